What follows belongs to an exercise in optimizing a design on an open flow for small area; a production flow would make more cautious choices. At most, simulation tests tie the RTL to the original design; equivalence was not proved. Order is by start time. A run may have started before the one above it ended, and the first run may already hold edits. Some runs may be left out. An edit can pass the tests and still lose a function that they never use. Only the layout flow was run in runs 1 and 4 to 7; the RTL was not checked for function there. The flow treats the clock pin as an ideal source, which a real chip does not have.

$ cat flow/constraint.sdc
create_clock -name core_clock -period 36.0 [get_ports {CLK}]
set_input_delay 7.2000 -clock core_clock [delete_from_list [all_inputs] [get_ports {CLK}]]
set_output_delay 7.2000 -clock core_clock [all_outputs]
set_load 0.01 [all_outputs]
$ cat flow/config.mk
export PLATFORM = sky130hd
export DESIGN_NAME = SYS_TOP
export DESIGN_NICKNAME = SYS_TOP
export VERILOG_FILES = /design/flow/design.v
export SDC_FILE = /design/flow/constraint.sdc
export NUM_CORES = 4
export LEC_CHECK = 0
export CAP_MARGIN = 20
export CORE_MARGIN = 2
export CORE_UTILIZATION = 40
export PLACE_DENSITY = 0.6
export SLEW_MARGIN = 20
$ cat flow/run.sh
#!/bin/bash
# synth_recipe.tcl (not shown) runs the flow's synth.tcl, then flattens the netlist and writes it again
# the make line also repeats each setting of config.mk as NAME=value (left out here)
make -C /OpenROAD-flow-scripts/flow DESIGN_CONFIG=/design/flow/config.mk WORK_HOME=/design/flow/orfs CLKGATE_MAP_FILE= SYNTH_SCRIPT=/design/flow/synth_recipe.tcl finish
$ cat flow/design.v
module D_FF 
(
	input   wire   D   ,
	input   wire   CLK ,
	input   wire   RST ,
	input   wire   EN  ,
	output  reg    Q 
);
always @(posedge CLK or negedge RST) begin
	if (!RST) begin
		Q <= 0 ;
	end
	else if (EN) begin
		Q <= D ;
	end
end
endmodule
module BIT_SYNC #(parameter BUS_WIDTH = 1 , parameter NUM_STAGES = 2)       
(
	input   wire  [BUS_WIDTH-1 : 0] ASYNC  ,
	input   wire                    CLK    ,
	input   wire                    RST    ,
	input   wire                    EN     ,
	output  wire  [BUS_WIDTH-1 : 0] SYNC
);
wire [BUS_WIDTH-1 : 0]   internal [NUM_STAGES-2  : 0] ;                 
generate
	genvar i;
	for (i = 0 ; i < BUS_WIDTH ; i = i + 1)
	begin: Multiple_Bit_Synchronizers
		D_FF U0 (                                                       
				 .D   (ASYNC[i])       , 
				 .CLK (CLK)            , 
				 .RST (RST)            , 
				 .EN  (EN)             , 
				 .Q   (internal[0] [i]) 
				);
		genvar j;		
		for (j = 0 ; j < NUM_STAGES-1 ; j = j + 1)
		begin: Multi_Flop_Synchronization
		    if (j < NUM_STAGES-2) begin: Multi_Flop_Synchronization
			D_FF Uj (                                                   
				     .D   (internal[j] [i])   , 
				     .CLK (CLK)               , 
				     .RST (RST)               , 
				     .EN  (EN)                , 
				     .Q   (internal[j+1] [i]) 
				    );
		    end
		    else begin: Multi_Flop_Synchronization
		    D_FF UN (                                                   
				 .D   (internal[j] [i])  , 
				 .CLK (CLK)              , 
				 .RST (RST)              , 
				 .EN  (EN)               , 
				 .Q   (SYNC[i]) 
				);				
		    end
		end
	end
endgenerate
endmodule
module Pulse_Gen
(
	input   wire  Pulse_Gen_input  ,
	input   wire  CLK              ,
	input   wire  RST              ,
	input   wire  EN               ,
	output  wire  Pulse_Gen_output 
);
wire internal ;
D_FF U0 (                         
		 .D   (Pulse_Gen_input) , 
		 .CLK (CLK)             , 
		 .RST (RST)             , 
		 .EN  (EN)              , 
         .Q   (internal) 
		);
assign Pulse_Gen_output = (Pulse_Gen_input & ~internal) ;
endmodule
module DATA_SYNC #(parameter BUS_WIDTH = 8 , parameter NUM_STAGES = 2)       
(
	input   wire  [BUS_WIDTH-1 : 0] Unsync_bus   ,
	input   wire                    bus_enable   ,	
	input   wire                    dest_clk     ,
	input   wire                    dest_rst     ,
	input   wire                    dest_en      ,
	output  reg   [BUS_WIDTH-1 : 0] sync_bus     ,
	output  reg                     enable_pulse
);
wire Pulse_Gen_input  ;
wire Pulse_Gen_output ;
BIT_SYNC #(.BUS_WIDTH(1) , .NUM_STAGES(NUM_STAGES)) B1 (
	                                                     .ASYNC (bus_enable)      ,
	                                                     .CLK   (dest_clk)        ,
	                                                     .RST   (dest_rst)        ,
	                                                     .EN    (dest_en)         ,
	                                                     .SYNC  (Pulse_Gen_input)
	                                                    );
Pulse_Gen B2 (
	          .Pulse_Gen_input  (Pulse_Gen_input)  ,
	          .CLK              (dest_clk)         ,
	          .RST              (dest_rst)         ,
	          .EN               (dest_en)          ,
	          .Pulse_Gen_output (Pulse_Gen_output)
	         );
always @(posedge dest_clk or negedge dest_rst) begin
	if (!dest_rst) begin
		sync_bus <= 0 ;		
	end
	else if (dest_en && Pulse_Gen_output) begin
		sync_bus <= Unsync_bus ;
	end
	else begin
		sync_bus <= sync_bus ;
	end
end
always @(posedge dest_clk or negedge dest_rst) begin
	if (!dest_rst) begin
		enable_pulse <= 0 ;
	end
	else if (dest_en) begin
		enable_pulse <= Pulse_Gen_output ;
	end
end
endmodule
module RST_SYNC #(parameter NUM_STAGES = 2)          
(
	input   wire  CLK      ,
	input   wire  RST      ,
	output  wire  SYNC_RST
);
wire [NUM_STAGES-2  : 0] internal  ;                 
generate
	D_FF U0 (                                        
			 .D   (1'b1)        , 
			 .CLK (CLK)         , 
			 .RST (RST)         , 
			 .EN  (1'b1)        , 
			 .Q   (internal[0]) 
			);
	genvar j;		
	for (j = 0 ; j < NUM_STAGES-1 ; j = j + 1)
	begin: Multi_Flop_Synchronization
		if (j < NUM_STAGES-2) begin: Multi_Flop_Synchronization
		D_FF Uj (                                    
				 .D   (internal[j])   , 
				 .CLK (CLK)           , 
				 .RST (RST)           , 
				 .EN  (1'b1)          , 
				 .Q   (internal[j+1]) 
				);
		end
		else begin: Multi_Flop_Synchronization
		D_FF UN (                                    
				 .D   (internal[j])  , 
				 .CLK (CLK)          , 
				 .RST (RST)          , 
				 .EN  (1'b1)         , 
				 .Q   (SYNC_RST) 
				);				
		end
	end
endgenerate
endmodule
module ClkDiv
#(parameter RARIO_SIZE = 4)
(
 	input    wire                    i_ref_clk    ,
 	input    wire                    i_rst_n      ,
 	input    wire                    i_clk_en     ,
 	input    wire  [RARIO_SIZE-1:0]  i_div_ratio  ,
	output   wire                    o_tick
);
reg [RARIO_SIZE-1:0] counter  ;
reg                  odd_flag ;
reg                  new_clk  ;
wire                 clk_en   ;
assign clk_en = (i_clk_en == 1'b1  &&  i_div_ratio != 1'b1  &&  i_div_ratio != 1'b0 )? 1'b1 : 1'b0 ;
wire                 toggle   ;
assign toggle = (i_div_ratio[0] == 0 && counter == (i_div_ratio>>1)-1)  ||
                (i_div_ratio[0] == 1 && counter == (i_div_ratio>>1)-1 && odd_flag != 1)  ||
                (i_div_ratio[0] == 1 && counter == (i_div_ratio>>1) && odd_flag == 1) ;
assign o_tick = (clk_en == 1'b1)? (toggle && !new_clk) : 1'b1 ;
always @(posedge i_ref_clk or negedge i_rst_n)
begin
	if (! i_rst_n) begin
		new_clk <= 0 ;
		counter <= 0 ;
		odd_flag <= 0 ;
	end	
	else if (clk_en != 1) begin
		new_clk <= new_clk ;
		counter <= 0 ;
	end
	else if (i_div_ratio[0] == 0 && counter == (i_div_ratio>>1)-1) begin
		new_clk <= ~new_clk ;
		counter <= 0 ;
	end
	else if ((i_div_ratio[0] == 1 && counter == (i_div_ratio>>1)-1 && odd_flag != 1)  ||  (i_div_ratio[0] == 1 && counter == (i_div_ratio>>1) && odd_flag == 1)) begin
		new_clk <= ~new_clk ;
		counter <= 0 ;
		odd_flag <= ~odd_flag ;
	end
	else begin
		counter <= counter + 1 ;
	end
end
endmodule
module ALU 
#(parameter IN_WIDTH  = 8  ,
  parameter OUT_WIDTH = 16 ,
  parameter FUN_WIDTH = 4  )
(
  input  wire [IN_WIDTH-1 : 0]  A         ,
  input  wire [IN_WIDTH-1 : 0]  B         ,
  input  wire [FUN_WIDTH-1 : 0] ALU_FUN   ,
  input  wire                   Enable    ,
  input  wire                   CLK       ,
  input  wire                   CLK_EN    ,
  input  wire                   RST       ,
  output reg  [OUT_WIDTH-1 : 0] ALU_OUT   ,
  output reg                    ALU_VALID 
);
always @(posedge CLK or negedge RST) begin
  if (!RST) begin
      ALU_OUT   <=  'b0 ;
      ALU_VALID <= 1'b0 ;
  end
  else if (!CLK_EN) begin       
  end
  else if (Enable) begin
    case (ALU_FUN)
      4'b0000: ALU_OUT <= A + B ;
      4'b0001: ALU_OUT <= A - B ;
      4'b0010: ALU_OUT <= A * B ;
      4'b0011: ALU_OUT <= (B != 0)? A / B : 16'b0 ;
      4'b0100: ALU_OUT <=  (A & B) ;
      4'b0101: ALU_OUT <=  (A | B) ;
      4'b0110: ALU_OUT <= ~(A & B) ;
      4'b0111: ALU_OUT <= ~(A | B) ;
      4'b1000: ALU_OUT <=  (A ^ B) ;
      4'b1001: ALU_OUT <= ~(A ^ B) ;
      4'b1010: ALU_OUT <= (A == B)? 'd1 : 'd0 ;
      4'b1011: ALU_OUT <= (A  > B)? 'd2 : 'd0 ;
      4'b1100: ALU_OUT <= (A <  B)? 'd3 : 'd0 ;
      4'b1101: ALU_OUT <= A >> 1 ;
      4'b1110: ALU_OUT <= A << 1 ;
      default: ALU_OUT <= 'b0 ;
    endcase    
    ALU_VALID <= 1'b1 ;
  end
  else begin
      ALU_OUT   <= ALU_OUT ;
      ALU_VALID <= 1'b0    ;    
  end
end
endmodule 
module RegFile                        
#(parameter WIDTH     = 8  ,          
  parameter DEPTH     = 16 ,
  parameter ADDR_SIZE = 4  )          
 (
	input   wire  [WIDTH-1:0]     WrData       ,
	input   wire  [ADDR_SIZE-1:0] Address      ,
	input   wire                  WrEn         ,
	input   wire                  RdEn         ,
	input   wire                  CLK          ,
	input   wire                  RST          ,
	output  reg   [WIDTH-1:0]     RdData       ,
	output  reg                   RdData_Valid ,
	output  wire  [WIDTH-1:0]     REG0         ,      
	output  wire  [WIDTH-1:0]     REG1         ,      
	output  wire  [WIDTH-1:0]     REG2         ,      
	output  wire  [WIDTH-1:0]     REG3                
 );
reg [WIDTH-1:0] mem [DEPTH-1:0] ;
integer i ;
always @(posedge CLK or negedge RST) begin
	if (!RST) begin
		RdData       <=  'b0 ;
		RdData_Valid <= 1'b0 ;
		for (i=0 ; i<DEPTH ; i=i+1) begin
			if ((i == 'd0) || (i == 'd1)) begin
				mem[i] <= 'b 0000_0000 ;     
			end
			else if (i == 'd2) begin
				mem[i] <= 'b 1000_0_0  ;     
			end
			else if (i == 'd3) begin
				mem[i] <= 'b 0000_1000 ;     
			end
			else begin
				mem[i] <= 'b 0000_0000 ;
			end
		end
	end
	else if (WrEn && !RdEn) begin    
		mem[Address] <= WrData ;	
		RdData       <= RdData ;
		RdData_Valid <= 1'b0   ;
	end
	else if (RdEn && !WrEn) begin    
		RdData       <= mem[Address] ;
		RdData_Valid <= 1'b1         ;
	end
	else begin
		RdData       <= RdData ;
		RdData_Valid <= 1'b0   ;		
	end
end
assign REG0 = mem[0] ;
assign REG1 = mem[1] ;
assign REG2 = mem[2] ;
assign REG3 = mem[3] ;
endmodule
module SYS_CTRL_Rx
(
	input   wire   [7:0]   RX_P_DATA    ,
	input   wire           RX_D_VLD     ,
	input   wire           CLK          ,
	input   wire           RST          ,
    output  reg            ALU_EN       ,
    output  reg    [3:0]   ALU_FUN      ,
    output  reg            CLK_EN_reg   ,
    output  reg    [3:0]   Address      ,
    output  reg            RdEn         ,
    output  reg            WrEn         ,
    output  reg    [7:0]   WrData       
);
localparam IDLE     = 4'b 0000 ;
localparam WR_ADD   = 4'b 0001 ;
localparam WR_DATA  = 4'b 0011 ;
localparam RD_ADD   = 4'b 0010 ;
localparam ALU_OP_A = 4'b 0110 ;
localparam ALU_OP_B = 4'b 0111 ;
localparam ALU_FUNC = 4'b 1111 ;
localparam ALU_NOP  = 4'b 1000 ;
reg [3:0] current_state , next_state ;
reg [3:0] Addr_reg ;                      
reg       CLK_EN   ;
always @(posedge CLK or negedge RST) begin
	if (!RST) begin
		current_state <= IDLE ;
		Addr_reg      <= 4'b0 ;
		CLK_EN_reg    <= 1'b0 ;
	end
	else begin
		current_state <= next_state ;
		Addr_reg      <= Address    ;          
		CLK_EN_reg    <= CLK_EN     ;          
	end
end
always @(*) begin
	case(current_state)
		IDLE: begin
			ALU_EN  = 1'b0 ;
			ALU_FUN = 4'b0 ;
			Address = 4'h4 ;   
			RdEn    = 1'b0 ;
			WrEn    = 1'b0 ;
			WrData  = 8'b0 ;
			if (!RX_D_VLD) begin
				CLK_EN  = 1'b0 ;
				next_state = IDLE ;
			end
			else begin
				case(RX_P_DATA)
					8'h AA: begin
						CLK_EN  = 1'b0 ;
						next_state = WR_ADD ;
					end  
					8'h BB: begin
						CLK_EN  = 1'b0 ;
						next_state = RD_ADD ;
					end
					8'h CC: begin
						CLK_EN  = 1'b0 ;
						next_state = ALU_OP_A ;
					end
					8'h DD: begin
						CLK_EN  = 1'b0 ;
						next_state = ALU_NOP ;
					end
					default: begin
						CLK_EN  = 1'b0 ;
						next_state = IDLE ;
					end
				endcase
			end
		end
		WR_ADD: begin
			ALU_EN  = 1'b0 ;
			ALU_FUN = 4'b0 ;
			CLK_EN  = 1'b0 ;
			RdEn    = 1'b0 ;
			WrEn    = 1'b0 ;
			WrData  = 8'b0 ;	
			if (!RX_D_VLD) begin
				Address = 4'h4 ;
				next_state = WR_ADD ;
			end
			else begin
				Address = RX_P_DATA ;
				next_state = WR_DATA ;	
			end	
		end
		WR_DATA: begin
			ALU_EN  = 1'b0      ;
			ALU_FUN = 4'b0      ;
			CLK_EN  = 1'b0      ;
			Address = Addr_reg  ;
			RdEn    = 1'b0      ;
			WrData  = RX_P_DATA ;	
			if (!RX_D_VLD) begin
			    WrEn = 1'b0 ;
				next_state = WR_DATA ;
			end
			else begin
			    WrEn = 1'b1 ;
				next_state = IDLE ;	
			end					
		end
		RD_ADD: begin
			ALU_EN  = 1'b0 ;
			ALU_FUN = 4'b0 ;
			CLK_EN  = 1'b0 ;
			WrEn    = 1'b0 ;
			WrData  = 8'b0 ;
			if (!RX_D_VLD) begin
				Address = 4'h4 ;
				RdEn    = 1'b0 ;
				next_state = RD_ADD ;
			end
			else begin
				Address = RX_P_DATA ;
				RdEn    = 1'b1      ;
				next_state = IDLE ;	
			end				
		end
		ALU_OP_A: begin
			ALU_EN  = 1'b0 ;
			ALU_FUN = 4'b0 ;
			CLK_EN  = 1'b0 ;
			RdEn    = 1'b0 ;	
			if (!RX_D_VLD) begin
				Address = 4'h4 ;
				WrEn    = 1'b0 ;
				WrData  = 8'b0 ;
				next_state = ALU_OP_A ;
			end
			else begin
				Address = 4'h0      ;   
				WrEn    = 1'b1      ;
				WrData  = RX_P_DATA ;
				next_state = ALU_OP_B ;	
			end						
		end
		ALU_OP_B: begin
			ALU_EN  = 1'b0 ;
			ALU_FUN = 4'b0 ;
			CLK_EN  = 1'b0 ;
			RdEn    = 1'b0 ;	
			if (!RX_D_VLD) begin
				Address = 4'h4 ;
				WrEn    = 1'b0 ;
				WrData  = 8'b0 ;
				next_state = ALU_OP_B ;
			end
			else begin
				Address = 4'h1      ;   
				WrEn    = 1'b1      ;
				WrData  = RX_P_DATA ;
				next_state = ALU_FUNC ;	
			end				
		end
		ALU_FUNC: begin
			CLK_EN  = 1'b1 ;
			Address = 4'h4 ;
			RdEn    = 1'b0 ;
			WrEn    = 1'b0 ;
			WrData  = 8'b0 ;	
			if (!RX_D_VLD) begin
				ALU_EN  = 1'b0 ;
				ALU_FUN = 4'b0 ;
				next_state = ALU_FUNC ;
			end
			else begin
				ALU_EN  = 1'b1      ;
				ALU_FUN = RX_P_DATA ;
				next_state = IDLE ;	
			end				
		end
		ALU_NOP: begin
			CLK_EN  = 1'b1 ;
			Address = 4'h4 ;
			RdEn    = 1'b0 ;
			WrEn    = 1'b0 ;
			WrData  = 8'b0 ;	
			if (!RX_D_VLD) begin
				ALU_EN  = 1'b0 ;
				ALU_FUN = 4'b0 ;
				next_state = ALU_NOP ;
			end
			else begin
				ALU_EN  = 1'b1      ;
				ALU_FUN = RX_P_DATA ;
				next_state = IDLE ;	
			end				
		end
		default: begin
			ALU_EN  = 1'b0 ;
			ALU_FUN = 4'b0 ;
			CLK_EN  = 1'b0 ;
			Address = 4'h4 ; 
			RdEn    = 1'b0 ;
			WrEn    = 1'b0 ;
			WrData  = 8'b0 ;
			next_state = IDLE ;			
		end
	endcase
end
endmodule
module SYS_CTRL_Tx
(
	input   wire   [15:0]  ALU_OUT      ,
	input   wire           OUT_Valid    ,
	input   wire   [7:0]   RdData       ,
	input   wire           RdData_Valid ,
	input   wire           Busy         ,
	input   wire           CLK          ,
	input   wire           RST          ,
    output  reg    [7:0]   TX_P_DATA    ,
    output  reg            TX_D_VLD     ,
    output  reg            clk_div_en
);
localparam IDLE     = 3'b 000 ;
localparam RD_DATA  = 3'b 001 ;
localparam ALU_B1   = 3'b 010 ;   
localparam ALU_WAIT = 3'b 011 ;		 
localparam ALU_B2   = 3'b 111 ;		 
reg [2:0] current_state , next_state ;
reg [7:0] TX_P_DATA_reg ;
always @(posedge CLK or negedge RST) begin
	if (!RST) begin
		current_state <= IDLE ;
		TX_P_DATA_reg <= 8'b0 ;
	end
	else begin
		current_state <= next_state ;
		TX_P_DATA_reg <= TX_P_DATA  ;	 
	end
end
always @(*) begin
	case(current_state)
		IDLE: begin
			TX_P_DATA  = TX_P_DATA_reg ;
			TX_D_VLD   = 1'b0          ;
			clk_div_en = 1'b1          ; 
			case({OUT_Valid , RdData_Valid})
				2'b 00: begin
					next_state = IDLE ;
				end 
				2'b 01: begin
					if (Busy) begin
						next_state = IDLE    ;
					end
					else begin
						next_state = RD_DATA ;
					end
				end
				2'b 10: begin
					if (Busy) begin
						next_state = IDLE   ;
					end
					else begin
						next_state = ALU_B1 ;
					end
				end
				default: begin
					next_state = IDLE ;
				end
			endcase				
		end
		RD_DATA: begin 
			TX_P_DATA  = RdData ;
			TX_D_VLD   = 1'b1   ;
			clk_div_en = 1'b1   ; 
			if (!Busy) begin
				next_state = RD_DATA ;
			end
			else begin
				next_state = IDLE    ;	
			end	
		end
		ALU_B1: begin
			TX_P_DATA  = ALU_OUT[7:0] ;
			TX_D_VLD   = 1'b1         ;
			clk_div_en = 1'b1         ; 
			if (!Busy) begin
				next_state = ALU_B1   ;
			end
			else begin
				next_state = ALU_WAIT ;	
			end					
		end
		ALU_WAIT: begin
			TX_P_DATA  = TX_P_DATA_reg;
			TX_D_VLD   = 1'b0         ;
			clk_div_en = 1'b1         ; 
			if (Busy) begin
				next_state = ALU_WAIT ;
			end
			else begin
				next_state = ALU_B2   ;	
			end					
		end
		ALU_B2: begin
			TX_P_DATA  = ALU_OUT[15:8] ;
			TX_D_VLD   = 1'b1          ;
			clk_div_en = 1'b1          ; 
			if (!Busy) begin
				next_state = ALU_B2 ;
			end
			else begin
				case({OUT_Valid , RdData_Valid})
					2'b 00: begin
						next_state = IDLE    ;
					end 
					2'b 01: begin
						next_state = RD_DATA ;
					end
					2'b 10: begin
						next_state = ALU_B1  ;
					end
					default: begin
						next_state = IDLE    ;
					end
				endcase
			end			
		end
		default: begin
			TX_P_DATA  = 8'b0 ;
			TX_D_VLD   = 1'b0 ;
			clk_div_en = 4'b0 ;
			next_state = IDLE ;			
		end
	endcase
end
endmodule
module SYS_CTRL
(
	input   wire   [15:0]  ALU_OUT      ,
	input   wire           OUT_Valid    ,
	input   wire   [7:0]   RdData       ,
	input   wire           RdData_Valid ,
	input   wire   [7:0]   RX_P_DATA    ,
	input   wire           RX_D_VLD     ,
	input   wire           Busy         ,
	input   wire           CLK          ,
	input   wire           RST          ,
    output  wire           ALU_EN       ,
    output  wire   [3:0]   ALU_FUN      ,
    output  wire           CLK_EN       ,
    output  wire   [3:0]   Address      ,
    output  wire           RdEn         ,
    output  wire           WrEn         ,
    output  wire   [7:0]   WrData       ,
    output  wire   [7:0]   TX_P_DATA    ,
    output  wire           TX_D_VLD     ,
    output  wire           clk_div_en
);
SYS_CTRL_Tx TX_CTRL (
	.ALU_OUT      (ALU_OUT)      ,
	.OUT_Valid    (OUT_Valid)    ,
	.RdData       (RdData)       ,
	.RdData_Valid (RdData_Valid) ,
	.Busy         (Busy)         ,
	.CLK          (CLK)          ,
	.RST          (RST)          ,
	.TX_P_DATA    (TX_P_DATA)    ,
	.TX_D_VLD     (TX_D_VLD)     ,
	.clk_div_en   (clk_div_en)
);
SYS_CTRL_Rx RX_CTRL (
	.RX_P_DATA  (RX_P_DATA) ,
	.RX_D_VLD   (RX_D_VLD)  ,
	.CLK        (CLK)    ,
	.RST        (RST)       ,
	.ALU_EN     (ALU_EN)    ,
	.ALU_FUN    (ALU_FUN)   ,
	.CLK_EN_reg (CLK_EN)    ,
	.Address    (Address)   ,
	.RdEn       (RdEn)      ,
	.WrEn       (WrEn)      ,
	.WrData     (WrData)
);
endmodule
module UART_Rx_FSM 
(
	input   wire       RX_IN       ,
	input   wire       PAR_EN      ,
	input   wire [4:0] edge_cnt    ,    
	input   wire [3:0] bit_cnt     ,    
	input   wire       strt_glitch ,
	input   wire       par_err     ,
	input   wire       stp_err     ,
	input   wire [4:0] Prescale    ,
	input   wire       CLK         ,
	input   wire       RST         ,
	output  reg        dat_samp_en ,
	output  reg        cnt_enable  ,
	output  reg        strt_chk_en ,	
	output  reg        par_chk_en  ,
	output  reg        stp_chk_en  ,
	output  reg        data_valid  ,
	output  reg        deser_en    
);
localparam IDLE   = 3'b000 ;
localparam START  = 3'b001 ;
localparam DATA   = 3'b011 ; 
localparam PAR    = 3'b010 ;
localparam STOP   = 3'b110 ;
reg [2:0] current_state , next_state ;
reg data_valid_comp ;
always @(posedge CLK or negedge RST) begin
	if (!RST) begin
		current_state <= IDLE ;
		data_valid    <= 1'd0 ;
	end
	else begin
		current_state <= next_state      ;
		data_valid    <= data_valid_comp ;		
	end
end
always @(*) begin
	case(current_state)
	    IDLE: begin
	    	dat_samp_en     = 1'd0 ;
	    	cnt_enable      = 1'd0 ;
	    	strt_chk_en     = 1'd0 ;
	    	par_chk_en      = 1'd0 ;
	    	stp_chk_en      = 1'd0 ;
	    	data_valid_comp = 1'd0 ;
	    	deser_en        = 1'd0 ;
	    	if (RX_IN == 1'd1) begin       
	    		next_state = IDLE  ;
	    	end
	    	else begin
	    		next_state = START ;
	    	end
	    end
	    START: begin
	    	dat_samp_en     = 1'd1 ;
	    	cnt_enable      = 1'd1 ;
	    	if (edge_cnt == (Prescale>>1)) begin
	    	    strt_chk_en = 1'd1 ;	    		
	    	end
	    	else begin
	    	    strt_chk_en = 1'd0 ;
	    	end
	    	par_chk_en      = 1'd0 ;
	    	stp_chk_en      = 1'd0 ;
	    	data_valid_comp = 1'd0 ;
	    	deser_en        = 1'd0 ;
	    	if (bit_cnt == 4'd0) begin     
	    		next_state = START ;
	    	end
	    	else begin
	    	    if (strt_glitch == 1'd1) begin
	    	    	next_state = IDLE ;
	    	    end
	    	    else begin
	    	    	next_state = DATA  ;
	    	    end
	    	end
	    end
	    DATA: begin
	    	dat_samp_en     = 1'd1 ;
	    	cnt_enable      = 1'd1 ;
	    	strt_chk_en     = 1'd0 ;
	    	if (PAR_EN == 1'd1) begin
	    	    par_chk_en  = 1'd1 ;
	    	end
	    	else begin
	    	    par_chk_en  = 1'd0 ;
	    	end
	    	stp_chk_en      = 1'd0 ;
	    	data_valid_comp = 1'd0 ;
	    	deser_en        = 1'd1 ;
	    	if (bit_cnt != 4'd9) begin     
	    		next_state = DATA ;
	    	end
	    	else begin
	    	    if (PAR_EN == 1'd1) begin
	    	    	next_state = PAR  ;
	    	    end
	    	    else begin
	    	    	next_state = STOP ;
	    	    end
	    	end
	    end
	    PAR: begin
	    	dat_samp_en     = 1'd1 ;
	    	cnt_enable      = 1'd1 ;
	    	strt_chk_en     = 1'd0 ;
	    	par_chk_en      = 1'd1 ;
	    	stp_chk_en      = 1'd0 ;
	    	data_valid_comp = 1'd0 ;
	    	deser_en        = 1'd0 ;
	    	if (bit_cnt != 4'd10) begin     
	    		next_state = PAR ;
	    	end
	    	else begin
	    	    if (par_err == 1'd1) begin
	    	    	next_state = IDLE ;
	    	    end
	    	    else begin
	    	    	next_state = STOP ;
	    	    end
	    	end
	    end
	    STOP: begin
	    	dat_samp_en     = 1'd1 ;
	    	cnt_enable      = 1'd1 ;
	    	strt_chk_en     = 1'd0 ;
	    	par_chk_en      = 1'd0 ;
	    	if (edge_cnt == (Prescale>>1)) begin     
	    	    stp_chk_en  = 1'd1 ;	    		
	    	end
	    	else begin
	    	    stp_chk_en  = 1'd0 ;
	    	end
	    	deser_en        = 1'd0 ;	
            if (edge_cnt != 5'd7) begin
	    	    data_valid_comp = 1'd0 ;
	    	    next_state = STOP ;
	    	end
	    	else if (stp_err == 1'd1) begin
	    	    data_valid_comp = 1'd0 ;
	    	    next_state = IDLE ;	    	        	
	    	end
	    	else if (RX_IN == 1'd1) begin
	    	    data_valid_comp = 1'd1 ;
	    	    next_state = IDLE ;
	    	end
	    	else begin                            
	    	    data_valid_comp = 1'd1 ;
	    	    next_state = START ;
	    	end            	
        end
        default: begin
	    	dat_samp_en     = 1'd0 ;
	    	cnt_enable      = 1'd0 ;
	    	strt_chk_en     = 1'd0 ;
	    	par_chk_en      = 1'd0 ;
	    	stp_chk_en      = 1'd0 ;
	    	data_valid_comp = 1'd0 ;
	    	deser_en        = 1'd0 ;
	    	next_state      = IDLE ;     	
        end
	endcase
end
endmodule
module UART_Rx_data_sampling 
(
	input   wire       RX_IN       ,
	input   wire [4:0] Prescale    ,
	input   wire       dat_samp_en ,
	input   wire [4:0] edge_cnt    ,
	input   wire       CLK         ,
	input   wire       RST         ,
	output  wire       sampled_bit
);
reg first_sample  ;
reg second_sample ;
reg third_sample  ;
wire [2:0] samples ;
assign samples = {first_sample , second_sample , third_sample} ;
assign sampled_bit = ((~^samples & |samples)  |  &samples) ;        
always @(posedge CLK or negedge RST) begin
	if (!RST) begin
		first_sample  <= 1'd0 ;
		second_sample <= 1'd0 ;
		third_sample  <= 1'd0 ;
	end
	else if (dat_samp_en) begin
		if (edge_cnt == (Prescale>>1) - 2) begin
			first_sample  <= RX_IN ;
			second_sample <= second_sample ;
			third_sample  <= third_sample  ;
		end
		else if (edge_cnt == (Prescale>>1) - 1) begin
		    first_sample  <= first_sample ;
			second_sample <= RX_IN ;
			third_sample  <= third_sample ;
		end
		else if (edge_cnt == (Prescale>>1)) begin
		    first_sample  <= first_sample  ;
		    second_sample <= second_sample ;
			third_sample  <= RX_IN ;
		end
		else begin
			first_sample  <= first_sample  ;
		    second_sample <= second_sample ;
			third_sample  <= third_sample  ;
		end
	end
	else begin
		first_sample  <= first_sample  ;
		second_sample <= second_sample ;
		third_sample  <= third_sample  ;		
	end
end
endmodule
module UART_Rx_deserializer
(
	input   wire       deser_en    ,
	input   wire       sampled_bit ,
	input   wire [3:0] bit_cnt     ,
	input   wire       CLK         ,
	input   wire       RST         ,
	output  reg  [7:0] P_DATA 
);
always @(posedge CLK or negedge RST) begin
	if (!RST) begin
		P_DATA  <= 8'd0 ;
	end
	else if (deser_en) begin
		if (bit_cnt >= 4'd1 && bit_cnt <= 4'd8)     
			P_DATA[bit_cnt-1] <= sampled_bit ;
	end
	else begin
		P_DATA  <= P_DATA  ;
	end
end
endmodule
module UART_Rx_edge_bit_counter
#(parameter PRESCALE = 5'd8)
(
	input  wire      cnt_enable ,
	input  wire      PAR_EN     ,
	input  wire      CLK        ,
	input  wire      RST        ,
	output reg [4:0] edge_cnt   ,    
	output reg [3:0] bit_cnt         
);
always @(posedge CLK or negedge RST) begin
	if (!RST) begin
		edge_cnt <= 5'd0 ;
		bit_cnt  <= 4'd0 ;
	end
	else if (cnt_enable) begin
		if (edge_cnt < (PRESCALE-1)) begin
			edge_cnt <= edge_cnt + 5'd1 ;
		end
		else begin
			edge_cnt <= 5'd0 ;
			if (PAR_EN) begin
				if (bit_cnt < 4'd10) begin
                    bit_cnt <= bit_cnt + 4'd1 ;
				end
				else begin
					bit_cnt <= 4'd0 ;
				end
			end
			else begin
				if (bit_cnt < 4'd9) begin
                    bit_cnt <= bit_cnt + 4'd1 ;
				end
				else begin
					bit_cnt <= 4'd0 ;
				end						
			end	
	    end
	end 
	else begin
		edge_cnt <= 5'd0 ;
		bit_cnt  <= 4'd0 ;		
	end
end
endmodule
module UART_Rx_parity_check
(
	input   wire  	   PAR_TYP     ,
	input   wire       par_chk_en  ,
	input   wire       sampled_bit ,
	input   wire [3:0] bit_cnt     ,
	input   wire [4:0] edge_cnt    ,
	input   wire [4:0] Prescale    ,
	input   wire       CLK         ,
	input   wire   	   RST         ,
	output  reg        par_err
);
reg [7:0] data ;
reg       par_bit ;
always @(posedge CLK or negedge RST) begin
	if (!RST) begin
		data    <= 8'd0 ;
		par_err <= 1'd0 ;
	end
	else if (par_chk_en) begin
		if (bit_cnt < 5'd9) begin
		    if (bit_cnt >= 4'd1)     
			    data[bit_cnt-1] <= sampled_bit ;
		    par_err <= 1'd0 ;
		end
		else if (edge_cnt == (Prescale>>1) + 1) begin
	        data <= data ;
			if (par_bit == sampled_bit) begin
				par_err <= 1'd0 ;
			end
			else begin
				par_err <= 1'd1 ;
			end
		end	
		else begin
		        data    <= data    ;
				par_err <= par_err ;
			end	
	end
	else begin
		data    <= data    ;
		par_err <= par_err ;
	end
end
always @(posedge CLK or negedge RST) begin
    if (!RST) begin
    	par_bit <= 1'd0 ;
    end
	else if (bit_cnt == 4'd8) begin
		if ((PAR_TYP && ~^data) || (~PAR_TYP && ^data)) begin
			par_bit <= 1'd1 ;
		end
		else begin
			par_bit <= 1'd0 ;
		end
	end
	else begin
		par_bit <= par_bit ;
	end
end
endmodule
module UART_Rx_strt_check
(
	input   wire   strt_chk_en  ,
	input   wire   sampled_bit  ,
	output  wire   strt_glitch
);
assign strt_glitch = (strt_chk_en && sampled_bit)? 1'd1 : 1'd0 ;     
endmodule
module UART_Rx_stop_check
(
	input   wire   stp_chk_en  ,
	input   wire   sampled_bit ,
	input   wire   CLK         ,
	input   wire   RST         ,
	output  reg   stp_err
);
always @(posedge CLK or negedge RST) begin
	if (!RST) begin
		stp_err <= 1'd0 ;
	end
	else if (stp_chk_en) begin    
	    if (~sampled_bit) begin
			stp_err <= 1'd1 ;	    	
	    end
	    else begin
	    	stp_err <= 1'd0 ;
	    end
	end
	else begin
		stp_err <= stp_err ;
	end
end
endmodule
module UART_Rx_Top 
(
	input   wire       RX_IN         ,
	input   wire [4:0] Prescale      ,
	input   wire       PAR_EN        ,
	input   wire       PAR_TYP       ,
	input   wire       CLK           ,
	input   wire       RST           ,
	output  wire [7:0] P_DATA        ,
	output  wire       data_valid    ,
	output  wire       parity_error  ,
	output  wire       framing_error 
);
wire [4:0] edge_cnt    ;
wire [3:0] bit_cnt     ;
wire       strt_glitch ;
wire       dat_samp_en ;
wire       cnt_enable  ;
wire       strt_chk_en ;
wire       par_chk_en  ;
wire       stp_chk_en  ;
wire       deser_en    ;
wire       sampled_bit ;
UART_Rx_FSM U0 (
	.RX_IN       (RX_IN)         ,
	.PAR_EN      (PAR_EN)        ,
	.edge_cnt    (edge_cnt)      ,
	.bit_cnt     (bit_cnt)       ,
	.strt_glitch (strt_glitch)   ,
	.par_err     (parity_error)  ,
	.stp_err     (framing_error) ,
	.Prescale    (Prescale)      ,
	.CLK         (CLK)           ,
	.RST         (RST)           ,
	.dat_samp_en (dat_samp_en)   ,
	.cnt_enable  (cnt_enable)    ,
	.strt_chk_en (strt_chk_en)   ,  
	.par_chk_en  (par_chk_en)    , 
	.stp_chk_en  (stp_chk_en)    , 
	.data_valid  (data_valid)    , 
	.deser_en    (deser_en)  
);
UART_Rx_data_sampling U1 (
	.RX_IN       (RX_IN)       ,
	.Prescale    (Prescale)    ,
	.dat_samp_en (dat_samp_en) ,
	.edge_cnt    (edge_cnt)    ,
	.CLK         (CLK)         ,
	.RST         (RST)         ,
	.sampled_bit (sampled_bit)
);
UART_Rx_deserializer U2 (
	.deser_en    (deser_en)    ,
	.sampled_bit (sampled_bit) ,
	.bit_cnt     (bit_cnt)     ,
	.CLK         (CLK)         ,
	.RST         (RST)         ,
	.P_DATA      (P_DATA)
);
UART_Rx_edge_bit_counter U3 (
	.cnt_enable (cnt_enable) ,
	.PAR_EN     (PAR_EN)     ,
	.CLK        (CLK)        ,
	.RST        (RST)        ,
	.edge_cnt   (edge_cnt)   ,
	.bit_cnt    (bit_cnt)
);
UART_Rx_parity_check U4 (
	.PAR_TYP     (PAR_TYP)      ,
	.par_chk_en  (par_chk_en)   ,
	.sampled_bit (sampled_bit)  , 
	.bit_cnt     (bit_cnt)      ,
	.edge_cnt    (edge_cnt)     ,
	.Prescale    (Prescale)     ,
	.CLK         (CLK)          ,
	.RST         (RST)          ,
	.par_err     (parity_error)
);
UART_Rx_strt_check U5 (
	.strt_chk_en (strt_chk_en) ,
	.sampled_bit (sampled_bit) ,
	.strt_glitch (strt_glitch)
);
UART_Rx_stop_check U6 (
	.stp_chk_en  (stp_chk_en)    ,
	.sampled_bit (sampled_bit)   ,
	.CLK         (CLK)           ,
	.RST         (RST)           ,
	.stp_err     (framing_error)
);
endmodule
module UART_Tx_FSM 
(
	input   wire        Data_Valid ,
	input   wire        PAR_EN     ,
	input   wire        ser_done   ,
	input   wire        CLK        ,
	input   wire        RST        ,
	input   wire        EN         ,
	output  reg         ser_en     ,
	output  reg   [1:0] mux_sel    ,
	output  reg         busy      
);
localparam IDLE  = 3'b000 ;
localparam START = 3'b001 ;
localparam DATA  = 3'b011 ; 
localparam PAR   = 3'b010 ;
localparam STOP  = 3'b110 ;
reg [2:0] current_state , next_state ;
reg busy_comp ;
always @(posedge CLK or negedge RST)
 begin
 	if (!RST) begin
 		current_state <= IDLE ; 
 		busy          <= 1'd0 ;		
 	end
 	else if (EN) begin
 		current_state <= next_state ; 	
 		busy          <= busy_comp  ;	 	 
 	end
 end
always @(*) begin 		
    case (current_state)
 		IDLE : begin
 			ser_en  = 1'd0 ;
 			mux_sel = 2'd1 ;           
 			busy_comp    = 1'd0 ;
 			if (Data_Valid) begin
 				next_state = START ;
 			end
 			else begin
 				next_state = IDLE  ;
 			end
 		end
 		START: begin
 			ser_en     = 1'd1 ;      
 			mux_sel    = 2'd0 ;
 			busy_comp  = 1'd1 ;
 			next_state = DATA ;		
 		end
 		DATA : begin 			 
 			mux_sel   = 2'd2 ;
 			busy_comp = 1'd1 ;
 			if (ser_done) begin
 			    ser_en  = 1'd0 ;         
 			    if (PAR_EN) begin
 			    	next_state = PAR  ;
 			    end
 			    else begin
 			    	next_state = STOP ;
 			    end
 			end
 			else begin
 			    ser_en     = 1'd1 ;
 				next_state = DATA  ;
 			end
 		end
 		PAR  : begin
 			ser_en     = 1'd0 ;   
 			mux_sel    = 2'd3 ;
 			busy_comp  = 1'd1 ;
 			next_state = STOP ;	
 		end
 		STOP : begin
 			ser_en    = 1'd0 ;  
 			mux_sel   = 2'd1 ;
 			busy_comp = 1'd1 ;
 			if (Data_Valid) begin
 				next_state = START   ;
 			end
 			else begin
 				next_state = IDLE  ;
 			end
 		end
 		default : begin
 		ser_en     = 1'd0 ;
 		mux_sel    = 2'd1 ;
 		busy_comp  = 1'd0 ;
 		next_state = IDLE ; 	
 		end
 	endcase
end
 endmodule
module UART_Tx_Serializer 
(
	input   wire [7:0] P_DATA   ,
	input   wire       ser_en   ,
	input   wire       CLK      ,
	input   wire       RST      ,
	input   wire       EN       ,
	output  reg        ser_data ,
	output  reg        ser_done
);
reg [2:0] counter ;
always @(posedge CLK or negedge RST)
 begin
 	if (!RST) begin
 		counter  <= 3'd0 ;
 		ser_data <= 1'd0 ;
 		ser_done <= 1'd0 ;
 	end
 	else if (!EN) begin
 	end
 	else if (ser_en == 1'd1) begin
 		if (counter != 3'd7) begin
 			counter  <= counter + 3'd1  ;
 			ser_data <= P_DATA[counter] ;
 			ser_done <= 1'd0            ;
  		end
  		else begin
  			counter  <= 3'd0      ;
  			ser_data <= P_DATA[7] ;
  			ser_done <= 1'd1      ;
  		end
 	end
 	else begin
 		counter  <= 3'd0 ;
 		ser_data <= 1'd0 ;
 		ser_done <= 1'd0 ;
 	end
 end
endmodule
module UART_Tx_ParityCalc 
(
	input   wire [7:0] P_DATA     ,
	input   wire       Data_Valid ,
	input   wire       PAR_EN     ,   
	input   wire       PAR_TYP    ,   
	input   wire       CLK        ,
	input   wire       RST        ,
	input   wire       EN         ,
	output  reg        par_bit 
);
always @(posedge CLK or negedge RST) begin
    if (!RST) begin
    	par_bit <= 1'd0 ;
    end
	else if (EN && Data_Valid && PAR_EN) begin
		if ((PAR_TYP && ~^P_DATA) || (~PAR_TYP && ^P_DATA)) begin
			par_bit <= 1'd1 ;
		end
		else begin
			par_bit <= 1'd0 ;
		end
	end
	else begin
		par_bit <= par_bit ;
	end
end
endmodule
module UART_Tx_MUX 
(
	input   wire  [1:0]  mux_sel  ,
	input   wire         ser_data ,
	input   wire         par_bit  ,
    input   wire         CLK      ,
    input   wire         EN       ,
	output  reg          TX_OUT
);
always @(posedge CLK) begin
	if (EN)
	case (mux_sel)
	2'b00: TX_OUT <= 1'd0     ;     
	2'b01: TX_OUT <= 1'd1     ;     
	2'b10: TX_OUT <= ser_data ;
	2'b11: TX_OUT <= par_bit  ;
	default: TX_OUT <= 1'd1 ;       
	endcase
end
endmodule
module UART_Tx_Top 
(
	input   wire [7:0] P_DATA     ,
	input   wire       DATA_VALID ,
	input   wire       PAR_EN     ,
	input   wire       PAR_TYP    ,
	input   wire       CLK        ,
	input   wire       RST        ,
	input   wire       EN         ,
	output  wire       TX_OUT     ,
	output  wire       Busy
);
wire       ser_done ;
wire       ser_en   ;
wire [1:0] mux_sel  ;
wire       ser_data ;
wire       par_bit  ;
UART_Tx_FSM U0 (
	.Data_Valid (DATA_VALID) ,
	.PAR_EN     (PAR_EN)     ,
	.ser_done   (ser_done)   ,
	.CLK        (CLK)        ,
	.RST        (RST)        ,
	.EN         (EN)         ,
	.ser_en     (ser_en)     ,
	.mux_sel    (mux_sel)    ,
	.busy       (Busy)    
);
UART_Tx_Serializer U1 (
	.P_DATA   (P_DATA)   ,
	.ser_en   (ser_en)   ,
	.CLK      (CLK)      ,
	.RST      (RST)      ,
	.EN       (EN)       ,
	.ser_data (ser_data) ,
	.ser_done (ser_done)
);
UART_Tx_ParityCalc U2 (
	.P_DATA     (P_DATA)     ,
	.Data_Valid (DATA_VALID) ,
	.PAR_EN     (PAR_EN)     ,
	.PAR_TYP    (PAR_TYP)    ,
	.CLK        (CLK)        ,
	.RST        (RST)        ,
	.EN         (EN)         ,
	.par_bit    (par_bit)
);
UART_Tx_MUX U3 (
	.mux_sel  (mux_sel)  ,
	.ser_data (ser_data) ,
	.par_bit  (par_bit)  , 
	.CLK      (CLK)      ,
	.EN       (EN)       ,
	.TX_OUT   (TX_OUT)
);
endmodule
module UART
(
	input   wire [7:0] UART_Config   ,	
	input   wire       RX_IN         ,	
	input   wire [7:0] TX_P_DATA     ,
	input   wire       TX_DATA_VALID ,
	input   wire       CLK           ,
	input   wire       TX_EN         ,
	input   wire       RST           ,
	output  wire       TX_OUT        ,
	output  wire       Busy          ,
	output  wire [7:0] RX_P_DATA     ,
	output  wire       RX_DATA_VALID ,
	output  wire       parity_error  ,
	output  wire       framing_error 
);
UART_Tx_Top TX (
	.P_DATA     (TX_P_DATA)      ,
	.DATA_VALID (TX_DATA_VALID)  ,
	.PAR_EN     (UART_Config[0]) ,
	.PAR_TYP    (UART_Config[1]) ,
	.CLK        (CLK)            ,
	.EN         (TX_EN)          ,
	.RST        (RST)            ,
	.TX_OUT     (TX_OUT)         ,
	.Busy       (Busy)
);
UART_Rx_Top RX (
	.RX_IN         (RX_IN)            ,
	.Prescale      (UART_Config[6:2]) ,
	.PAR_EN        (UART_Config[0])   ,
	.PAR_TYP       (UART_Config[1])   ,
	.CLK           (CLK)              ,
	.RST           (RST)              ,
	.P_DATA        (RX_P_DATA)        ,
	.data_valid    (RX_DATA_VALID)    ,
	.parity_error  (parity_error)     ,
	.framing_error (framing_error) 
);
endmodule
module SYS_TOP 
(
	input   wire   RX_IN    ,    
	input   wire   CLK      ,    
	input   wire   RST      ,    
	output  wire   TX_OUT   ,    
	output  wire   PAR_ERR  ,    
	output  wire   STP_ERR       
);
wire   [15:0]  ALU_OUT        ;    
wire           OUT_Valid      ;    
wire           ALU_EN         ;    
wire   [3:0]   ALU_FUN        ;    
wire           CLK_EN         ;    
wire   [7:0]   RdData         ;    
wire           RdData_Valid   ;    
wire   [3:0]   Address        ;    
wire           RdEn           ;    
wire           WrEn           ;    
wire   [7:0]   WrData         ;    
wire   [7:0]   REG0           ;    
wire   [7:0]   REG1           ;    
wire   [7:0]   REG2           ;    
wire   [7:0]   REG3           ;    
wire           clk_div_en     ;    
wire           tx_tick        ;    
wire           Busy           ;    
wire           SYNC_Busy      ;    
wire   [7:0]   RX_P_DATA      ;    
wire           RX_D_VLD       ;    
wire   [7:0]   SYNC_RX_P_DATA ;    
wire           SYNC_RX_D_VLD  ;    
wire   [7:0]   TX_P_DATA      ;    
wire           TX_D_VLD       ;    
wire   [7:0]   SYNC_TX_P_DATA ;    
wire           SYNC_TX_D_VLD  ;    
wire           SYNC_RST       ;    
SYS_CTRL U0 (
	.ALU_OUT      (ALU_OUT)        ,
	.OUT_Valid    (OUT_Valid)      ,
	.RdData       (RdData)         ,
	.RdData_Valid (RdData_Valid)   ,
	.RX_P_DATA    (SYNC_RX_P_DATA) ,
	.RX_D_VLD     (SYNC_RX_D_VLD)  ,	
	.Busy         (SYNC_Busy)      ,
	.CLK          (CLK)            ,
	.RST          (SYNC_RST)       ,
	.ALU_EN    	  (ALU_EN)         ,
	.ALU_FUN      (ALU_FUN)        ,
	.CLK_EN       (CLK_EN)         ,
	.Address      (Address)        ,
	.RdEn         (RdEn)           ,
	.WrEn         (WrEn)           ,
	.WrData       (WrData)         ,
	.TX_P_DATA    (TX_P_DATA)      ,
	.TX_D_VLD     (TX_D_VLD)       ,
	.clk_div_en   (clk_div_en)
	);
ALU U1 (
	.A         (REG0)       ,
	.B         (REG1)       ,
	.ALU_FUN   (ALU_FUN)    ,
	.Enable    (ALU_EN)     ,
	.CLK       (CLK)        ,
	.CLK_EN    (CLK_EN)     ,
	.RST       (SYNC_RST)   ,
	.ALU_OUT   (ALU_OUT)    ,
	.ALU_VALID (OUT_Valid)  
	);
RegFile U2 (
	.WrData       (WrData)       ,
	.Address      (Address)      ,
	.WrEn         (WrEn)         ,
	.RdEn         (RdEn)         ,
	.CLK          (CLK)          ,
	.RST          (SYNC_RST)     ,
	.RdData       (RdData)       ,
	.RdData_Valid (RdData_Valid) ,
	.REG0         (REG0)         ,
	.REG1         (REG1)         ,
	.REG2         (REG2)         ,
	.REG3         (REG3)         
	);
UART U3 (
	.UART_Config   (REG2)            ,
	.RX_IN         (RX_IN)           ,
	.TX_P_DATA     (SYNC_TX_P_DATA)  ,
	.TX_DATA_VALID (SYNC_TX_D_VLD)   ,
	.CLK           (CLK)             ,
	.TX_EN         (tx_tick)         ,
	.RST           (SYNC_RST)        ,
	.TX_OUT        (TX_OUT)          ,
	.Busy          (Busy)            ,
	.RX_P_DATA     (RX_P_DATA)       ,
	.RX_DATA_VALID (RX_D_VLD)        ,
	.parity_error  (PAR_ERR)         ,
	.framing_error (STP_ERR)
	);
ClkDiv U4 (
	.i_ref_clk   (CLK)        ,
	.i_rst_n     (SYNC_RST)   ,
	.i_clk_en    (clk_div_en) ,
	.i_div_ratio (REG3[3:0])  ,
	.o_tick      (tx_tick)
	);
BIT_SYNC U6 (
	.ASYNC  (Busy)       ,
	.CLK    (CLK)        , 
	.RST    (SYNC_RST)   , 
	.EN     (1'b1)       ,
	.SYNC   (SYNC_Busy)
	);
DATA_SYNC U7 (
	.Unsync_bus   (RX_P_DATA)      ,
	.bus_enable   (RX_D_VLD)       ,
	.dest_clk     (CLK)            ,
	.dest_rst     (SYNC_RST)       ,
	.dest_en      (1'b1)           ,
	.sync_bus     (SYNC_RX_P_DATA) ,
	.enable_pulse (SYNC_RX_D_VLD)
	);
DATA_SYNC U8 (
	.Unsync_bus   (TX_P_DATA)      ,
	.bus_enable   (TX_D_VLD)       ,
	.dest_clk     (CLK)            ,
	.dest_rst     (SYNC_RST)       ,
	.dest_en      (tx_tick)        ,
	.sync_bus     (SYNC_TX_P_DATA) ,
	.enable_pulse (SYNC_TX_D_VLD)
	);
RST_SYNC U9 (
	.CLK      (CLK)        ,
	.RST      (RST)        ,
	.SYNC_RST (SYNC_RST)
	);
endmodule
==> run_results.csv, run 1 <==
group,metric,value,unit
placement,placed_area,0.0211,mm2
clocking,cts_root_buf,"clkbuf_16",
sta,rsz0062_at_grt,"false",
drt,drc,0,
finish,layout_common_cells,"nand2_1, dfrtp_1, o21ai_0, ha_1, nor2_1",
floorplanning,num_rows,82,
logic_synthesis,yosys_warnings,20,
sta,worst_pin_slew,1010,ps
sta,setup_tns,0,ps
setup_path,cpMostUsedCell,"o21a_1",
logic_synthesis,synth_top_family_by_area,"compound AO/OA/AOI/OAI gates",
finish,reg_top3,"U2.mem (128), U1.ALU_OUT (16)",
sta,relSlewSlack,32.5,%
logic_synthesis,yosys.area_share.simple,18.0,%
floorplanning,dieArea,0.0528,mm2
finish,drive_gt1_share,7.25,%
global_route,grt_pass1_vias,17600,
global_route,grt-ovfl-total,0,
drt,wl_per_cell,19.3,um
global_route,grt_usage,22.3,%
finish,fillers,5053,
logic_synthesis,synth_cell_types,97,
logic_synthesis,synth_xor_area_share,4.51,%
floorplanning,start_util,40.6,%
finish,largest_reg_flops,128,
placement,portBuffers,5,
sta,finClkSkew,20.1,ps
floorplanning,fp.dieH,230,um
finish,antenna_cells,0,
global_route,grt_pass1_wl,96.0,mm
logic_synthesis,netlist_area,0.0204,mm2
setup_path,critical_path_class,"flip-flop to flip-flop",
setup_path,crit_arrival,30920,ps
clocking,cts_max_level,1,
clocking,hold_buffers,0,
floorplanning,pin_count,6,
clocking,clkTransAtPathRegs,70,ps
setup_path,critPathMaxStageDelay,810,ps
global_route,grt_max_degree,74,
finish,stdcell_area,0.0220,mm2
logic_synthesis,post_synth.cell_area_avg,8.54,um2
drt,via_per_inst,5.80,
clocking,insertion_delay,550,ps
floorplanning,core,0.0503,mm2
global_route,antenna_found_initial,0,
logic_synthesis,synthAdderAreaFrac,15.4,%
sta,hold_ws,335,ps
logic_synthesis,syn-instance-count,2386,
hold_path,min_from,"U9.U0.Q",
placement,hpwl,42.4,mm
clocking,cts_tree,"built",
run,cap_violations,0,
logic_synthesis,synth_seq_cells,254,
finish,registers.top_by_ff_count,"U2.mem",
logic_synthesis,synth_compound_area_share,21.2,%
logic_synthesis,synth.area.mux_share,5.25,%
drt,vias,17700,
floorplanning,die_x,230,um
setup_path,cpMaxStageDelayCell,"o41ai_2",
sta,setup_violations,0,
sta,final_max_slew_viol_count,0,
logic_synthesis,async_reset_ff_share,99.6,%
placement,gp_congestion,0.922,
setup_path,required,36410,ps
clocking,post_cts_buffers,0,
logic_synthesis,yosysTopAreaCellShare,30.8,%
setup_path,cp-startpoint,"U2.mem[1][2]",
logic_synthesis,synth_edf_count,1,
run_status,status,"finished clean",
drt,drt_iter0_drc,1439,
hold_path,hold_class,"flip-flop to flip-flop",
setup_path,r2r_start,"U2.mem[1][2]",
drt,final_antenna_net_count,0,
sta,final_hold_viol_count,0,
clocking,cts_buffers,26,
clocking,cts_resized,0,
finish,fin_nets,2583,
drt,postRouteWirelength,58.7,mm
sta,layout_worst_path_cycle_share,84.7,%
logic_synthesis,ys_seq_area_share,31.2,%
clocking,clkSinkCount,254,
sta,max_clock_freq,0.0328,GHz
logic_synthesis,yosysTopAreaCell,"dfrtp_1",
logic_synthesis,synthTopCellsByArea,"dfrtp_1, ha_1, nand2_1, o21ai_0, fa_1",
setup_path,startpoint_type,"flip-flop",
finish,final_common_cell,"nand2_1",
clocking,cts.path.max_buffers,3,
logic_synthesis,synth-main-ff-cell,"dfrtp_1",
finish,areaGrowthSynthToFinish,8.06,%
drt,first_pass_iters,5,
setup_path,crit_fanout,20,
setup_path,crit_path_end_kind,"flip-flop",
sta,fin_crit,30500,ps
## path summary, 6_finish.rpt
check / cells after the start / end / slack, ps
hold / removal: 0 / flip-flop / 330
setup reg to reg: 116 / U1.ALU_OUT[0] / 5500
setup / recovery: 116 / U1.ALU_OUT[0] / 5500
hold reg to reg: 0 / flip-flop / 330
max in group asynchronous: 1 / asynchronous set/reset pin / 29060
min in group asynchronous: 0 / U4.counter[0] / 430
## per-layer routing
layer,GRT usage (%),vias up,share of wire (%)
li1,-,8463,-
met1,30.2,8593,45
met2,37.6,489,47
met3,1.80,105,4.6
met4,7.56,0,3.2
met5,0,-,0
## Yosys cell counts (all sizes together) (26+ instances only)
cell and n:
nand2 356, o21a 45, nand4 33, fa 39, a21oi 117, dfrtp 251
inv 127, o21ai 244, xor2 30, nand3 45, a22oi 41, nor3 56
mux2 67, nor2 171, xnor2 75, clkbuf 85, ha 188, mux2i 26
## cell type report
cell class,instances,area [um2],area share (%)
repair buffers,29,230,1.04
multi-input cells,1914,13200,59.9
clock inverters,11,174,0.789
flip-flops and latches,254,6370,28.9
clock buffers,37,742,3.37
inverters,128,480,2.18
well taps,672,841,3.82
## through the flow
| stage | utilization [%] | setup WS [ps] | instances |
|---|---|---|---|
| floorplan | - | 9310 | 2395 |
| global placement | 42.0 | 6480 | 2997 |
| detailed placement | 42.0 | 5560 | 2997 |
| CTS | 43.8 | 5410 | 3045 |
| global route | 43.8 | 2810 | 3045 |
| finish | 43.8 | 5500 | 3045 |
## critical path: cells and delay by family (launching register included)
kind                     cells  cell delay (ps)
AO/OA/AOI/OAI               66            16220
adder cells (fa/ha/maj)     14             4150
buffers and inverters        3              550
flip-flops                   1              500
multiplexers                 7             2530
AND/OR/NAND/NOR             26             6480
## logic make-up after synthesis
kind of cell	count (synthesis)
simple gates	800
flops	254
fa+ha+maj	227
xor+xnor	105
other cells	2
buf+inv	227
mux	95
compound gates	676
Power of run 1 is left out: the tool's default activity adds up to more than one toggle a clock period on the data nets, which glitch-free logic cannot reach.
==> run 2, diff against run 1 <==
==> flow/design.v (replaced) <==
module SYS_TOP
(
	input   wire   RX_IN    ,
	input   wire   CLK      ,
	input   wire   RST      ,
	output  reg    TX_OUT   ,
	output  reg    PAR_ERR  ,
	output  reg    STP_ERR
);
localparam IDLE = 3'd0, WA = 3'd1, WD = 3'd2, RA = 3'd3, CA = 3'd4, CB = 3'd5, CF = 3'd6;
reg  [2:0]  ph;               
reg         init;             
reg  [2:0]  cs;               
reg         pend, go;         
reg         rsp;              
reg         tx;               
reg         fr;               
reg  [3:0]  sc;               
reg  [3:0]  tm;               
reg         tp;               
reg         rxa;              
reg  [2:0]  e;                
reg  [3:0]  b;                
reg         u, rp, prev;      
reg  [7:0]  sr;               
reg  [7:0]  S;                
reg         eq;               
reg  [7:0]  r0, r1, r3;
reg         r2p, r2t, r2h;    
reg  [95:0] ring;             
wire dbit   = (b != 4'd0) & ~(b[3] & (b[2:0] != 3'd0));    
wire pbit   = (b == 4'd9) & r2p;
wire sbit   = dbit | pbit;
wire stopb  = r2p ? (b == 4'd10) : (b == 4'd9);
wire rxend  = rxa & stopb & (e == 3'd1);
wire par_ok = ~r2p | ~(rp ^ r2t);
wire vld    = rxend & par_ok & RX_IN;
always @(posedge CLK or negedge RST) begin
	if (!RST)
		rxa <= 1'b0;
	else if (!rxa)
		rxa <= prev & ~RX_IN;
	else if (rxend)
		rxa <= 1'b0;
end
always @(posedge CLK) begin
	prev <= RX_IN;
	if (!rxa) begin
		e  <= 3'd1;
		b  <= 4'd0;
		rp <= 1'b0;
	end
	else begin
		e <= e + 3'd1;
		if (e == 3'd7)
			b <= b + 4'd1;
		if (sbit) begin
			if (e == 3'd2)
				u <= RX_IN;
			if (e == 3'd3) begin
				u <= u ^ RX_IN;
				if (u & RX_IN)
					rp <= ~rp;
			end
			if (e == 3'd4 && u && RX_IN)
				rp <= ~rp;
		end
	end
end
always @(posedge CLK or negedge RST) begin
	if (!RST) begin
		PAR_ERR <= 1'b0;
		STP_ERR <= 1'b0;
	end
	else if (rxend) begin
		if (r2p)
			PAR_ERR <= ~par_ok;
		if (par_ok)
			STP_ERR <= ~RX_IN;
	end
end
wire wwin = go & ~rsp;                 
wire pre  = go &  rsp;                 
wire isrd = (cs == RA);
wire isal = (cs == CF);
wire [3:0] F = sr[3:0];
wire f_add = (F == 4'd0);
wire f_sub = (F == 4'd1);
wire f_mul = (F == 4'd2);
wire f_div = (F == 4'd3);
wire f_shr = (F == 4'd13);
wire f_shl = (F == 4'd14);
wire f_cmp = (F == 4'd10) | (F == 4'd11) | (F == 4'd12);
wire pre_rd  = pre & isrd;
wire pre_div = pre & isal & f_div;
wire pre_cmp = pre & isal & f_cmp;
wire [3:0] N    = r3[3:0];
wire       bnd  = (N[3:1] == 3'd0) | (tm == N - 4'd1);
wire       txs  = tx & bnd & ~sc[3];           
wire       g    = ~fr;
wire [3:0] last = r2p ? 4'd10 : 4'd9;
wire a0 = r0[0];
wire b0 = r1[0];
wire ar = isal & (f_add | f_sub | f_shl | f_cmp);
wire x0 = g ? ((f_shl ? a0 : b0) ^ (f_sub | f_cmp)) : f_sub;
wire [7:0] X = pre_div ? {1'b1, ~r1[7:1]} :
               (isal & (f_mul | f_div)) ? (r1 & {8{g & a0}}) :
               {7'b0, ar & x0};
wire cin = pre_div ? (r0[7] | ~b0) : (ar & g & a0);
wire [8:0] sum = S + X + cin;
wire bnz = |r1;
wire q   = sum[8] & bnz;
reg rbit;
wire rd2 = ((ph == 3'd0) & r2p) | ((ph == 3'd1) & r2t) | (ph == 3'd5) | ((ph == 3'd7) & r2h);
integer k;
always @(*) begin
	case (F)
		4'd0: rbit = r0[0];
		4'd1: rbit = r1[0];
		4'd2: rbit = rd2;
		4'd3: rbit = r3[0];
		default: rbit = ring[8*(F-4)];
	endcase
end
reg ob;
always @(*) begin
	if (isrd)
		ob = sum[0];
	else if (g) begin
		case (F)
			4'd3:  ob = a0;
			4'd4:  ob = a0 & b0;
			4'd5:  ob = a0 | b0;
			4'd6:  ob = ~(a0 & b0);
			4'd7:  ob = ~(a0 | b0);
			4'd8:  ob = a0 ^ b0;
			4'd9:  ob = ~(a0 ^ b0);
			4'd10: ob = (sc == 4'd0) & eq;
			4'd11: ob = (sc == 4'd1) & S[0] & ~eq;
			4'd12: ob = (sc[3:1] == 3'd0) & ~S[0];
			4'd13: ob = (sc != 4'd7) & r0[1];
			4'd15: ob = 1'b0;
			default: ob = sum[0];
		endcase
	end
	else begin
		case (F)
			4'd0, 4'd1, 4'd2, 4'd3, 4'd14: ob = sum[0];
			4'd6, 4'd7, 4'd9: ob = 1'b1;
			default: ob = 1'b0;
		endcase
	end
end
always @(posedge CLK or negedge RST) begin
	if (!RST) begin
		ph   <= 3'd0;
		init <= 1'b1;
		cs   <= IDLE;
		pend <= 1'b0;
		go   <= 1'b0;
		rsp  <= 1'b0;
		tx   <= 1'b0;
	end
	else begin
		ph <= ph + 3'd1;
		if (ph == 3'd7)
			init <= 1'b0;
		if (vld) begin
			case (cs)
				IDLE: begin
					if (sr == 8'hAA)      cs <= WA;
					else if (sr == 8'hBB) cs <= RA;
					else if (sr == 8'hCC) cs <= CA;
					else if (sr == 8'hDD) cs <= CF;
				end
				WA: cs <= WD;
				WD: begin cs <= IDLE; pend <= 1'b1; end
				CA: begin cs <= CB;   pend <= 1'b1; end
				CB: begin cs <= CF;   pend <= 1'b1; end
				default: begin pend <= 1'b1; rsp <= 1'b1; end    
			endcase
		end
		if (pend && ph == 3'd7) begin
			pend <= 1'b0;
			go   <= 1'b1;
		end
		if (go && ph == 3'd7) begin
			go <= 1'b0;
			if (rsp)
				tx <= 1'b1;
		end
		if (tx && bnd && sc == last && !(isal && g)) begin
			tx  <= 1'b0;
			rsp <= 1'b0;
			cs  <= IDLE;
		end
	end
end
wire txstart = pre & (ph == 3'd7);
always @(posedge CLK) begin
	if (vld)
		fr <= 1'b0;
	if (txstart) begin
		TX_OUT <= 1'b0;
		sc <= 4'd0;
		tm <= 4'd0;
		tp <= 1'b0;
	end
	else if (tx) begin
		if (!bnd)
			tm <= tm + 4'd1;
		else begin
			tm <= 4'd0;
			if (!sc[3]) begin
				TX_OUT <= ob;
				tp <= tp ^ ob;
				sc <= sc + 4'd1;
			end
			else if (sc == 4'd8 && r2p) begin
				TX_OUT <= tp ^ r2t;
				sc <= 4'd9;
			end
			else if (sc != last) begin
				TX_OUT <= 1'b1;
				sc <= sc + 4'd1;
			end
			else if (isal && g) begin
				TX_OUT <= 1'b0;
				sc <= 4'd0;
				fr <= 1'b1;
				tp <= 1'b0;
			end
			else
				TX_OUT <= 1'b1;
		end
	end
	else
		TX_OUT <= 1'b1;
end
always @(posedge CLK) begin
	if (vld && cs != WD)
		S <= {4'b0, (cs == WA) ? sr[3:1] : 3'b0,
		      (cs == WA) ? sr[0] : ((cs == CB) | ((cs == CF) & (f_sub | f_cmp)))};
	else if (pre_div)
		S <= q ? {sum[6:0], r0[7] ^ b0} : {S[6:0], r0[7]};
	else if (pre_rd | pre_cmp | (txs & ~(isal & f_cmp)))
		S <= {sum[8] | (pre_rd & rbit), sum[7:1]};
	if (vld)
		eq <= 1'b1;
	else if (pre_cmp && (a0 != b0))
		eq <= 1'b0;
	if (rxa && dbit && e == 3'd2)
		sr <= {RX_IN, sr[7:1]};
	else if (rxa && dbit && e == 3'd4 && u)
		sr[7] <= RX_IN;
	else if (wwin)
		sr <= {sr[0], sr[7:1]};
end
wire [3:0] wa   = S[3:0];
wire       wbit = ~init & sr[0];
always @(posedge CLK) begin
	if (init || (wwin && wa == 4'd0))
		r0 <= {wbit, r0[7:1]};
	else if (pre_div)
		r0 <= {r0[6:0], q};
	else if (pre_rd || pre_cmp || (txs && g && isal))
		r0 <= {(isal & f_div) ? sum[0] : r0[0], r0[7:1]};
	if (init || (wwin && wa == 4'd1))
		r1 <= {wbit, r1[7:1]};
	else if (pre_rd || pre_cmp || (txs && g && isal && !(f_mul || f_div)))
		r1 <= {r1[0], r1[7:1]};
	if (init || (wwin && wa == 4'd3))
		r3 <= {init ? (ph == 3'd3) : sr[0], r3[7:1]};
	else if (pre_rd)
		r3 <= {r3[0], r3[7:1]};
	if (init)
		{r2h, r2t, r2p} <= 3'b0;
	else if (wwin && wa == 4'd2 && ph == 3'd0)
		{r2h, r2t, r2p} <= {sr[7], sr[1], sr[0]};
	for (k = 0; k < 12; k = k + 1)
		ring[8*k +: 8] <= {(init || (wwin && wa == k + 4)) ? wbit : ring[8*k], ring[8*k+1 +: 7]};
end
endmodule
==> run 2 against run 1 <==
Net effect: still clean; worst hold slack got worse by 7.5 ps; maximum frequency grew to 3.6 times the previous value; final cell count is 69% lower; area after synthesis shrank 64%; sequential cell count fell by 79; register-to-register slack improved by 25000 ps; design area is 63% lower; via count is 71% lower; core utilization up 1.9 points; die area shrank 63%; first-iteration DRC count decreased by 64%; critical endpoint is now S[2].
==> run_results.csv, run 2 <==
group,metric,value,unit
finish,drive_gt1_share,9.00,%
drt,postRouteWirelength,14.9,mm
logic_synthesis,synth_most_common_cell,"dfxtp_1",
logic_synthesis,yosys_warnings,1,
global_route,grt_pass1_wl,25.1,mm
drt,drt_iter0_drc,520,
setup_path,startpoint_type,"input port",
floorplanning,start_util,41.0,%
floorplanning,die_x,140,um
sta,max_clock_freq,0.117,GHz
setup_path,path_delay_family,"simple AND/OR/NAND/NOR gates",
run,cap_violations,0,
finish,final_common_cell,"dfxtp_1",
sta,setup_violations,0,
global_route,grt-ovfl-total,0,
setup_path,critical_path_class,"input port to flip-flop",
drt,wl_per_cell,15.8,um
placement,hpwl,10.6,mm
clocking,clkSinkCount,175,
clocking,insertion_delay,430,ps
logic_synthesis,post_synth.cell_area_avg,10.7,um2
finish,fin_nets,740,
clocking,hold_buffers,0,
logic_synthesis,syn-instance-count,694,
hold_path,hold_class,"flip-flop to flip-flop",
finish,layout_common_cells,"dfxtp_1, nor2_1, nand2_1, o21ai_0",
drt,via_per_inst,5.37,
setup_path,cpMostUsedCell,"nand3_1",
sta,final_max_slew_viol_count,0,
logic_synthesis,synth-main-ff-cell,"dfxtp_1",
sta,layout_worst_path_cycle_share,23.8,%
clocking,cts_buffers,17,
floorplanning,fp.dieH,140,um
clocking,cts_max_level,4,
run_status,status,"finished clean",
sta,fin_crit,8560,ps
logic_synthesis,yosysTopAreaCellShare,33.5,%
sta,worst_pin_slew,917,ps
global_route,antenna_found_initial,0,
global_route,grt_pass1_vias,4980,
finish,registers.top_by_ff_count,"ring",
setup_path,critPathBufInv,1,
global_route,grt_usage,16.1,%
floorplanning,num_rows,49,
logic_synthesis,synth_cell_types,74,
sta,finClkSkew,12.6,ps
logic_synthesis,synthTopCellsByArea,"dfxtp_1, edfxtp_1, ha_1, dfrtp_1, mux2i_1",
setup_path,crit_arrival,8830,ps
sta,final_hold_viol_count,0,
sta,relSlewSlack,38.4,%
setup_path,critPathMaxStageDelay,620,ps
logic_synthesis,yosys-top-cells-count,"dfxtp_1, nor2_1, nand2_1",
clocking,cts_tree,"built",
setup_path,crit_chain,"clkdlybuf4s50_1, nand3_1, nor2_1, nand3_1, o21ai_0",
floorplanning,core,0.0181,mm2
logic_synthesis,ys_seq_area_share,53.2,%
sta,setup_tns,0,ps
logic_synthesis,async_reset_ff_share,8.00,%
floorplanning,pin_count,6,
drt,vias,5044,
drt,first_pass_iters,7,
finish,antenna_cells,0,
placement,gp_congestion,0.912,
logic_synthesis,netlist_area,0.00741,mm2
setup_path,cpMaxStageDelayCell,"clkdlybuf4s50_1",
sta,rsz0062_at_grt,"false",
drt,final_antenna_net_count,0,
clocking,cts.path.max_buffers,2,
logic_synthesis,yosysTopAreaCell,"dfxtp_1",
clocking,post_cts_buffers,0,
setup_path,required,36270,ps
finish,areaGrowthSynthToFinish,11.5,%
clocking,cts_root_buf,"clkbuf_16",
global_route,grt_max_degree,26,
clocking,cts_resized,0,
placement,portBuffers,5,
logic_synthesis,synth_edf_count,37,
logic_synthesis,synth_seq_cells,175,
setup_path,crit_fanout,8,
setup_path,crit_path_end_kind,"flip-flop",
drt,drc,0,
finish,largest_reg_flops,96,
floorplanning,dieArea,0.0196,mm2
clocking,clkTransAtPathRegs,70,ps
[run 2: kinds of logic after synthesis]
| group | count (synthesis) | synth area share (%) |
|---|---|---|
| adder cells (fa/ha/maj) | 39 | 6.79 |
| buffers and inverters | 58 | 3.09 |
| XOR/XNOR | 17 | 2.21 |
| AO/OA/AOI/OAI | 129 | 11.6 |
| AND/OR/NAND/NOR | 236 | 16.8 |
| flip-flops | 175 | 53.2 |
| multiplexers | 40 | 6.25 |
[run 2: worst reg2reg max path, cell delays in order, from the launching register on]
cell and delay [ps]:
edfxtp_1 490, inv_1 190, ha_1 390, nand3_1 150, nor2_1 230, nand2_1 480
nor2_1 270, a41oi_1 90, fa_1 490, fa_1 420, nor2b_1 180, o211ai_1 250
a211oi_2 780, mux2_2 410, o221ai_1 170, o21ai_0 120
[run 2: cell type report]
type | instances | area, um2
Clock inverter | 14 | 163
Multi-Input combinational cell | 461 | 3240
Tap cell | 229 | 287
Inverter | 36 | 135
Sequential cell | 175 | 3950
Timing Repair Buffer | 7 | 65.1
Clock buffer | 18 | 429
Fill cell | 1660 | 9830
[run 2: routing by layer]
layer  vias up  wire, um  share of wire (%)  global-route usage [%]
met5         -         0                  0                       0
met4         0       353                2.4                    7.07
met3        23       628                4.2                    3.73
met2       111      6720                 45                    24.9
met1      2419      7170                 48                    21.8
li1       2491         -                  -                       -
[run 2: per-stage QoR]
step | cells | area (um2) | hold slack [ps] | util [%] | worst slack [ps]
3_5_place_dp | 908 | 7670 | 312 | 42.4 | 27040
4_1_cts | 940 | 8260 | 329 | 45.7 | 27470
5_1_grt | 940 | 8260 | 335 | 45.7 | 27260
3_3_place_gp | 908 | 7670 | 310 | 42.4 | 27100
6_report | 940 | 8260 | 327 | 45.7 | 27440
2_1_floorplan | 694 | 7410 | 310 | - | 27960
[run 2: final timing paths]
check                      startpoint        to  slack, ps  cells after the start
min in group asynchronous         RST       rxa       7170                      1
setup reg to reg                sr[2]      S[3]      30620                     15
hold reg to reg              ring[89]  ring[88]        330                      0
hold / removal               ring[89]  ring[88]        330                      0
max in group asynchronous         RST   STP_ERR      28410                      1
setup / recovery                RX_IN      S[2]      27440                      5
Power of run 2 is not shown: the default activity estimate is doubtful for this run.
==> run 3, diff against run 2 <==
--- a/flow/config.mk
+++ b/flow/config.mk
@@ -5,8 +5,9 @@
 export SDC_FILE = /design/flow/constraint.sdc
 export NUM_CORES = 4
 export LEC_CHECK = 0
+export ABC_AREA = 1
 export CAP_MARGIN = 20
 export CORE_MARGIN = 2
-export CORE_UTILIZATION = 40
-export PLACE_DENSITY = 0.6
+export CORE_UTILIZATION = 60
+export PLACE_DENSITY = 0.75
 export SLEW_MARGIN = 20
==> run 3 against run 2 <==
Net effect: still clean; setup slack got worse by 51 ps; register-to-register slack gained 1100 ps; final cell count rose by 12%; critical path depth did not move; global-route usage grew 8.8 points; sequential share of layout area is 0.30 points lower; worst hold slack got worse by 1.4 ps; design area up 0.64%; sequential cell count is the same; clock skew is essentially flat; non-clock buffer count is 2 lower; first-iteration DRC count is 1.3% lower; critical endpoint is now S[0].
==> run_results.csv, run 3 <==
group,metric,value,unit
run_status,status,"finished clean",
floorplanning,dieArea,0.0134,mm2
logic_synthesis,yosysTopAreaCell,"dfxtp_1",
global_route,grt_max_degree,19,
finish,antenna_cells,0,
logic_synthesis,synth_most_common_cell,"nand2_1",
setup_path,crit_chain,"clkdlybuf4s50_1, inv_1, nor2_2, nand2_2, nand2_1",
global_route,antenna_found_initial,0,
sta,fin_crit,8610,ps
run,cap_violations,0,
sta,worst_slack,27390,ps
logic_synthesis,synth_edf_count,37,
sta,worst_pin_slew,1000,ps
global_route,grt_pass1_vias,5569,
sta,rsz0062_at_grt,"false",
clocking,clkSinkCount,175,
hold_path,min_from,"ring[93]",
logic_synthesis,yosysTopAreaCellShare,33.0,%
floorplanning,start_util,62.0,%
sta,layout_worst_path_cycle_share,23.9,%
logic_synthesis,synth_cell_types,52,
finish,fillers,978,
clocking,cts_root_buf,"clkbuf_16",
sta,max_clock_freq,0.116,GHz
drt,drc,0,
clocking,cts_tree,"built",
clocking,cts_resized,0,
logic_synthesis,netlist_area,0.00751,mm2
logic_synthesis,yosys_warnings,1,
logic_synthesis,synthTopCellsByArea,"dfxtp_1, edfxtp_1, nand2_1, ha_1, inv_1",
setup_path,r2r_start,"sr[2]",
placement,place_ws,27000,ps
setup_path,path_delay_family,"simple AND/OR/NAND/NOR gates",
sta,final_hold_viol_count,0,
global_route,grt-ovfl-total,0,
setup_path,reg2reg_depth,19,
finish,registers.top_by_ff_count,"ring",
setup_path,cpMaxStageDelayCell,"clkdlybuf4s50_1",
setup_path,crit_fanout,10,
logic_synthesis,synth_seq_cells,175,
sta,finClkSkew,13.0,ps
clocking,hold_buffers,0,
sta,setup_violations,0,
hold_path,min_to,"ring[92]",
drt,postRouteWirelength,15.7,mm
finish,fin_nets,912,
finish,final_cells,1051,
global_route,grt_usage,24.9,%
clocking,insertion_delay,430,ps
logic_synthesis,async_reset_ff_share,8.00,%
hold_path,hold_depth,0,
drt,via_per_inst,5.43,
clocking,clkTransAtPathRegs,70,ps
global_route,grt_pass1_wl,26.0,mm
floorplanning,num_rows,40,
logic_synthesis,post_synth.cell_area_avg,8.81,um2
sta,final_max_slew_viol_count,0,
logic_synthesis,ys_seq_area_share,52.5,%
logic_synthesis,syn-instance-count,853,
floorplanning,die_x,116,um
setup_path,critPathMaxStageDelay,570,ps
floorplanning,fp.dieH,116,um
drt,drt_iter0_drc,513,
placement,hpwl,11.3,mm
finish,layout_common_cells,"nand2_1, dfxtp_1, inv_1, nor2_1, o21ai_0",
clocking,cts_max_level,4,
setup_path,crit_path_end_kind,"flip-flop",
finish,largest_reg_flops,96,
drt,final_antenna_net_count,0,
floorplanning,core,0.0121,mm2
setup_path,r2r_end,"S[0]",
setup_path,startpoint_type,"input port",
drt,vias,5709,
clocking,cts.path.max_buffers,2,
placement,portBuffers,5,
sta,relSlewSlack,32.8,%
setup_path,critical_path_class,"input port to flip-flop",
placement,gp_congestion,0.909,
placement,placed_cells,1019,
finish,areaGrowthSynthToFinish,10.7,%
setup_path,critPathBufInv,2,
setup_path,crit_arrival,8730,ps
sta,setup_tns,0,ps
logic_synthesis,yosys-top-cells-count,"nand2_1, dfxtp_1, inv_1",
setup_path,reg2reg_slack,31700,ps
finish,final_common_cell,"nand2_1",
floorplanning,pin_count,6,
drt,wl_per_cell,14.9,um
clocking,post_cts_buffers,0,
sta,hold_ws,326,ps
setup_path,required,36120,ps
logic_synthesis,synth-main-ff-cell,"dfxtp_1",
drt,first_pass_iters,6,
clocking,cts_buffers,17,
finish,drive_gt1_share,7.59,%
hold_path,hold_class,"flip-flop to flip-flop",
## run 3: changes by cell type in the layout (fill, tap and decap cells not counted), moves of 13 or more
cell / before / now
o21ai_0: 39 / 58
mux2i_1: 26 / 5
nand2b_1: 13 / 0
inv_1: 36 / 117
nand2_1: 46 / 185
nand3_1: 29 / 55
nor2_1: 51 / 69
## run 3: cell type report
cell class | count | area, um2 | area share (%)
Sequential cell | 175 | 3950 | 47.5
Multi-Input combinational cell | 547 | 3040 | 36.6
Inverter | 124 | 470 | 5.66
Clock buffer | 18 | 429 | 5.16
Tap cell | 168 | 210 | 2.53
Clock inverter | 14 | 168 | 2.02
Timing Repair Buffer | 5 | 50.0 | 0.602
## run 3: kinds of logic (layout without fill, tap and decap cells)
kind of cell,Yosys count,in the layout,share of synthesized area (%)
simple gates,371,371,22.8
fa+ha+maj,39,39,6.70
mux,5,5,0.666
compound gates,124,124,9.43
buf+inv,131,161,7.01
flops,175,175,52.5
xor+xnor,8,8,0.933
## run 3: per-stage QoR
step           utilization, %  instance area [um2]
2_1_floorplan               -                 7510
3_3_place_gp             63.7                 7720
3_5_place_dp             63.7                 7720
4_1_cts                  68.6                 8310
5_1_grt                  68.6                 8310
6_report                 68.6                 8310
## run 3: worst max path at each step
stage / endpoint / from / slack (ps) / cells past startpoint
finish: S[0] / RX_IN / 27390 / 5
global route: S[1] / RX_IN / 27310 / 5
CTS: S[0] / RX_IN / 27430 / 5
detailed placement: S[0] / RX_IN / 27000 / 5
global placement: S[0] / RX_IN / 27050 / 5
floorplan: S[0] / RX_IN / 27900 / 4
## run 3: per-layer routing
metal	global-route usage, %	vias up	share of wire (%)
met5	0	-	0
met4	10.4	0	2.1
met3	5.44	28	5.0
met2	41.9	174	49
met1	31.2	2674	44
li1	-	2833	-
Power of run 3 is not shown: the default activity estimate is doubtful for this run.
==> run 4, diff against run 3 <==
--- a/flow/design.v
+++ b/flow/design.v
@@ -13,21 +13,24 @@
 reg  [2:0]  cs;               
 reg         pend, go;         
 reg         rsp;              
-reg         tx;               
 reg         fr;               
-reg  [3:0]  sc;               
-reg  [3:0]  tm;               
-reg         tp;               
 reg         rxa;              
-reg  [2:0]  e;                
-reg  [3:0]  b;                
-reg         u, rp, prev;      
+reg  [3:0]  lo, hi;
+reg         u;                
+reg         rp;               
+reg         prev;             
 reg  [7:0]  sr;               
 reg  [7:0]  S;                
-reg         eq;               
 reg  [7:0]  r0, r1, r3;
 reg         r2p, r2t, r2h;    
 reg  [95:0] ring;             
+wire [2:0] e = lo[2:0];
+wire [3:0] b = hi;
+wire [3:0] tm = lo;
+wire [3:0] sc = hi;
+wire eq = u;
+wire tx = rsp & ~pend & ~go;          
+wire rxst = ~rxa & prev & ~RX_IN;    
 wire dbit   = (b != 4'd0) & ~(b[3] & (b[2:0] != 3'd0));    
 wire pbit   = (b == 4'd9) & r2p;
 wire sbit   = dbit | pbit;
@@ -39,33 +42,20 @@
 	if (!RST)
 		rxa <= 1'b0;
 	else if (!rxa)
-		rxa <= prev & ~RX_IN;
+		rxa <= rxst;
 	else if (rxend)
 		rxa <= 1'b0;
 end
 always @(posedge CLK) begin
 	prev <= RX_IN;
-	if (!rxa) begin
-		e  <= 3'd1;
-		b  <= 4'd0;
-		rp <= 1'b0;
-	end
-	else begin
-		e <= e + 3'd1;
-		if (e == 3'd7)
-			b <= b + 4'd1;
-		if (sbit) begin
-			if (e == 3'd2)
-				u <= RX_IN;
-			if (e == 3'd3) begin
-				u <= u ^ RX_IN;
-				if (u & RX_IN)
-					rp <= ~rp;
-			end
-			if (e == 3'd4 && u && RX_IN)
-				rp <= ~rp;
-		end
-	end
+	if (rxa && sbit && e == 3'd2)
+		u <= RX_IN;
+	else if (rxa && sbit && e == 3'd3)
+		u <= u ^ RX_IN;
+	else if (vld)
+		u <= 1'b1;                    
+	else if (pre_cmp && (a0 != b0))
+		u <= 1'b0;
 end
 always @(posedge CLK or negedge RST) begin
 	if (!RST) begin
@@ -159,7 +149,6 @@
 		pend <= 1'b0;
 		go   <= 1'b0;
 		rsp  <= 1'b0;
-		tx   <= 1'b0;
 	end
 	else begin
 		ph <= ph + 3'd1;
@@ -184,13 +173,9 @@
 			pend <= 1'b0;
 			go   <= 1'b1;
 		end
-		if (go && ph == 3'd7) begin
+		if (go && ph == 3'd7)
 			go <= 1'b0;
-			if (rsp)
-				tx <= 1'b1;
-		end
 		if (tx && bnd && sc == last && !(isal && g)) begin
-			tx  <= 1'b0;
 			rsp <= 1'b0;
 			cs  <= IDLE;
 		end
@@ -200,35 +185,47 @@
 always @(posedge CLK) begin
 	if (vld)
 		fr <= 1'b0;
+	if (rxst) begin
+		lo <= 4'd1;
+		hi <= 4'd0;
+		rp <= 1'b0;
+	end
+	else if (rxa) begin
+		lo[2:0] <= lo[2:0] + 3'd1;
+		if (lo[2:0] == 3'd7)
+			hi <= hi + 4'd1;
+		if (sbit && RX_IN && u && (e == 3'd3 || e == 3'd4))
+			rp <= ~rp;
+	end
 	if (txstart) begin
 		TX_OUT <= 1'b0;
-		sc <= 4'd0;
-		tm <= 4'd0;
-		tp <= 1'b0;
+		hi <= 4'd0;
+		lo <= 4'd0;
+		rp <= 1'b0;
 	end
 	else if (tx) begin
 		if (!bnd)
-			tm <= tm + 4'd1;
+			lo <= lo + 4'd1;
 		else begin
-			tm <= 4'd0;
+			lo <= 4'd0;
 			if (!sc[3]) begin
 				TX_OUT <= ob;
-				tp <= tp ^ ob;
-				sc <= sc + 4'd1;
+				rp <= rp ^ ob;
+				hi <= hi + 4'd1;
 			end
 			else if (sc == 4'd8 && r2p) begin
-				TX_OUT <= tp ^ r2t;
-				sc <= 4'd9;
+				TX_OUT <= rp ^ r2t;
+				hi <= 4'd9;
 			end
 			else if (sc != last) begin
 				TX_OUT <= 1'b1;
-				sc <= sc + 4'd1;
+				hi <= hi + 4'd1;
 			end
 			else if (isal && g) begin
 				TX_OUT <= 1'b0;
-				sc <= 4'd0;
+				hi <= 4'd0;
 				fr <= 1'b1;
-				tp <= 1'b0;
+				rp <= 1'b0;
 			end
 			else
 				TX_OUT <= 1'b1;
@@ -245,10 +242,6 @@
 		S <= q ? {sum[6:0], r0[7] ^ b0} : {S[6:0], r0[7]};
 	else if (pre_rd | pre_cmp | (txs & ~(isal & f_cmp)))
 		S <= {sum[8] | (pre_rd & rbit), sum[7:1]};
-	if (vld)
-		eq <= 1'b1;
-	else if (pre_cmp && (a0 != b0))
-		eq <= 1'b0;
 	if (rxa && dbit && e == 3'd2)
 		sr <= {RX_IN, sr[7:1]};
 	else if (rxa && dbit && e == 3'd4 && u)
==> flow/config.mk (replaced) <==
export PLATFORM = sky130hd
export DESIGN_NAME = SYS_TOP
export DESIGN_NICKNAME = SYS_TOP
export VERILOG_FILES = /design/flow/design.v
export SDC_FILE = /design/flow/constraint.sdc
export NUM_CORES = 4
export LEC_CHECK = 0
export CAP_MARGIN = 20
export CORE_MARGIN = 2
export CORE_UTILIZATION = 40
export CTS_BUF_LIST = sky130_fd_sc_hd__clkbuf_8
export CTS_CLUSTER_DIAMETER = 300
export CTS_CLUSTER_SIZE = 50
export PLACE_DENSITY = 0.6
export SLEW_MARGIN = 20
==> run 4 against run 3 <==
Net effect: setup slack got worse by 160 ps; maximum frequency fell by 1.8%; core utilization fell by 25 points; final cell count fell by 12%.
==> run_results.csv, run 4 <==
group,metric,value,unit
floorplanning,start_util,40.4,%
sta,setup_violations,0,
drt,vias,5093,
clocking,hold_buffers,0,
logic_synthesis,synth-main-ff-cell,"dfxtp_1",
setup_path,crit_path_end_kind,"flip-flop",
logic_synthesis,synth_seq_cells,165,
setup_path,cpMaxStageDelayCell,"clkdlybuf4s50_1",
logic_synthesis,syn-instance-count,690,
floorplanning,dieArea,0.0191,mm2
run,cap_violations,0,
global_route,antenna_found_initial,0,
setup_path,critPathMaxStageDelay,630,ps
sta,finClkSkew,11.5,ps
clocking,insertion_delay,450,ps
logic_synthesis,yosys_warnings,1,
clocking,clkSinkCount,165,
global_route,grt-ovfl-total,0,
clocking,cts.path.max_buffers,2,
sta,relSlewSlack,44.8,%
logic_synthesis,yosys-top-cells-count,"dfxtp_1, nor2_1, nand2_1",
logic_synthesis,ys_seq_area_share,51.9,%
global_route,use_met3,2.91,%
sta,final_max_slew_viol_count,0,
finish,areaGrowthSynthToFinish,8.35,%
logic_synthesis,post_synth.cell_area_avg,10.4,um2
logic_synthesis,yosysTopAreaCellShare,31.9,%
clocking,cts_root_buf,"clkbuf_8",
finish,registers.top_by_ff_count,"ring",
placement,hpwl,11.3,mm
drt,final_antenna_net_count,0,
setup_path,path_delay_family,"simple AND/OR/NAND/NOR gates",
drt,drt_iter0_drc,356,
sta,max_clock_freq,0.114,GHz
floorplanning,fp.dieH,138,um
floorplanning,pin_count,6,
logic_synthesis,netlist_area,0.00721,mm2
clocking,cts_tree,"built",
drt,wl_per_cell,16.9,um
logic_synthesis,synth_most_common_cell,"dfxtp_1",
floorplanning,die_x,138,um
global_route,grt_usage,16.7,%
setup_path,required,36150,ps
finish,fin_nets,722,
sta,final_hold_viol_count,0,
finish,drive_gt1_share,9.17,%
finish,final_common_cell,"dfxtp_1",
drt,first_pass_iters,5,
drt,via_per_inst,5.49,
finish,layout_common_cells,"dfxtp_1, nor2_1, nand2_1, edfxtp_1, o21ai_0",
logic_synthesis,synthTopCellsByArea,"dfxtp_1, edfxtp_1, ha_1, dfrtp_1, nor2_1",
placement,gp_congestion,0.861,
placement,portBuffers,5,
setup_path,critPathBufInv,1,
run_status,status,"finished clean",
clocking,cts_max_level,4,
setup_path,crit_arrival,8920,ps
floorplanning,num_rows,49,
sta,layout_worst_path_cycle_share,24.4,%
global_route,grt_max_degree,26,
clocking,cts_resized,0,
floorplanning,core,0.0178,mm2
global_route,busiest_layer,"met2",
logic_synthesis,async_reset_ff_share,7.88,%
logic_synthesis,synth_edf_count,37,
finish,largest_reg_flops,96,
global_route,grt_pass1_wl,25.4,mm
sta,worst_pin_slew,828,ps
setup_path,crit_fanout,9,
global_route,grt_pass1_vias,4931,
clocking,clkTransAtPathRegs,90,ps
sta,rsz0062_at_grt,"false",
clocking,post_cts_buffers,0,
global_route,grtUsageMet2,26.4,%
setup_path,crit_chain,"clkdlybuf4s50_1, nor3b_1, o21ai_0, nand2_1",
sta,setup_tns,0,ps
setup_path,critical_path_class,"input port to flip-flop",
finish,antenna_cells,0,
logic_synthesis,yosysTopAreaCell,"dfxtp_1",
drt,drc,0,
logic_synthesis,synth_cell_types,82,
drt,postRouteWirelength,15.7,mm
hold_path,hold_class,"flip-flop to flip-flop",
setup_path,startpoint_type,"input port",
clocking,cts_buffers,17,
sta,fin_crit,8770,ps
global_route,use_met1,22.7,%
## run 4: cell count changes after synthesis, moves of 9 or more
| cell | delta |
|---|---|
| nor2b_1 | +9 |
| nand2_1 | -132 |
| a21o_1 | +9 |
| o21ai_0 | -25 |
| buf_2 | +9 |
| mux2i_1 | +15 |
| dfxtp_1 | -9 |
| nand3_1 | -29 |
| nor2_1 | -15 |
| inv_1 | -91 |
| clkbuf_1 | +15 |
## run 4: layout make-up
type                    instances  area, um2
inverters                      27        101
clock inverters                11        111
well taps                     229        287
clock buffers                  21        289
multi-input cells             466       3210
flip-flops and latches        165       3740
fillers                      1671      10000
repair buffers                  8       72.6
## run 4: path summary, 6_finish.rpt
check	startpoint	slack [ps]	cells after the start	endpoint
max	RX_IN	27230	4	S[0]
min	ring[1]	330	0	ring[0]
max reg2reg	sr[2]	31330	17	S[1]
min reg2reg	ring[1]	330	0	ring[0]
max in group asynchronous	RST	28410	1	pend
min in group asynchronous	RST	7150	1	rxa
## run 4: metrics by stage
| step | worst slack, ps | std cells | instance area (um2) | utilization [%] | hold slack (ps) |
|---|---|---|---|---|---|
| 6_report | 27230 | 927 | 7810 | 43.8 | 325 |
| 2_1_floorplan | 27770 | 690 | 7210 | - | 310 |
| 3_3_place_gp | 26860 | 895 | 7410 | 41.5 | 312 |
| 3_5_place_dp | 26780 | 895 | 7410 | 41.5 | 312 |
| 5_1_grt | 27070 | 927 | 7810 | 43.8 | 331 |
| 4_1_cts | 27260 | 927 | 7810 | 43.8 | 320 |
## run 4: logic make-up after synthesis
kind of cell	after synthesis	share of synthesized area, %
DFF	165	51.9
AOI/OAI and AO/OA	152	14.3
and+or+nand+nor	236	17.3
muxes	30	4.86
xor gates and xnor gates	14	1.91
adders and majority gates	34	6.11
buffers and inverters	59	3.59
## run 4: worst register-to-register path: cells and delay by family (launching register included)
family | cells | cell delay, ps
fa+ha+maj | 3 | 1030
simple gates | 3 | 380
mux | 2 | 430
flops | 1 | 460
buf+inv | 2 | 250
compound gates | 7 | 1880
## run 4: metal layers
metal,vias to the layer above,part of all wire (%)
met5,-,0
met4,0,1.8
met3,17,3.6
met2,91,47
met1,2488,48
li1,2497,-
Power of run 4 is not shown: the default activity estimate is doubtful for this run.
==> run 5, diff against run 4 <==
==> flow/flow/run.sh (new file) <==
#!/bin/bash
# Standard layout, unchanged.
bash standard.sh > standard.log 2>&1
==> flow/standard.sh (new file) <==
#!/bin/bash
# synth_recipe.tcl (not shown) runs the flow's synth.tcl, then flattens the netlist and writes it again
# the make line also repeats each setting of config.mk as NAME=value (left out here)
make -C /OpenROAD-flow-scripts/flow DESIGN_CONFIG=/design/flow/config.mk WORK_HOME=/design/flow/orfs CLKGATE_MAP_FILE= SYNTH_SCRIPT=/design/flow/synth_recipe.tcl "${@:-finish}"
--- a/flow/config.mk
+++ b/flow/config.mk
@@ -8,8 +8,5 @@
 export CAP_MARGIN = 20
 export CORE_MARGIN = 2
 export CORE_UTILIZATION = 40
-export CTS_BUF_LIST = sky130_fd_sc_hd__clkbuf_8
-export CTS_CLUSTER_DIAMETER = 300
-export CTS_CLUSTER_SIZE = 50
 export PLACE_DENSITY = 0.6
 export SLEW_MARGIN = 20
removed: flow/run.sh
==> run 5 against run 4 <==
Net effect: routed wire length is 1.0% higher; area after synthesis unchanged; via count up 1.2%; clock skew increased by 2.2 ps; sequential share of layout area fell by 1.1 points; global-route usage is essentially flat; first-iteration DRC count down 9.3%; count of clock-buffer cells in the layout grew 2; sequential cell count did not move; final cell count did not move.
==> run_results.csv, run 5 <==
group,metric,value,unit
run_status,status,"finished clean",
logic_synthesis,yosysTopAreaCellShare,31.9,%
floorplanning,die_x,138,um
clocking,insertion_delay,430,ps
global_route,grt_pass1_vias,4928,
setup_path,r2r_start,"sr[2]",
clocking,clkSinkCount,165,
sta,max_clock_freq,0.113,GHz
finish,final_common_cell,"dfxtp_1",
hold_path,hold_class,"flip-flop to flip-flop",
setup_path,critPathMaxStageDelay,630,ps
clocking,cts_tree,"built",
clocking,cts_root_buf,"clkbuf_16",
finish,antenna_cells,0,
drt,first_pass_iters,5,
finish,registers.top_by_ff_count,"ring",
global_route,antenna_found_initial,0,
logic_synthesis,synth-main-ff-cell,"dfxtp_1",
sta,final_hold_viol_count,0,
logic_synthesis,yosysTopAreaCell,"dfxtp_1",
drt,drc,0,
clocking,cts_resized,0,
finish,layout_common_cells,"dfxtp_1, nor2_1, nand2_1, edfxtp_1, o21ai_0",
setup_path,crit_fanout,9,
setup_path,cp.depth,4,
floorplanning,fp.dieH,138,um
setup_path,crit_chain,"clkdlybuf4s50_1, nor3b_1, o21ai_0, nand2_1",
global_route,use_met1,22.6,%
setup_path,r2r_end,"S[1]",
logic_synthesis,syn-instance-count,690,
clocking,cts_buffers,17,
sta,fin_crit,8850,ps
clocking,hold_buffers,0,
floorplanning,pin_count,6,
logic_synthesis,async_reset_ff_share,7.88,%
logic_synthesis,synth_edf_count,37,
drt,wl_per_cell,17.1,um
logic_synthesis,yosys-top-cells-count,"dfxtp_1, nor2_1, nand2_1",
sta,rsz0062_at_grt,"false",
setup_path,path_delay_family,"simple AND/OR/NAND/NOR gates",
drt,vias,5152,
finish,areaGrowthSynthToFinish,10.9,%
finish,drive_gt1_share,9.17,%
clocking,cts.path.max_buffers,2,
drt,postRouteWirelength,15.8,mm
floorplanning,core,0.0178,mm2
logic_synthesis,post_synth.cell_area_avg,10.4,um2
logic_synthesis,synth_cell_types,82,
logic_synthesis,ys_seq_area_share,51.9,%
global_route,grt_max_degree,26,
logic_synthesis,yosys_warnings,1,
global_route,grt_pass1_wl,25.4,mm
placement,gp_congestion,0.861,
placement,portBuffers,5,
floorplanning,dieArea,0.0191,mm2
floorplanning,num_rows,49,
sta,setup_tns,0,ps
logic_synthesis,synthTopCellsByArea,"dfxtp_1, edfxtp_1, ha_1, dfrtp_1, nor2_1",
drt,via_per_inst,5.56,
drt,final_antenna_net_count,0,
setup_path,cpMaxStageDelayCell,"clkdlybuf4s50_1",
global_route,grt-ovfl-total,0,
setup_path,reg2reg_depth,17,
placement,hpwl,11.3,mm
drt,drt_iter0_drc,323,
clocking,cts_max_level,4,
floorplanning,start_util,40.4,%
sta,relSlewSlack,42.2,%
setup_path,crit_end,"S[0]",
clocking,post_cts_buffers,0,
setup_path,reg2reg_slack,31320,ps
global_route,use_met3,2.81,%
setup_path,critical_path_class,"input port to flip-flop",
setup_path,cp-startpoint,"RX_IN",
clocking,clkTransAtPathRegs,60,ps
logic_synthesis,synth_seq_cells,165,
logic_synthesis,synth_most_common_cell,"dfxtp_1",
logic_synthesis,netlist_area,0.00721,mm2
sta,final_max_slew_viol_count,0,
global_route,grt_usage,16.7,%
setup_path,crit_path_end_kind,"flip-flop",
setup_path,startpoint_type,"input port",
sta,layout_worst_path_cycle_share,24.6,%
setup_path,crit_arrival,8960,ps
global_route,busiest_layer,"met2",
finish,fin_nets,722,
sta,setup_violations,0,
setup_path,required,36110,ps
run,cap_violations,0,
sta,worst_pin_slew,867,ps
setup_path,critPathBufInv,1,
sta,finClkSkew,13.7,ps
global_route,grtUsageMet2,26.5,%
finish,largest_reg_flops,96,
==> run 5: cell counts after synthesis <==
No cell type changed its count.
==> run 5: through the flow <==
stage / std cells / hold WS, ps / utilization, % / setup WS, ps / area (um2)
finish: 927 / 325 / 44.8 / 27150 / 8000
global route: 927 / 328 / 44.8 / 27030 / 8000
CTS: 927 / 325 / 44.8 / 27220 / 8000
detailed placement: 895 / 312 / 41.5 / 26780 / 7410
global placement: 895 / 312 / 41.5 / 26860 / 7410
floorplan: 690 / 310 / - / 27770 / 7210
==> run 5: worst min-delay path by stage <==
stage	from	end	slack, ps	depth (start not counted)
finish	ring[47]	ring[46]	320	0
global route	ring[45]	ring[44]	330	0
CTS	ring[1]	ring[0]	320	0
detailed placement	ring[62]	ring[61]	310	0
global placement	ring[33]	ring[32]	310	0
floorplan	ring[1]	ring[0]	310	0
==> run 5: area by class of cell <==
cell class                 instances  area (um2)
fill                            1645        9840
tap                              229         287
clock inverter                     9        77.6
sequential                       165        3740
timing repair buffer               8        72.6
inverter                          27         101
multi-input combinational        466        3210
clock buffer                      23         509
==> run 5: worst reg2reg max path: stages (launching register included) <==
cell and delay, ps:
edfxtp_1 460, inv_1 150, ha_1 320, mux2_4 310
a22o_4 290, a21oi_1 310, a221oi_1 140, a32oi_1 230
mux2i_1 120, fa_1 510, inv_1 100, fa_1 200
nor2b_1 70, o31a_1 330, o211a_1 380, and3_1 240
o32ai_1 210, nand2_1 80
==> run 5: cells by family after synthesis <==
| group | after synthesis | synth area share [%] |
|---|---|---|
| DFF | 165 | 51.9 |
| adders and majority gates | 34 | 6.11 |
| xor gates and xnor gates | 14 | 1.91 |
| and+or+nand+nor | 236 | 17.3 |
| AOI/OAI and AO/OA | 152 | 14.3 |
| muxes | 30 | 4.86 |
| buffers and inverters | 59 | 3.59 |
==> run 5: metal layers <==
metal,vias up,share of wire (%)
li1,2501,-
met1,2512,47
met2,116,46
met3,23,4.3
met4,0,1.9
met5,-,0
Power of run 5 is not shown: the default activity estimate is doubtful for this run.
==> run 6, diff against run 5 <==
==> flow/flow/run.sh (replaced) <==
#!/bin/bash
# Own layout flow: the standard flow (standard.sh) with two changes:
#  * synthesis maps the combinational logic with an area-oriented ABC script
#    (flow/area.abc) and without the full/half-adder extraction; registers
#    are mapped exactly as in the standard synthesis (dfflibmap runs before abc);
#  * CTS builds the clock tree from clkbuf_8 cells without dummy loads.
# Every tool's output goes to standard.log (make) and ORFS's own logs under orfs/logs.
set -euo pipefail
W=$PWD
{
  echo "proc abc {args} { set i \[lsearch -exact \$args -script\]; if {\$i >= 0} { lset args \[expr {\$i+1}\] $W/flow/area.abc }; puts \"area abc: \$args\"; yosys abc {*}\$args }"
  cat synth_recipe.tcl
} > my_synth.tcl
bash standard.sh SYNTH_SCRIPT=$W/my_synth.tcl ADDER_MAP_FILE= \
  "CTS_ARGS=-sink_clustering_enable -repair_clock_nets -dont_use_dummy_load -buf_list sky130_fd_sc_hd__clkbuf_8 -sink_clustering_size 30 -sink_clustering_max_diameter 300" \
  finish > standard.log 2>&1
==> flow/flow/area.abc (new file) <==
strash
dch
map -a
strash
dch
map -a
strash
dch
map -a
strash
dch
map -a
topo
==> run 6 against run 5 <==
Net effect: the run now fails in synthesis.
==> run_results.csv, run 6 <==
group,metric,value,unit
run_status,stop_error,"ERROR: TCL interpreter returned an error: wrong # args: should be \"set varName ?newValue?\"",
run_status,stop_stage,"synthesis",
run_status,status,"did not finish",
logic_synthesis,yosys_warnings,1,
==> run 7, diff against run 6 <==
==> flow/flow/run.sh (replaced) <==
#!/bin/bash
# Own layout flow: the standard flow (standard.sh) with two changes:
#  * synthesis maps the combinational logic with an area-oriented ABC script
#    (flow/area.abc) and without the full/half-adder extraction; registers
#    are mapped exactly as in the standard synthesis (dfflibmap runs before abc);
#  * CTS builds the clock tree from clkbuf_8 cells without dummy loads.
# make's output goes to standard.log; ORFS keeps each step's log under orfs/logs.
set -euo pipefail
W=$PWD
sed "s#__ABC__#$W/flow/area.abc#" flow/abc_override.tcl > my_synth.tcl
cat synth_recipe.tcl >> my_synth.tcl
bash standard.sh SYNTH_SCRIPT=$W/my_synth.tcl ADDER_MAP_FILE= \
  "CTS_ARGS=-sink_clustering_enable -repair_clock_nets -dont_use_dummy_load -buf_list sky130_fd_sc_hd__clkbuf_8 -sink_clustering_size 30 -sink_clustering_max_diameter 300" \
  finish > standard.log 2>&1
==> flow/flow/abc_override.tcl (new file) <==
# Prepended to synth_recipe.tcl by run.sh: ORFS's synthesis calls abc once for
# the combinational logic; this runs it with the area script flow/area.abc.
proc abc {args} {
  set i [lsearch -exact $args -script]
  if {$i >= 0} { lset args [expr {$i + 1}] __ABC__ }
  puts "area abc: $args"
  yosys abc {*}$args
}
==> run 7 against run 6 <==
Net effect: the run now finishes clean.
==> run_results.csv, run 7 <==
group,metric,value,unit
sta,worst_pin_slew,842,ps
logic_synthesis,synth_seq_cells,165,
setup_path,crit_fanout,7,
setup_path,critical_path_class,"input port to flip-flop",
clocking,insertion_delay,440,ps
clocking,cts_buffers,17,
logic_synthesis,syn-instance-count,683,
floorplanning,fp.dieH,128,um
drt,final_antenna_net_count,0,
floorplanning,die_x,128,um
placement,gp_congestion,0.906,
setup_path,cpMostUsedCell,"clkinv_1",
run_status,status,"finished clean",
drt,via_per_inst,5.33,
drt,first_pass_iters,4,
finish,drive_gt1_share,3.26,%
drt,postRouteWirelength,14.4,mm
floorplanning,num_rows,45,
global_route,grt_max_degree,19,
global_route,antenna_found_initial,0,
global_route,grt_usage,18.7,%
global_route,grt_pass1_wl,23.5,mm
hold_path,min_to,"ring[4]",
clocking,clkSinkCount,165,
clocking,post_cts_buffers,0,
logic_synthesis,async_reset_ff_share,7.88,%
finish,layout_common_cells,"dfxtp_1, nor2_1, clkinv_1, nand2_1, o21ai_0",
logic_synthesis,synth_edf_count,37,
hold_path,min_from,"ring[5]",
finish,fin_nets,711,
logic_synthesis,synth-main-ff-cell,"dfxtp_1",
placement,portBuffers,5,
finish,largest_reg_flops,96,
setup_path,crit_chain,"clkdlybuf4s50_1, clkinv_1, nor2_1, clkinv_1, a21oi_1, clkinv_1, nand2_1",
setup_path,required,36130,ps
logic_synthesis,yosys_warnings,1,
setup_path,cpMaxStageDelayCell,"clkdlybuf4s50_1",
run,cap_violations,0,
setup_path,reg2reg_depth,30,
clocking,cts_resized,0,
sta,max_clock_freq,0.108,GHz
sta,relSlewSlack,43.7,%
logic_synthesis,synth_cell_types,31,
clocking,cts.path.max_buffers,2,
setup_path,critPathMaxStageDelay,550,ps
sta,worst_slack,26740,ps
clocking,hold_buffers,0,
setup_path,startpoint_type,"input port",
setup_path,r2r_start,"sr[2]",
sta,setup_violations,0,
logic_synthesis,synth_most_common_cell,"dfxtp_1",
drt,drc,0,
sta,layout_worst_path_cycle_share,25.7,%
floorplanning,dieArea,0.0165,mm2
logic_synthesis,yosysTopAreaCellShare,37.2,%
sta,setup_tns,0,ps
clocking,cts_root_buf,"clkbuf_8",
logic_synthesis,synthTopCellsByArea,"dfxtp_1, edfxtp_1, nor2_1, clkinv_1, nand2_1",
setup_path,crit_path_end_kind,"flip-flop",
placement,placed_cells,877,
logic_synthesis,ys_seq_area_share,60.4,%
clocking,cts_max_level,4,
finish,areaGrowthSynthToFinish,8.51,%
setup_path,r2r_end,"S[2]",
clocking,cts_tree,"built",
setup_path,crit_arrival,9390,ps
drt,drt_iter0_drc,411,
global_route,grt_pass1_vias,4558,
hold_path,hold_class,"flip-flop to flip-flop",
finish,antenna_cells,0,
drt,wl_per_cell,16.1,um
placement,hpwl,10.7,mm
hold_path,hold_depth,0,
drt,vias,4767,
finish,fillers,1465,
sta,final_max_slew_viol_count,0,
sta,fin_crit,9260,ps
logic_synthesis,post_synth.cell_area_avg,9.07,um2
sta,finClkSkew,27.7,ps
floorplanning,pin_count,6,
logic_synthesis,netlist_area,0.00619,mm2
sta,final_hold_viol_count,0,
global_route,grt-ovfl-total,0,
finish,registers.top_by_ff_count,"ring",
setup_path,reg2reg_slack,30520,ps
clocking,clkTransAtPathRegs,70,ps
sta,rsz0062_at_grt,"false",
finish,final_cells,894,
floorplanning,core,0.0151,mm2
placement,place_ws,26310,ps
finish,final_common_cell,"dfxtp_1",
floorplanning,start_util,40.9,%
logic_synthesis,yosysTopAreaCell,"dfxtp_1",
logic_synthesis,yosys-top-cells-count,"dfxtp_1, nor2_1, clkinv_1",
## run 7: final cells by class
cell class / count / area, um2 / area share (%)
Sequential cell: 165 / 3740 / 55.7
Inverter: 93 / 349 / 5.20
Clock buffer: 17 / 234 / 3.48
Multi-Input combinational cell: 425 / 2100 / 31.3
Timing Repair Buffer: 6 / 57.6 / 0.857
Tap cell: 188 / 235 / 3.50
## run 7: worst max-delay path by stage
stage	from	to
after global placement	RX_IN	S[3]
after detailed placement	RX_IN	S[2]
after global routing	RX_IN	S[2]
after CTS	RX_IN	S[2]
after floorplan	RX_IN	S[0]
final	RX_IN	S[2]
## run 7: per-layer routing
layer,up-vias,GRT usage (%),wire (um)
li1,2385,-,-
met1,2205,25.9,7060
met2,149,27.4,6150
met3,28,5.24,760
met4,0,7.69,412
met5,-,0,0
## run 7: critical path, delay by kind of cell
kind            cells  cell delay (ps)
simple gates        2              600
compound gates      1              400
buf+inv             4             1190
## run 7: cells by family after synthesis
| kind of cell | share of synthesized area, % |
|---|---|
| and+or+nand+nor | 16.9 |
| DFF | 60.4 |
| AOI/OAI and AO/OA | 14.7 |
| buffers and inverters | 5.64 |
| xor gates and xnor gates | 2.40 |
## run 7: stage by stage
stage	hold slack, ps	utilization [%]	area, um2
detailed placement	312	42.8	6480
global route	326	44.4	6720
finish	315	44.4	6720
CTS	320	44.4	6720
floorplan	310	-	6190
global placement	310	42.8	6480
Power of run 7 is not shown: the default activity estimate is doubtful for this run.
==> run 8, diff against run 7 <==
--- a/flow/design.v
+++ b/flow/design.v
@@ -7,9 +7,8 @@
 	output  reg    PAR_ERR  ,
 	output  reg    STP_ERR
 );
-localparam IDLE = 3'd0, WA = 3'd1, WD = 3'd2, RA = 3'd3, CA = 3'd4, CB = 3'd5, CF = 3'd6;
+localparam IDLE = 3'd0, WA = 3'd1, WD = 3'd2, RA = 3'd3, CA = 3'd4, CB = 3'd5, CF = 3'd6, INIT = 3'd7;
 reg  [2:0]  ph;               
-reg         init;             
 reg  [2:0]  cs;               
 reg         pend, go;         
 reg         rsp;              
@@ -18,7 +17,6 @@
 reg  [3:0]  lo, hi;
 reg         u;                
 reg         rp;               
-reg         prev;             
 reg  [7:0]  sr;               
 reg  [7:0]  S;                
 reg  [7:0]  r0, r1, r3;
@@ -30,7 +28,8 @@
 wire [3:0] sc = hi;
 wire eq = u;
 wire tx = rsp & ~pend & ~go;          
-wire rxst = ~rxa & prev & ~RX_IN;    
+wire init = (cs == INIT);
+wire rxst = ~rxa & ~RX_IN;           
 wire dbit   = (b != 4'd0) & ~(b[3] & (b[2:0] != 3'd0));    
 wire pbit   = (b == 4'd9) & r2p;
 wire sbit   = dbit | pbit;
@@ -43,11 +42,10 @@
 		rxa <= 1'b0;
 	else if (!rxa)
 		rxa <= rxst;
-	else if (rxend)
-		rxa <= 1'b0;
-end
-always @(posedge CLK) begin
-	prev <= RX_IN;
+	else if (stopb && ((e == 3'd1 && RX_IN) || e == 3'd7))
+		rxa <= 1'b0;                  
+end
+always @(posedge CLK) begin
 	if (rxa && sbit && e == 3'd2)
 		u <= RX_IN;
 	else if (rxa && sbit && e == 3'd3)
@@ -85,7 +83,8 @@
 wire pre_div = pre & isal & f_div;
 wire pre_cmp = pre & isal & f_cmp;
 wire [3:0] N    = r3[3:0];
-wire       bnd  = (N[3:1] == 3'd0) | (tm == N - 4'd1);
+wire [3:0] lo1  = lo + 4'd1;
+wire       bnd  = (N[3:1] == 3'd0) | (lo1 == N);
 wire       txs  = tx & bnd & ~sc[3];           
 wire       g    = ~fr;
 wire [3:0] last = r2p ? 4'd10 : 4'd9;
@@ -144,16 +143,15 @@
 always @(posedge CLK or negedge RST) begin
 	if (!RST) begin
 		ph   <= 3'd0;
-		init <= 1'b1;
-		cs   <= IDLE;
+		cs   <= INIT;
 		pend <= 1'b0;
 		go   <= 1'b0;
 		rsp  <= 1'b0;
 	end
 	else begin
 		ph <= ph + 3'd1;
-		if (ph == 3'd7)
-			init <= 1'b0;
+		if (init && ph == 3'd7)
+			cs <= IDLE;
 		if (vld) begin
 			case (cs)
 				IDLE: begin
@@ -205,7 +203,7 @@
 	end
 	else if (tx) begin
 		if (!bnd)
-			lo <= lo + 4'd1;
+			lo <= lo1;
 		else begin
 			lo <= 4'd0;
 			if (!sc[3]) begin
==> run 8 against run 7 <==
Net effect: still clean on timing, DRC and antenna; routed wire length shrank 2.8%; register-to-register slack lost 1000 ps; first-iteration DRC count shrank 2.9%; count of clock-buffer cells in the layout is the same; area after synthesis shrank 0.91%; clock skew grew 0.86 ps; sequential share of layout area shrank 0.17 points; non-clock buffer count is the same; final cell count grew 0.11%; design area shrank 0.84%; critical path type unchanged; highest routed layer unchanged.
==> run_results.csv, run 8 <==
group,metric,value,unit
clocking,cts_resized,0,
setup_path,crit_arrival,9650,ps
clocking,cts.path.max_buffers,2,
hold_path,min_from,"ring[66]",
setup_path,reg2reg_slack,29480,ps
global_route,grt_max_degree,23,
clocking,cts_root_buf,"clkbuf_8",
floorplanning,num_rows,45,
global_route,grt_usage,17.8,%
floorplanning,core,0.0151,mm2
clocking,cts_tree,"built",
finish,areaGrowthSynthToFinish,8.58,%
floorplanning,die_x,128,um
sta,relSlewSlack,47.6,%
setup_path,r2r_start,"sr[1]",
global_route,grt_pass1_wl,22.2,mm
logic_synthesis,synth-main-ff-cell,"dfxtp_1",
sta,fin_crit,9530,ps
drt,final_antenna_net_count,0,
finish,fin_nets,712,
floorplanning,fp.dieH,128,um
logic_synthesis,post_synth.cell_area_avg,8.97,um2
clocking,hold_buffers,0,
logic_synthesis,yosys-top-cells-count,"dfxtp_1, nor2_1, nand2_1",
run_status,status,"finished clean",
run,cap_violations,0,
logic_synthesis,synth_most_common_cell,"dfxtp_1",
drt,vias,4713,
logic_synthesis,ys_seq_area_share,60.3,%
setup_path,crit_end,"S[0]",
placement,gp_congestion,0.926,
logic_synthesis,syn-instance-count,684,
clocking,post_cts_buffers,0,
hold_path,hold_depth,0,
clocking,cts_buffers,17,
logic_synthesis,synthTopCellsByArea,"dfxtp_1, edfxtp_1, nor2_1, nand2_1, clkinv_1",
drt,wl_per_cell,15.6,um
drt,drc,0,
global_route,antenna_found_initial,0,
finish,registers.top_by_ff_count,"ring",
hold_path,hold_class,"flip-flop to flip-flop",
sta,layout_worst_path_cycle_share,26.5,%
finish,largest_reg_flops,96,
setup_path,crit_path_end_kind,"flip-flop",
finish,final_common_cell,"dfxtp_1",
setup_path,cp-startpoint,"RX_IN",
sta,finClkSkew,28.6,ps
logic_synthesis,yosysTopAreaCell,"dfxtp_1",
drt,first_pass_iters,5,
sta,worst_pin_slew,783,ps
setup_path,critical_path_class,"input port to flip-flop",
finish,antenna_cells,0,
sta,final_max_slew_viol_count,0,
finish,layout_common_cells,"dfxtp_1, nor2_1, nand2_1, clkinv_1, a21oi_1",
logic_synthesis,yosys_warnings,1,
setup_path,r2r_end,"S[1]",
sta,setup_violations,0,
clocking,insertion_delay,440,ps
global_route,grt_pass1_vias,4303,
logic_synthesis,yosysTopAreaCellShare,37.2,%
floorplanning,pin_count,6,
clocking,cts_max_level,4,
clocking,clkSinkCount,163,
drt,via_per_inst,5.27,
placement,hpwl,10.3,mm
sta,max_clock_freq,0.105,GHz
sta,final_hold_viol_count,0,
logic_synthesis,async_reset_ff_share,7.36,%
sta,rsz0062_at_grt,"false",
placement,portBuffers,5,
floorplanning,dieArea,0.0163,mm2
logic_synthesis,netlist_area,0.00614,mm2
clocking,clkTransAtPathRegs,80,ps
logic_synthesis,synth_edf_count,37,
drt,postRouteWirelength,14.0,mm
drt,drt_iter0_drc,399,
finish,drive_gt1_share,3.82,%
sta,setup_tns,0,ps
setup_path,crit_fanout,7,
logic_synthesis,synth_seq_cells,163,
global_route,grt-ovfl-total,0,
floorplanning,start_util,40.7,%
setup_path,required,36120,ps
setup_path,startpoint_type,"input port",
setup_path,reg2reg_depth,35,
logic_synthesis,synth_cell_types,33,
run 8: cells by family (layout without fill, tap and decap cells):
family / after synthesis / count (layout) / share of synthesized area [%]
flip-flops: 163 / 163 / 60.3
AND/OR/NAND/NOR: 272 / 272 / 18.3
buffers and inverters: 93 / 116 / 5.69
XOR/XNOR: 17 / 17 / 2.43
AO/OA/AOI/OAI: 139 / 139 / 13.3
run 8: cell type report:
| class | count | area (um2) |
|---|---|---|
| Fill cell | 1495 | 8430 |
| Timing Repair Buffer | 6 | 57.6 |
| Sequential cell | 163 | 3700 |
| Inverter | 93 | 349 |
| Tap cell | 188 | 235 |
| Multi-Input combinational cell | 428 | 2090 |
| Clock buffer | 17 | 234 |
run 8: per-stage QoR:
stage	setup slack [ps]	util [%]	cells	instance area, um2	hold WS [ps]
6_report	26470	44.2	895	6660	297
3_3_place_gp	26220	42.6	878	6430	310
2_1_floorplan	27280	-	684	6140	310
3_5_place_dp	26100	42.6	878	6430	312
4_1_cts	26520	44.2	895	6660	296
5_1_grt	26270	44.2	895	6660	297
run 8: worst min path at each step:
stage	endpoint
after detailed placement	ring[6]
final	ring[65]
after global routing	ring[65]
after global placement	ring[40]
after floorplan	ring[0]
after CTS	ring[65]
run 8: worst max-delay path, cell delays in order:
cell             delay (ps)
clkdlybuf4s50_1         560
clkinv_1                160
nor2_1                  410
clkinv_1                220
a31oi_1                 520
clkinv_1                320
nand2_1                 250
run 8: metal layers:
layer,part of all wire (%),GRT usage [%],up-vias
met3,4.8,4.09,10
met1,48,24.7,2230
met2,46,27.9,108
met4,1.1,5.24,0
li1,-,-,2365
met5,0,0,-
Power of run 8 is not shown: the default activity estimate is doubtful for this run.
==> run 9, diff against run 8 <==
--- a/flow/design.v
+++ b/flow/design.v
@@ -17,8 +17,9 @@
 reg  [3:0]  lo, hi;
 reg         u;                
 reg         rp;               
-reg  [7:0]  sr;               
-reg  [7:0]  S;                
+reg  [11:0] Z;
+wire [7:0]  sr = Z[7:0];
+wire [7:0]  S  = Z[11:4];
 reg  [7:0]  r0, r1, r3;
 reg         r2p, r2t, r2h;    
 reg  [95:0] ring;             
@@ -92,10 +93,11 @@
 wire b0 = r1[0];
 wire ar = isal & (f_add | f_sub | f_shl | f_cmp);
 wire x0 = g ? ((f_shl ? a0 : b0) ^ (f_sub | f_cmp)) : f_sub;
-wire [7:0] X = pre_div ? {1'b1, ~r1[7:1]} :
-               (isal & (f_mul | f_div)) ? (r1 & {8{g & a0}}) :
+wire dsub = (ph == 3'd0) | a0;
+wire [7:0] X = pre_div ? {dsub, r1[7:1] ^ {7{dsub}}} :
+               (isal & (f_mul | f_div)) ? (r1 & {8{g & (a0 | (f_div & (sc == 4'd0)))}}) :
                {7'b0, ar & x0};
-wire cin = pre_div ? (r0[7] | ~b0) : (ar & g & a0);
+wire cin = pre_div ? (dsub ? (r0[7] | ~b0) : (r0[7] & b0)) : (ar & g & a0);
 wire [8:0] sum = S + X + cin;
 wire bnz = |r1;
 wire q   = sum[8] & bnz;
@@ -134,7 +136,7 @@
 	end
 	else begin
 		case (F)
-			4'd0, 4'd1, 4'd2, 4'd3, 4'd14: ob = sum[0];
+			4'd0, 4'd1, 4'd2, 4'd14: ob = sum[0];
 			4'd6, 4'd7, 4'd9: ob = 1'b1;
 			default: ob = 1'b0;
 		endcase
@@ -233,21 +235,22 @@
 		TX_OUT <= 1'b1;
 end
 always @(posedge CLK) begin
-	if (vld && cs != WD)
-		S <= {4'b0, (cs == WA) ? sr[3:1] : 3'b0,
-		      (cs == WA) ? sr[0] : ((cs == CB) | ((cs == CF) & (f_sub | f_cmp)))};
+	if (vld && (cs == WA || cs == CA || cs == CB))
+		Z[11:8] <= (cs == WA) ? sr[3:0] : {3'b0, cs == CB};      
+	else if (vld && (cs == RA || cs == CF))
+		Z[11:4] <= {7'b0, (cs == CF) & (f_sub | f_cmp)};
 	else if (pre_div)
-		S <= q ? {sum[6:0], r0[7] ^ b0} : {S[6:0], r0[7]};
+		Z[11:4] <= {sum[6:0], r0[7] ^ b0};
 	else if (pre_rd | pre_cmp | (txs & ~(isal & f_cmp)))
-		S <= {sum[8] | (pre_rd & rbit), sum[7:1]};
-	if (rxa && dbit && e == 3'd2)
-		sr <= {RX_IN, sr[7:1]};
+		Z[11:4] <= {sum[8] | (pre_rd & rbit), sum[7:1]};
+	else if (rxa && dbit && e == 3'd2)
+		Z[7:0] <= {RX_IN, sr[7:1]};
 	else if (rxa && dbit && e == 3'd4 && u)
-		sr[7] <= RX_IN;
+		Z[7] <= RX_IN;
 	else if (wwin)
-		sr <= {sr[0], sr[7:1]};
-end
-wire [3:0] wa   = S[3:0];
+		Z[7:0] <= {sr[0], sr[7:1]};
+end
+wire [3:0] wa   = Z[11:8];
 wire       wbit = ~init & sr[0];
 always @(posedge CLK) begin
 	if (init || (wwin && wa == 4'd0))
==> run 9 against run 8 <==
Net effect: via count rose by 2.6%; maximum frequency increased by 1.6%; non-clock buffer count is 2 higher; still clean; core utilization is 0.14 points lower; area after synthesis down 1.0%; design area shrank 0.69%; final cell count down 0.67%; clock skew shrank 5.6 ps; critical endpoint is now Z[2]; register-to-register slack better by 490 ps; worst hold slack about the same.
==> run_results.csv, run 9 <==
group,metric,value,unit
placement,hpwl,10.7,mm
drt,drc,0,
sta,setup_tns,0,ps
sta,setup_violations,0,
drt,vias,4837,
logic_synthesis,ys_seq_area_share,59.5,%
setup_path,critical_path_class,"input port to flip-flop",
sta,rsz0062_at_grt,"false",
finish,drive_gt1_share,4.28,%
drt,postRouteWirelength,14.4,mm
placement,portBuffers,5,
logic_synthesis,synthTopCellsByArea,"dfxtp_1, edfxtp_1, nor2_1, nand2_1, clkinv_1",
logic_synthesis,yosysTopAreaCell,"dfxtp_1",
logic_synthesis,synth_edf_count,37,
sta,final_hold_viol_count,0,
clocking,post_cts_buffers,0,
clocking,cts_max_level,4,
logic_synthesis,synth-main-ff-cell,"dfxtp_1",
logic_synthesis,async_reset_ff_share,7.55,%
sta,relSlewSlack,44.7,%
floorplanning,start_util,40.4,%
logic_synthesis,synth_cell_types,35,
finish,registers.top_by_ff_count,"ring",
placement,gp_congestion,0.970,
finish,reg_top3,"ring (96), Z (12)",
finish,antenna_cells,0,
global_route,grt_pass1_vias,4528,
floorplanning,die_x,127,um
global_route,grt_pass1_wl,23.1,mm
clocking,cts_buffers,17,
floorplanning,num_rows,45,
setup_path,crit_chain,"clkdlybuf4s50_1, clkinv_1, nor2_1, clkinv_1, a21oi_1, nor2_1, nand2_1, nor2_1",
global_route,grt_usage,18.6,%
run,cap_violations,0,
clocking,cts.path.max_buffers,2,
clocking,cts_root_buf,"clkbuf_8",
setup_path,cpMaxStageDelayCell,"clkdlybuf4s50_1",
finish,fillers,1453,
setup_path,crit_fanout,8,
sta,max_clock_freq,0.107,GHz
sta,fin_crit,9380,ps
drt,final_antenna_net_count,0,
global_route,grt-ovfl-total,0,
sta,final_max_slew_viol_count,0,
drt,via_per_inst,5.44,
placement,place_ws,26260,ps
floorplanning,fp.dieH,127,um
floorplanning,core,0.0150,mm2
clocking,clkTransAtPathRegs,80,ps
floorplanning,dieArea,0.0162,mm2
setup_path,cpMostUsedCell,"nor2_1",
drt,first_pass_iters,5,
clocking,cts_resized,0,
setup_path,crit_path_end_kind,"flip-flop",
clocking,cts_tree,"built",
logic_synthesis,syn-instance-count,676,
clocking,clkSinkCount,159,
sta,worst_pin_slew,826,ps
drt,drt_iter0_drc,440,
setup_path,required,36180,ps
run_status,status,"finished clean",
logic_synthesis,yosys_warnings,1,
logic_synthesis,synth_most_common_cell,"dfxtp_1",
finish,layout_common_cells,"dfxtp_1, nor2_1, nand2_1, clkinv_1, o21ai_0",
finish,final_common_cell,"dfxtp_1",
setup_path,startpoint_type,"input port",
drt,wl_per_cell,16.2,um
floorplanning,pin_count,6,
setup_path,critPathMaxStageDelay,570,ps
global_route,antenna_found_initial,0,
global_route,grt_max_degree,24,
logic_synthesis,synth_seq_cells,159,
finish,fin_nets,706,
logic_synthesis,yosys-top-cells-count,"dfxtp_1, nor2_1, nand2_1",
hold_path,hold_class,"flip-flop to flip-flop",
sta,layout_worst_path_cycle_share,26.1,%
clocking,insertion_delay,450,ps
finish,largest_reg_flops,96,
logic_synthesis,netlist_area,0.00607,mm2
logic_synthesis,post_synth.cell_area_avg,8.99,um2
setup_path,crit_arrival,9560,ps
sta,finClkSkew,23.0,ps
logic_synthesis,yosysTopAreaCellShare,36.3,%
finish,areaGrowthSynthToFinish,8.92,%
sta,worst_slack,26620,ps
clocking,hold_buffers,0,
run 9: cell types whose count changed after synthesis, moves of 5 or more:
cell      previous run  this run
clkinv_1            93        88
xor2_1              14         7
a22oi_1              2         8
nand2_1            100        95
o21ai_0             39        48
nor3_1              20        26
o22ai_1             19         6
run 9: cells by family (layout without fill, tap and decap cells):
group           Yosys count  count (layout)  share of synthesized area (%)
fa+ha+maj                 1               1                          0.165
xor+xnor                 14              14                           2.02
flops                   159             159                           59.5
compound gates          146             146                           14.5
simple gates            268             268                           18.4
buf+inv                  88             113                           5.44
run 9: layout make-up:
| class | count | area [um2] | area share (%) |
|---|---|---|---|
| Clock buffer | 17 | 234 | 3.54 |
| Sequential cell | 159 | 3620 | 54.7 |
| Timing Repair Buffer | 8 | 72.6 | 1.10 |
| Inverter | 88 | 330 | 4.99 |
| Multi-Input combinational cell | 429 | 2130 | 32.1 |
| Tap cell | 188 | 235 | 3.56 |
run 9: metrics by stage:
stage,instances,cell area [um2],hold WS (ps),utilization (%)
after global placement,872,6380,310,42.5
after floorplan,676,6070,310,-
after CTS,889,6620,305,44.0
after detailed placement,872,6380,312,42.5
after global routing,889,6620,315,44.0
final,889,6620,298,44.0
run 9: per-layer routing:
metal | vias up | global-route usage (%) | part of all wire (%)
li1 | 2362 | - | -
met3 | 29 | 4.23 | 4.9
met5 | - | 0 | 0
met2 | 148 | 28.3 | 45
met1 | 2298 | 25.4 | 47
met4 | 0 | 8.53 | 2.5
run 9: final timing paths:
| check | start | end | slack [ps] | cells after the start |
|---|---|---|---|---|
| worst max-delay path | RX_IN | Z[2] | 26620 | 8 |
| worst min-delay path | ring[7] | ring[6] | 300 | 0 |
| worst max register to register | Z[1] | Z[11] | 29970 | 29 |
| worst min register to register | ring[7] | ring[6] | 300 | 0 |
| max in group asynchronous | RST | ph[1] | 28420 | 1 |
| min in group asynchronous | RST | rsp | 7160 | 1 |
run 9: worst max-delay path, delay by kind of cell:
family | cells | cell delay, ps
buffers and inverters | 3 | 1060
AND/OR/NAND/NOR | 4 | 900
AO/OA/AOI/OAI | 1 | 390
Power of run 9 is not shown: the default activity estimate is doubtful for this run.
==> run 10, diff against run 9 <==
--- a/flow/flow/run.sh
+++ b/flow/flow/run.sh
@@ -1,6 +1,7 @@
 #!/bin/bash
 # Own layout flow: the standard flow (standard.sh) with two changes:
 #  * synthesis maps the combinational logic with an area-oriented ABC script
+#    (deep AIG resynthesis, then repeated area mapping)
 #    (flow/area.abc) and without the full/half-adder extraction; registers
 #    are mapped exactly as in the standard synthesis (dfflibmap runs before abc);
 #  * CTS builds the clock tree from clkbuf_8 cells without dummy loads.
==> flow/flow/area.abc (replaced) <==
strash
&get -n
&deepsyn -T 20
&put
dch
map -a
strash
dch
map -a
topo
==> run 10 against run 9 <==
Net effect: maximum frequency decreased by 0.95%; routed wire length decreased by 0.65%; sequential share of layout area increased by 1.4 points; design area decreased by 2.4%; clock skew increased by 1.5 ps; non-clock buffer count decreased by 2; core utilization increased by 0.40 points; area after synthesis decreased by 2.3%; still clean; die area decreased by 2.3%.
==> run_results.csv, run 10 <==
group,metric,value,unit
sta,rsz0062_at_grt,"false",
sta,final_max_slew_viol_count,0,
setup_path,critical_path_class,"input port to flip-flop",
drt,top_layer_used,"met4",
logic_synthesis,synth_seq_cells,159,
logic_synthesis,synthTopCellsByArea,"dfxtp_1, edfxtp_1, clkinv_1, nand2_1, nor2_1",
hold_path,hold_class,"flip-flop to flip-flop",
floorplanning,core,0.0145,mm2
drt,met2_length,6.76,mm
finish,antenna_cells,0,
logic_synthesis,synth_most_common_cell,"dfxtp_1",
finish,areaGrowthSynthToFinish,8.79,%
clocking,insertion_delay,440,ps
clocking,cts_resized,0,
sta,final_hold_viol_count,0,
drt,via_per_inst,5.31,
logic_synthesis,synth_edf_count,37,
drt,drc,0,
finish,fin_nets,672,
floorplanning,die_x,126,um
drt,vias,4521,
finish,registers.top_by_ff_count,"ring",
logic_synthesis,post_synth.cell_area_avg,9.21,um2
setup_path,required,36140,ps
logic_synthesis,netlist_area,0.00593,mm2
logic_synthesis,async_reset_ff_share,7.55,%
setup_path,crit_arrival,9610,ps
clocking,clkTransAtPathRegs,80,ps
finish,largest_reg_flops,96,
sta,setup_tns,0,ps
global_route,grt_pass1_vias,4295,
finish,final_common_cell,"dfxtp_1",
logic_synthesis,synth-main-ff-cell,"dfxtp_1",
logic_synthesis,syn-instance-count,644,
sta,layout_worst_path_cycle_share,26.3,%
sta,worst_slack,26530,ps
sta,fin_crit,9470,ps
drt,wl_per_cell,16.8,um
clocking,cts_max_level,4,
run,cap_violations,0,
floorplanning,fp.dieH,126,um
clocking,clkSinkCount,159,
clocking,cts.path.max_buffers,2,
global_route,grt_max_degree,19,
floorplanning,pin_count,6,
setup_path,startpoint_type,"input port",
placement,place_ws,26100,ps
setup_path,crit_fanout,6,
global_route,grt-ovfl-total,0,
setup_path,crit_path_end_kind,"flip-flop",
floorplanning,num_rows,44,
clocking,cts_tree,"built",
clocking,post_cts_buffers,0,
placement,portBuffers,5,
finish,layout_common_cells,"dfxtp_1, clkinv_1, nand2_1, nor2_1, a21oi_1",
sta,relSlewSlack,33.3,%
drt,postRouteWirelength,14.3,mm
sta,finClkSkew,24.5,ps
sta,max_clock_freq,0.106,GHz
drt,first_pass_iters,5,
sta,setup_violations,0,
logic_synthesis,synth_cell_types,33,
logic_synthesis,ys_seq_area_share,61.0,%
global_route,antenna_found_initial,0,
drt,met3RoutedLength,706,um
floorplanning,dieArea,0.0158,mm2
global_route,grt_usage,18.7,%
clocking,cts_root_buf,"clkbuf_8",
global_route,grt_pass1_wl,22.7,mm
drt,wl_met1,6.58,mm
finish,reg_top3,"ring (96), Z (12)",
run_status,status,"finished clean",
drt,drt_iter0_drc,376,
clocking,cts_buffers,17,
logic_synthesis,yosysTopAreaCellShare,37.1,%
placement,hpwl,10.9,mm
logic_synthesis,yosysTopAreaCell,"dfxtp_1",
floorplanning,start_util,40.8,%
logic_synthesis,yosys_warnings,1,
logic_synthesis,yosys-top-cells-count,"dfxtp_1, clkinv_1, nand2_1",
clocking,hold_buffers,0,
drt,final_antenna_net_count,0,
sta,worst_pin_slew,990,ps
placement,gp_congestion,0.911,
finish,drive_gt1_share,4.20,%
==> run 10: final timing paths <==
| kind | startpoint | endpoint | slack, ps | cells after the start |
|---|---|---|---|---|
| worst max register to register | cs[2] | Z[11] | 30940 | 24 |
| min in group asynchronous | RST | ph[2] | 7120 | 1 |
| max in group asynchronous | RST | cs[0] | 28500 | 1 |
| worst min-delay path | ring[1] | ring[0] | 310 | 0 |
| worst max-delay path | RX_IN | Z[9] | 26530 | 10 |
| worst min register to register | ring[1] | ring[0] | 310 | 0 |
==> run 10: cells by family (layout without fill, tap and decap cells) <==
logic type | Yosys count | in the layout | synth area share [%]
AOI/OAI and AO/OA | 155 | 155 | 15.5
xor gates and xnor gates | 13 | 13 | 1.92
adders and majority gates | 1 | 1 | 0.169
buffers and inverters | 92 | 115 | 5.82
DFF | 159 | 159 | 61.0
and+or+nand+nor | 224 | 224 | 15.6
==> run 10: worst max-delay path, stage by stage <==
cell             delay (ps)
clkdlybuf4s50_1         530
clkinv_1                190
nor2_1                  380
clkinv_1                170
a21oi_1                 270
nand2_1                 130
nor2_1                  360
nor2_1                  130
clkinv_1                 80
or2_2                   170
==> run 10: layout make-up <==
type / count / area (um2)
inverters: 92 / 345
repair buffers: 6 / 57.6
multi-input cells: 393 / 1970
well taps: 184 / 230
flip-flops and latches: 159 / 3620
fillers: 1430 / 8080
clock buffers: 17 / 234
==> run 10: per-stage QoR <==
| step | hold WS (ps) | util, % | cell area, um2 | cells |
|---|---|---|---|---|
| 3_3_place_gp | 310 | 42.8 | 6220 | 834 |
| 6_report | 310 | 44.4 | 6450 | 851 |
| 4_1_cts | 307 | 44.4 | 6450 | 851 |
| 2_1_floorplan | 310 | - | 5930 | 644 |
| 5_1_grt | 326 | 44.4 | 6450 | 851 |
| 3_5_place_dp | 312 | 42.8 | 6220 | 834 |
==> run 10: metal layers <==
layer	vias to the layer above	GRT usage [%]
met1	2140	24.5
li1	2254	-
met3	15	4.21
met5	-	0
met2	112	30.7
met4	0	6.59
Power of run 10 is not shown: the default activity estimate is doubtful for this run.
==> run 11, diff against run 10 <==
--- a/flow/design.v
+++ b/flow/design.v
@@ -10,7 +10,7 @@
 localparam IDLE = 3'd0, WA = 3'd1, WD = 3'd2, RA = 3'd3, CA = 3'd4, CB = 3'd5, CF = 3'd6, INIT = 3'd7;
 reg  [2:0]  ph;               
 reg  [2:0]  cs;               
-reg         pend, go;         
+reg         go;               
 reg         rsp;              
 reg         fr;               
 reg         rxa;              
@@ -28,14 +28,14 @@
 wire [3:0] tm = lo;
 wire [3:0] sc = hi;
 wire eq = u;
-wire tx = rsp & ~pend & ~go;          
+wire tx = rsp & ~go;                  
 wire init = (cs == INIT);
 wire rxst = ~rxa & ~RX_IN;           
 wire dbit   = (b != 4'd0) & ~(b[3] & (b[2:0] != 3'd0));    
 wire pbit   = (b == 4'd9) & r2p;
 wire sbit   = dbit | pbit;
 wire stopb  = r2p ? (b == 4'd10) : (b == 4'd9);
-wire rxend  = rxa & stopb & (e == 3'd1);
+wire rxend  = rxa & stopb & (ph == 3'd7);
 wire par_ok = ~r2p | ~(rp ^ r2t);
 wire vld    = rxend & par_ok & RX_IN;
 always @(posedge CLK or negedge RST) begin
@@ -43,7 +43,7 @@
 		rxa <= 1'b0;
 	else if (!rxa)
 		rxa <= rxst;
-	else if (stopb && ((e == 3'd1 && RX_IN) || e == 3'd7))
+	else if ((rxend && RX_IN) || (stopb && e == 3'd7))
 		rxa <= 1'b0;                  
 end
 always @(posedge CLK) begin
@@ -146,7 +146,6 @@
 	if (!RST) begin
 		ph   <= 3'd0;
 		cs   <= INIT;
-		pend <= 1'b0;
 		go   <= 1'b0;
 		rsp  <= 1'b0;
 	end
@@ -163,15 +162,11 @@
 					else if (sr == 8'hDD) cs <= CF;
 				end
 				WA: cs <= WD;
-				WD: begin cs <= IDLE; pend <= 1'b1; end
-				CA: begin cs <= CB;   pend <= 1'b1; end
-				CB: begin cs <= CF;   pend <= 1'b1; end
-				default: begin pend <= 1'b1; rsp <= 1'b1; end    
+				WD: begin cs <= IDLE; go <= 1'b1; end
+				CA: begin cs <= CB;   go <= 1'b1; end
+				CB: begin cs <= CF;   go <= 1'b1; end
+				default: begin go <= 1'b1; rsp <= 1'b1; end    
 			endcase
-		end
-		if (pend && ph == 3'd7) begin
-			pend <= 1'b0;
-			go   <= 1'b1;
 		end
 		if (go && ph == 3'd7)
 			go <= 1'b0;
==> run 11 against run 10 <==
Net effect: first-iteration DRC count is 13% higher; via count is 3.2% higher; global-route usage is 1.0 points higher; routed wire length is 4.2% higher; critical path depth is 1 higher; maximum frequency is 3.1% lower; non-clock buffer count is 2 higher; sequential share of layout area is 0.20 points lower; synthesized cell count is 0.16% lower; highest routed layer unchanged.
==> run_results.csv, run 11 <==
group,metric,value,unit
finish,fin_nets,673,
logic_synthesis,yosys-top-cells-count,"dfxtp_1, clkinv_1, nor2_1",
run,cap_violations,0,
clocking,cts.path.max_buffers,2,
clocking,post_cts_buffers,0,
hold_path,hold_class,"flip-flop to flip-flop",
finish,multi_input_area,0.00196,mm2
sta,relSlewSlack,60.4,%
finish,regArea,0.00359,mm2
logic_synthesis,netlist_area,0.00590,mm2
logic_synthesis,syn-instance-count,643,
run_status,status,"finished clean",
setup_path,required,36150,ps
drt,via_per_inst,5.48,
global_route,antenna_found_initial,0,
drt,first_pass_iters,5,
logic_synthesis,synth-main-ff-cell,"dfxtp_1",
global_route,grt_usage,19.7,%
placement,gp_congestion,0.964,
logic_synthesis,yosysTopAreaCellShare,37.3,%
finish,areaGrowthSynthToFinish,9.10,%
drt,final_antenna_net_count,0,
sta,setup_tns,0,ps
clocking,cts_root_buf,"clkbuf_8",
finish,drive_gt1_share,4.19,%
drt,postRouteWirelength,14.9,mm
clocking,cts_resized,0,
hold_path,min_to,"ring[45]",
sta,layout_worst_path_cycle_share,27.2,%
logic_synthesis,synth_seq_cells,158,
setup_path,critical_path_class,"input port to flip-flop",
global_route,grt_pass1_wl,23.8,mm
sta,max_clock_freq,0.102,GHz
setup_path,r2r_start,"Z[0]",
floorplanning,die_x,125,um
clocking,insertion_delay,460,ps
clocking,hold_buffers,0,
logic_synthesis,synthTopCellsByArea,"dfxtp_1, edfxtp_1, clkinv_1, nor2_1, nand2_1",
sta,fin_crit,9780,ps
clocking,cts_tree,"built",
hold_path,min_from,"ring[46]",
clocking,clkSinkCount,158,
finish,largest_reg_flops,96,
setup_path,reg2reg_depth,27,
placement,hpwl,11.4,mm
sta,setup_violations,0,
finish,layout_common_cells,"dfxtp_1, clkinv_1, nor2_1, nand2_1, o21ai_0",
logic_synthesis,synth_most_common_cell,"dfxtp_1",
finish,reg_top3,"ring (96), Z (12)",
setup_path,reg2reg_slack,30200,ps
floorplanning,core,0.0145,mm2
logic_synthesis,synth_cell_types,33,
sta,rsz0062_at_grt,"false",
setup_path,r2r_end,"Z[11]",
finish,fillers,1409,
floorplanning,dieArea,0.0157,mm2
finish,final_common_cell,"dfxtp_1",
placement,portBuffers,5,
floorplanning,start_util,40.7,%
sta,final_max_slew_viol_count,0,
finish,registers.top_by_ff_count,"ring",
finish,antenna_cells,0,
clocking,cts_buffers,17,
setup_path,startpoint_type,"input port",
sta,finClkSkew,28.6,ps
logic_synthesis,post_synth.cell_area_avg,9.17,um2
setup_path,crit_arrival,9920,ps
setup_path,crit_path_end_kind,"flip-flop",
clocking,clkTransAtPathRegs,90,ps
floorplanning,fp.dieH,125,um
global_route,grt_pass1_vias,4408,
hold_path,hold_depth,0,
setup_path,crit_fanout,11,
drt,drt_iter0_drc,426,
clocking,cts_max_level,4,
logic_synthesis,yosys_warnings,1,
sta,final_hold_viol_count,0,
drt,drc,0,
floorplanning,pin_count,6,
floorplanning,num_rows,44,
global_route,grt-ovfl-total,0,
global_route,grt_max_degree,18,
logic_synthesis,ys_seq_area_share,60.9,%
drt,wl_per_cell,17.4,um
logic_synthesis,yosysTopAreaCell,"dfxtp_1",
logic_synthesis,async_reset_ff_share,6.96,%
logic_synthesis,synth_edf_count,37,
sta,worst_pin_slew,592,ps
drt,vias,4667,
run 11: cell types whose count changed after synthesis, sizes merged, moves of 6 or more:
cell   previous run  this run
o21ai            39        51
nand3            20        27
nor2             86        92
a21oi            59        30
nor3             13        22
a31oi            13         3
run 11: stage by stage:
| step | instances | setup slack, ps | util (%) | hold WS [ps] | instance area, um2 |
|---|---|---|---|---|---|
| after global placement | 835 | 26050 | 42.8 | 310 | 6200 |
| after global routing | 852 | 26070 | 44.4 | 294 | 6430 |
| final | 852 | 26220 | 44.4 | 301 | 6430 |
| after detailed placement | 835 | 25920 | 42.8 | 312 | 6200 |
| after CTS | 852 | 26340 | 44.4 | 298 | 6430 |
| after floorplan | 643 | 26780 | - | 310 | 5900 |
run 11: worst max path at each step:
| stage | slack, ps | endpoint | cells past startpoint | start |
|---|---|---|---|---|
| 5_1_grt | 26070 | Z[7] | 11 | RX_IN |
| 2_1_floorplan | 26780 | Z[7] | 9 | RX_IN |
| 4_1_cts | 26340 | Z[7] | 11 | RX_IN |
| 3_3_place_gp | 26050 | Z[7] | 11 | RX_IN |
| 6_report | 26220 | Z[7] | 11 | RX_IN |
| 3_5_place_dp | 25920 | Z[7] | 11 | RX_IN |
run 11: layout make-up:
type,count,area share (%)
flip-flops and latches,158,55.8
repair buffers,8,1.13
clock buffers,17,3.64
inverters,93,5.43
multi-input cells,392,30.4
well taps,184,3.58
run 11: logic make-up (layout without fill, tap and decap cells):
logic type,Yosys count,in the layout,synth area share (%)
AOI/OAI and AO/OA,131,131,13.5
xor gates and xnor gates,13,13,1.93
DFF,158,158,60.9
buffers and inverters,93,118,5.92
and+or+nand+nor,247,247,17.6
adders and majority gates,1,1,0.170
run 11: layer usage:
metal  up-vias  part of all wire [%]  GRT usage (%)
met1      2227                    48           27.3
met3        37                   5.8           4.54
met4         0                   3.7           9.48
li1       2234                     -              -
met5         -                     0              0
met2       169                    43           29.3
run 11: critical path, stage by stage:
cell             delay, ps
clkdlybuf4s50_1        630
clkinv_1               220
nor2_1                 140
buf_4                  200
nor2_1                  70
nor3_1                 240
clkinv_1               190
o21ai_0                420
clkinv_1               170
o21ai_0                230
or2_2                  200
Power of run 11 is not shown: the default activity estimate is doubtful for this run.
==> run 12, diff against run 11 <==
--- a/flow/flow/run.sh
+++ b/flow/flow/run.sh
@@ -4,12 +4,14 @@
 #    (deep AIG resynthesis, then repeated area mapping)
 #    (flow/area.abc) and without the full/half-adder extraction; registers
 #    are mapped exactly as in the standard synthesis (dfflibmap runs before abc);
-#  * CTS builds the clock tree from clkbuf_8 cells without dummy loads.
+#  * CTS builds the clock tree from clkbuf_8 cells without dummy loads;
+#  * the port buffers are buf_1 cells.
 # make's output goes to standard.log; ORFS keeps each step's log under orfs/logs.
 set -euo pipefail
 W=$PWD
 sed "s#__ABC__#$W/flow/area.abc#" flow/abc_override.tcl > my_synth.tcl
 cat synth_recipe.tcl >> my_synth.tcl
 bash standard.sh SYNTH_SCRIPT=$W/my_synth.tcl ADDER_MAP_FILE= \
+  "BUFFER_PORTS_ARGS=-buffer_cell sky130_fd_sc_hd__buf_1" \
   "CTS_ARGS=-sink_clustering_enable -repair_clock_nets -dont_use_dummy_load -buf_list sky130_fd_sc_hd__clkbuf_8 -sink_clustering_size 30 -sink_clustering_max_diameter 300" \
   finish > standard.log 2>&1
==> run 12 against run 11 <==
Net effect: still clean; count of clock-buffer cells in the layout did not move; area after synthesis is the same; design area decreased by 0.49%; worst hold slack lost 2.0 ps; first-iteration DRC count is 5.6% higher; final cell count unchanged; setup slack better by 390 ps; sequential share of layout area grew 0.27 points; routed wire length is 0.42% lower; via count shrank 0.88%; maximum frequency up 4.2%; critical path depth stayed put.
==> run_results.csv, run 12 <==
group,metric,value,unit
logic_synthesis,yosys-top-cells-count,"dfxtp_1, clkinv_1, nor2_1",
finish,final_cells,852,
logic_synthesis,synth_most_common_cell,"dfxtp_1",
floorplanning,pin_count,6,
sta,relSlewSlack,59.0,%
setup_path,crit_fanout,11,
run,cap_violations,0,
drt,drc,0,
placement,placed_cells,835,
hold_path,hold_class,"flip-flop to flip-flop",
floorplanning,die_x,125,um
logic_synthesis,async_reset_ff_share,6.96,%
placement,portBuffers,5,
setup_path,crit_arrival,9530,ps
clocking,cts_buffers,17,
floorplanning,start_util,40.7,%
drt,via_per_inst,5.43,
drt,vias,4626,
finish,stdcell_area,0.00640,mm2
clocking,cts_tree,"built",
logic_synthesis,synthTopCellsByArea,"dfxtp_1, edfxtp_1, clkinv_1, nor2_1, nand2_1",
global_route,antenna_found_initial,0,
finish,fillers,1433,
setup_path,crit_path_end_kind,"flip-flop",
finish,layout_common_cells,"dfxtp_1, clkinv_1, nor2_1, nand2_1, o21ai_0",
drt,first_pass_iters,5,
setup_path,path_delay_family,"buffers and inverters",
run_status,status,"finished clean",
sta,setup_tns,0,ps
global_route,grt_pass1_vias,4509,
clocking,cts_max_level,4,
finish,areaGrowthSynthToFinish,8.57,%
sta,setup_violations,0,
sta,finClkSkew,31.7,ps
logic_synthesis,synth_edf_count,37,
drt,drt_iter0_drc,450,
logic_synthesis,yosysTopAreaCell,"dfxtp_1",
drt,wl_per_cell,17.4,um
logic_synthesis,synth_seq_cells,158,
floorplanning,dieArea,0.0157,mm2
drt,final_antenna_net_count,0,
floorplanning,num_rows,44,
global_route,grt_pass1_wl,23.8,mm
logic_synthesis,synth-main-ff-cell,"dfxtp_1",
finish,largest_reg_flops,96,
global_route,grt_max_degree,18,
clocking,clkTransAtPathRegs,90,ps
finish,drive_gt1_share,4.19,%
setup_path,critPathMaxStageDelay,470,ps
sta,final_max_slew_viol_count,0,
clocking,insertion_delay,460,ps
setup_path,critical_path_class,"input port to flip-flop",
sta,final_hold_viol_count,0,
sta,worst_pin_slew,613,ps
clocking,post_cts_buffers,0,
sta,fin_crit,9380,ps
logic_synthesis,syn-instance-count,643,
global_route,grt-ovfl-total,0,
global_route,grt_usage,19.7,%
setup_path,cpMaxStageDelayCell,"o21ai_0",
floorplanning,fp.dieH,125,um
logic_synthesis,netlist_area,0.00590,mm2
sta,rsz0062_at_grt,"false",
sta,hold_ws,299,ps
finish,reg_top3,"ring (96), Z (12)",
sta,layout_worst_path_cycle_share,26.1,%
logic_synthesis,yosysTopAreaCellShare,37.3,%
clocking,hold_buffers,0,
clocking,cts.path.max_buffers,2,
logic_synthesis,yosys_warnings,1,
logic_synthesis,ys_seq_area_share,60.9,%
sta,max_clock_freq,0.107,GHz
clocking,cts_root_buf,"clkbuf_8",
placement,hpwl,11.5,mm
finish,final_common_cell,"dfxtp_1",
setup_path,critPathBufInv,5,
placement,gp_congestion,0.930,
finish,antenna_cells,0,
drt,postRouteWirelength,14.8,mm
clocking,cts_resized,0,
clocking,clkSinkCount,158,
placement,placed_area,0.00617,mm2
setup_path,required,36150,ps
finish,registers.top_by_ff_count,"ring",
setup_path,crit_chain,"buf_1, clkinv_1, nor2_1, buf_4, nor2_1, nor3_1, clkinv_1, o21ai_0, clkinv_1, o21ai_0, or2_2",
setup_path,cpMostUsedCell,"clkinv_1",
logic_synthesis,synth_cell_types,33,
finish,fin_nets,673,
setup_path,startpoint_type,"input port",
logic_synthesis,post_synth.cell_area_avg,9.17,um2
floorplanning,core,0.0145,mm2
run 12: path summary, 6_finish.rpt:
kind / endpoint / cells after the start / startpoint / slack, ps
worst max register to register: Z[11] / 27 / Z[1] / 30100
worst max-delay path: Z[7] / 11 / RX_IN / 26620
worst min register to register: ring[62] / 0 / ring[63] / 300
max in group asynchronous: go / 1 / RST / 28860
min in group asynchronous: STP_ERR / 1 / RST / 6730
worst min-delay path: ring[62] / 0 / ring[63] / 300
run 12: final cells by class:
type / instances / area (um2) / share of cell area (%)
Multi-Input combinational cell: 392 / 1960 / 30.5
Sequential cell: 158 / 3590 / 56.1
Timing Repair Buffer: 8 / 41.3 / 0.645
Tap cell: 184 / 230 / 3.60
Inverter: 93 / 349 / 5.45
Clock buffer: 17 / 234 / 3.65
run 12: cell families (layout without fill, tap and decap cells):
family / Yosys count / count (layout) / share of synthesized area [%]
flops: 158 / 158 / 60.9
xor+xnor: 13 / 13 / 1.93
simple gates: 247 / 247 / 17.6
fa+ha+maj: 1 / 1 / 0.170
buf+inv: 93 / 118 / 5.92
compound gates: 131 / 131 / 13.5
run 12: worst register-to-register path: cells and delay by family (launching register included):
family	cells	cell delay [ps]
buffers and inverters	6	1140
xor gates and xnor gates	1	130
DFF	1	670
adders and majority gates	1	370
AOI/OAI and AO/OA	8	1670
and+or+nand+nor	11	1690
run 12: metal layers:
metal	track usage (%)	vias up	share of wire [%]
met5	0	-	0
met4	8.37	0	2.9
met2	31.1	172	45
met3	5.39	30	7.1
li1	-	2238	-
met1	25.6	2186	45
run 12: per-stage QoR:
step / setup WS [ps] / util [%]
floorplan: 26780 / -
global placement: 26400 / 42.6
CTS: 26680 / 44.2
detailed placement: 26240 / 42.6
finish: 26620 / 44.2
global route: 26300 / 44.2
Power of run 12 is not shown: the default activity estimate is doubtful for this run.
==> run 13, diff against run 12 <==
==> flow/flow/run.sh (replaced) <==
#!/bin/bash
# Own layout flow: the standard flow (standard.sh) with these changes:
#  * synthesis maps the combinational logic with an area-oriented ABC script
#    (flow/area.abc: deep AIG resynthesis, then repeated area mapping) and
#    without the full/half-adder extraction; registers
#    are mapped exactly as in the standard synthesis (dfflibmap runs before abc);
#  * the port buffers are buf_1 cells.
# make's output goes to standard.log; ORFS keeps each step's log under orfs/logs.
set -euo pipefail
W=$PWD
sed "s#__ABC__#$W/flow/area.abc#" flow/abc_override.tcl > my_synth.tcl
cat synth_recipe.tcl >> my_synth.tcl
bash standard.sh SYNTH_SCRIPT=$W/my_synth.tcl ADDER_MAP_FILE= \
  POST_CTS_TCL=$W/flow/shrink_clk.tcl CLK_LEAF_SLEW=0.105 \
  "BUFFER_PORTS_ARGS=-buffer_cell sky130_fd_sc_hd__buf_1" \
  "CTS_ARGS=-sink_clustering_enable -repair_clock_nets -dont_use_dummy_load -buf_list sky130_fd_sc_hd__clkbuf_8 -sink_clustering_size 30 -sink_clustering_max_diameter 300" \
  finish > standard.log 2>&1
==> flow/flow/shrink_clk.tcl (new file) <==
# POST_CTS_TCL hook: the clock tree's leaf buffers are built as clkbuf_8.
# Each leaf is tried as the smaller clkbuf_4 and kept so only if the slew at
# every flip-flop clock pin it drives stays under CLK_LEAF_SLEW (ns).
set db [ord::get_db]
set block [ord::get_db_block]
set small [$db findMaster sky130_fd_sc_hd__clkbuf_4]
set limit [expr {[info exists ::env(CLK_LEAF_SLEW)] ? $::env(CLK_LEAF_SLEW) : 0.105}]
set clk_net [$block findNet CLK]
set root ""
foreach it [$clk_net getITerms] {
  if {[string match "*clkbuf*" [[$it getInst] getName]]} { set root [$it getInst] }
}
if {$root eq ""} { error "shrink_clk: no root clock buffer" }
set leaves {}
foreach it [[[$root findITerm X] getNet] getITerms] {
  set inst [$it getInst]
  if {$inst ne $root && [string match "sky130_fd_sc_hd__clkbuf*" [[$inst getMaster] getName]]} {
    lappend leaves [list $inst [$inst getMaster]]
  }
}
proc leaf_slew {inst} {
  set mx 0
  foreach it [[[$inst findITerm X] getNet] getITerms] {
    if {[$it getInst] eq $inst} { continue }
    set pin [get_pins -quiet "[[$it getInst] getName]/[[$it getMTerm] getName]"]
    if {$pin eq ""} { continue }
    set s [get_property $pin slew_max]
    if {$s > $mx} { set mx $s }
  }
  return $mx
}
foreach l $leaves { [lindex $l 0] swapMaster $small }
estimate_parasitics -placement
set kept 0
foreach l $leaves {
  lassign $l inst master
  set s [leaf_slew $inst]
  if {$s > $limit} {
    $inst swapMaster $master
  } else {
    incr kept
  }
  puts "shrink_clk: [$inst getName] slew [format %.3f $s] -> [[$inst getMaster] getName]"
}
puts "shrink_clk: $kept of [llength $leaves] leaves are clkbuf_4"
estimate_parasitics -placement
==> run 13 against run 12 <==
Net effect: non-clock buffer count did not move; die area did not move; sequential share of layout area rose by 0.61 points; core utilization fell by 0.48 points; maximum frequency fell by 0.25%; setup slack got worse by 24 ps; area after synthesis did not move; first-iteration DRC count fell by 22%; worst hold slack improved by 8.2 ps; synthesized cell count did not move; critical path depth did not move; routed wire length fell by 0.26%; highest routed layer unchanged.
==> run_results.csv, run 13 <==
group,metric,value,unit
logic_synthesis,yosys-top-cells-count,"dfxtp_1, clkinv_1, nor2_1",
global_route,grt-ovfl-total,0,
hold_path,min_from,"ring[37]",
global_route,grt_usage,19.7,%
logic_synthesis,syn-instance-count,643,
logic_synthesis,synthTopCellsByArea,"dfxtp_1, edfxtp_1, clkinv_1, nor2_1, nand2_1",
hold_path,hold_class,"flip-flop to flip-flop",
logic_synthesis,async_reset_ff_share,6.96,%
sta,finClkSkew,29.6,ps
floorplanning,pin_count,6,
finish,antenna_cells,0,
run,cap_violations,0,
sta,worst_pin_slew,609,ps
sta,setup_tns,0,ps
logic_synthesis,post_synth.cell_area_avg,9.17,um2
setup_path,reg2reg_slack,30210,ps
setup_path,crit_arrival,9550,ps
clocking,clkTransAtPathRegs,90,ps
logic_synthesis,synth-main-ff-cell,"dfxtp_1",
logic_synthesis,ys_seq_area_share,60.9,%
floorplanning,start_util,40.7,%
finish,reg_top3,"ring (96), Z (12)",
sta,layout_worst_path_cycle_share,26.1,%
sta,final_max_slew_viol_count,0,
floorplanning,die_x,125,um
placement,portBuffers,5,
sta,fin_crit,9410,ps
sta,rsz0062_at_grt,"false",
placement,hpwl,11.5,mm
drt,final_antenna_net_count,0,
sta,final_hold_viol_count,0,
setup_path,reg2reg_depth,27,
sta,relSlewSlack,59.4,%
logic_synthesis,yosys_warnings,1,
floorplanning,num_rows,44,
logic_synthesis,synth_edf_count,37,
placement,placed_area,0.00617,mm2
finish,layout_common_cells,"dfxtp_1, clkinv_1, nor2_1, nand2_1, o21ai_0",
setup_path,critical_path_class,"input port to flip-flop",
setup_path,crit_chain,"buf_1, clkinv_1, nor2_1, buf_4, nor2_1, nor3_1, clkinv_1, o21ai_0, clkinv_1, o21ai_0, or2_2",
logic_synthesis,yosysTopAreaCellShare,37.3,%
global_route,grt_max_degree,18,
run_status,status,"finished clean",
setup_path,r2r_end,"Z[11]",
setup_path,cpMostUsedCell,"clkinv_1",
drt,first_pass_iters,5,
finish,final_common_cell,"dfxtp_1",
finish,fillers,1445,
hold_path,min_to,"ring[36]",
finish,drive_gt1_share,4.19,%
drt,via_per_inst,5.44,
placement,gp_congestion,0.930,
drt,vias,4637,
finish,areaGrowthSynthToFinish,7.40,%
finish,largest_reg_flops,96,
drt,postRouteWirelength,14.8,mm
setup_path,critPathMaxStageDelay,470,ps
global_route,antenna_found_initial,0,
setup_path,startpoint_type,"input port",
floorplanning,fp.dieH,125,um
clocking,cts_tree,"built",
logic_synthesis,yosysTopAreaCell,"dfxtp_1",
logic_synthesis,netlist_area,0.00590,mm2
sta,max_clock_freq,0.106,GHz
clocking,clkSinkCount,158,
setup_path,r2r_start,"Z[1]",
hold_path,hold_depth,0,
setup_path,cpMaxStageDelayCell,"o21ai_0",
finish,fin_nets,673,
drt,drt_iter0_drc,352,
logic_synthesis,synth_cell_types,33,
finish,registers.top_by_ff_count,"ring",
finish,stdcell_area,0.00633,mm2
clocking,insertion_delay,440,ps
setup_path,crit_path_end_kind,"flip-flop",
drt,wl_per_cell,17.3,um
global_route,grt_pass1_wl,23.8,mm
floorplanning,dieArea,0.0157,mm2
logic_synthesis,synth_most_common_cell,"dfxtp_1",
floorplanning,core,0.0145,mm2
global_route,grt_pass1_vias,4500,
setup_path,crit_fanout,11,
sta,setup_violations,0,
setup_path,required,36140,ps
logic_synthesis,synth_seq_cells,158,
drt,drc,0,
-- run 13: per-layer routing --
metal / GRT usage [%] / vias to the layer above / wire length (um)
met3: 6.03 / 31 / 922
li1: - / 2241 / -
met4: 7.58 / 0 / 380
met5: 0 / - / 0
met2: 31.1 / 164 / 6750
met1: 25.6 / 2201 / 6710
-- run 13: kinds of logic (layout without fill, tap and decap cells) --
kind of cell	Yosys count	count (layout)	share of synthesized area, %
adders and majority gates	1	1	0.170
xor gates and xnor gates	13	13	1.93
and+or+nand+nor	247	247	17.6
buffers and inverters	93	118	5.92
AOI/OAI and AO/OA	131	131	13.5
DFF	158	158	60.9
-- run 13: worst max-delay path by stage --
stage | startpoint | endpoint | slack [ps]
after floorplan | RX_IN | Z[7] | 26780
after global placement | RX_IN | Z[7] | 26400
after detailed placement | RX_IN | Z[7] | 26240
after global routing | RX_IN | Z[7] | 26300
final | RX_IN | Z[7] | 26590
-- run 13: metrics by stage --
step                      worst slack (ps)  cells  hold slack, ps  util, %
after floorplan                      26780    643             310        -
after global placement               26400    835             310     42.6
after detailed placement             26240    835             312     42.6
after global routing                 26300    852             315     43.7
final                                26590    852             307     43.7
-- run 13: layout make-up --
type	count	area [um2]	area share [%]
Clock buffer	17	165	2.61
Inverter	93	349	5.51
Multi-Input combinational cell	392	1960	30.9
Sequential cell	158	3590	56.7
Tap cell	184	230	3.63
Timing Repair Buffer	8	41.3	0.652
-- run 13: critical path, delay by kind of cell --
family / cells / cell delay [ps]
buffers and inverters: 5 / 990
AO/OA/AOI/OAI: 2 / 710
AND/OR/NAND/NOR: 4 / 640
Power of run 13 is not shown: the default activity estimate is doubtful for this run.
==> run 14, diff against run 13 <==
--- a/flow/flow/run.sh
+++ b/flow/flow/run.sh
@@ -1,7 +1,7 @@
 #!/bin/bash
 # Own layout flow: the standard flow (standard.sh) with these changes:
 #  * synthesis maps the combinational logic with an area-oriented ABC script
-#    (flow/area.abc: deep AIG resynthesis, then repeated area mapping) and
+#    (flow/area.abc: deep AIG resynthesis, structural choices, area mapping) and
 #    without the full/half-adder extraction; registers
 #    are mapped exactly as in the standard synthesis (dfflibmap runs before abc);
 #  * the port buffers are buf_1 cells.
==> flow/flow/area.abc (replaced) <==
strash
&get -n
&deepsyn -T 20
&dch
&nf -a -R 1000
&put
topo
==> run 14 against run 13 <==
Net effect: worst hold slack gained 1.3 ps; setup slack better by 290 ps; sequential cell count stayed put; still clean; maximum frequency grew 3.2%; die area down 1.2%.
==> run_results.csv, run 14 <==
group,metric,value,unit
clocking,clkTransAtPathRegs,100,ps
hold_path,min_from,"ring[65]",
drt,met3RoutedLength,647,um
sta,setup_tns,0,ps
setup_path,crit_path_end_kind,"flip-flop",
floorplanning,start_util,40.5,%
finish,regArea,0.00359,mm2
floorplanning,die_x,125,um
floorplanning,pin_count,6,
finish,layout_common_cells,"dfxtp_1, nand2_1, nor2_1, edfxtp_1, a21oi_1",
logic_synthesis,async_reset_ff_share,6.96,%
floorplanning,core,0.0144,mm2
drt,drt_iter0_drc,485,
finish,fin_nets,572,
global_route,antenna_found_initial,0,
placement,portBuffers,5,
sta,final_max_slew_viol_count,0,
finish,drive_gt1_share,4.06,%
logic_synthesis,synth_cell_types,53,
drt,met2_length,5.86,mm
finish,multi_input_area,0.00219,mm2
setup_path,critical_path_class,"input port to flip-flop",
drt,via_per_inst,5.60,
drt,postRouteWirelength,13.3,mm
finish,antenna_cells,0,
floorplanning,fp.dieH,125,um
logic_synthesis,synth_edf_count,37,
sta,setup_violations,0,
logic_synthesis,yosys_warnings,1,
sta,max_clock_freq,0.110,GHz
setup_path,r2r_end,"Z[11]",
logic_synthesis,ys_seq_area_share,61.7,%
sta,finClkSkew,28.5,ps
logic_synthesis,post_synth.cell_area_avg,10.7,um2
logic_synthesis,synth-main-ff-cell,"dfxtp_1",
finish,areaGrowthSynthToFinish,7.48,%
floorplanning,dieArea,0.0155,mm2
logic_synthesis,synthTopCellsByArea,"dfxtp_1, edfxtp_1, nand2_1, dfrtp_1, nor2_1",
drt,vias,4202,
global_route,grt_pass1_vias,3866,
clocking,insertion_delay,430,ps
setup_path,crit_arrival,9280,ps
clocking,clkSinkCount,158,
setup_path,reg2reg_slack,30110,ps
setup_path,crit_fanout,11,
logic_synthesis,synth_seq_cells,158,
setup_path,required,36160,ps
hold_path,hold_depth,0,
logic_synthesis,yosys-top-cells-count,"dfxtp_1, nand2_1, nor2_1",
drt,top_layer_used,"met4",
sta,rsz0062_at_grt,"false",
setup_path,reg2reg_depth,18,
finish,final_common_cell,"dfxtp_1",
global_route,grt-ovfl-total,0,
setup_path,startpoint_type,"input port",
logic_synthesis,yosysTopAreaCell,"dfxtp_1",
drt,drc,0,
logic_synthesis,syn-instance-count,543,
finish,fillers,1404,
setup_path,r2r_start,"Z[2]",
global_route,grt_max_degree,18,
finish,largest_reg_flops,96,
drt,wl_per_cell,17.7,um
drt,first_pass_iters,5,
global_route,grt_usage,17.7,%
clocking,cts_tree,"built",
logic_synthesis,netlist_area,0.00582,mm2
setup_path,critPathMaxStageDelay,580,ps
finish,registers.top_by_ff_count,"ring",
floorplanning,num_rows,44,
sta,final_hold_viol_count,0,
sta,layout_worst_path_cycle_share,25.3,%
setup_path,cpMaxStageDelayCell,"a211oi_1",
sta,relSlewSlack,42.2,%
logic_synthesis,synth_most_common_cell,"dfxtp_1",
finish,reg_top3,"ring (96), Z (12)",
placement,gp_congestion,0.868,
drt,final_antenna_net_count,0,
hold_path,hold_class,"flip-flop to flip-flop",
run,cap_violations,0,
run_status,status,"finished clean",
global_route,grt_pass1_wl,21.2,mm
drt,wl_met1,6.55,mm
sta,fin_crit,9110,ps
placement,hpwl,9.67,mm
sta,worst_pin_slew,865,ps
setup_path,crit_chain,"buf_1, nand4_1, a211oi_1, or2_0, a21o_1, clkinv_1",
logic_synthesis,yosysTopAreaCellShare,37.8,%
hold_path,min_to,"ring[64]",
[run 14: how the worst max path moves through the flow]
stage	depth (start not counted)	endpoint	slack, ps	startpoint
global placement	6	Z[4]	26560	RX_IN
detailed placement	6	Z[4]	26460	RX_IN
floorplan	5	Z[4]	27240	RX_IN
finish	6	Z[1]	26890	RX_IN
global route	6	Z[1]	26630	RX_IN
[run 14: final cells by class]
cell class | count | area share, %
Timing Repair Buffer | 7 | 0.540
Tap cell | 184 | 3.68
Inverter | 13 | 0.780
Clock buffer | 17 | 2.64
Multi-Input combinational cell | 372 | 35.0
Sequential cell | 158 | 57.4
[run 14: logic make-up after synthesis]
group	after synthesis	share of synthesized area (%)
XOR/XNOR	23	4.17
AO/OA/AOI/OAI	131	14.9
buffers and inverters	13	0.838
AND/OR/NAND/NOR	212	17.4
multiplexers	2	0.387
adder cells (fa/ha/maj)	4	0.688
flip-flops	158	61.7
[run 14: metal layers]
layer,track usage [%],vias to the layer above
met5,0,-
met4,5.62,0
met3,5.07,25
met2,26.1,112
met1,25.1,2019
li1,-,2046
[run 14: stage by stage]
stage | util, % | setup slack, ps | hold slack (ps) | cells | area, um2
6_report | 43.6 | 26890 | 309 | 751 | 6260
2_1_floorplan | - | 27240 | 310 | 543 | 5820
3_5_place_dp | 42.4 | 26460 | 312 | 734 | 6090
5_1_grt | 43.6 | 26630 | 307 | 751 | 6260
3_3_place_gp | 42.4 | 26560 | 310 | 734 | 6090
[run 14: critical path, delay by kind of cell]
kind / cells / cell delay [ps]
and+or+nand+nor: 2 / 850
buffers and inverters: 2 / 470
AOI/OAI and AO/OA: 2 / 750
Power of run 14 is not shown: the default activity estimate is doubtful for this run.
==> run 15, diff against run 14 <==
==> flow/flow/area.abc (replaced) <==
strash
&get -n
&deepsyn -T 20
&dch -f
&nf -a -R 1000
&put
topo
--- a/flow/config.mk
+++ b/flow/config.mk
@@ -8,5 +8,6 @@
 export CAP_MARGIN = 20
 export CORE_MARGIN = 2
 export CORE_UTILIZATION = 40
+export GPL_TIMING_DRIVEN = 0
 export PLACE_DENSITY = 0.6
 export SLEW_MARGIN = 20
==> run 15 against run 14 <==
Net effect: still clean; maximum frequency shrank 0.52%; via count grew 0.98%; synthesized cell count grew 2.2%; first-iteration DRC count is 1.9% higher; sequential share of layout area hardly changed; final cell count rose by 1.5%.
==> run_results.csv, run 15 <==
group,metric,value,unit
logic_synthesis,netlist_area,0.00583,mm2
global_route,grt_usage,17.4,%
floorplanning,die_x,125,um
finish,reg_top3,"ring (96), Z (12)",
drt,drt_iter0_drc,494,
logic_synthesis,yosys_warnings,1,
logic_synthesis,synthAdderAreaFrac,0.858,%
floorplanning,num_rows,44,
clocking,cts_tree,"built",
run_status,status,"finished clean",
logic_synthesis,synth-main-ff-cell,"dfxtp_1",
logic_synthesis,post_synth.cell_area_avg,10.5,um2
floorplanning,core,0.0144,mm2
hold_path,hold_class,"flip-flop to flip-flop",
logic_synthesis,synth_most_common_cell,"dfxtp_1",
drt,via_per_inst,5.57,
setup_path,crit_path_end_kind,"flip-flop",
sta,setup_violations,0,
logic_synthesis,synthTopCellsByArea,"dfxtp_1, edfxtp_1, o21ai_0, nor2_1, dfrtp_1",
finish,areaGrowthSynthToFinish,7.18,%
finish,largest_reg_flops,96,
drt,wl_per_cell,16.8,um
global_route,grt-ovfl-total,0,
finish,layout_common_cells,"dfxtp_1, nor2_1, o21ai_0, nand2_1, edfxtp_1",
setup_path,cp-startpoint,"RX_IN",
logic_synthesis,synth_edf_count,37,
drt,vias,4243,
setup_path,crit_chain,"buf_1, and2_0, nor2_1, nor3_1, a21oi_1, o21ai_0, nand2b_1",
logic_synthesis,yosysTopAreaCell,"dfxtp_1",
finish,registers.top_by_ff_count,"ring",
drt,final_antenna_net_count,0,
clocking,clkTransAtPathRegs,100,ps
drt,drc,0,
finish,drive_gt1_share,3.63,%
logic_synthesis,synth_compound_area_share,16.5,%
floorplanning,pin_count,6,
logic_synthesis,yosys.area_share.simple,15.7,%
setup_path,crit_fanout,9,
sta,max_clock_freq,0.109,GHz
global_route,grt_max_degree,21,
logic_synthesis,yosysTopAreaCellShare,37.7,%
floorplanning,fp.dieH,125,um
global_route,antenna_found_initial,0,
sta,worst_pin_slew,817,ps
logic_synthesis,async_reset_ff_share,6.96,%
setup_path,crit_end,"Z[7]",
global_route,grt_pass1_vias,4085,
drt,first_pass_iters,6,
sta,setup_tns,0,ps
logic_synthesis,synth.area.mux_share,0.751,%
placement,gp_congestion,0.897,
setup_path,reg2reg_slack,29950,ps
run,cap_violations,0,
sta,finClkSkew,30.2,ps
sta,rsz0062_at_grt,"false",
logic_synthesis,synth_top_family_by_area,"compound AO/OA/AOI/OAI gates",
sta,fin_crit,9160,ps
logic_synthesis,yosys-top-cells-count,"dfxtp_1, nor2_1, o21ai_0",
setup_path,r2r_end,"Z[11]",
logic_synthesis,synth_seq_cells,158,
clocking,insertion_delay,430,ps
setup_path,startpoint_type,"input port",
setup_path,required,36140,ps
setup_path,reg2reg_depth,17,
finish,antenna_cells,0,
finish,final_common_cell,"dfxtp_1",
finish,fin_nets,583,
logic_synthesis,synth_xor_area_share,3.75,%
setup_path,r2r_start,"Z[1]",
setup_path,crit_arrival,9300,ps
setup_path,critPathMaxStageDelay,510,ps
placement,hpwl,9.31,mm
sta,relSlewSlack,45.0,%
floorplanning,dieArea,0.0156,mm2
logic_synthesis,synth_cell_types,52,
sta,final_max_slew_viol_count,0,
drt,postRouteWirelength,12.8,mm
sta,layout_worst_path_cycle_share,25.5,%
clocking,clkSinkCount,158,
sta,final_hold_viol_count,0,
logic_synthesis,syn-instance-count,555,
placement,portBuffers,5,
logic_synthesis,ys_seq_area_share,61.6,%
global_route,grt_pass1_wl,21.1,mm
setup_path,cpMaxStageDelayCell,"nor3_1",
setup_path,critical_path_class,"input port to flip-flop",
floorplanning,start_util,40.6,%
-- run 15: cell count changes after synthesis, sizes merged, moves of 6 or more --
| cell | before | now |
|---|---|---|
| a21oi | 34 | 28 |
| xnor2 | 9 | 15 |
| nand2 | 68 | 43 |
| nor2 | 46 | 69 |
| nand3 | 26 | 12 |
| nor3 | 15 | 21 |
| o21ai | 26 | 56 |
-- run 15: critical path, delay by kind of cell --
kind	cells	cell delay [ps]
AO/OA/AOI/OAI	2	550
buffers and inverters	1	370
AND/OR/NAND/NOR	4	1180
-- run 15: area by class of cell --
type	instances	area, um2
fill	1341	8120
tap	184	230
sequential	158	3590
timing repair buffer	6	23.8
clock buffer	17	165
inverter	13	48.8
multi-input combinational	384	2190
-- run 15: through the flow --
stage	cell area (um2)	utilization [%]	cells	hold slack [ps]	worst slack (ps)
after global routing	6250	43.5	762	306	26730
after global placement	6080	42.3	744	309	26480
after detailed placement	6090	42.4	745	312	26460
final	6250	43.5	762	301	26840
after floorplan	5830	-	555	310	27310
-- run 15: cell families (layout without fill, tap and decap cells) --
group	after synthesis	count (layout)
xor gates and xnor gates	25	25
and+or+nand+nor	196	196
DFF	158	158
muxes	4	4
adders and majority gates	5	5
buffers and inverters	13	36
AOI/OAI and AO/OA	154	154
-- run 15: how the worst min path moves through the flow --
stage | from | to | slack, ps | depth (start not counted)
6_report | ring[27] | ring[26] | 300 | 0
5_1_grt | ring[27] | ring[26] | 310 | 0
3_5_place_dp | ring[62] | ring[61] | 310 | 0
3_3_place_gp | ring[29] | ring[28] | 310 | 0
2_1_floorplan | ring[1] | ring[0] | 310 | 0
-- run 15: routing by layer --
metal	GRT usage, %	vias to the layer above	share of wire [%]	wire length, um
met3	4.42	22	5.0	640
met4	7.80	0	2.4	311
met1	23.5	2008	48	6180
li1	-	2069	-	-
met5	0	-	0	0
met2	26.3	144	44	5700
Power of run 15 is not shown: the default activity estimate is doubtful for this run.
==> run 16, diff against run 15 <==
--- a/flow/config.mk
+++ b/flow/config.mk
@@ -9,5 +9,5 @@
 export CORE_MARGIN = 2
 export CORE_UTILIZATION = 40
 export GPL_TIMING_DRIVEN = 0
-export PLACE_DENSITY = 0.6
+export PLACE_DENSITY = 0.85
 export SLEW_MARGIN = 20
==> run 16 against run 15 <==
Net effect: still clean on timing, DRC and antenna; worst hold slack better by 7.2 ps; routed wire length down 6.8%; first-iteration DRC count down 7.7%; synthesized cell count down 2.0%; die area down 0.26%; clock skew down 2.0 ps; sequential share of layout area up 0.081 points.
==> run_results.csv, run 16 <==
group,metric,value,unit
logic_synthesis,synth_cell_types,55,
global_route,grt_pass1_wl,19.5,mm
finish,regArea,0.00359,mm2
finish,final_common_cell,"dfxtp_1",
drt,wl_per_cell,15.9,um
finish,antenna_cells,0,
logic_synthesis,synth_most_common_cell,"dfxtp_1",
logic_synthesis,synth_edf_count,37,
floorplanning,fp.dieH,125,um
setup_path,crit_path_end_kind,"flip-flop",
setup_path,r2r_start,"Z[0]",
logic_synthesis,yosys_warnings,1,
floorplanning,num_rows,44,
logic_synthesis,yosys.area_share.simple,17.9,%
hold_path,min_from,"ring[46]",
logic_synthesis,netlist_area,0.00582,mm2
global_route,grt-ovfl-total,0,
sta,final_max_slew_viol_count,0,
finish,reg_top3,"ring (96), Z (12)",
drt,drt_iter0_drc,456,
drt,final_antenna_net_count,0,
logic_synthesis,synth.area.mux_share,0.753,%
sta,rsz0062_at_grt,"false",
sta,fin_crit,9180,ps
logic_synthesis,yosysTopAreaCell,"dfxtp_1",
sta,setup_violations,0,
sta,setup_tns,0,ps
logic_synthesis,post_synth.cell_area_avg,10.7,um2
floorplanning,start_util,40.5,%
hold_path,hold_class,"flip-flop to flip-flop",
placement,placed_cells,733,
finish,drive_gt1_share,3.71,%
drt,postRouteWirelength,12.0,mm
run,cap_violations,0,
sta,layout_worst_path_cycle_share,25.5,%
finish,largest_reg_flops,96,
sta,relSlewSlack,33.5,%
logic_synthesis,yosys-top-cells-count,"dfxtp_1, nor2_1, nand2_1",
finish,multi_input_area,0.00219,mm2
logic_synthesis,syn-instance-count,544,
logic_synthesis,yosysTopAreaCellShare,37.8,%
setup_path,critical_path_class,"input port to flip-flop",
drt,first_pass_iters,6,
finish,final_cells,750,
floorplanning,die_x,125,um
floorplanning,core,0.0144,mm2
finish,fin_nets,571,
setup_path,crit_arrival,9350,ps
logic_synthesis,synthTopCellsByArea,"dfxtp_1, edfxtp_1, nor2_1, nand2_1, dfrtp_1",
run_status,status,"finished clean",
placement,hpwl,8.59,mm
global_route,grt_max_degree,20,
clocking,clkSinkCount,158,
setup_path,required,36170,ps
setup_path,crit_fanout,10,
logic_synthesis,ys_seq_area_share,61.7,%
placement,gp_congestion,0.985,
sta,max_clock_freq,0.109,GHz
sta,final_hold_viol_count,0,
global_route,grt_usage,16.1,%
finish,fillers,1343,
sta,finClkSkew,28.2,ps
clocking,clkTransAtPathRegs,100,ps
floorplanning,pin_count,6,
logic_synthesis,synth-main-ff-cell,"dfxtp_1",
clocking,insertion_delay,430,ps
setup_path,cp-startpoint,"RX_IN",
logic_synthesis,synthAdderAreaFrac,0.516,%
drt,drc,0,
logic_synthesis,synth_xor_area_share,3.89,%
global_route,grt_pass1_vias,3837,
finish,areaGrowthSynthToFinish,7.33,%
setup_path,startpoint_type,"input port",
global_route,antenna_found_initial,0,
finish,registers.top_by_ff_count,"ring",
drt,via_per_inst,5.57,
finish,layout_common_cells,"dfxtp_1, nor2_1, nand2_1, edfxtp_1, o21ai_0",
drt,vias,4177,
logic_synthesis,synth_seq_cells,158,
logic_synthesis,synth_compound_area_share,14.5,%
clocking,cts_tree,"built",
logic_synthesis,synth_top_family_by_area,"simple AND/OR/NAND/NOR gates",
floorplanning,dieArea,0.0155,mm2
sta,hold_ws,308,ps
sta,worst_pin_slew,987,ps
placement,portBuffers,5,
logic_synthesis,async_reset_ff_share,6.96,%
run 16: area by class of cell:
| class | instances | area share (%) |
|---|---|---|
| Tap cell | 184 | 3.69 |
| Clock buffer | 17 | 2.74 |
| Timing Repair Buffer | 5 | 0.301 |
| Inverter | 11 | 0.661 |
| Sequential cell | 158 | 57.5 |
| Multi-Input combinational cell | 375 | 35.1 |
run 16: metal layers:
layer	GRT usage, %	routed length (um)	up-vias
met4	6.01	230	0
li1	-	-	2035
met3	5.46	989	21
met1	21.9	5460	1935
met5	0	0	-
met2	23.7	5270	186
run 16: final timing paths:
check / to / slack (ps) / cells after the start
max in group asynchronous: ph[1] / 28800 / 1
setup / recovery: Z[4] / 26820 / 8
hold reg to reg: ring[45] / 310 / 0
setup reg to reg: Z[11] / 29980 / 20
min in group asynchronous: ph[2] / 6770 / 1
hold / removal: ring[45] / 310 / 0
run 16: cell families (layout without fill, tap and decap cells):
kind of cell	after synthesis	in the layout
xor gates and xnor gates	21	21
muxes	4	4
and+or+nand+nor	217	217
AOI/OAI and AO/OA	130	130
adders and majority gates	3	3
buffers and inverters	11	33
DFF	158	158
run 16: per-stage QoR:
step / utilization (%) / setup slack [ps] / instance area, um2
after floorplan: - / 27420 / 5820
after global placement: 42.2 / 26490 / 6070
after detailed placement: 42.3 / 26490 / 6070
after global routing: 43.5 / 26750 / 6240
final: 43.5 / 26820 / 6240
run 16: worst max-delay path: stages:
cell,delay [ps]
buf_1,370
nand4_1,530
nand2_1,260
nand2_1,90
nor2_1,190
a21oi_1,190
a222oi_1,430
nand2_1,90
Power of run 16 is not shown: the default activity estimate is doubtful for this run.
==> run 17, diff against run 16 <==
--- a/flow/config.mk
+++ b/flow/config.mk
@@ -9,5 +9,5 @@
 export CORE_MARGIN = 2
 export CORE_UTILIZATION = 40
 export GPL_TIMING_DRIVEN = 0
-export PLACE_DENSITY = 0.85
+export PLACE_DENSITY = 0.95
 export SLEW_MARGIN = 20
==> run 17 against run 16 <==
Net effect: non-clock buffer count is the same; clock skew shrank 3.4 ps; still clean on timing, DRC and antenna; routed wire length rose by 6.1%; count of clock-buffer cells in the layout stayed put; register-to-register slack worse by 100 ps; critical path type unchanged; critical path depth unchanged; via count is 3.4% higher; worst hold slack gained 4.4 ps.
==> run_results.csv, run 17 <==
group,metric,value,unit
setup_path,crit_fanout,10,
drt,via_per_inst,5.76,
finish,final_common_cell,"dfxtp_1",
setup_path,startpoint_type,"input port",
logic_synthesis,synth-main-ff-cell,"dfxtp_1",
drt,postRouteWirelength,12.7,mm
finish,registers.top_by_ff_count,"ring",
sta,finClkSkew,24.9,ps
logic_synthesis,synthTopCellsByArea,"dfxtp_1, edfxtp_1, nor2_1, nand2_1, dfrtp_1",
drt,final_antenna_net_count,0,
logic_synthesis,yosys_warnings,1,
logic_synthesis,synth_cell_types,55,
run_status,status,"finished clean",
setup_path,crit_chain,"buf_1, nand4_1, nand2_1, nand2_1, or2_0, nand2b_1, a21o_1, clkinv_1",
finish,fin_nets,571,
setup_path,crit_arrival,9140,ps
logic_synthesis,netlist_area,0.00582,mm2
clocking,clkTransAtPathRegs,90,ps
drt,drc,0,
drt,first_pass_iters,6,
finish,final_util,43.5,%
logic_synthesis,synth_edf_count,37,
setup_path,r2r_start,"Z[1]",
floorplanning,start_util,40.5,%
logic_synthesis,post_synth.cell_area_avg,10.7,um2
finish,areaGrowthSynthToFinish,7.55,%
setup_path,reg2reg_slack,29880,ps
sta,worst_pin_slew,910,ps
floorplanning,die_x,125,um
setup_path,reg2reg_depth,19,
sta,fin_crit,9010,ps
sta,rsz0062_at_grt,"false",
setup_path,critPathMaxStageDelay,510,ps
sta,hold_ws,313,ps
logic_synthesis,yosysTopAreaCell,"dfxtp_1",
placement,hpwl,9.06,mm
logic_synthesis,yosysTopAreaCellShare,37.8,%
floorplanning,dieArea,0.0155,mm2
global_route,antenna_found_initial,0,
finish,largest_reg_flops,96,
global_route,use_met1,21.7,%
drt,wl_per_cell,16.9,um
floorplanning,core,0.0144,mm2
hold_path,min_from,"ring[10]",
placement,portBuffers,5,
sta,setup_violations,0,
hold_path,hold_depth,0,
floorplanning,num_rows,44,
global_route,use_met3,4.21,%
setup_path,cpMaxStageDelayCell,"nand4_1",
global_route,grt_pass1_vias,4066,
floorplanning,pin_count,6,
setup_path,required,36140,ps
drt,drt_iter0_drc,434,
sta,max_clock_freq,0.111,GHz
global_route,grt_usage,16.8,%
clocking,cts_tree,"built",
drt,vias,4319,
logic_synthesis,async_reset_ff_share,6.96,%
global_route,grtUsageMet2,26.6,%
global_route,grt_max_degree,20,
placement,gp_congestion,0.952,
logic_synthesis,ys_seq_area_share,61.7,%
finish,reg_top3,"ring (96), Z (12)",
setup_path,cp.depth,8,
finish,drive_gt1_share,3.71,%
logic_synthesis,synth_most_common_cell,"dfxtp_1",
setup_path,crit_path_end_kind,"flip-flop",
sta,layout_worst_path_cycle_share,25.0,%
floorplanning,fp.dieH,125,um
logic_synthesis,synth_seq_cells,158,
run,cap_violations,0,
setup_path,critPathBufInv,2,
global_route,busiest_layer,"met2",
clocking,clkSinkCount,158,
sta,final_hold_viol_count,0,
logic_synthesis,syn-instance-count,544,
global_route,grt-ovfl-total,0,
hold_path,hold_class,"flip-flop to flip-flop",
global_route,grt_pass1_wl,20.6,mm
hold_path,min_to,"ring[9]",
logic_synthesis,yosys-top-cells-count,"dfxtp_1, nor2_1, nand2_1",
sta,final_max_slew_viol_count,0,
setup_path,critical_path_class,"input port to flip-flop",
sta,setup_tns,0,ps
setup_path,cpMostUsedCell,"nand2_1",
setup_path,r2r_end,"Z[11]",
finish,layout_common_cells,"dfxtp_1, nor2_1, nand2_1, edfxtp_1, o21ai_0",
clocking,insertion_delay,420,ps
sta,relSlewSlack,38.9,%
finish,antenna_cells,0,
setup_path,path_delay_family,"simple AND/OR/NAND/NOR gates",
-- run 17: cell counts after synthesis --
Identical to the previous run, type by type.
-- run 17: cell type report --
cell class	instances	area, um2
clock buffers	17	184
well taps	184	230
flip-flops and latches	158	3590
inverters	11	41.3
fillers	1346	8110
multi-input cells	375	2190
repair buffers	5	18.8
-- run 17: worst register-to-register path, delay by kind of cell (launching register included) --
kind | cells | cell delay, ps
AND/OR/NAND/NOR | 8 | 2600
adder cells (fa/ha/maj) | 3 | 1210
flip-flops | 1 | 790
AO/OA/AOI/OAI | 7 | 990
XOR/XNOR | 1 | 290
-- run 17: cells by family after synthesis --
group | count (synthesis) | synth area share (%)
simple gates | 217 | 17.9
xor+xnor | 21 | 3.89
flops | 158 | 61.7
buf+inv | 11 | 0.710
compound gates | 130 | 14.5
fa+ha+maj | 3 | 0.516
mux | 4 | 0.753
-- run 17: layer usage --
layer	share of wire [%]	routed length, um	vias up
li1	-	-	2039
met1	42	5390	2055
met2	47	5950	190
met3	7.7	982	35
met4	2.9	362	0
met5	0	0	-
-- run 17: worst max path at each step --
stage,slack [ps],end,startpoint
6_report,26990,Z[0],RX_IN
5_1_grt,26850,Z[2],RX_IN
3_5_place_dp,26670,Z[0],RX_IN
3_3_place_gp,26650,Z[0],RX_IN
2_1_floorplan,27420,Z[0],RX_IN
-- run 17: metrics by stage --
stage / instance area (um2) / std cells / worst slack, ps
finish: 6260 / 750 / 26990
global route: 6260 / 750 / 26850
floorplan: 5820 / 544 / 27420
global placement: 6070 / 733 / 26650
detailed placement: 6070 / 733 / 26670
Power of run 17 is not shown: the default activity estimate is doubtful for this run.

==> re-timing with driven ports <==
The results above use ideal ports. As a check the final layouts listed here were re-extracted and re-timed, cells and wires unchanged.
Step 1: set_driving_cell puts a clkbuf_16 on CLK and a buf_2 on each other input, an assumption about the parent block.
Step 2, shift: input delay + t, output delay - t, t = (earliest + latest rising clock arrival at the registers) / 2. This alone moves slack from input paths to output paths.
a / b / c = ideal / step 1 / step 2; a / b = the first two.
| run | t (ns) | setup slack, ns | pins driven straight from the clock port |
|---|---|---|---|
| run 1 | 0.592 | 5.495 / 5.495 / 5.495 | 1 |
| run 2 | 0.466 | 27.439 / 27.456 / 26.990 | 1 |
| run 3 | 0.467 | 27.388 / 27.403 / 26.937 | 1 |
| run 4 | 0.483 | 27.226 / 27.239 / 26.756 | 1 |
| run 5 | 0.459 | 27.154 / 27.168 / 26.709 | 1 |
| run 7 | 0.464 | 26.744 / 26.758 / 26.294 | 1 |
| run 8 | 0.461 | 26.470 / 26.484 / 26.023 | 1 |
| run 9 | 0.469 | 26.616 / 26.625 / 26.156 | 1 |
| run 10 | 0.466 | 26.526 / 26.537 / 26.071 | 1 |
| run 11 | 0.476 | 26.223 / 26.232 / 25.756 | 1 |
| run 12 | 0.478 | 26.617 / 26.626 / 26.149 | 1 |
| run 13 | 0.456 | 26.594 / 26.602 / 26.147 | 1 |
| run 14 | 0.449 | 26.885 / 26.898 / 26.449 | 1 |
| run 15 | 0.456 | 26.837 / 26.851 / 26.395 | 1 |
| run 16 | 0.453 | 26.819 / 26.836 / 26.383 | 1 |
| run 17 | 0.448 | 26.994 / 27.008 / 26.560 | 1 |
After both steps setup and hold are still met in every run listed. The setup slack of run 4, which loses most, moves by +0.013 ns with the drivers and by -0.470 ns with both steps.
